What follows belongs to an exercise in optimizing a design on an open flow for small area; a production flow would make more cautious choices. Where RTL was checked, it was by simulation tests only, not by an equivalence proof against the original. Runs are listed by start time; runs that overlapped did not see each other's results, and the first one shown may already differ from the original design. Not every run is shown, and edits may drop behaviour that the tests do not exercise. For runs 3, 5 and 6, only the layout was checked, not whether the RTL still works. The clock input has no modelled driver; a real chip could not lean on it and would need a root buffer or a full tree.

**run.sh**
```bash
#!/bin/bash
# synth_recipe.tcl (not shown) runs the flow's synth.tcl, then flattens the netlist and writes it again
# the make line also repeats each setting of config.mk as NAME=value (left out here)
make -C /OpenROAD-flow-scripts/flow DESIGN_CONFIG=/design/flow/config.mk WORK_HOME=/design/flow/orfs CLKGATE_MAP_FILE= SYNTH_SCRIPT=/design/flow/synth_recipe.tcl finish
```
**config.mk**
```make
export PLATFORM = sky130hd
export DESIGN_NAME = Top_UART
export DESIGN_NICKNAME = Top_UART
export VERILOG_FILES = /design/flow/design.v
export SDC_FILE = /design/flow/constraint.sdc
export NUM_CORES = 4
export LEC_CHECK = 0
export CAP_MARGIN = 20
export CORE_MARGIN = 2
export CORE_UTILIZATION = 40
export SLEW_MARGIN = 20
```
**constraint.sdc**
```tcl
create_clock -name core_clock -period 10.0 [get_ports {i_clk}]
set_input_delay 2.0000 -clock core_clock [delete_from_list [all_inputs] [get_ports {i_clk}]]
set_output_delay 2.0000 -clock core_clock [all_outputs]
set_load 0.01 [all_outputs]
```
**design.v**
```verilog
`timescale 1ns / 1ps
module BaudGenerator#(parameter BAUD_RATE = 19200,
                      parameter OVERSAMPLING_FACTOR = 16,
                      parameter CLOCK_FREQUENCY = 100000000)
(
        input i_clk,           
        input i_reset,
        output o_tickSignal    
);
   localparam counter_max_value = CLOCK_FREQUENCY / (BAUD_RATE * OVERSAMPLING_FACTOR);  
    reg[8:0] counter;  
    assign o_tickSignal = (counter == counter_max_value);     
    always @(posedge i_clk)
        begin
            if (i_reset)
                counter <= 0;
            else if (counter == counter_max_value) 
                counter <= 0;
			else
                counter <= counter + 1;
        end
endmodule
`timescale 1ns / 1ps
module Receiver#(parameter IO_SIZE = 8,  
                 parameter SB_TICK = 16  
                 )
(
    input wire i_clk,
    input wire i_reset,
    input wire i_rx,         
    input wire i_tick,       
    output reg o_rx_done,    
    output wire [IO_SIZE-1:0] o_data_out  
);
localparam IDLE  = 2'b00;
localparam START = 2'b01;
localparam DATA  = 2'b10;
localparam STOP  = 2'b11;
reg [1:0] state, next_state;                 
reg [3:0] ticks, next_ticks;                 
reg [2:0] bits_rx, bits_rx_next;             
reg [IO_SIZE-1:0] byte_rx, byte_rx_next;     
always @(posedge i_clk) begin
    if (i_reset) begin
        state <= IDLE;
        ticks <= 0;
        bits_rx <= 0;
        byte_rx <= 0;
    end
    else begin
        state <= next_state;
        ticks <= next_ticks;
        bits_rx <= bits_rx_next;
        byte_rx <= byte_rx_next;
    end
end
always @(*) begin
    next_state = state;
    next_ticks = ticks;
    bits_rx_next = bits_rx;
    byte_rx_next = byte_rx;
    o_rx_done = 1'b0;
    case (state)
        IDLE:
            if (~i_rx) begin  
               next_state = START;
               next_ticks = 0; 
               o_rx_done = 1'b0;
            end
        START:
            if (i_tick) begin
                if (ticks == 7) begin
                    next_state = DATA;
                    next_ticks = 0;
                    bits_rx_next = 0;
                end
                else begin
                    next_ticks = ticks + 1;
                end
            end
        DATA:
            if (i_tick) begin
                if (ticks == SB_TICK-1) begin
                    next_ticks = 0;
                    byte_rx_next = {i_rx, byte_rx[IO_SIZE-1:1]}; 
                    if (bits_rx == (IO_SIZE-1)) begin
                        next_state = STOP;
                    end
                    else begin
                        bits_rx_next = bits_rx + 1;
                    end
                end
                else begin 
                    next_ticks = ticks + 1;
                end
            end
        STOP:
            if (i_tick) begin
                if (ticks == (SB_TICK-1)) begin
                    next_state = IDLE;
                    if(i_rx) begin
                        o_rx_done = 1'b1;
                    end
                end 
                else begin
                    next_ticks = ticks + 1;
                end
            end
        default: 
            next_state = IDLE;   
    endcase
end
assign o_data_out = byte_rx;
endmodule
`timescale 1ns / 1ps
module Interface_Rx(
    input wire i_clk, i_reset,
    input wire [7:0] i_data,               
    input wire i_reception_done,           
    input wire i_alu_result_ready,         
    output wire [7:0] o_data_A,            
    output wire [7:0] o_data_B,            
    output wire [5:0] o_opcode,            
    output wire o_ready                    
);
    localparam STATE_A = 2'b00;        
    localparam STATE_B = 2'b01;        
    localparam STATE_OPCODE = 2'b10;   
    localparam STATE_READY = 2'b11;    
    reg [1:0] state, next_state;                  
    reg [7:0] buffer_A, buffer_B;                 
    reg [7:0] next_buffer_A, next_buffer_B;       
    reg [5:0] buffer_opcode, next_opcode;         
    reg ready_flag, next_ready_flag;              
    always @(posedge i_clk) begin
        if (i_reset) begin
            state      <= STATE_A;
            buffer_A   <= 8'b00000000;
            buffer_B   <= 8'b00000000;
            buffer_opcode <= 8'b00000000;
            ready_flag <= 1'b0;
        end
        else begin
            state <= next_state;
            buffer_A <= next_buffer_A;
            buffer_B <= next_buffer_B;
            buffer_opcode <= next_opcode;
            ready_flag <= next_ready_flag;
        end
    end
    always @(*) begin
        next_state = state;
        next_buffer_A = buffer_A;
        next_buffer_B = buffer_B;
        next_opcode = buffer_opcode;
        next_ready_flag = ready_flag;
        case (state)
            STATE_A: begin
                if (i_reception_done) begin
                    next_buffer_A = i_data;     
                    next_state = STATE_B;
                end
            end
            STATE_B: begin
                if (i_reception_done) begin
                    next_buffer_B = i_data;     
                    next_state = STATE_OPCODE;
                end
            end
            STATE_OPCODE: begin
                if (i_reception_done) begin
                    next_opcode = i_data[5:0];  
                    next_state = STATE_READY;
                    next_ready_flag = 1'b1;     
                end
            end
            STATE_READY: begin 
                if (i_alu_result_ready)  begin   
                    next_state = STATE_A;       
                    next_ready_flag = 1'b0;  
                 end           
            end
            default:
            next_state = STATE_A;
        endcase
    end
    assign o_data_A = buffer_A;
    assign o_data_B = buffer_B;
    assign o_opcode = buffer_opcode;
    assign o_ready = ready_flag;
endmodule
`timescale 1ns / 1ps
module ALU#(parameter DATA_SIZE = 8)(
    input [7:0] i_OperandoA,
    input [7:0] i_OperandoB,
    input  [5:0] i_opcode,
    input i_clk, i_reset,                            
    input i_start,                           
    output [DATA_SIZE - 1 : 0] o_output,     
    output o_alu_result_ready                      
);
    localparam SRL      =   6'b101000;    
    localparam SRA      =   6'b100111;    
    localparam ADD      =   6'b100000;
    localparam SUBU     =   6'b100010;    
    localparam AND      =   6'b100100; 
    localparam OR       =   6'b100101; 
    localparam XOR      =   6'b100110; 
    localparam NOR      =   6'b101001;
   reg[DATA_SIZE : 0] reg_resultado;  
   reg alu_result_ready;
    always @(*) begin     
     alu_result_ready = i_start;
	 case (i_opcode)
                SRL  : reg_resultado    = i_OperandoB  >>  i_OperandoA;
                SRA  : reg_resultado    = $signed(i_OperandoB) >>>  i_OperandoA;
                ADD  : reg_resultado    = $signed (i_OperandoA) + $signed (i_OperandoB);
                SUBU : reg_resultado    = $signed (i_OperandoA) - $signed (i_OperandoB);
                AND  : reg_resultado    =  i_OperandoA & i_OperandoB;
                OR   : reg_resultado    =  i_OperandoA | i_OperandoB;
                XOR  : reg_resultado    =  i_OperandoA ^ i_OperandoB;
                NOR  : reg_resultado    = ~(i_OperandoA | i_OperandoB);
                default: reg_resultado   = {DATA_SIZE{1'b1}};
	    endcase
    end
    assign o_alu_result_ready = alu_result_ready;
    assign o_output = reg_resultado;
endmodule
`timescale 1ns / 1ps
module Interface_Tx(
        input wire i_clk, i_reset,
        input wire [7:0] i_data,            
        input wire i_transmission_done,     
        input wire i_alu_result_ready,             
        output wire [7:0] o_data,           
        output wire o_interface_tx_full      
    );
    reg [7:0] buffer, buffer_next;
    reg tx_full_flag, tx_full_flag_next;
    always@(posedge i_clk) begin
        if(i_reset)begin
            buffer <= 0; 
            tx_full_flag <= 0;   
        end
        else begin
            buffer <= buffer_next;
            tx_full_flag <= tx_full_flag_next;
        end
    end
    always@(*) begin
        buffer_next = buffer;
        tx_full_flag_next = tx_full_flag;
        if(i_transmission_done) begin
            tx_full_flag_next = 1'b0;            
        end 
       if(i_alu_result_ready) begin    
           if(~tx_full_flag)begin
            buffer_next = i_data;                  
            tx_full_flag_next = 1'b1;           
           end
        end
     end
    assign o_data = buffer;                      
    assign o_interface_tx_full = tx_full_flag;    
endmodule
`timescale 1ns / 1ps
module Transmitter(
        input wire i_clk, i_reset,
        input wire i_tx_start, i_tickSignal,
        input wire [7:0] i_received_data_tx,     
        output wire o_transmission_done,
        output wire o_transmitted_data_tx
    );
    localparam idle = 2'b00;
    localparam start = 2'b01;
    localparam data = 2'b10;
    localparam stop = 2'b11;
    reg [1:0] state, next_state;                 
    reg [2:0] bit_counter, next_bit_counter;     
    reg [3:0] tick_counter, next_tick_counter;   
    reg [7:0] data_reg, next_data_reg;           
    reg tx_reg, tx_next;                         
    reg transmission_done, transmission_done_next;
    always@(posedge i_clk)
        begin
            if (i_reset) begin
                state <= 2'b0;
                bit_counter <= 3'b0;
                tick_counter <= 4'b0;
                data_reg <= 8'b0;
                tx_reg <= 1'b0;
                transmission_done <= 1'b0;
            end
            else begin
                state <= next_state;
                bit_counter <= next_bit_counter;
                tick_counter <= next_tick_counter;
                data_reg <= next_data_reg;
                tx_reg <= tx_next;
                transmission_done <= transmission_done_next;
            end
        end
        always@*
            begin
                next_state = state;
                next_data_reg = data_reg;
                next_bit_counter = bit_counter;
                next_tick_counter = tick_counter;
                transmission_done_next = 1'b0;
                case(state)
                    idle:
                        begin
                            tx_next = 1'b1;                          
                            if(i_tx_start && !transmission_done) begin    
                                next_state = start;
                                transmission_done_next = 1'b0;
                                next_tick_counter = 4'b0;         
                                next_data_reg = i_received_data_tx;  
                            end
                        end
                     start:
                        begin
                            tx_next = 1'b0;                          
                            if(i_tickSignal) begin
                                if(tick_counter == 15) begin
                                    next_state = data;
                                    next_tick_counter = 4'b0;
                                    next_bit_counter = 3'b0;
                                end
                                else begin
                                    next_tick_counter = tick_counter + 1;
                                end
                            end
                        end
                     data:
                        begin
                            tx_next = data_reg[0];                       
                            if(i_tickSignal) begin
                                if(tick_counter == 15) begin
                                    next_tick_counter = 4'b0;
                                    next_data_reg = data_reg >> 1;       
                                    if(bit_counter == 7) begin
                                        next_state = stop;
                                    end
                                    else begin
                                        next_bit_counter = bit_counter + 1;
                                    end 
                                end
                                else begin
                                    next_tick_counter = tick_counter + 1;
                                end
                            end                           
                        end
                    stop:
                        begin
                            tx_next = 1'b1;          
                            if(i_tickSignal) begin
                                if (tick_counter == 15) begin
                                    next_state = idle;
                                    next_tick_counter = 4'b0;
                                    transmission_done_next = 1'b1;
                                end   
                                else begin
                                    next_tick_counter = tick_counter + 1;
                                end                               
                            end 
                        end
                    default: 
                    next_state = idle; 
                endcase
            end  
    assign o_transmitted_data_tx = tx_reg;  
    assign o_transmission_done = transmission_done;
endmodule
`timescale 1ns / 1ps
module Top_UART(
    input wire i_clk,           
    input wire i_reset,         
    input wire i_rx,            
    output wire o_tx,
    output wire [7:0] operando_A, operando_B
);
    wire tx_done, rx_done;
    wire [7:0] alu_out;
    wire [7:0] byte_to_transmit;
    wire tx_interface_buffer_full;
    wire tickSignal;
    wire [7:0] byte_recived;
    wire [5:0] opcode;
    wire alu_start;
    wire alu_result_ready;
    BaudGenerator u_baud_generator (
        .i_clk(i_clk),
        .i_reset(i_reset),
        .o_tickSignal(tickSignal)      
    );
    Receiver u_rx (
        .i_clk(i_clk),
        .i_reset(i_reset),
        .i_rx(i_rx),            
        .i_tick(tickSignal),
        .o_rx_done(rx_done),
        .o_data_out(byte_recived)           
    );
    Interface_Rx u_interface_rx (
        .i_clk(i_clk),
        .i_reset(i_reset),
        .i_data(byte_recived),     
        .i_reception_done(rx_done),    
        .i_alu_result_ready(alu_result_ready),       
        .o_data_A(operando_A),         
        .o_data_B(operando_B),         
        .o_opcode(opcode),             
        .o_ready(alu_start)                
    );
    ALU u_alu (
        .i_OperandoA(operando_A),
        .i_OperandoB(operando_B),
        .i_opcode(opcode),
        .i_clk(i_clk),
        .i_reset(i_reset),
        .i_start(alu_start),               
        .o_output(alu_out),         
        .o_alu_result_ready(alu_result_ready)              
    );
    Interface_Tx u_interface_tx (
        .i_clk(i_clk),
        .i_reset(i_reset),
        .i_data(alu_out),           
        .i_alu_result_ready(alu_result_ready),       
        .i_transmission_done(tx_done),  
        .o_data(byte_to_transmit),              
        .o_interface_tx_full(tx_interface_buffer_full)   
    );
    Transmitter u_tx (
        .i_clk(i_clk),
        .i_reset(i_reset),
        .i_tx_start(tx_interface_buffer_full),         
        .i_tickSignal(tickSignal),     
        .i_received_data_tx(byte_to_transmit),  
        .o_transmission_done(tx_done), 
        .o_transmitted_data_tx(o_tx)   
    );
endmodule
```
==> results of run 1 <==
[per-layer routing]
layer	global-route usage	share of wire
met5	0	0
met4	0.0698	0.017
met3	0.0278	0.041
met2	0.314	0.47
met1	0.260	0.47
[stage by stage]
stage / cells / hold slack, ns / setup slack (ns)
after floorplan: 604 / 0.442 / 7.05
after global placement: 773 / 0.457 / 6.31
after detailed placement: 773 / 0.465 / 6.26
after CTS: 789 / 0.476 / 6.05
after global routing: 789 / 0.505 / 5.95
final: 789 / 0.475 / 6.05
[worst paths after layout]
path                                        start                       end  slack, ns  cells past startpoint
setup reg to reg  u_interface_rx.buffer_opcode[5]  u_interface_tx.buffer[7]       7.02                     11
hold / removal                   u_tx.data_reg[7]          u_tx.data_reg[7]       0.47                      2
hold reg to reg                  u_tx.data_reg[7]          u_tx.data_reg[7]       0.47                      2
setup / recovery       u_interface_rx.buffer_A[1]             operando_A[1]       6.05                      1
[cells by family (layout without fill, tap and decap cells)]
group / count (synthesis) / count (layout) / share of synthesized area
mux: 54 / 54 / 0.111
compound gates: 137 / 137 / 0.172
flops: 79 / 79 / 0.310
xor+xnor: 17 / 17 / 0.0291
simple gates: 214 / 214 / 0.207
fa+ha+maj: 49 / 49 / 0.121
buf+inv: 54 / 67 / 0.0500
[layout by cell type, fill, tap and decap left out, types with 6 or more instances in the layout]
| cell type | n |
|---|---|
| ha_1 | 48 |
| dfxtp_1 | 79 |
| a21oi_1 | 41 |
| nor2_1 | 72 |
| o21ai_0 | 29 |
| xnor2_1 | 8 |
| nor3_1 | 10 |
| o21a_1 | 6 |
| clkdlybuf4s50_1 | 18 |
| xor2_1 | 9 |
| a31oi_1 | 8 |
| o22ai_1 | 6 |
| nand2_1 | 56 |
| nand2b_1 | 13 |
| clkbuf_16 | 9 |
| mux2i_1 | 50 |
| a211oi_1 | 14 |
| a22oi_1 | 7 |
| nand3_1 | 17 |
| inv_1 | 30 |
[final cells by class]
type	count	area, um^2	area share
Clock buffer	12	236	0.0420
Multi-Input combinational cell	471	3270	0.580
Sequential cell	79	1580	0.281
Timing Repair Buffer	20	193	0.0342
Tap cell	172	215	0.0382
Inverter	31	116	0.0206
Clock inverter	4	22.5	0.00400
==> summary.md, run 1 <==
| Metric | Value |
|---|---|
| Status | `finished clean` |
| Fin crit share | `0.395` |
| Crit-path slowest cell | `dfxtp_1` |
| Die width | `117 um` |
| Yosys top cell area share | `0.310` |
| Area leader, netlist | `dfxtp_1` |
| Ys async rst share | `0` |
| Top FF cell, synth | `dfxtp_1` |
| Buffers inserted by post-CTS timing repair | `0` |
| Mapped Nets | `656` |
| Layout Utilization | `0.448` |
| Clock Sinks | `79` |
| Via Count | `4,344` |
| Syn Area/Cell | `8.46 um^2` |
| Max Cap Viol | `0` |
| WL/cell | `15.7 um` |
| CTS Buf Count | `9` |
| 1st-pass router iterations | `5` |
| Share of layout cells above drive strength 1 | `0.0502` |
| Max incr delay on CP | `0.92 ns` |
| Initial Util | `0.406` |
| Dpl hpwl | `9.13 mm` |
| Antenna-violating nets left | `0` |
| CTS tree | `yes` |
| Site Rows | `41` |
| Fmax | `0.253 GHz` |
| Min-Delay Path Class | `reg -> reg` |
| CP Data Arrival Time | `1.95 ns` |
| Synth unique cells | `64` |
| Tot GR Track Use | `0.192` |
| Sequential share of the synthesized area | `0.310` |
| RSZ-0062 raised after global routing | `false` |
| ANT cells | `0` |
| Drc violations | `0` |
| WS Path Type | `reg -> out` |
| WP data required | `8.00 ns` |
| Nets | `664` |
| Vias in the first global route | `4,158` |
| Clock latency on the worst-skew pair | `0.34 ns` |
| Max-slew violations | `0` |
| Worst-Margin Slew | `about 0.97 ns` |
| Port-buffer cells | `19` |
| Layout Area Growth over Synthesis | `10.3%` |
| Root buffer cell | `clkbuf_16` |
| Critical path cell sequence | `clkdlybuf4s50_1` |
| Top post-synthesis cells by area | `dfxtp_1 (31%), ha_1 (12%), mux2i_1 (9.8%), nor2_1 (5.3%), nand2_1 (4.1%)` |
| Family with the most delay on the worst path | `flip-flops` |
| Clock Skew | `0.00496 ns` |
| Max reg flops | `9` |
| Grt total ovfl | `0` |
| YS warnings | `6` |
| First-pass GRT wire length | `around 21 mm` |
| # fillers | `1,247` |
| Buf/Inv on CP | `1` |
| # IOs | `20` |
| Final Cell Area | `about 5600 um^2` |
| Startpoint types | `flop` |
| Post-synth top cells | `dfxtp_1 (79), nor2_1 (72), nand2_1 (56)` |
| Drt total wl | `between 10 and 15 mm` |
| Clk slew on worst S/H paths | `approximately 0.060 ns` |
| # hold bufs at CTS | `0` |
| Core box area | `about 13,000 um^2` |
| Post-route setup TNS | `0 ns` |
| Kind of end point of the critical path | `primary output` |
| Slew HR | `0.353` |
| CTS max path bufs | `2` |
| Top reg by flops | `u_baud_generator.counter` |
| Syn Std Cell Area | `5110 um^2` |
| Die area | `13,700 um^2` |
| Synth Instances | `about 600` |
| Final hold violations | `0` |
| Placer's final routability congestion estimate | `approximately 0.9` |
| Post-Place Cell Area | `approximately 5400 um^2` |
| Post-CTS Resized | `0` |
| Setup violators final | `0` |
| Largest net degree at the start of global routing | `63` |
| Chip height | `approximately 120 um` |
| #FFs+latches synth | `slightly below 80` |
| Max FO, Critical Path | `20` |
| H-tree levels | `3` |
| Initial drt markers | `263` |
| Most common cell in the netlist | `dfxtp_1` |
| Antenna violations before repair | `0` |
| Number of flops mapped to enable cells by yosys | `0` |
| Final Critical Period | `3.95 ns` |
| Via density per instance | `5.51` |
Power of run 1 is not shown: the default activity estimate is doubtful for this run.
==> run 2: changes to the inputs <==
==> design.v (replaced) <==
`timescale 1ns / 1ps
module Top_UART(
    input wire i_clk,
    input wire i_reset,
    input wire i_rx,
    output wire o_tx,
    output wire [7:0] operando_A, operando_B
);
    reg [8:0] bcnt;
    wire tick = (bcnt == 9'd325);
    always @(posedge i_clk)
        if (i_reset | tick) bcnt <= 9'd0;
        else                bcnt <= bcnt + 9'd1;
    reg        ridle;
    reg [3:0]  rt;
    reg [9:0]  rsr;
    wire rseg    = tick & (rt == 4'd15);
    wire rx_done = ~ridle & rseg & rsr[0] & i_rx;
    wire [7:0] rbyte = rsr[9:2];
    always @(posedge i_clk) begin
        if (i_reset)
            ridle <= 1'b1;
        else if (ridle) begin
            if (~i_rx) ridle <= 1'b0;
        end else if (rseg & rsr[0])
            ridle <= 1'b1;
    end
    always @(posedge i_clk) begin
        if (ridle) begin
            rt  <= 4'd8;
            rsr <= 10'b10_0000_0000;
        end else begin
            if (tick) rt <= rt + 4'd1;
            if (rseg) rsr <= {i_rx, rsr[9:1]};
        end
    end
    reg [1:0] ist;           
    reg [7:0] ra, rb;
    always @(posedge i_clk) begin
        if (i_reset) begin
            ist <= 2'd0;
            ra  <= 8'd0;
            rb  <= 8'd0;
        end else if (rx_done) begin
            ist <= {ist[0], ~(ist[1] | ist[0])};
            if (ist == 2'd0) ra <= rbyte;
            if (ist == 2'd1) rb <= rbyte;
        end
    end
    assign operando_A = ra;
    assign operando_B = rb;
    wire load = rx_done & ist[1];
    localparam C_ADD = 4'd0, C_SUB = 4'd1, C_AND = 4'd2, C_OR = 4'd3,
               C_XOR = 4'd4, C_NOR = 4'd5, C_SRA = 4'd6, C_SRL = 4'd7,
               C_FF = 4'd8;
    reg [3:0] opc;
    reg [3:0] cls;
    always @(*) begin
        case (rbyte[5:0])
            6'b100000: cls = C_ADD;
            6'b100010: cls = C_SUB;
            6'b100100: cls = C_AND;
            6'b100101: cls = C_OR;
            6'b100110: cls = C_XOR;
            6'b101001: cls = C_NOR;
            6'b100111: cls = C_SRA;
            6'b101000: cls = C_SRL;
            default:   cls = C_FF;
        endcase
    end
    always @(posedge i_clk)
        if (load) opc <= cls;
    reg [7:0] tc;
    wire [3:0] s = tc[7:4];
    wire pre = ~s[3] & s[2] & ~s[0];
    wire tadv = pre | (tick & (s[3] | s[2]));
    always @(posedge i_clk) begin
        if (i_reset)   tc <= 8'd0;
        else if (load) tc <= 8'h6E;
        else if (tadv) tc <= tc + 8'd1;
    end
    wire tseg = tick & (tc[3:0] == 4'd15);
    wire [2:0] bi = s[2:0];
    wire shift = (opc == C_SRA) | (opc == C_SRL);
    wire [3:0] bidx = {1'b0, bi} + (shift ? {1'b0, ra[2:0]} : 4'd0);
    wire ovf = bidx[3] | (|ra[7:3]);
    wire a = ra[bi];
    wire b = rb[bidx[2:0]];
    reg cy;
    wire sub = (opc == C_SUB);
    wire bx = b ^ sub;
    wire cout = (a & bx) | (a & cy) | (bx & cy);
    always @(posedge i_clk)
        if (~s[3])     cy <= sub;
        else if (tseg) cy <= cout;
    reg rbit;
    always @(*) begin
        case (opc)
            C_ADD, C_SUB: rbit = a ^ bx ^ cy;
            C_AND: rbit = a & b;
            C_OR:  rbit = a | b;
            C_XOR: rbit = a ^ b;
            C_NOR: rbit = ~(a | b);
            C_SRA: rbit = ovf ? rb[7] : b;
            C_SRL: rbit = ~ovf & b;
            default: rbit = 1'b1;
        endcase
    end
    reg txr;
    always @(posedge i_clk)
        if (i_reset) txr <= 1'b0;
        else         txr <= s[3] ? rbit : ~s[0];
    assign o_tx = txr;
endmodule
==> run 2 against run 1 <==
  * Largest cell class unchanged
  * Still clean
  * Flip-flop and latch count decreased by 23
  * First-iteration DRC count is 76% lower
  * Clock-buffer cell count down 7
  * Hold slack improved by 0.023 ns
  * Global-route usage decreased by 4.0 points
  * Setup slack improved by 0.38 ns
  * Via count shrank 56%
==> summary.md, run 2 <==
| Metric | Value |
|---|---|
| Status | `finished clean (unchanged)` |
| WS Path Type | `reg -> reg (was reg -> out)` |
| Drc violations | `0 (unchanged)` |
| Placer's final routability congestion estimate | `0.751 (was 0.904)` |
| 1st-pass router iterations | `16 (was 5)` |
| Initial Util | `0.418 (was 0.406)` |
| #FFs+latches synth | `56 (was 79)` |
| CTS max path bufs | `2 (unchanged)` |
| Kind of end point of the critical path | `flop (was primary output)` |
| Min-Delay Path Class | `reg -> reg (unchanged)` |
| Final Non-Filler Cells | `367 (was 789)` |
| Clock Skew | `0.00583 ns (was 0.00496 ns)` |
| # IOs | `20 (unchanged)` |
| Worst-Margin Slew | `0.947 ns (was 0.970 ns)` |
| Fmax | `0.280 GHz (was 0.253 GHz)` |
| Max incr delay on CP | `0.57 ns (was 0.92 ns)` |
| Fin crit share | `0.358 (was 0.395)` |
| Tot GR Track Use | `0.153 (was 0.192)` |
| Slew HR | `0.365 (was 0.353)` |
| Syn Area/Cell | `9.75 um^2 (was 8.46 um^2)` |
| Drt total wl | `5.24 mm (was 12.4 mm)` |
| Post-CTS Resized | `0 (unchanged)` |
| Post-synth top cells | `dfxtp_1 (51), nor2_1 (51), mux2i_1 (29) (was dfxtp_1 (79), nor2_1 (72), nand2_1 (56))` |
| Largest regs | `rsr (10), bcnt (9)` |
| Via density per instance | `5.16 (was 5.51)` |
| WL/cell | `14.3 um (was 15.7 um)` |
| Antenna violations before repair | `0 (unchanged)` |
| Buffers inserted by post-CTS timing repair | `0 (unchanged)` |
| H-tree levels | `2 (was 3)` |
| YS warnings | `1 (was 6)` |
| Area leader, netlist | `dfxtp_1 (unchanged)` |
| Max reg flops | `10 (was 9)` |
| Commonest non-fill, non-tap cells in the layout | `nor2_1 (51), dfxtp_1 (51), mux2i_1 (29), clkdlybuf4s50_1 (18), a21oi_1 (12) (was dfxtp_1 (79), nor2_1 (72), nand2_1 (56), mux2i_1 (50), ha_1 (48))` |
| Startpoint types | `flop (unchanged)` |
| Layout Area Growth over Synthesis | `12.3% (was 10.3%)` |
| Share of layout cells above drive strength 1 | `0.0724 (was 0.0502)` |
| Dpl hpwl | `3.82 mm (was 9.13 mm)` |
| # hold bufs at CTS | `0 (unchanged)` |
| ANT cells | `0 (unchanged)` |
| Via Count | `1,894 (was 4,344)` |
| CTS Buf Count | `5 (was 9)` |
| Root buffer cell | `clkbuf_8 (was clkbuf_16)` |
| Clock latency on the worst-skew pair | `0.31 ns (was 0.34 ns)` |
| Vias in the first global route | `1,847 (was 4,158)` |
| Core box area | `6420 um^2 (was 12,600 um^2)` |
| Final hold violations | `0 (unchanged)` |
| Antenna-violating nets left | `0 (unchanged)` |
| Post-route setup TNS | `0 ns (unchanged)` |
| Clock Sinks | `56 (was 79)` |
| Site Rows | `29 (was 41)` |
| # fillers | `596 (was 1,247)` |
| Die area | `7380 um^2 (was 13,700 um^2)` |
| Most Frequent Cell on Critical Path | `fa_1` |
| Syn Std Cell Area | `2680 um^2 (was 5110 um^2)` |
| Clk slew on worst S/H paths | `0.10 ns (was 0.06 ns)` |
| Top FF cell, synth | `dfxtp_1 (unchanged)` |
| Yosys top cell area share | `0.381 (was 0.310)` |
| Top reg by flops | `rsr (was u_baud_generator.counter)` |
| Die width | `85.9 um (was 117 um)` |
| CTS tree | `yes (unchanged)` |
| First-pass GRT wire length | `9.02 mm (was 20.6 mm)` |
| Ys async rst share | `0 (unchanged)` |
| Setup violators final | `0 (unchanged)` |
| Sequential share of the synthesized area | `0.437 (was 0.310)` |
| Max Cap Viol | `0 (unchanged)` |
| Grt total ovfl | `0 (unchanged)` |
| Chip height | `85.9 um (was 117 um)` |
| Initial drt markers | `62 (was 263)` |
| Critical path cell sequence | `and3b_1 -> and2_1 -> ha_1 -> fa_1 -> mux4_2 -> mux2i_1 -> xor2_1 -> fa_1 -> nor2_1 -> o21ai_0 -> a31oi_1 (was clkdlybuf4s50_1)` |
| CP Data Arrival Time | `3.82 ns (was 1.95 ns)` |
| WP data required | `10.24 ns (was 8.00 ns)` |
| Number of flops mapped to enable cells by yosys | `5 (was 0)` |
| RSZ-0062 raised after global routing | `false (unchanged)` |
| Setup WS pre-CTS | `6.14 ns (was 6.26 ns)` |
| Synth Instances | `275 (was 604)` |
| Final Critical Period | `3.58 ns (was 3.95 ns)` |
| Port-buffer cells | `19 (unchanged)` |
| Crit-path slowest cell | `fa_1 (was dfxtp_1)` |
| Mapped Nets | `287 (was 656)` |
| Max-slew violations | `0 (unchanged)` |
| WHS | `0.497 ns (was 0.475 ns)` |
| Largest net degree at the start of global routing | `30 (was 63)` |
| Top post-synthesis cells by area | `dfxtp_1 (38%), mux2i_1 (11%), nor2_1 (7.1%), edfxtp_1 (5.6%), mux4_2 (3.4%) (was dfxtp_1 (31%), ha_1 (12%), mux2i_1 (9.8%), nor2_1 (5.3%), nand2_1 (4.1%))` |
| Max FO, Critical Path | `7 (was 20)` |
| Placed Instances | `359 (was 773)` |
| Nets | `301 (was 664)` |
| Fin worst setup slack | `6.42 ns (was 6.05 ns)` |
| Synth unique cells | `46 (was 64)` |
## run 2: cell count changes after synthesis, moves of 7 or more
cell	previous run	this run
dfxtp_1	79	51
inv_1	30	7
nand2b_1	13	5
a31oi_1	8	1
ha_1	48	7
o21ai_0	29	3
mux2i_1	50	29
nand3_1	17	6
a21oi_1	41	12
a22oi_1	7	0
nor2_1	72	51
nand2_1	56	11
a211oi_1	14	1
## run 2: critical path, delay by kind of cell (launching register included)
family | cells | cell delay, ns
DFF | 1 | 0.49
xor gates and xnor gates | 1 | 0.24
AOI/OAI and AO/OA | 2 | 0.22
and+or+nand+nor | 3 | 0.52
muxes | 2 | 0.82
adders and majority gates | 3 | 1.22
## run 2: layer usage
layer	share of wire	vias up	wire, um	track usage
li1	-	985	-	-
met1	0.53	887	2760	0.220
met2	0.45	18	2340	0.237
met3	0.019	4	98	0.0269
met4	0.0088	0	46	0.0404
met5	0	-	0	0
## run 2: cells by family after synthesis
group                      count (synthesis)  share of synthesized area
and+or+nand+nor                          108                      0.210
AOI/OAI and AO/OA                         30                     0.0709
muxes                                     33                      0.142
xor gates and xnor gates                  19                     0.0620
adders and majority gates                  9                     0.0476
buffers and inverters                     20                     0.0312
DFF                                       56                      0.437
## run 2: final timing paths
check | startpoint | endpoint | slack, ns | depth (start not counted)
max | opc[1] | txr | 6.42 | 11
min | rsr[1] | rsr[0] | 0.50 | 2
max reg2reg | opc[1] | txr | 6.42 | 11
min reg2reg | rsr[1] | rsr[0] | 0.50 | 2
## run 2: layout make-up
type                    instances  area [um^2]  share of cell area
clock inverters                 3         28.8             0.00955
clock buffers                   5         68.8              0.0228
flip-flops and latches         56         1170               0.389
inverters                       8         30.0             0.00997
repair buffers                 19          185              0.0615
multi-input cells             199         1430               0.475
well taps                      77         96.3              0.0320
## run 2: stage by stage
step | cell area [um^2] | utilization
6_report | 3010 | 0.469
5_1_grt | 3010 | 0.469
4_1_cts | 3020 | 0.470
3_5_place_dp | 2920 | 0.455
3_3_place_gp | 2920 | 0.455
2_1_floorplan | 2680 | -
Power of run 2 is not shown: the default activity estimate is doubtful for this run.
==> run 3: changes to the inputs <==
--- a/design.v
+++ b/design.v
@@ -7,10 +7,10 @@
     output wire [7:0] operando_A, operando_B
 );
     reg [8:0] bcnt;
-    wire tick = (bcnt == 9'd325);
+    wire tick = ~bcnt[8] & ~bcnt[6] & bcnt[5] & ~bcnt[4] & bcnt[3] & bcnt[1];
     always @(posedge i_clk)
-        if (i_reset | tick) bcnt <= 9'd0;
-        else                bcnt <= bcnt + 9'd1;
+        if (i_reset | tick) bcnt <= 9'd48;
+        else                bcnt <= {bcnt[7:0], bcnt[8] ^ bcnt[3]};
     reg        ridle;
     reg [3:0]  rt;
     reg [9:0]  rsr;
@@ -50,26 +50,26 @@
     assign operando_A = ra;
     assign operando_B = rb;
     wire load = rx_done & ist[1];
-    localparam C_ADD = 4'd0, C_SUB = 4'd1, C_AND = 4'd2, C_OR = 4'd3,
-               C_XOR = 4'd4, C_NOR = 4'd5, C_SRA = 4'd6, C_SRL = 4'd7,
-               C_FF = 4'd8;
-    reg [3:0] opc;
-    reg [3:0] cls;
+    localparam K_ADD = 3'd0, K_SUB = 3'd1, K_XOR = 3'd2, K_MAJ = 3'd3,
+               K_NOR = 3'd4, K_SHF = 3'd5, K_FF = 3'd6;
+    reg [2:0] opc;
+    reg [2:0] kin;
+    reg       cin;
     always @(*) begin
         case (rbyte[5:0])
-            6'b100000: cls = C_ADD;
-            6'b100010: cls = C_SUB;
-            6'b100100: cls = C_AND;
-            6'b100101: cls = C_OR;
-            6'b100110: cls = C_XOR;
-            6'b101001: cls = C_NOR;
-            6'b100111: cls = C_SRA;
-            6'b101000: cls = C_SRL;
-            default:   cls = C_FF;
+            6'b100000: begin kin = K_ADD; cin = 1'b0; end
+            6'b100010: begin kin = K_SUB; cin = 1'b1; end
+            6'b100100: begin kin = K_MAJ; cin = 1'b0; end
+            6'b100101: begin kin = K_MAJ; cin = 1'b1; end
+            6'b100110: begin kin = K_XOR; cin = 1'b0; end
+            6'b101001: begin kin = K_NOR; cin = 1'b1; end
+            6'b100111: begin kin = K_SHF; cin = 1'b1; end
+            6'b101000: begin kin = K_SHF; cin = 1'b0; end
+            default:   begin kin = K_FF;  cin = 1'b0; end
         endcase
     end
     always @(posedge i_clk)
-        if (load) opc <= cls;
+        if (load) opc <= kin;
     reg [7:0] tc;
     wire [3:0] s = tc[7:4];
     wire pre = ~s[3] & s[2] & ~s[0];
@@ -81,28 +81,26 @@
     end
     wire tseg = tick & (tc[3:0] == 4'd15);
     wire [2:0] bi = s[2:0];
-    wire shift = (opc == C_SRA) | (opc == C_SRL);
+    wire shift = (opc == K_SHF);
     wire [3:0] bidx = {1'b0, bi} + (shift ? {1'b0, ra[2:0]} : 4'd0);
     wire ovf = bidx[3] | (|ra[7:3]);
     wire a = ra[bi];
     wire b = rb[bidx[2:0]];
     reg cy;
-    wire sub = (opc == C_SUB);
-    wire bx = b ^ sub;
-    wire cout = (a & bx) | (a & cy) | (bx & cy);
+    wire bx = b ^ (opc == K_SUB);
+    wire sum = a ^ bx ^ cy;
+    wire mj = (a & bx) | (a & cy) | (bx & cy);
+    wire upd = (opc == K_ADD) | (opc == K_SUB);
     always @(posedge i_clk)
-        if (~s[3])     cy <= sub;
-        else if (tseg) cy <= cout;
+        if (load)              cy <= cin;
+        else if (tseg & upd & s[3]) cy <= mj;
     reg rbit;
     always @(*) begin
         case (opc)
-            C_ADD, C_SUB: rbit = a ^ bx ^ cy;
-            C_AND: rbit = a & b;
-            C_OR:  rbit = a | b;
-            C_XOR: rbit = a ^ b;
-            C_NOR: rbit = ~(a | b);
-            C_SRA: rbit = ovf ? rb[7] : b;
-            C_SRL: rbit = ~ovf & b;
+            K_ADD, K_SUB, K_XOR: rbit = sum;
+            K_MAJ: rbit = mj;
+            K_NOR: rbit = ~mj;
+            K_SHF: rbit = ovf ? (cy & rb[7]) : b;
             default: rbit = 1'b1;
         endcase
     end
==> flow/run.sh (new file) <==
#!/bin/bash
bash standard.sh finish > flow_standard.log 2>&1
==> standard.sh (new file) <==
#!/bin/bash
# synth_recipe.tcl (not shown) runs the flow's synth.tcl, then flattens the netlist and writes it again
# the make line also repeats each setting of config.mk as NAME=value (left out here)
make -C /OpenROAD-flow-scripts/flow DESIGN_CONFIG=/design/flow/config.mk WORK_HOME=/design/flow/orfs CLKGATE_MAP_FILE= SYNTH_SCRIPT=/design/flow/synth_recipe.tcl "${@:-finish}"
removed: run.sh
==> run 3 against run 2 <==
  * Critical endpoint is now rb[2]
  * Cell count up 1.6%
  * Clock-buffer cell count up 1
  * Critical path type is now in -> reg
  * Utilization shrank 0.92 points
  * Synthesized area is 2.0% lower
  * Still clean
  * Largest cell class unchanged
  * Flip-flop and latch count is 1 lower
  * Via count up 10%
  * Wire length up 2.8%
  * Die area shrank 1.9%
==> summary.md, run 3 <==
| Metric | Value |
|---|---|
| Status | `finished clean (unchanged)` |
| CTS Buf Count | `5 (unchanged)` |
| Mapped Nets | `297 (was 287)` |
| Post-Place Cell Area | `2840 um^2 (was 2920 um^2)` |
| Antenna-violating nets left | `0 (unchanged)` |
| CTS max path bufs | `2 (unchanged)` |
| Yosys top cell area share | `0.388 (was 0.381)` |
| Core box area | `6350 um^2 (was 6420 um^2)` |
| CP Data Arrival Time | `3.87 ns (was 3.82 ns)` |
| Syn Area/Cell | `9.16 um^2 (was 9.75 um^2)` |
| WP data required | `10.18 ns (was 10.24 ns)` |
| Min-Delay Path Class | `reg -> reg (unchanged)` |
| Max-slew violations | `0 (unchanged)` |
| ANT cells | `0 (unchanged)` |
| Max Cap Viol | `0 (unchanged)` |
| Port-buffer cells | `19 (unchanged)` |
| Critical path cell sequence | `clkdlybuf4s50_1 -> nand3b_1 -> or4_1 -> o21ai_0 -> a21oi_1 (was and3b_1 -> and2_1 -> ha_1 -> fa_1 -> mux4_2 -> mux2i_1 -> xor2_1 -> fa_1 -> nor2_1 -> o21ai_0 -> a31oi_1)` |
| Max FO, Critical Path | `18 (was 7)` |
| Syn Std Cell Area | `2630 um^2 (was 2680 um^2)` |
| Buffers inserted by post-CTS timing repair | `0 (unchanged)` |
| RSZ-0062 raised after global routing | `false (unchanged)` |
| Via Count | `2,090 (was 1,894)` |
| Initial Util | `0.414 (was 0.418)` |
| 1st-pass router iterations | `4 (was 16)` |
| # IOs | `20 (unchanged)` |
| Grt total ovfl | `0 (unchanged)` |
| Post-synth top cells | `dfxtp_1 (51), a21oi_1 (30), nand3_1 (22) (was dfxtp_1 (51), nor2_1 (51), mux2i_1 (29))` |
| WS Path Type | `in -> reg (was reg -> reg)` |
| Clock Sinks | `55 (was 56)` |
| Top FF cell, synth | `dfxtp_1 (unchanged)` |
| Commonest non-fill, non-tap cells in the layout | `dfxtp_1 (51), a21oi_1 (30), nand3_1 (22), nor2_1 (20), clkdlybuf4s50_1 (19) (was nor2_1 (51), dfxtp_1 (51), mux2i_1 (29), clkdlybuf4s50_1 (18), a21oi_1 (12))` |
| Top post-synthesis cells by area | `dfxtp_1 (39%), a21oi_1 (5.7%), mux2i_1 (4.9%), edfxtp_1 (4.6%), nand3_1 (4.2%) (was dfxtp_1 (38%), mux2i_1 (11%), nor2_1 (7.1%), edfxtp_1 (5.6%), mux4_2 (3.4%))` |
| Clock latency on the worst-skew pair | `0.30 ns (was 0.31 ns)` |
| Antenna violations before repair | `0 (unchanged)` |
| Family with the most delay on the worst path | `simple AND/OR/NAND/NOR gates (was adder cells)` |
| Worst-Margin Slew | `0.845 ns (was 0.947 ns)` |
| Site Rows | `29 (unchanged)` |
| Crit-path slowest cell | `or4_1 (was fa_1)` |
| Placer's final routability congestion estimate | `0.772 (was 0.751)` |
| #FFs+latches synth | `55 (was 56)` |
| Dpl hpwl | `3.83 mm (was 3.82 mm)` |
| Vias in the first global route | `1,847 (unchanged)` |
| Fin crit share | `0.370 (was 0.358)` |
| Tot GR Track Use | `0.157 (was 0.153)` |
| Clk slew on worst S/H paths | `0.09 ns (was 0.10 ns)` |
| Synth Instances | `287 (was 275)` |
| Largest regs | `rsr (10), bcnt (9) (unchanged)` |
| Final Cell Area | `2920 um^2 (was 3010 um^2)` |
| Buf/Inv on CP | `1 (was 0)` |
| Commonest non-fill, non-tap cell in the layout | `dfxtp_1` |
| Area occupied by multi-input gates | `1380 um^2 (was 1430 um^2)` |
| Area leader, netlist | `dfxtp_1 (unchanged)` |
| Final Critical Period | `3.70 ns (was 3.58 ns)` |
| Nets | `305 (was 301)` |
| Sequential share of the synthesized area | `0.434 (was 0.437)` |
| Drt total wl | `5.38 mm (was 5.24 mm)` |
| YS warnings | `1 (unchanged)` |
| Register area | `1140 um^2 (was 1170 um^2)` |
| Layout Area Growth over Synthesis | `11.0% (was 12.3%)` |
| Share of layout cells above drive strength 1 | `0.0608 (was 0.0724)` |
| Most common cell in the netlist | `dfxtp_1` |
| First-pass GRT wire length | `9.18 mm (was 9.02 mm)` |
| Post-CTS Resized | `0 (unchanged)` |
| Max incr delay on CP | `0.80 ns (was 0.57 ns)` |
| Post-route setup TNS | `0 ns (unchanged)` |
| # hold bufs at CTS | `0 (unchanged)` |
| Drc violations | `0 (unchanged)` |
| Layout Utilization | `0.460 (was 0.469)` |
| Root buffer cell | `clkbuf_8 (unchanged)` |
| Top reg by flops | `rsr (unchanged)` |
| Fmax | `0.271 GHz (was 0.280 GHz)` |
| Via density per instance | `5.60 (was 5.16)` |
| Kind of end point of the critical path | `flop (unchanged)` |
| WL/cell | `14.4 um (was 14.3 um)` |
| Slew HR | `0.432 (was 0.365)` |
| Ys async rst share | `0 (unchanged)` |
| Die width | `85.1 um (was 85.9 um)` |
| Max reg flops | `10 (unchanged)` |
| Die area | `7240 um^2 (was 7380 um^2)` |
| Clock Skew | `0.0103 ns (was 0.00583 ns)` |
| Final hold violations | `0 (unchanged)` |
| Number of flops mapped to enable cells by yosys | `4 (was 5)` |
| # fillers | `619 (was 596)` |
| Setup violators final | `0 (unchanged)` |
| Synth unique cells | `48 (was 46)` |
| CTS tree | `yes (unchanged)` |
| H-tree levels | `2 (unchanged)` |
| Initial drt markers | `135 (was 62)` |
| Chip height | `85.1 um (was 85.9 um)` |
| Largest net degree at the start of global routing | `32 (was 30)` |
| Startpoint types | `input pin (was flop)` |
[run 3: cell type report]
cell class	instances	area share
flip-flops and latches	55	0.391
well taps	77	0.0330
multi-input cells	206	0.472
clock inverters	2	0.00257
clock buffers	6	0.0249
repair buffers	20	0.0677
inverters	7	0.00900
[run 3: path summary, 6_finish.rpt]
check,from,to,slack (ns),cells after the start
max,i_rx,rb[2],6.30,5
min,bcnt[2],bcnt[3],0.43,1
max reg2reg,opc[0],txr,6.42,13
min reg2reg,bcnt[2],bcnt[3],0.43,1
[run 3: kinds of logic after synthesis]
| kind of cell | synth area share |
|---|---|
| simple gates | 0.215 |
| compound gates | 0.156 |
| flops | 0.434 |
| buf+inv | 0.0419 |
| mux | 0.0880 |
| xor+xnor | 0.0266 |
| fa+ha+maj | 0.0390 |
[run 3: stage by stage]
| stage | worst slack (ns) | std cells | hold slack [ns] |
|---|---|---|---|
| final | 6.30 | 373 | 0.432 |
| after global routing | 6.25 | 373 | 0.477 |
| after CTS | 6.34 | 373 | 0.435 |
| after detailed placement | 6.02 | 365 | 0.413 |
| after global placement | 6.05 | 365 | 0.409 |
| after floorplan | 6.77 | 287 | 0.406 |
[run 3: per-layer routing]
layer | up-vias | share of wire | GRT usage
met5 | - | 0 | 0
met4 | 0 | 0.026 | 0.0606
met3 | 13 | 0.032 | 0.0302
met2 | 49 | 0.43 | 0.212
met1 | 974 | 0.51 | 0.245
li1 | 1054 | - | -
Power of run 3 is not shown: the default activity estimate is doubtful for this run.
==> run 4: changes to the inputs <==
--- a/design.v
+++ b/design.v
@@ -36,16 +36,13 @@
     end
     reg [1:0] ist;           
     reg [7:0] ra, rb;
+    always @(posedge i_clk)
+        if (i_reset)      ist <= 2'd0;
+        else if (rx_done) ist <= {ist[0], ~(ist[1] | ist[0])};
+    wire [7:0] rdat = rbyte & {8{~i_reset}};
     always @(posedge i_clk) begin
-        if (i_reset) begin
-            ist <= 2'd0;
-            ra  <= 8'd0;
-            rb  <= 8'd0;
-        end else if (rx_done) begin
-            ist <= {ist[0], ~(ist[1] | ist[0])};
-            if (ist == 2'd0) ra <= rbyte;
-            if (ist == 2'd1) rb <= rbyte;
-        end
+        if (i_reset | (rx_done & (ist == 2'd0))) ra <= rdat;
+        if (i_reset | (rx_done & (ist == 2'd1))) rb <= rdat;
     end
     assign operando_A = ra;
     assign operando_B = rb;
==> flow/run.sh (replaced) <==
#!/bin/bash
# The standard layout with three changes:
#  - the synthesis script is the standard flow's own, except that ABC maps the logic with
#    an area-oriented script (flow/area.abc); registers are mapped as before;
#  - port buffers are the smallest buffer (buf_1);
#  - clock tree buffers are small ones, without dummy loads.
set -euo pipefail
here=$(pwd)
export FLOW_ABC_SCRIPT=$here/flow/area.abc
{ head -n 1 synth_recipe.tcl; cat flow/abc_override.tcl; tail -n +2 synth_recipe.tcl; } > flow_synth.tcl
bash standard.sh \
  SYNTH_SCRIPT=$here/flow_synth.tcl \
  "BUFFER_PORTS_ARGS=-buffer_cell sky130_fd_sc_hd__buf_1" \
  "CTS_ARGS=-sink_clustering_enable -repair_clock_nets -dont_use_dummy_load -buf_list sky130_fd_sc_hd__clkbuf_8" \
  finish > flow_standard.log 2>&1
==> flow/abc_override.tcl (new file) <==
# ORFS maps the logic with one abc call; give it an area-oriented script.
proc abc {args} {
  set i [lsearch -exact $args -script]
  if {$i >= 0} { lset args [expr {$i + 1}] $::env(FLOW_ABC_SCRIPT) }
  yosys abc {*}$args
}
==> flow/area.abc (new file) <==
strash
dch -f
amap
topo
==> run 4 against run 3 <==
  * Sequential share of layout area is 12 points higher
  * Via count is 16% lower
  * Setup slack worse by 0.18 ns
  * Global-route usage is 0.52 points lower
  * Register-to-register slack better by 0.31 ns
  * Non-clock buffer count stayed put
  * Critical path depth is 2 lower
  * Wire length is 16% lower
  * Synthesized cell count is 18% lower
==> summary.md, run 4 <==
| Metric | Value |
|---|---|
| Fin crit share | `0.387 (was 0.370)` |
| Kind of end point of the critical path | `flop (unchanged)` |
| Via density per instance | `5.27 (was 5.60)` |
| Number of flops mapped to enable cells by yosys | `20 (was 4)` |
| Clk slew on worst S/H paths | `0.09 ns (about the same)` |
| Top post-synthesis cells by area | `dfxtp_1 (30%), edfxtp_1 (26%), nor2_1 (5.5%), clkinv_1 (5.0%), a21oi_1 (3.4%) (was dfxtp_1 (39%), a21oi_1 (5.7%), mux2i_1 (4.9%), edfxtp_1 (4.6%), nand3_1 (4.2%))` |
| # hold bufs at CTS | `0 (unchanged)` |
| XOR/XNOR Fraction of Synth Area | `0 (was 0.0266)` |
| Syn Area/Cell | `9.85 um^2 (was 9.16 um^2)` |
| Dpl hpwl | `3.48 mm (was 3.83 mm)` |
| Drt total wl | `4.54 mm (was 5.38 mm)` |
| Final Critical Period | `3.87 ns (was 3.70 ns)` |
| Max reg flops | `10 (unchanged)` |
| Family with the most delay on the worst path | `buffers and inverters (was simple AND/OR/NAND/NOR gates)` |
| Buf/Inv on CP | `2 (was 1)` |
| Syn Std Cell Area | `2320 um^2 (was 2630 um^2)` |
| Share of layout cells above drive strength 1 | `0.0268 (was 0.0608)` |
| #FFs+latches synth | `55 (unchanged)` |
| RSZ-0062 raised after global routing | `false (unchanged)` |
| Mapped Nets | `246 (was 297)` |
| CP Data Arrival Time | `3.78 ns (was 3.87 ns)` |
| Simple-Gate Fraction of Synth Area | `0.160 (was 0.215)` |
| Yosys top cell area share | `0.301 (was 0.388)` |
| Area leader, netlist | `dfxtp_1 (unchanged)` |
| Commonest non-fill, non-tap cells in the layout | `dfxtp_1 (35), nor2_1 (34), clkinv_1 (31), edfxtp_1 (20), buf_1 (19) (was dfxtp_1 (51), a21oi_1 (30), nand3_1 (22), nor2_1 (20), clkdlybuf4s50_1 (19))` |
| WP data required | `9.91 ns (was 10.18 ns)` |
| Min-Delay Path Class | `reg -> reg (unchanged)` |
| Commonest non-fill, non-tap cell in the layout | `dfxtp_1 (unchanged)` |
| Antenna-violating nets left | `0 (unchanged)` |
| Sequential share of the synthesized area | `0.560 (was 0.434)` |
| Clock latency on the worst-skew pair | `0.31 ns (was 0.30 ns)` |
| Crit-path slowest cell | `a21oi_1 (was or4_1)` |
| Final hold violations | `0 (unchanged)` |
| Multiplexer share of the synthesized area | `0 (was 0.0880)` |
| Die area | `6440 um^2 (was 7240 um^2)` |
| Largest regs | `rsr (10), bcnt (9) (unchanged)` |
| Core box area | `5570 um^2 (was 6350 um^2)` |
| Antenna violations before repair | `0 (unchanged)` |
| Grt total ovfl | `0 (unchanged)` |
| Worst-Margin Slew | `0.857 ns (was 0.845 ns)` |
| Largest family of logic cells by synthesized area | `compound AO/OA/AOI/OAI gates (was simple AND/OR/NAND/NOR gates)` |
| H-tree levels | `2 (unchanged)` |
| Site Rows | `27 (was 29)` |
| Max incr delay on CP | `0.71 ns (was 0.80 ns)` |
| Top FF cell, synth | `dfxtp_1 (unchanged)` |
| Hold path startpoint | `bcnt[5] (was bcnt[2])` |
| Max Cap Viol | `0 (unchanged)` |
| Post-CTS Resized | `0 (unchanged)` |
| Startpoint types | `input pin (unchanged)` |
| Root buffer cell | `clkbuf_8 (unchanged)` |
| WL/cell | `13.6 um (was 14.4 um)` |
| Layout Area Growth over Synthesis | `10.4% (was 11.0%)` |
| Top reg by flops | `rsr (unchanged)` |
| # fillers | `535 (was 619)` |
| CTS Buf Count | `5 (unchanged)` |
| Initial drt markers | `76 (was 135)` |
| Adder-cell area share of the yosys netlist | `0.0441 (was 0.0390)` |
| WS Path Type | `in -> reg (unchanged)` |
| Port-buffer cells | `19 (unchanged)` |
| Critical path cell sequence | `buf_1 -> clkinv_1 -> a21oi_1 (was clkdlybuf4s50_1 -> nand3b_1 -> or4_1 -> o21ai_0 -> a21oi_1)` |
| Nets | `273 (was 305)` |
| Status | `finished clean (unchanged)` |
| CTS tree | `yes (unchanged)` |
| Slew HR | `0.429 (was 0.432)` |
| Chip height | `80.2 um (was 85.1 um)` |
| Largest net degree at the start of global routing | `21 (was 32)` |
| Synth Area in Compound Gates | `0.186 (was 0.156)` |
| ANT cells | `0 (unchanged)` |
| YS warnings | `1 (unchanged)` |
| Ys async rst share | `0 (unchanged)` |
| First-pass GRT wire length | `7.45 mm (was 9.18 mm)` |
| Vias in the first global route | `1,569 (was 1,847)` |
| R2R Path Start | `opc[0] (unchanged)` |
| Placer's final routability congestion estimate | `0.773 (was 0.772)` |
| CP startpoint | `i_reset (was i_rx)` |
| Post-route setup TNS | `0 ns (unchanged)` |
| Drc violations | `0 (unchanged)` |
| Synth unique cells | `30 (was 48)` |
| Via Count | `1,755 (was 2,090)` |
| Most common cell in the netlist | `dfxtp_1 (unchanged)` |
| 1st-pass router iterations | `5 (was 4)` |
| Synth Instances | `236 (was 287)` |
| Clock Skew | `0.0343 ns (was 0.0103 ns)` |
| Max-slew violations | `0 (unchanged)` |
| CTS max path bufs | `2 (unchanged)` |
| Buffers inserted by post-CTS timing repair | `0 (unchanged)` |
| Post-synth top cells | `dfxtp_1 (35), nor2_1 (34), clkinv_1 (31) (was dfxtp_1 (51), a21oi_1 (30), nand3_1 (22))` |
| WHS | `0.434 ns (was 0.432 ns)` |
| Setup violators final | `0 (unchanged)` |
| Die width | `80.2 um (was 85.1 um)` |
| Max FO, Critical Path | `20 (was 18)` |
| Clock Sinks | `55 (unchanged)` |
| # IOs | `20 (unchanged)` |
| Fmax | `0.258 GHz (was 0.271 GHz)` |
| Tot GR Track Use | `0.152 (was 0.157)` |
| Initial Util | `0.417 (was 0.414)` |
[run 4: changes by cell type in the layout (fill, tap and decap cells not counted), moves of 8 or more]
| cell | delta |
|---|---|
| nand3_1 | -15 |
| edfxtp_1 | +16 |
| mux2i_1 | -13 |
| o21ai_1 | -8 |
| dfxtp_1 | -16 |
| buf_1 | +19 |
| clkdlybuf4s50_1 | -19 |
| clkinv_1 | +29 |
| nor2_1 | +14 |
| a21oi_1 | -14 |
| and2_1 | -9 |
[run 4: cell type report]
| type | count | area, um^2 | share of cell area |
|---|---|---|---|
| clock buffers | 5 | 68.8 | 0.0268 |
| repair buffers | 20 | 78.8 | 0.0307 |
| well taps | 72 | 90.1 | 0.0351 |
| flip-flops and latches | 55 | 1300 | 0.507 |
| multi-input cells | 150 | 912 | 0.355 |
| inverters | 31 | 116 | 0.0453 |
[run 4: cell families (layout without fill, tap and decap cells)]
group	count (synthesis)	count (layout)
simple gates	79	79
compound gates	64	64
flops	55	55
buf+inv	31	56
fa+ha+maj	7	7
[run 4: final timing paths]
check / to / slack (ns) / cells past startpoint
min: bcnt[6] / 0.43 / 2
min reg2reg: bcnt[6] / 0.43 / 2
max: ra[1] / 6.13 / 3
max reg2reg: txr / 6.73 / 18
[run 4: layer usage]
layer  up-vias  GRT usage  part of all wire
li1        920          -                 -
met1       803      0.218              0.52
met2        30      0.221              0.44
met3         2     0.0416             0.038
met4         0     0.0508            0.0075
met5         -          0                 0
[run 4: worst min-delay path, delay by kind of cell (launching register included)]
kind / cells / cell delay, ns
flops: 1 / 0.31
buf+inv: 1 / 0.05
simple gates: 1 / 0.04
[run 4: metrics by stage]
| step | util | setup WS (ns) | instance area (um^2) | std cells |
|---|---|---|---|---|
| CTS | 0.460 | 6.13 | 2560 | 333 |
| finish | 0.461 | 6.13 | 2570 | 333 |
| global placement | 0.447 | 5.87 | 2490 | 328 |
| global route | 0.461 | 5.86 | 2570 | 333 |
| floorplan | - | 6.42 | 2320 | 236 |
| detailed placement | 0.447 | 5.84 | 2490 | 328 |
Power of run 4 is not shown: the default activity estimate is doubtful for this run.
==> run 5: changes to the inputs <==
==> design.v (replaced) <==
`timescale 1ns / 1ps
module Top_UART(
    input wire i_clk,
    input wire i_reset,
    input wire i_rx,
    output wire o_tx,
    output wire [7:0] operando_A, operando_B
);
    reg [8:0] bcnt;
    wire tick = bcnt[0] & ~bcnt[2] & ~bcnt[5] & bcnt[6] & bcnt[7] & ~bcnt[8];
    always @(posedge i_clk)
        if (i_reset | tick) bcnt <= 9'd17;
        else                bcnt <= {~bcnt[7:0], bcnt[8] ^ bcnt[1]};
    reg        ridle;
    reg [3:0]  rt;
    reg [9:0]  rsr;
    wire rseg    = tick & (rt == 4'd15);
    wire rx_done = ~ridle & rseg & rsr[0] & i_rx;
    wire [7:0] rbyte = rsr[9:2];
    always @(posedge i_clk) begin
        if (i_reset)
            ridle <= 1'b1;
        else if (ridle) begin
            if (~i_rx) ridle <= 1'b0;
        end else if (rseg & rsr[0])
            ridle <= 1'b1;
    end
    always @(posedge i_clk) begin
        if (ridle) begin
            rt  <= 4'd8;
            rsr <= 10'b10_0000_0000;
        end else begin
            if (tick) rt <= rt + 4'd1;
            if (rseg) rsr <= {i_rx, rsr[9:1]};
        end
    end
    reg [1:0] ist;           
    reg [7:0] ra, rb;
    always @(posedge i_clk)
        if (i_reset)      ist <= 2'd0;
        else if (rx_done) ist <= {ist[0], ~(ist[1] | ist[0])};
    wire [7:0] rdat = rbyte & {8{~i_reset}};
    always @(posedge i_clk) begin
        if (i_reset | (rx_done & (ist == 2'd0))) ra <= rdat;
        if (i_reset | (rx_done & (ist == 2'd1))) rb <= rdat;
    end
    assign operando_A = ra;
    assign operando_B = rb;
    wire load = rx_done & ist[1];
    reg [7:0] tc;
    wire [3:0] s = tc[7:4];
    wire pre = ~s[3] & s[2] & ~s[0];
    wire tadv = pre | (tick & (s[3] | s[2]));
    wire tend = (tc[3:0] == 4'd15);
    always @(posedge i_clk) begin
        if (load)      tc[3:0] <= 4'hE;
        else if (tadv) tc[3:0] <= tc[3:0] + 4'd1;
        if (i_reset)   tc[7:4] <= 4'd0;
        else if (load) tc[7:4] <= 4'd6;
        else if (tadv & tend) tc[7:4] <= tc[7:4] + 4'd1;
    end
    wire tseg = tick & tend;
    wire [5:0] o = rbyte[5:0];
    wire valid = o[5] & ~o[4] & ~(o[3] & (o[2] | o[1])) & ~(~o[3] & ~o[2] & o[0]);
    reg [2:0] opc;
    reg cy;
    wire [2:0] bi = s[2:0];
    wire p2 = opc[2], p1 = opc[1], p0 = opc[0];
    wire shift = (~p2 & p1 & p0 & cy) | (p2 & ~p1 & ~cy);
    wire [3:0] bidx = {1'b0, bi} + (shift ? {1'b0, ra[2:0]} : 4'd0);
    wire ovf = bidx[3] | (|ra[7:3]);
    wire a = ra[bi];
    wire b = rb[bidx[2:0]];
    wire sub = ~p2 & ~p1 & p0;
    wire bx = b ^ sub;
    wire sum = a ^ bx ^ cy;
    wire mj = (a & bx) | (a & cy) | (bx & cy);
    wire upd = ~p2 & ~p1;
    always @(posedge i_clk) begin
        if (load) begin
            opc <= o[3:1] | {3{~valid}};
            cy  <= o[0] | (~o[2] & o[1]);
        end else if (tseg & upd & s[3])
            cy <= mj;
    end
    wire shb = ovf ? (cy & rb[7]) : b;
    wire rbit = p2 ? (p1 ? 1'b1 : (cy ? ~mj : shb)) : (p1 ? (p0 ? (cy ? shb : sum) : mj) : sum);
    reg txr;
    always @(posedge i_clk)
        if (i_reset) txr <= 1'b0;
        else         txr <= s[3] ? rbit : ~s[0];
    assign o_tx = txr;
endmodule
==> run 5 against run 4 <==
  * Still clean on timing, DRC and antenna
  * Register-to-register slack got worse by 0.63 ns
  * Synthesized cell count fell by 6.4%
  * Die area fell by 1.7%
  * Clock-buffer cell count did not move
  * Critical endpoint is now txr
  * Largest cell class unchanged
==> summary.md, run 5 <==
| Metric | Value |
|---|---|
| Setup violators final | `0 (unchanged)` |
| Worst-Margin Slew | `0.732 ns (was 0.857 ns)` |
| Antenna violations before repair | `0 (unchanged)` |
| #FFs+latches synth | `55 (unchanged)` |
| Status | `finished clean (unchanged)` |
| RSZ-0062 raised after global routing | `false (unchanged)` |
| Sequential share of the synthesized area | `0.570 (was 0.560)` |
| Grt total ovfl | `0 (unchanged)` |
| First-pass GRT wire length | `7.32 mm (was 7.45 mm)` |
| Synth unique cells | `34 (was 30)` |
| Register area | `1300 um^2 (unchanged)` |
| Largest net degree at the start of global routing | `17 (was 21)` |
| H-tree levels | `2 (unchanged)` |
| Final Non-Filler Cells | `317 (was 333)` |
| Dpl hpwl | `3.31 mm (was 3.48 mm)` |
| Drc violations | `0 (unchanged)` |
| FF-to-FF path depth | `18 (unchanged)` |
| Via Count | `1,671 (was 1,755)` |
| Site Rows | `27 (unchanged)` |
| WP data required | `10.15 ns (was 9.91 ns)` |
| CP Data Arrival Time | `4.05 ns (was 3.78 ns)` |
| Nets | `258 (was 273)` |
| Initial drt markers | `79 (was 76)` |
| Startpoint types | `flop (was input pin)` |
| YS warnings | `1 (unchanged)` |
| Max-slew violations | `0 (unchanged)` |
| Die width | `79.6 um (was 80.2 um)` |
| Port-buffer cells | `19 (unchanged)` |
| Antenna-violating nets left | `0 (unchanged)` |
| Core box area | `5510 um^2 (was 5570 um^2)` |
| Syn Area/Cell | `10.3 um^2 (was 9.85 um^2)` |
| Fmax | `0.257 GHz (was 0.258 GHz)` |
| Most common cell in the netlist | `dfxtp_1 (unchanged)` |
| WS Path Type | `reg -> reg (was in -> reg)` |
| Area leader, netlist | `dfxtp_1 (unchanged)` |
| Placer's final routability congestion estimate | `0.786 (was 0.773)` |
| Chip height | `79.6 um (was 80.2 um)` |
| CTS Buf Count | `5 (unchanged)` |
| 1st-pass router iterations | `4 (was 5)` |
| Commonest non-fill, non-tap cells in the layout | `dfxtp_1 (35), nor2_1 (32), clkinv_1 (25), edfxtp_1 (20), buf_1 (19) (was dfxtp_1 (35), nor2_1 (34), clkinv_1 (31), edfxtp_1 (20), buf_1 (19))` |
| Max FO, Critical Path | `6 (was 20)` |
| Min-Delay Path Class | `reg -> reg (unchanged)` |
| Buffers inserted by post-CTS timing repair | `0 (unchanged)` |
| Initial Util | `0.415 (was 0.417)` |
| ANT cells | `0 (unchanged)` |
| Placed Instances | `312 (was 328)` |
| Area occupied by multi-input gates | `893 um^2 (was 912 um^2)` |
| Share of layout cells above drive strength 1 | `0.0245 (was 0.0268)` |
| Commonest non-fill, non-tap cell in the layout | `dfxtp_1 (unchanged)` |
| Tot GR Track Use | `0.150 (was 0.152)` |
| # hold bufs at CTS | `0 (unchanged)` |
| Top reg by flops | `rsr (unchanged)` |
| CTS tree | `yes (unchanged)` |
| Number of flops mapped to enable cells by yosys | `20 (unchanged)` |
| Final hold violations | `0 (unchanged)` |
| CTS max path bufs | `2 (unchanged)` |
| Top FF cell, synth | `dfxtp_1 (unchanged)` |
| Mapped Nets | `232 (was 246)` |
| Post-synth top cells | `dfxtp_1 (35), nor2_1 (32), clkinv_1 (25) (was dfxtp_1 (35), nor2_1 (34), clkinv_1 (31))` |
| Slew HR | `0.509 (was 0.429)` |
| Via density per instance | `5.27 (about the same)` |
| # fillers | `528 (was 535)` |
| Largest regs | `rsr (10), bcnt (9) (unchanged)` |
| Clock Skew | `0.0147 ns (was 0.0343 ns)` |
| Root buffer cell | `clkbuf_8 (unchanged)` |
| Yosys top cell area share | `0.307 (was 0.301)` |
| Hold depth | `1 (was 2)` |
| Clock latency on the worst-skew pair | `0.30 ns (was 0.31 ns)` |
| Max reg flops | `10 (unchanged)` |
| WL/cell | `13.7 um (was 13.6 um)` |
| Synth Instances | `221 (was 236)` |
| Die area | `6330 um^2 (was 6440 um^2)` |
| # IOs | `20 (unchanged)` |
| Layout Area Growth over Synthesis | `10.3% (was 10.4%)` |
| Syn Std Cell Area | `2280 um^2 (was 2320 um^2)` |
| Clock Sinks | `55 (unchanged)` |
| Drt total wl | `4.36 mm (was 4.54 mm)` |
| Ys async rst share | `0 (unchanged)` |
| Top post-synthesis cells by area | `dfxtp_1 (31%), edfxtp_1 (26%), nor2_1 (5.3%), clkinv_1 (4.1%), ha_1 (3.3%) (was dfxtp_1 (30%), edfxtp_1 (26%), nor2_1 (5.5%), clkinv_1 (5.0%), a21oi_1 (3.4%))` |
| Vias in the first global route | `1,568 (was 1,569)` |
| Post-CTS Resized | `0 (unchanged)` |
| Post-route setup TNS | `0 ns (unchanged)` |
| Clk slew on worst S/H paths | `0.09 ns (about the same)` |
| Final Critical Period | `3.90 ns (was 3.87 ns)` |
| Max Cap Viol | `0 (unchanged)` |
| Kind of end point of the critical path | `flop (unchanged)` |
| Fin crit share | `0.390 (was 0.387)` |
## run 5: logic make-up after synthesis
kind of cell,synth area share
simple gates,0.140
compound gates,0.198
fa+ha+maj,0.0504
flops,0.570
buf+inv,0.0411
## run 5: worst paths after layout
kind | start | endpoint | slack (ns)
max | cy | txr | 6.10
max reg2reg | cy | txr | 6.10
min reg2reg | bcnt[4] | bcnt[5] | 0.39
min | bcnt[4] | bcnt[5] | 0.39
## run 5: per-stage QoR
step           worst slack (ns)   util  hold WS (ns)  cell area, um^2
6_report                   6.10  0.457         0.387             2520
5_1_grt                    5.59  0.457         0.431             2520
4_1_cts                    5.95  0.456         0.390             2510
3_5_place_dp               5.94  0.444         0.377             2440
3_3_place_gp               6.10  0.444         0.369             2440
2_1_floorplan              6.60      -         0.368             2280
## run 5: cell type report
type,instances,share of cell area
tap,72,0.0358
multi-input combinational,141,0.355
inverter,25,0.0373
timing repair buffer,19,0.0283
sequential,55,0.517
clock buffer,5,0.0273
## run 5: critical path, stage by stage (launching register included)
cell,delay (ns)
edfxtp_1,0.48
clkinv_1,0.14
o221ai_1,0.35
nor2b_1,0.09
ha_1,0.22
fa_1,0.54
clkinv_1,0.10
o22ai_1,0.14
nor2_1,0.05
a31oi_1,0.26
nor2_1,0.07
a21oi_1,0.15
fa_1,0.46
o21ai_0,0.15
a21oi_1,0.06
o22ai_1,0.16
o21ai_0,0.10
a21oi_1,0.17
nor2_1,0.05
## run 5: layer usage
metal / vias up / GRT usage / share of wire
met3: 7 / 0.0328 / 0.036
met2: 34 / 0.218 / 0.46
met4: 0 / 0.0707 / 0.014
met5: - / 0 / 0
li1: 871 / - / -
met1: 759 / 0.210 / 0.49
Power of run 5 is not shown: the default activity estimate is doubtful for this run.
==> run 6: changes to the inputs <==
==> flow/run.sh (replaced) <==
#!/bin/bash
# The standard layout with these changes:
#  - the synthesis script is the standard flow's own, except that ABC maps the logic with
#    an area-oriented script (flow/area.abc); registers are mapped as before;
#  - port buffers are the smallest buffer (buf_1);
#  - after CTS, its tree is replaced by two clkbuf_16 driven from the clock
#    port, each driving one half of the flip-flops (flow/clock_tree.tcl).
set -euo pipefail
here=$(pwd)
export FLOW_ABC_SCRIPT=$here/flow/area.abc
export FLOW_CLK_K=2
export FLOW_CLK_BUF=sky130_fd_sc_hd__clkbuf_16
{ head -n 1 synth_recipe.tcl; cat flow/abc_override.tcl; tail -n +2 synth_recipe.tcl; } > flow_synth.tcl
bash standard.sh \
  SYNTH_SCRIPT=$here/flow_synth.tcl \
  "BUFFER_PORTS_ARGS=-buffer_cell sky130_fd_sc_hd__buf_1" \
  "CTS_ARGS=-sink_clustering_enable -repair_clock_nets -dont_use_dummy_load -buf_list sky130_fd_sc_hd__clkbuf_8" \
  POST_CTS_TCL=$here/flow/clock_tree.tcl \
  finish > flow_standard.log 2>&1
==> flow/clock_tree.tcl (new file) <==
# Replace the clock tree built by CTS with FLOW_CLK_K buffers driven straight
# from the clock port, each driving one cluster of the clock sinks (k-means on
# the sink locations), placed at its cluster's centre.
set block [ord::get_db_block]
set clk_port_net [$block findNet i_clk]
set bufs {}
foreach inst [$block getInsts] {
  set m [[$inst getMaster] getName]
  if {[string match "sky130_fd_sc_hd__clkbuf_*" $m] && [string match "clkbuf_*" [$inst getName]]} {
    lappend bufs [$inst getName]
  }
}
puts "flow: removing clock tree buffers: $bufs"
if {[llength $bufs] > 0} { remove_buffers {*}$bufs }
set pts {}
foreach it [$clk_port_net getITerms] {
  set inst [$it getInst]
  set bb [$inst getBBox]
  set x [expr {([$bb xMin] + [$bb xMax]) / 2.0}]
  set y [expr {([$bb yMin] + [$bb yMax]) / 2.0}]
  lappend pts [list [$inst getName] [[$it getMTerm] getName] $x $y]
}
set k $::env(FLOW_CLK_K)
set n [llength $pts]
# initial centres: sinks spread by sorted x+y
set sorted [lsort -real -index 2 $pts]
set cs {}
for {set i 0} {$i < $k} {incr i} {
  set p [lindex $sorted [expr {int(($i + 0.5) * $n / $k)}]]
  lappend cs [list [lindex $p 2] [lindex $p 3]]
}
for {set iter 0} {$iter < 50} {incr iter} {
  set groups {}
  for {set i 0} {$i < $k} {incr i} { lappend groups {} }
  foreach p $pts {
    set best 0; set bd 1e30
    for {set i 0} {$i < $k} {incr i} {
      set c [lindex $cs $i]
      set d [expr {abs([lindex $p 2] - [lindex $c 0]) + abs([lindex $p 3] - [lindex $c 1])}]
      if {$d < $bd} { set bd $d; set best $i }
    }
    lset groups $best [concat [lindex $groups $best] [list $p]]
  }
  set cs {}
  foreach g $groups {
    set sx 0; set sy 0
    foreach p $g { set sx [expr {$sx + [lindex $p 2]}]; set sy [expr {$sy + [lindex $p 3]}] }
    set m [llength $g]
    if {$m == 0} { set m 1 }
    lappend cs [list [expr {$sx / $m}] [expr {$sy / $m}]]
  }
}
set dbu [$block getDbUnitsPerMicron]
for {set i 0} {$i < $k} {incr i} {
  set g [lindex $groups $i]
  if {[llength $g] == 0} continue
  set pins {}
  foreach p $g { lappend pins [get_pins "[lindex $p 0]/[lindex $p 1]"] }
  set c [lindex $cs $i]
  set cx [expr {[lindex $c 0] / $dbu}]; set cy [expr {[lindex $c 1] / $dbu}]
  set ib [insert_buffer -buffer_cell $::env(FLOW_CLK_BUF) -net i_clk -load_pins $pins -location [list $cx $cy] -buffer_name clkleaf_$i -net_name clkleaf_$i]
  set bi [$block findInst [get_full_name $ib]]
  puts "flow: buffer [$bi getName] [[$bi getMaster] getName] drives [llength $g] sinks at $cx $cy"
  foreach it [$bi getITerms] {
    if {[$it isOutputSignal]} { [$it getNet] setSigType CLOCK }
  }
}
$clk_port_net setSigType CLOCK
detailed_placement
check_placement -verbose
estimate_parasitics -placement
--- a/config.mk
+++ b/config.mk
@@ -7,5 +7,5 @@
 export LEC_CHECK = 0
 export CAP_MARGIN = 20
 export CORE_MARGIN = 2
-export CORE_UTILIZATION = 40
+export CORE_UTILIZATION = 70
 export SLEW_MARGIN = 20
==> run 6 against run 5 <==
  * Still clean
  * Critical path depth unchanged
  * Global-route usage grew 16 points
  * Sequential share of layout area grew 1.1 points
  * Clock skew grew 0.0024 ns
  * Cell count decreased by 9.8%
  * Flip-flop and latch count stayed put
  * Register-to-register slack lost 0.08 ns
  * Setup slack lost 0.082 ns
  * Synthesized area unchanged
  * Wire length increased by 11%
  * Final area is 2.1% lower
  * Die area fell by 41%
  * Critical path type unchanged
  * Critical endpoint unchanged
==> summary.md, run 6 <==
| Metric | Value |
|---|---|
| Syn Area/Cell | `10.3 um^2 (unchanged)` |
| Top FF cell, synth | `dfxtp_1 (unchanged)` |
| Reg2reg end | `txr (unchanged)` |
| Clock Sinks | `55 (unchanged)` |
| Max reg flops | `10 (unchanged)` |
| # fillers | `207 (was 528)` |
| Final hold violations | `0 (unchanged)` |
| Top reg by flops | `rsr (unchanged)` |
| WHS Endpoint | `bcnt[5] (unchanged)` |
| Port-buffer cells | `19 (unchanged)` |
| Fin crit share | `0.398 (was 0.390)` |
| Top post-synthesis cells by area | `dfxtp_1 (31%), edfxtp_1 (26%), nor2_1 (5.3%), clkinv_1 (4.1%), ha_1 (3.3%) (unchanged)` |
| Setup violators final | `0 (unchanged)` |
| WP data required | `10.02 ns (was 10.15 ns)` |
| Hold path startpoint | `bcnt[4] (unchanged)` |
| Nets | `255 (was 258)` |
| Slew HR | `0.512 (was 0.509)` |
| Post-route setup TNS | `0 ns (unchanged)` |
| # IOs | `20 (unchanged)` |
| WS Path Type | `reg -> reg (unchanged)` |
| Crit-path slowest cell | `fa_1 (unchanged)` |
| Synth Instances | `221 (unchanged)` |
| Fin worst setup slack | `6.02 ns (was 6.10 ns)` |
| Max Cap Viol | `0 (unchanged)` |
| Drt total wl | `4.85 mm (was 4.36 mm)` |
| Antenna violations before repair | `0 (unchanged)` |
| Startpoint types | `flop (unchanged)` |
| #FFs+latches synth | `55 (unchanged)` |
| RSZ-0062 raised after global routing | `false (unchanged)` |
| Tot GR Track Use | `0.313 (was 0.150)` |
| Die area | `3740 um^2 (was 6330 um^2)` |
| WL/cell | `17.0 um (was 13.7 um)` |
| Yosys top cell area share | `0.307 (unchanged)` |
| Area leader, netlist | `dfxtp_1 (unchanged)` |
| Mapped Nets | `232 (unchanged)` |
| Worst-Margin Slew | `0.727 ns (was 0.732 ns)` |
| Largest net degree at the start of global routing | `32 (was 17)` |
| Sequential share of the synthesized area | `0.570 (unchanged)` |
| Vias in the first global route | `1,647 (was 1,568)` |
| Synth unique cells | `34 (unchanged)` |
| Initial drt markers | `323 (was 79)` |
| Antenna-violating nets left | `0 (unchanged)` |
| Final Critical Period | `3.98 ns (was 3.90 ns)` |
| FF-to-FF path depth | `18 (unchanged)` |
| Initial Util | `0.742 (was 0.415)` |
| Placer's final routability congestion estimate | `0.858 (was 0.786)` |
| ANT cells | `0 (unchanged)` |
| Clock latency on the worst-skew pair | `0.17 ns (was 0.30 ns)` |
| Most common cell in the netlist | `dfxtp_1 (unchanged)` |
| Grt total ovfl | `0 (unchanged)` |
| YS warnings | `1 (unchanged)` |
| Status | `finished clean (unchanged)` |
| Register area | `1300 um^2 (unchanged)` |
| Site Rows | `20 (was 27)` |
| Drc violations | `0 (unchanged)` |
| Area occupied by multi-input gates | `893 um^2 (unchanged)` |
| Commonest non-fill, non-tap cell in the layout | `dfxtp_1 (unchanged)` |
| Max-slew violations | `0 (unchanged)` |
| CP Data Arrival Time | `4.00 ns (was 4.05 ns)` |
| Setup WS pre-CTS | `5.98 ns (was 5.94 ns)` |
| Post-synth top cells | `dfxtp_1 (35), nor2_1 (32), clkinv_1 (25) (unchanged)` |
| Routed wl met2 | `2.43 mm (was 2.00 mm)` |
| Kind of end point of the critical path | `flop (unchanged)` |
| Syn Std Cell Area | `2280 um^2 (unchanged)` |
| Min-Delay Path Class | `reg -> reg (unchanged)` |
| Hold depth | `1 (unchanged)` |
| 1st-pass router iterations | `7 (was 4)` |
| Number of flops mapped to enable cells by yosys | `20 (unchanged)` |
| First-pass GRT wire length | `7.63 mm (was 7.32 mm)` |
| Via Count | `1,862 (was 1,671)` |
| Max incr delay on CP | `0.54 ns (about the same)` |
| Ys async rst share | `0 (unchanged)` |
| Commonest non-fill, non-tap cells in the layout | `dfxtp_1 (35), nor2_1 (32), clkinv_1 (25), edfxtp_1 (20), buf_1 (19) (unchanged)` |
| Clk slew on worst S/H paths | `0.10 ns (was 0.09 ns)` |
| Top Metal Used | `met4 (unchanged)` |
| Max FO, Critical Path | `6 (unchanged)` |
| Largest regs | `rsr (10), bcnt (9) (unchanged)` |
| Dpl hpwl | `3.62 mm (was 3.31 mm)` |
| Routed wl met3 | `369 um (was 157 um)` |
| Clock Skew | `0.0171 ns (was 0.0147 ns)` |
| Share of layout cells above drive strength 1 | `0.0124 (was 0.0245)` |
| Layout Area Growth over Synthesis | `7.95% (was 10.3%)` |
| Core box area | `3080 um^2 (was 5510 um^2)` |
| Via density per instance | `6.51 (was 5.27)` |
| Wire length on met1 | `1.89 mm (was 2.14 mm)` |
| Chip height | `61.1 um (was 79.6 um)` |
| R2R Path Start | `cy (unchanged)` |
| Critical path cell sequence | `clkinv_1 -> o221ai_1 -> nor2b_1 -> ha_1 -> fa_1 -> clkinv_1 -> o22ai_1 -> nor2_1 -> a31oi_1 -> nor2_1 -> a21oi_1 -> fa_1 -> o21ai_0 -> a21oi_1 -> o22ai_1 -> o21ai_0 -> a21oi_1 -> nor2_1 (unchanged)` |
| Die width | `61.1 um (was 79.6 um)` |
| Reg-to-reg setup timing slack | `6.02 ns (was 6.10 ns)` |
| Fmax | `0.251 GHz (was 0.257 GHz)` |
## run 6: area by class of cell, clock buffers not listed
class | instances | area share
multi-input combinational | 141 | 0.362
tap | 44 | 0.0223
inverter | 25 | 0.0381
timing repair buffer | 19 | 0.0289
sequential | 55 | 0.528
## run 6: logic make-up after synthesis
kind of cell             count (synthesis)  share of synthesized area
adder cells (fa/ha/maj)                  8                     0.0504
buffers and inverters                   25                     0.0411
AO/OA/AOI/OAI                           64                      0.198
flip-flops                              55                      0.570
AND/OR/NAND/NOR                         69                      0.140
## run 6: metrics by stage
step | area (um^2) | cells | hold slack [ns] | util
floorplan | 2280 | 221 | 0.368 | -
global placement | 2410 | 284 | 0.381 | 0.783
detailed placement | 2410 | 284 | 0.376 | 0.783
global route | 2460 | 286 | 0.423 | 0.801
finish | 2460 | 286 | 0.402 | 0.801
## run 6: per-layer routing
metal,vias up,global-route usage
met5,-,0
met4,0,0.106
met3,22,0.0441
met2,119,0.547
li1,869,-
met1,852,0.401
## run 6: critical path: cells and delay by family, from the launching register on
kind                     cells  cell delay, ns
adder cells (fa/ha/maj)      3            1.22
buffers and inverters        2            0.26
AO/OA/AOI/OAI                9            1.58
AND/OR/NAND/NOR              4            0.27
flip-flops                   1            0.50
## run 6: worst max-delay path by stage
| stage | from | end | slack, ns | depth (start not counted) |
|---|---|---|---|---|
| final | cy | txr | 6.02 | 18 |
| after global routing | bcnt[8] | ra[4] | 5.73 | 9 |
| after floorplan | i_rx | ra[0] | 6.60 | 2 |
| after global placement | i_rx | ra[4] | 6.26 | 3 |
| after detailed placement | bcnt[8] | ra[6] | 5.98 | 9 |
Power of run 6 is not shown: the default activity estimate is doubtful for this run.
==> run 7: changes to the inputs <==
--- a/design.v
+++ b/design.v
@@ -13,25 +13,25 @@
         else                bcnt <= {~bcnt[7:0], bcnt[8] ^ bcnt[1]};
     reg        ridle;
     reg [3:0]  rt;
-    reg [9:0]  rsr;
+    reg [9:0]  rsn;
     wire rseg    = tick & (rt == 4'd15);
-    wire rx_done = ~ridle & rseg & rsr[0] & i_rx;
-    wire [7:0] rbyte = rsr[9:2];
+    wire rx_done = ~ridle & rseg & ~rsn[0] & i_rx;
+    wire [7:0] rbyte = ~rsn[9:2];
     always @(posedge i_clk) begin
         if (i_reset)
             ridle <= 1'b1;
         else if (ridle) begin
             if (~i_rx) ridle <= 1'b0;
-        end else if (rseg & rsr[0])
+        end else if (rseg & ~rsn[0])
             ridle <= 1'b1;
     end
     always @(posedge i_clk) begin
         if (ridle) begin
             rt  <= 4'd8;
-            rsr <= 10'b10_0000_0000;
+            rsn <= 10'b01_1111_1111;
         end else begin
             if (tick) rt <= rt + 4'd1;
-            if (rseg) rsr <= {i_rx, rsr[9:1]};
+            if (rseg) rsn <= {~i_rx, rsn[9:1]};
         end
     end
     reg [1:0] ist;           
@@ -39,7 +39,7 @@
     always @(posedge i_clk)
         if (i_reset)      ist <= 2'd0;
         else if (rx_done) ist <= {ist[0], ~(ist[1] | ist[0])};
-    wire [7:0] rdat = rbyte & {8{~i_reset}};
+    wire [7:0] rdat = ~(rsn[9:2] | {8{i_reset}});
     always @(posedge i_clk) begin
         if (i_reset | (rx_done & (ist == 2'd0))) ra <= rdat;
         if (i_reset | (rx_done & (ist == 2'd1))) rb <= rdat;
==> flow/run.sh (replaced) <==
#!/bin/bash
# The standard layout (standard.sh) with these changes:
#  - synthesis is the standard flow's own script, except that the one ABC call that maps
#    the logic is run with several area-oriented ABC scripts (flow/abc_*.abc)
#    and the smallest result is kept (flow/abc_override.tcl), and adders are
#    left to ABC instead of being mapped to full/half-adder cells first;
#    registers are mapped before ABC, as in the standard synthesis;
#  - port buffers are the smallest buffer (buf_1);
#  - clock tree: small buffers without dummy loads.
set -euo pipefail
here=$(pwd)
export FLOW_DIR=$here
export FLOW_ABC_SCRIPTS="$(ls $here/flow/abc_*.abc | tr '\n' ' ')"
{ head -n 1 synth_recipe.tcl; cat flow/abc_override.tcl; tail -n +2 synth_recipe.tcl; } > flow_synth.tcl
bash standard.sh \
  SYNTH_SCRIPT=$here/flow_synth.tcl \
  ADDER_MAP_FILE= \
  "BUFFER_PORTS_ARGS=-buffer_cell sky130_fd_sc_hd__buf_1" \
  "CTS_ARGS=-sink_clustering_enable -repair_clock_nets -dont_use_dummy_load -buf_list sky130_fd_sc_hd__clkbuf_8" \
  finish > flow_standard.log 2>&1
==> flow/abc_a2.abc (new file) <==
&get -n
&st
&dch -f
&nf -R 1000
&put
==> flow/abc_b5.abc (new file) <==
strash
dch -f
amap
topo
==> flow/abc_d1.abc (new file) <==
strash
dch
amap
==> flow/abc_d3.abc (new file) <==
strash
balance
dch -f
amap
==> flow/abc_d4.abc (new file) <==
&get -n
&st
&dch
&nf -R 1000
&put
==> flow/abc_d6.abc (new file) <==
&get -n
&st
&dc2
&dch -f
&nf -R 1000
&put
==> flow/abc_d7.abc (new file) <==
strash
dch -f
amap -m
==> flow/abc_override.tcl (replaced) <==
# ORFS maps the logic with one abc call. Run it once per script in
# FLOW_ABC_SCRIPTS (area-oriented ABC scripts) on the same design and keep the
# smallest result. Registers are mapped before this call and are not touched.
proc abc {args} {
  set si [expr {[lsearch -exact $args -script] + 1}]
  set statargs {}
  for {set j 0} {$j < [llength $args]} {incr j} {
    if {[lindex $args $j] eq "-liberty"} { lappend statargs -liberty [lindex $args [expr {$j + 1}]] }
  }
  yosys design -save flow_pre_abc
  set bestarea 1e18
  set best ""
  set k 0
  foreach sc $::env(FLOW_ABC_SCRIPTS) {
    yosys design -load flow_pre_abc
    if {$si > 0} { lset args $si $sc }
    yosys abc {*}$args
    set f $::env(FLOW_DIR)/abc_stat_$k.txt
    yosys tee -q -o $f stat {*}$statargs
    set fh [open $f]
    set txt [read $fh]
    close $fh
    set area 1e18
    foreach {m a} [regexp -all -inline {Chip area for module[^:]*:\s*([0-9.]+)} $txt] { set area $a }
    puts "flow: abc script [file tail $sc]: area $area"
    if {$area < $bestarea} {
      set bestarea $area
      set best $sc
      yosys design -save flow_best_abc
    }
    incr k
  }
  yosys design -load flow_best_abc
  puts "flow: kept abc script [file tail $best], area $bestarea"
}
--- a/config.mk
+++ b/config.mk
@@ -7,5 +7,5 @@
 export LEC_CHECK = 0
 export CAP_MARGIN = 20
 export CORE_MARGIN = 2
-export CORE_UTILIZATION = 70
+export CORE_UTILIZATION = 40
 export SLEW_MARGIN = 20
removed: flow/area.abc
==> run 7 against run 6 <==
  * Still clean
  * Setup slack better by 0.39 ns
  * Cell count increased by 7.7%
  * Hold slack got worse by 0.043 ns
  * Die area increased by 63%
  * First-iteration DRC count is 70% lower
  * Synthesized area decreased by 4.2%
  * Register-to-register slack better by 0.39 ns
  * Global-route usage shrank 16 points
  * Synthesized cell count down 3.6%
  * Via count decreased by 15%
  * Critical path depth is 3 lower
  * Critical endpoint unchanged
  * Largest cell class unchanged
==> summary.md, run 7 <==
| Metric | Value |
|---|---|
| Crit-path slowest cell | `mux4_2 (was fa_1)` |
| Ys async rst share | `0 (unchanged)` |
| Top reg by flops | `rsn (was rsr)` |
| Most common cell in the netlist | `dfxtp_1 (unchanged)` |
| Status | `finished clean (unchanged)` |
| #FFs+latches synth | `55 (unchanged)` |
| Site Rows | `26 (was 20)` |
| WS Path Type | `reg -> reg (unchanged)` |
| Clock Skew | `0.0187 ns (was 0.0171 ns)` |
| Commonest non-fill, non-tap cell in the layout | `dfxtp_1 (unchanged)` |
| Share of layout cells above drive strength 1 | `0.0420 (was 0.0124)` |
| Max FO, Critical Path | `9 (was 6)` |
| Number of flops mapped to enable cells by yosys | `20 (unchanged)` |
| WL/cell | `13.5 um (was 17.0 um)` |
| Root buffer cell | `clkbuf_8` |
| WHS Endpoint | `bcnt[5] (unchanged)` |
| CP startpoint | `cy (unchanged)` |
| Min-Delay Path Class | `reg -> reg (unchanged)` |
| Synth Instances | `213 (was 221)` |
| Buffers inserted by post-CTS timing repair | `0` |
| Worst-Margin Slew | `0.933 ns (was 0.727 ns)` |
| First-pass GRT wire length | `7.32 mm (was 7.63 mm)` |
| Layout Utilization | `0.465 (was 0.801)` |
| Max reg flops | `10 (unchanged)` |
| Fmax | `0.279 GHz (was 0.251 GHz)` |
| Startpoint types | `flop (unchanged)` |
| Reg2reg end | `txr (unchanged)` |
| Initial drt markers | `97 (was 323)` |
| Slew HR | `0.378 (was 0.512)` |
| Largest regs | `rsn (10), bcnt (9) (was rsr (10), bcnt (9))` |
| Register area | `1300 um^2 (unchanged)` |
| Drt total wl | `4.16 mm (was 4.85 mm)` |
| WP data required | `10.16 ns (was 10.02 ns)` |
| Most Frequent Cell on Critical Path | `a21oi_1` |
| Post-synth top cells | `dfxtp_1 (35), nand2_1 (31), nor2_1 (31) (was dfxtp_1 (35), nor2_1 (32), clkinv_1 (25))` |
| Placed Instances | `303 (was 284)` |
| H-tree levels | `2` |
| Top FF cell, synth | `dfxtp_1 (unchanged)` |
| Kind of end point of the critical path | `flop (unchanged)` |
| Top post-synthesis cells by area | `dfxtp_1 (32%), edfxtp_1 (27%), a21oi_1 (5.5%), nand2_1 (5.3%), nor2_1 (5.3%) (was dfxtp_1 (31%), edfxtp_1 (26%), nor2_1 (5.3%), clkinv_1 (4.1%), ha_1 (3.3%))` |
| 1st-pass router iterations | `4 (was 7)` |
| Via Count | `1,586 (was 1,862)` |
| # IOs | `20 (unchanged)` |
| Reg-to-reg setup timing slack | `6.41 ns (was 6.02 ns)` |
| Synth unique cells | `31 (was 34)` |
| Port-buffer cells | `19 (unchanged)` |
| Syn Area/Cell | `10.3 um^2 (about the same)` |
| Drc violations | `0 (unchanged)` |
| CTS tree | `yes` |
| # fillers | `514 (was 207)` |
| ANT cells | `0 (unchanged)` |
| Via density per instance | `5.15 (was 6.51)` |
| R2R Path Start | `cy (unchanged)` |
| Initial Util | `0.420 (was 0.742)` |
| # hold bufs at CTS | `0` |
| CP Data Arrival Time | `3.74 ns (was 4.00 ns)` |
| CTS Buf Count | `5` |
| Placer's final routability congestion estimate | `0.748 (was 0.858)` |
| Final Non-Filler Cells | `308 (was 286)` |
| Clock Sinks | `55 (unchanged)` |
| Mapped Nets | `216 (was 232)` |
| Hold path startpoint | `bcnt[4] (unchanged)` |
| Final Critical Period | `3.59 ns (was 3.98 ns)` |
| YS warnings | `1 (unchanged)` |
| Dpl hpwl | `3.09 mm (was 3.62 mm)` |
| Yosys top cell area share | `0.320 (was 0.307)` |
| Hold depth | `1 (unchanged)` |
| Nets | `243 (was 255)` |
| Max-slew violations | `0 (unchanged)` |
| Syn Std Cell Area | `2190 um^2 (was 2280 um^2)` |
| FF-to-FF path depth | `15 (was 18)` |
| Die area | `6080 um^2 (was 3740 um^2)` |
| Fin crit share | `0.359 (was 0.398)` |
| Setup violators final | `0 (unchanged)` |
| Vias in the first global route | `1,511 (was 1,647)` |
| Tot GR Track Use | `0.153 (was 0.313)` |
| Core box area | `5200 um^2 (was 3080 um^2)` |
| RSZ-0062 raised after global routing | `false (unchanged)` |
| Clk slew on worst S/H paths | `0.09 ns (was 0.10 ns)` |
| CTS max path bufs | `2` |
| Area leader, netlist | `dfxtp_1 (unchanged)` |
| Critical path cell sequence | `a21boi_0 -> a211oi_1 -> nand3_1 -> nand2_1 -> mux4_2 -> mux2i_1 -> xnor2_1 -> and2_0 -> clkinv_1 -> a21oi_1 -> o21ai_0 -> a21oi_1 -> o21ai_0 -> a21oi_1 -> nor2_1 (was clkinv_1 -> o221ai_1 -> nor2b_1 -> ha_1 -> fa_1 -> clkinv_1 -> o22ai_1 -> nor2_1 -> a31oi_1 -> nor2_1 -> a21oi_1 -> fa_1 -> o21ai_0 -> a21oi_1 -> o22ai_1 -> o21ai_0 -> a21oi_1 -> nor2_1)` |
| Clock latency on the worst-skew pair | `0.30 ns (was 0.17 ns)` |
| Antenna violations before repair | `0 (unchanged)` |
| Antenna-violating nets left | `0 (unchanged)` |
| Chip height | `77.9 um (was 61.1 um)` |
| Max Cap Viol | `0 (unchanged)` |
| Sequential share of the synthesized area | `0.595 (was 0.570)` |
| Max incr delay on CP | `0.50 ns (was 0.54 ns)` |
| Area occupied by multi-input gates | `875 um^2 (was 893 um^2)` |
| Post-route setup TNS | `0 ns (unchanged)` |
| Final hold violations | `0 (unchanged)` |
| Layout Area Growth over Synthesis | `10.8% (was 7.95%)` |
| Die width | `77.9 um (was 61.1 um)` |
| Grt total ovfl | `0 (unchanged)` |
| Post-CTS Resized | `0` |
| Commonest non-fill, non-tap cells in the layout | `dfxtp_1 (35), nand2_1 (31), nor2_1 (31), a21oi_1 (24), edfxtp_1 (20) (was dfxtp_1 (35), nor2_1 (32), clkinv_1 (25), edfxtp_1 (20), buf_1 (19))` |
| Largest net degree at the start of global routing | `24 (was 32)` |
==> run 7: cell types whose count changed after synthesis, sizes merged, moves of 4 or more <==
cell    delta
nor2b      -6
o221ai     -5
and2       +5
o22ai      -8
ha         -6
clkinv    -22
xnor2      +6
mux4       +4
nand2     +20
a22oi      -7
a221oi     -4
a21oi     +12
nor3       +5
==> run 7: worst max path at each step <==
| stage | end | slack (ns) | cells past startpoint |
|---|---|---|---|
| finish | txr | 6.41 | 15 |
| global placement | ra[0] | 6.43 | 2 |
| floorplan | txr | 6.89 | 15 |
| CTS | txr | 6.43 | 15 |
| detailed placement | ra[1] | 6.34 | 2 |
| global route | txr | 5.98 | 15 |
==> run 7: per-layer routing <==
metal	vias to the layer above	track usage	wire, um
li1	812	-	-
met1	735	0.211	2110
met2	32	0.230	1830
met3	7	0.0453	167
met4	0	0.0561	47
met5	-	0	0
==> run 7: logic make-up after synthesis <==
| group | synth area share |
|---|---|
| XOR/XNOR | 0.0320 |
| buffers and inverters | 0.00515 |
| adder cells (fa/ha/maj) | 0.00458 |
| multiplexers | 0.0503 |
| AO/OA/AOI/OAI | 0.116 |
| AND/OR/NAND/NOR | 0.197 |
| flip-flops | 0.595 |
==> run 7: cell type report <==
| class | count | area share |
|---|---|---|
| clock buffers | 5 | 0.0284 |
| inverters | 3 | 0.00465 |
| multi-input cells | 155 | 0.361 |
| flip-flops and latches | 55 | 0.537 |
| well taps | 70 | 0.0362 |
| repair buffers | 20 | 0.0325 |
==> run 7: stage by stage <==
step	hold WS (ns)	area (um^2)	setup WS, ns
2_1_floorplan	0.343	2190	6.89
3_3_place_gp	0.347	2350	6.43
3_5_place_dp	0.353	2350	6.34
4_1_cts	0.361	2420	6.43
5_1_grt	0.364	2420	5.98
6_report	0.358	2420	6.41
==> run 7: critical path, delay by kind of cell (launching register included) <==
kind | cells | cell delay [ns]
AO/OA/AOI/OAI | 7 | 1.24
buffers and inverters | 1 | 0.11
flip-flops | 1 | 0.48
XOR/XNOR | 1 | 0.18
AND/OR/NAND/NOR | 4 | 0.68
multiplexers | 2 | 0.75
Power of run 7 is not shown: the default activity estimate is doubtful for this run.
==> run 8: changes to the inputs <==
--- a/flow/run.sh
+++ b/flow/run.sh
@@ -6,10 +6,13 @@
 #    left to ABC instead of being mapped to full/half-adder cells first;
 #    registers are mapped before ABC, as in the standard synthesis;
 #  - port buffers are the smallest buffer (buf_1);
-#  - clock tree: small buffers without dummy loads.
+#  - after CTS, its tree is replaced by 4 clkbuf_8 driven straight from the
+#    clock port, each driving one cluster of flip-flops (flow/clock_tree.tcl).
 set -euo pipefail
 here=$(pwd)
 export FLOW_DIR=$here
+export FLOW_CLK_K=4
+export FLOW_CLK_BUF=sky130_fd_sc_hd__clkbuf_8
 export FLOW_ABC_SCRIPTS="$(ls $here/flow/abc_*.abc | tr '\n' ' ')"
 { head -n 1 synth_recipe.tcl; cat flow/abc_override.tcl; tail -n +2 synth_recipe.tcl; } > flow_synth.tcl
 bash standard.sh \
@@ -17,4 +20,5 @@
   ADDER_MAP_FILE= \
   "BUFFER_PORTS_ARGS=-buffer_cell sky130_fd_sc_hd__buf_1" \
   "CTS_ARGS=-sink_clustering_enable -repair_clock_nets -dont_use_dummy_load -buf_list sky130_fd_sc_hd__clkbuf_8" \
+  POST_CTS_TCL=$here/flow/clock_tree.tcl \
   finish > flow_standard.log 2>&1
==> run 8 against run 7 <==
  * Sequential share of layout area up 0.31 points
  * Synthesized area is the same
  * Critical path type unchanged
  * Register-to-register slack gained 0.03 ns
  * Final area fell by 0.57%
==> summary.md, run 8 <==
| Metric | Value |
|---|---|
| Status | `finished clean (unchanged)` |
| Clock Skew | `0.0389 ns (was 0.0187 ns)` |
| Startpoint types | `flop (unchanged)` |
| Via Count | `1,664 (was 1,586)` |
| Post-synth top cells | `dfxtp_1 (35), nand2_1 (31), nor2_1 (31) (unchanged)` |
| Grt total ovfl | `0 (unchanged)` |
| Clk slew on worst S/H paths | `0.11 ns (was 0.09 ns)` |
| Synth unique cells | `31 (unchanged)` |
| Chip height | `77.9 um (unchanged)` |
| Ys async rst share | `0 (unchanged)` |
| Final hold violations | `0 (unchanged)` |
| WL/cell | `13.8 um (was 13.5 um)` |
| Initial drt markers | `195 (was 97)` |
| Commonest non-fill, non-tap cells in the layout | `dfxtp_1 (35), nand2_1 (31), nor2_1 (31), a21oi_1 (24), edfxtp_1 (20) (unchanged)` |
| Placer's final routability congestion estimate | `0.748 (unchanged)` |
| Number of flops mapped to enable cells by yosys | `20 (unchanged)` |
| Initial Util | `0.420 (unchanged)` |
| Fin crit share | `0.356 (was 0.359)` |
| Via density per instance | `5.42 (was 5.15)` |
| 1st-pass router iterations | `6 (was 4)` |
| Top post-synthesis cells by area | `dfxtp_1 (32%), edfxtp_1 (27%), a21oi_1 (5.5%), nand2_1 (5.3%), nor2_1 (5.3%) (unchanged)` |
| WP data required | `10.02 ns (was 10.16 ns)` |
| WS Path Type | `reg -> reg (unchanged)` |
| First-pass GRT wire length | `7.23 mm (was 7.32 mm)` |
| Drt total wl | `4.24 mm (was 4.16 mm)` |
| Drc violations | `0 (unchanged)` |
| Critical path cell sequence | `a21boi_0 -> a211oi_1 -> nand3_1 -> nand2_1 -> mux4_2 -> mux2i_1 -> xnor2_1 -> and2_0 -> clkinv_1 -> a21oi_1 -> o21ai_0 -> a21oi_1 -> o21ai_0 -> a21oi_1 -> nor2_1 (unchanged)` |
| Site Rows | `26 (unchanged)` |
| Setup violators final | `0 (unchanged)` |
| Max FO, Critical Path | `9 (unchanged)` |
| RSZ-0062 raised after global routing | `false (unchanged)` |
| Min-Delay Path Class | `reg -> reg (unchanged)` |
| Most Frequent Cell on Critical Path | `a21oi_1 (unchanged)` |
| Die width | `77.9 um (unchanged)` |
| Largest regs | `rsn (10), bcnt (9) (unchanged)` |
| Max incr delay on CP | `0.50 ns (about the same)` |
| Yosys top cell area share | `0.320 (unchanged)` |
| Mapped Nets | `216 (unchanged)` |
| Port-buffer cells | `19 (unchanged)` |
| Syn Area/Cell | `10.3 um^2 (unchanged)` |
| M2 GR Usage | `0.260 (was 0.230)` |
| Worst-Margin Slew | `0.953 ns (was 0.933 ns)` |
| Kind of end point of the critical path | `flop (unchanged)` |
| Grt peak-use layer | `met2 (unchanged)` |
| # fillers | `518 (was 514)` |
| Area leader, netlist | `dfxtp_1 (unchanged)` |
| Core box area | `5200 um^2 (unchanged)` |
| Max-slew violations | `0 (unchanged)` |
| Sequential share of the synthesized area | `0.595 (unchanged)` |
| ANT cells | `0 (unchanged)` |
| Clock latency on the worst-skew pair | `0.16 ns (was 0.30 ns)` |
| Largest net degree at the start of global routing | `24 (unchanged)` |
| Synth Instances | `213 (unchanged)` |
| Commonest non-fill, non-tap cell in the layout | `dfxtp_1 (unchanged)` |
| Top FF cell, synth | `dfxtp_1 (unchanged)` |
| GR Util met1 | `0.253 (was 0.211)` |
| Syn Std Cell Area | `2190 um^2 (unchanged)` |
| Final Critical Period | `3.56 ns (was 3.59 ns)` |
| Tot GR Track Use | `0.175 (was 0.153)` |
| Crit-path slowest cell | `mux4_2 (unchanged)` |
| Most common cell in the netlist | `dfxtp_1 (unchanged)` |
| Nets | `242 (was 243)` |
| Slew HR | `0.365 (was 0.378)` |
| Clock Sinks | `55 (unchanged)` |
| Vias in the first global route | `1,491 (was 1,511)` |
| Antenna violations before repair | `0 (unchanged)` |
| Die area | `6080 um^2 (unchanged)` |
| #FFs+latches synth | `55 (unchanged)` |
| Routing usage on met3 | `0.0407 (was 0.0453)` |
| Layout Area Growth over Synthesis | `10.1% (was 10.8%)` |
| Max Cap Viol | `0 (unchanged)` |
| YS warnings | `1 (unchanged)` |
| Post-route setup TNS | `0 ns (unchanged)` |
| # IOs | `20 (unchanged)` |
| Dpl hpwl | `3.09 mm (unchanged)` |
| Top reg by flops | `rsn (unchanged)` |
| Max reg flops | `10 (unchanged)` |
| Antenna-violating nets left | `0 (unchanged)` |
| Fmax | `0.281 GHz (was 0.279 GHz)` |
| CP Data Arrival Time | `3.58 ns (was 3.74 ns)` |
| Share of layout cells above drive strength 1 | `0.0380 (was 0.0420)` |
## run 8: cell count changes in the layout (fill, tap and decap cells not counted), sizes merged
cell	previous run	this run
clkbuf	5	4
## run 8: cell families (layout without fill, tap and decap cells)
| group | Yosys count | in the layout | share of synthesized area |
|---|---|---|---|
| muxes | 6 | 6 | 0.0503 |
| buffers and inverters | 3 | 27 | 0.00515 |
| xor gates and xnor gates | 8 | 8 | 0.0320 |
| and+or+nand+nor | 95 | 95 | 0.197 |
| DFF | 55 | 55 | 0.595 |
| AOI/OAI and AO/OA | 45 | 45 | 0.116 |
| adders and majority gates | 1 | 1 | 0.00458 |
## run 8: metrics by stage
step	instance area [um^2]	setup slack (ns)	instances	hold slack, ns	util
finish	2410	6.44	307	0.375	0.463
floorplan	2190	6.89	213	0.343	-
global route	2410	5.98	307	0.393	0.463
detailed placement	2350	6.34	303	0.353	0.452
global placement	2350	6.43	303	0.347	0.452
## run 8: per-layer routing
layer | part of all wire | vias up
met5 | 0 | -
met4 | 0.017 | 0
met3 | 0.076 | 9
met2 | 0.46 | 59
met1 | 0.45 | 784
li1 | - | 812
## run 8: critical path: cells and delay by family, from the launching register on
family,cells,cell delay (ns)
buffers and inverters,1,0.11
AOI/OAI and AO/OA,7,1.22
and+or+nand+nor,4,0.67
xor gates and xnor gates,1,0.18
muxes,2,0.75
DFF,1,0.49
## run 8: final cells by class, clock buffers not listed
cell class	instances	area (um^2)	share of cell area
multi-input cells	155	875	0.363
well taps	70	87.6	0.0364
repair buffers	20	78.8	0.0327
inverters	3	11.3	0.00468
flip-flops and latches	55	1300	0.540
## run 8: final timing paths
path / from / end / slack (ns) / cells past startpoint
worst min-delay path: bcnt[3] / bcnt[4] / 0.37 / 1
worst max register to register: cy / txr / 6.44 / 15
worst min register to register: bcnt[3] / bcnt[4] / 0.37 / 1
worst max-delay path: cy / txr / 6.44 / 15
Power of run 8 is not shown: the default activity estimate is doubtful for this run.
==> run 9: changes to the inputs <==
--- a/flow/run.sh
+++ b/flow/run.sh
@@ -7,7 +7,7 @@
 #    registers are mapped before ABC, as in the standard synthesis;
 #  - port buffers are the smallest buffer (buf_1);
 #  - after CTS, its tree is replaced by 4 clkbuf_8 driven straight from the
-#    clock port, each driving one cluster of flip-flops (flow/clock_tree.tcl).
+#    clock port, each driving one balanced cluster of flip-flops (flow/clock_tree.tcl).
 set -euo pipefail
 here=$(pwd)
 export FLOW_DIR=$here
==> flow/abc_e4.abc (new file) <==
strash
ifraig
dch
amap
==> flow/abc_e7.abc (new file) <==
strash
refactor
rewrite
dch
amap
==> flow/abc_g4.abc (new file) <==
&get -n
&st
&syn2
&deepsyn -T 20 -S 3
&put
strash
dch
amap
==> flow/abc_h1.abc (new file) <==
&get -n
&st
&syn2
&deepsyn -T 20 -S 1
&put
strash
dch
amap
==> flow/abc_h2.abc (new file) <==
&get -n
&st
&syn2
&deepsyn -T 20 -S 2
&put
strash
dch
amap
==> flow/abc_h4.abc (new file) <==
&get -n
&st
&syn2
&deepsyn -T 20 -S 4
&put
strash
dch
amap
==> flow/abc_i2.abc (new file) <==
&get -n
&st
&syn2
&deepsyn -T 20 -S 2
&dch
&nf -R 1000
&put
==> flow/abc_i3.abc (new file) <==
&get -n
&st
&syn2
&deepsyn -T 20 -S 3
&dch
&nf -R 1000
&put
--- a/flow/clock_tree.tcl
+++ b/flow/clock_tree.tcl
@@ -1,6 +1,6 @@
 # Replace the clock tree built by CTS with FLOW_CLK_K buffers driven straight
 # from the clock port, each driving one cluster of the clock sinks (k-means on
-# the sink locations), placed at its cluster's centre.
+# the sink locations, balanced), placed at its cluster's centre.
 set block [ord::get_db_block]
 set clk_port_net [$block findNet i_clk]
 set bufs {}
@@ -29,17 +29,35 @@
   set p [lindex $sorted [expr {int(($i + 0.5) * $n / $k)}]]
   lappend cs [list [lindex $p 2] [lindex $p 3]]
 }
+# k-means with balanced clusters: each cluster takes at most ceil(n/k) sinks;
+# sinks are assigned in order of how much they prefer their nearest centre
+set cap [expr {($n + $k - 1) / $k}]
 for {set iter 0} {$iter < 50} {incr iter} {
-  set groups {}
-  for {set i 0} {$i < $k} {incr i} { lappend groups {} }
+  set order {}
   foreach p $pts {
-    set best 0; set bd 1e30
+    set ds {}
     for {set i 0} {$i < $k} {incr i} {
       set c [lindex $cs $i]
-      set d [expr {abs([lindex $p 2] - [lindex $c 0]) + abs([lindex $p 3] - [lindex $c 1])}]
-      if {$d < $bd} { set bd $d; set best $i }
+      lappend ds [list $i [expr {abs([lindex $p 2] - [lindex $c 0]) + abs([lindex $p 3] - [lindex $c 1])}]]
     }
-    lset groups $best [concat [lindex $groups $best] [list $p]]
+    set ds [lsort -real -index 1 $ds]
+    set regret [expr {[llength $ds] > 1 ? [lindex $ds 1 1] - [lindex $ds 0 1] : 0}]
+    lappend order [list $regret $p $ds]
+  }
+  set order [lsort -real -decreasing -index 0 $order]
+  set groups {}
+  set cnt {}
+  for {set i 0} {$i < $k} {incr i} { lappend groups {}; lappend cnt 0 }
+  foreach e $order {
+    set p [lindex $e 1]
+    foreach d [lindex $e 2] {
+      set i [lindex $d 0]
+      if {[lindex $cnt $i] < $cap} {
+        lset groups $i [concat [lindex $groups $i] [list $p]]
+        lset cnt $i [expr {[lindex $cnt $i] + 1}]
+        break
+      }
+    }
   }
   set cs {}
   foreach g $groups {
==> run 9 against run 8 <==
  * Synthesized cell count is 4.2% higher
  * Synthesized area down 1.1%
  * Setup slack better by 0.13 ns
  * Clock skew is 0.031 ns lower
  * First-iteration DRC count decreased by 23%
  * Final area is 0.73% lower
  * Flip-flop and latch count is the same
  * Register-to-register slack gained 0.13 ns
  * Die area fell by 1.1%
  * Global-route usage down 0.58 points
  * Sequential share of layout area up 0.40 points
==> summary.md, run 9 <==
| Metric | Value |
|---|---|
| Status | `finished clean (unchanged)` |
| Synth unique cells | `29 (was 31)` |
| Site Rows | `26 (unchanged)` |
| Max reg flops | `10 (unchanged)` |
| Top post-synthesis cells by area | `dfxtp_1 (32%), edfxtp_1 (28%), nor2_1 (8.2%), o22a_1 (4.1%), clkinv_1 (3.6%) (was dfxtp_1 (32%), edfxtp_1 (27%), a21oi_1 (5.5%), nand2_1 (5.3%), nor2_1 (5.3%))` |
| Chip height | `77.5 um (was 77.9 um)` |
| Antenna-violating nets left | `0 (unchanged)` |
| Largest regs | `rsn (10), bcnt (9) (unchanged)` |
| Mapped Nets | `225 (was 216)` |
| WS Path Type | `reg -> reg (unchanged)` |
| Final Critical Period | `3.43 ns (was 3.56 ns)` |
| Clock Sinks | `55 (unchanged)` |
| RSZ-0062 raised after global routing | `false (unchanged)` |
| Max-slew violations | `0 (unchanged)` |
| Initial drt markers | `151 (was 195)` |
| YS warnings | `1 (unchanged)` |
| Port-buffer cells | `19 (unchanged)` |
| WL/cell | `13.1 um (was 13.8 um)` |
| Sequential share of the synthesized area | `0.602 (was 0.595)` |
| First-pass GRT wire length | `7.00 mm (was 7.23 mm)` |
| Min-Delay Path Class | `reg -> reg (unchanged)` |
| Syn Area/Cell | `9.74 um^2 (was 10.3 um^2)` |
| Setup violators final | `0 (unchanged)` |
| Vias in the first global route | `1,490 (was 1,491)` |
| Dpl hpwl | `3.11 mm (was 3.09 mm)` |
| Initial Util | `0.418 (was 0.420)` |
| Max FO, Critical Path | `5 (was 9)` |
| Critical path cell sequence | `clkinv_1 -> nand2_1 -> o221ai_1 -> nor2b_1 -> nor2_1 -> a21oi_1 -> clkinv_1 -> o22ai_1 -> o22ai_1 -> o21ai_0 -> o21ai_0 -> nor2_1 -> o21ai_0 -> o22a_1 -> o2111a_1 -> nor2_1 -> nor2_1 (was a21boi_0 -> a211oi_1 -> nand3_1 -> nand2_1 -> mux4_2 -> mux2i_1 -> xnor2_1 -> and2_0 -> clkinv_1 -> a21oi_1 -> o21ai_0 -> a21oi_1 -> o21ai_0 -> a21oi_1 -> nor2_1)` |
| Share of layout cells above drive strength 1 | `0.0243 (was 0.0380)` |
| Buf/Inv on CP | `2 (was 1)` |
| Crit-path slowest cell | `edfxtp_1 (was mux4_2)` |
| Fin crit share | `0.343 (was 0.356)` |
| Die area | `6010 um^2 (was 6080 um^2)` |
| Drc violations | `0 (unchanged)` |
| FF-to-FF path depth | `17 (was 15)` |
| CP Data Arrival Time | `3.47 ns (was 3.58 ns)` |
| Clk slew on worst S/H paths | `0.08 ns (was 0.11 ns)` |
| Worst-Margin Slew | `0.666 ns (was 0.953 ns)` |
| Nets | `252 (was 242)` |
| Syn Std Cell Area | `2160 um^2 (was 2190 um^2)` |
| ANT cells | `0 (unchanged)` |
| Number of flops mapped to enable cells by yosys | `20 (unchanged)` |
| Worst path depth | `17 (was 15)` |
| Max incr delay on CP | `0.39 ns (was 0.50 ns)` |
| Most Frequent Cell on Critical Path | `nor2_1 (was a21oi_1)` |
| Largest net degree at the start of global routing | `19 (was 24)` |
| Post-synth top cells | `nor2_1 (47), dfxtp_1 (35), clkinv_1 (21) (was dfxtp_1 (35), nand2_1 (31), nor2_1 (31))` |
| Top reg by flops | `rsn (unchanged)` |
| Layout Area Growth over Synthesis | `10.6% (was 10.1%)` |
| Via density per instance | `5.16 (was 5.42)` |
| Hold depth | `1 (unchanged)` |
| Kind of end point of the critical path | `flop (unchanged)` |
| Synth Instances | `222 (was 213)` |
| Commonest non-fill, non-tap cell in the layout | `nor2_1 (was dfxtp_1)` |
| Grt total ovfl | `0 (unchanged)` |
| Ys async rst share | `0 (unchanged)` |
| Max Cap Viol | `0 (unchanged)` |
| Antenna violations before repair | `0 (unchanged)` |
| # IOs | `20 (unchanged)` |
| Via Count | `1,635 (was 1,664)` |
| #FFs+latches synth | `55 (unchanged)` |
| Slew HR | `0.553 (was 0.365)` |
| Die width | `77.5 um (was 77.9 um)` |
| Commonest non-fill, non-tap cells in the layout | `nor2_1 (47), dfxtp_1 (35), clkinv_1 (21), edfxtp_1 (20), buf_1 (19) (was dfxtp_1 (35), nand2_1 (31), nor2_1 (31), a21oi_1 (24), edfxtp_1 (20))` |
| Core box area | `5170 um^2 (was 5200 um^2)` |
| Top FF cell, synth | `dfxtp_1 (unchanged)` |
| Final hold violations | `0 (unchanged)` |
| Tot GR Track Use | `0.169 (was 0.175)` |
| Placer's final routability congestion estimate | `0.805 (was 0.748)` |
| Area leader, netlist | `dfxtp_1 (unchanged)` |
| WP data required | `10.04 ns (was 10.02 ns)` |
| Yosys top cell area share | `0.324 (was 0.320)` |
| Most common cell in the netlist | `nor2_1 (was dfxtp_1)` |
| Startpoint types | `flop (unchanged)` |
| Drt total wl | `4.16 mm (was 4.24 mm)` |
| Family with the most delay on the worst path | `compound AO/OA/AOI/OAI gates (unchanged)` |
| Fmax | `0.291 GHz (was 0.281 GHz)` |
| Post-route setup TNS | `0 ns (unchanged)` |
| Clock Skew | `0.00760 ns (was 0.0389 ns)` |
| Clock latency on the worst-skew pair | `0.15 ns (was 0.16 ns)` |
| 1st-pass router iterations | `4 (was 6)` |
run 9: changes by cell type in the layout (fill, tap and decap cells not counted), moves of 4 or more:
| cell | change |
|---|---|
| xnor2_1 | -6 |
| a21oi_1 | -18 |
| o22a_1 | +9 |
| nor2_1 | +16 |
| o22ai_1 | +9 |
| mux4_2 | -4 |
| nand2_1 | -14 |
| clkinv_1 | +18 |
run 9: cells by family (layout without fill, tap and decap cells):
logic type / after synthesis / count (layout) / share of synthesized area
buffers and inverters: 21 / 46 / 0.0365
AND/OR/NAND/NOR: 88 / 88 / 0.175
flip-flops: 55 / 55 / 0.602
AO/OA/AOI/OAI: 58 / 58 / 0.186
run 9: metrics by stage:
step / setup slack [ns] / cells / hold slack [ns] / utilization / instance area, um^2
2_1_floorplan: 6.89 / 222 / 0.343 / - / 2160
3_3_place_gp: 6.44 / 313 / 0.352 / 0.452 / 2340
3_5_place_dp: 6.48 / 313 / 0.353 / 0.452 / 2340
5_1_grt: 6.05 / 317 / 0.400 / 0.462 / 2390
6_report: 6.57 / 317 / 0.370 / 0.462 / 2390
run 9: final cells by class, clock buffers not listed:
class,instances,area [um^2]
tap,70,87.6
inverter,21,78.8
timing repair buffer,21,86.3
fill,521,2780
sequential,55,1300
multi-input combinational,146,782
run 9: path summary, 6_finish.rpt:
path / start / to / slack [ns]
max reg2reg: opc[2] / txr / 6.57
min reg2reg: bcnt[3] / bcnt[4] / 0.37
max: opc[2] / txr / 6.57
min: bcnt[3] / bcnt[4] / 0.37
run 9: metal layers:
metal	global-route usage	part of all wire	up-vias
met4	0.0321	0.0082	0
met5	0	0	-
met2	0.270	0.46	41
met1	0.236	0.48	731
li1	-	-	859
met3	0.0407	0.054	4
Power of run 9 is not shown: the default activity estimate is doubtful for this run.
==> run 10: changes to the inputs <==
--- a/config.mk
+++ b/config.mk
@@ -8,4 +8,5 @@
 export CAP_MARGIN = 20
 export CORE_MARGIN = 2
 export CORE_UTILIZATION = 40
+export GPL_TIMING_DRIVEN = 0
 export SLEW_MARGIN = 20
==> run 10 against run 9 <==
  * Via count rose by 1.5%
  * Sequential share of layout area rose by 0.34 points
  * Maximum frequency fell by 4.1%
  * Hold slack got worse by 0.0037 ns
  * Flip-flop and latch count did not move
  * Still clean
  * Largest cell class unchanged
  * Cell count fell by 0.63%
  * Register-to-register slack got worse by 0.15 ns
==> summary.md, run 10 <==
| Metric | Value |
|---|---|
| Via Count | `1,660 (was 1,635)` |
| Site Rows | `26 (unchanged)` |
| Max-slew violations | `0 (unchanged)` |
| Fin crit share | `0.358 (was 0.343)` |
| Initial Util | `0.418 (unchanged)` |
| YS warnings | `1 (unchanged)` |
| Drt total wl | `4.16 mm (unchanged)` |
| Post-synth top cells | `nor2_1 (47), dfxtp_1 (35), clkinv_1 (21) (unchanged)` |
| Synth Instances | `222 (unchanged)` |
| Nets | `250 (was 252)` |
| Grt total ovfl | `0 (unchanged)` |
| Syn Area/Cell | `9.74 um^2 (unchanged)` |
| # fillers | `498 (was 521)` |
| Sequential share of the synthesized area | `0.602 (unchanged)` |
| RSZ-0062 raised after global routing | `false (unchanged)` |
| Port-buffer cells | `19 (unchanged)` |
| Area leader, netlist | `dfxtp_1 (unchanged)` |
| Final Critical Period | `3.58 ns (was 3.43 ns)` |
| Most common cell in the netlist | `nor2_1 (unchanged)` |
| Startpoint types | `flop (unchanged)` |
| Tot GR Track Use | `0.168 (was 0.169)` |
| Layout Utilization | `0.459 (was 0.462)` |
| Initial drt markers | `143 (was 151)` |
| Setup violators final | `0 (unchanged)` |
| Syn Std Cell Area | `2160 um^2 (unchanged)` |
| Yosys top cell area share | `0.324 (unchanged)` |
| Drc violations | `0 (unchanged)` |
| WS Path Type | `reg -> reg (unchanged)` |
| Max reg flops | `10 (unchanged)` |
| #FFs+latches synth | `55 (unchanged)` |
| Clock Skew | `0.00894 ns (was 0.00760 ns)` |
| Commonest non-fill, non-tap cells in the layout | `nor2_1 (47), dfxtp_1 (35), clkinv_1 (21), edfxtp_1 (20), buf_1 (19) (unchanged)` |
| Antenna-violating nets left | `0 (unchanged)` |
| Antenna violations before repair | `0 (unchanged)` |
| Clock Sinks | `55 (unchanged)` |
| Post-route setup TNS | `0 ns (unchanged)` |
| Placed Instances | `311 (was 313)` |
| Clk slew on worst S/H paths | `0.09 ns (was 0.08 ns)` |
| Final Cell Area | `2380 um^2 (was 2390 um^2)` |
| Final hold violations | `0 (unchanged)` |
| Vias in the first global route | `1,391 (was 1,490)` |
| Share of layout cells above drive strength 1 | `0.0163 (was 0.0243)` |
| Top reg by flops | `rsn (unchanged)` |
| Largest net degree at the start of global routing | `19 (unchanged)` |
| Final Non-Filler Cells | `315 (was 317)` |
| Post-Place Cell Area | `2320 um^2 (was 2340 um^2)` |
| # IOs | `20 (unchanged)` |
| ANT cells | `0 (unchanged)` |
| Placer's final routability congestion estimate | `0.872 (was 0.805)` |
| Max FO, Critical Path | `5 (unchanged)` |
| 1st-pass router iterations | `7 (was 4)` |
| CP Data Arrival Time | `3.59 ns (was 3.47 ns)` |
| Area occupied by multi-input gates | `782 um^2 (unchanged)` |
| Layout Area Growth over Synthesis | `9.90% (was 10.6%)` |
| Ys async rst share | `0 (unchanged)` |
| Dpl hpwl | `3.12 mm (was 3.11 mm)` |
| Chip height | `77.5 um (unchanged)` |
| Via density per instance | `5.27 (was 5.16)` |
| Status | `finished clean (unchanged)` |
| Register area | `1300 um^2 (unchanged)` |
| Fmax | `0.279 GHz (was 0.291 GHz)` |
| Die width | `77.5 um (unchanged)` |
| Worst-Margin Slew | `0.841 ns (was 0.666 ns)` |
| Min-Delay Path Class | `reg -> reg (unchanged)` |
| Commonest non-fill, non-tap cell in the layout | `nor2_1 (unchanged)` |
| Top FF cell, synth | `dfxtp_1 (unchanged)` |
| Number of flops mapped to enable cells by yosys | `20 (unchanged)` |
| Mapped Nets | `225 (unchanged)` |
| Core box area | `5170 um^2 (unchanged)` |
| Top post-synthesis cells by area | `dfxtp_1 (32%), edfxtp_1 (28%), nor2_1 (8.2%), o22a_1 (4.1%), clkinv_1 (3.6%) (unchanged)` |
| Max Cap Viol | `0 (unchanged)` |
| Die area | `6010 um^2 (unchanged)` |
| Slew HR | `0.440 (was 0.553)` |
| Kind of end point of the critical path | `flop (unchanged)` |
| Largest regs | `rsn (10), bcnt (9) (unchanged)` |
| WP data required | `10.01 ns (was 10.04 ns)` |
| First-pass GRT wire length | `6.68 mm (was 7.00 mm)` |
| WL/cell | `13.2 um (was 13.1 um)` |
| Synth unique cells | `29 (unchanged)` |
| Clock latency on the worst-skew pair | `0.15 ns (about the same)` |
-- run 10: cell count changes in the layout (fill, tap and decap cells not counted) --
| cell | delta |
|---|---|
| buf_4 | -2 |
-- run 10: path summary, 6_finish.rpt --
kind	startpoint	end	slack (ns)	cells past startpoint
setup / recovery	opc[2]	txr	6.42	17
hold / removal	bcnt[3]	bcnt[4]	0.37	1
setup reg to reg	opc[2]	txr	6.42	17
hold reg to reg	bcnt[3]	bcnt[4]	0.37	1
-- run 10: metal layers --
metal / share of wire / up-vias / global-route usage
met4: 0.0091 / 0 / 0.0429
met1: 0.49 / 766 / 0.259
met5: 0 / - / 0
li1: - / 852 / -
met2: 0.46 / 38 / 0.239
met3: 0.041 / 4 / 0.0360
-- run 10: through the flow --
stage | worst slack [ns] | hold slack (ns)
floorplan | 6.89 | 0.343
global placement | 6.16 | 0.348
detailed placement | 6.18 | 0.351
global route | 5.99 | 0.386
finish | 6.42 | 0.366
-- run 10: critical path: stages, from the launching register on --
cell and delay (ns):
edfxtp_1 0.41, clkinv_1 0.13, nand2_1 0.12, o221ai_1 0.22, nor2b_1 0.20, nor2_1 0.05
a21oi_1 0.34, clkinv_1 0.23, o22ai_1 0.21, o22ai_1 0.10, o21ai_0 0.34, o21ai_0 0.20
nor2_1 0.18, o21ai_0 0.15, o22a_1 0.20, o2111a_1 0.23, nor2_1 0.08, nor2_1 0.04
-- run 10: final cells by class, clock buffers not listed --
class,instances,share of cell area
Sequential cell,55,0.548
Inverter,21,0.0332
Multi-Input combinational cell,146,0.329
Timing Repair Buffer,19,0.0300
Tap cell,70,0.0369
-- run 10: cell families after synthesis --
logic type / count (synthesis) / synth area share
AO/OA/AOI/OAI: 58 / 0.186
buffers and inverters: 21 / 0.0365
flip-flops: 55 / 0.602
AND/OR/NAND/NOR: 88 / 0.175
Power of run 10 is not shown: the default activity estimate is doubtful for this run.
==> run 11: changes to the inputs <==
--- a/design.v
+++ b/design.v
@@ -34,32 +34,30 @@
             if (rseg) rsn <= {~i_rx, rsn[9:1]};
         end
     end
-    reg [1:0] ist;           
+    reg [3:0] ts, tt;
+    wire [3:0] s = ts;
+    wire loada = rx_done & ~ts[2] & ~ts[1];
+    wire loadb = rx_done & ts[1];
+    wire load  = rx_done & ts[2];
+    wire pre   = ~ts[3] & ts[2] & ts[1] & ~ts[0];
+    wire tadv  = pre | (tick & (ts[3] | (ts[2] & ts[1])));
+    wire tend  = (tt == 4'd15);
+    always @(posedge i_clk) begin
+        if (load)      tt <= 4'hE;
+        else if (tadv) tt <= tt + 4'd1;
+        if (i_reset)   ts <= 4'd0;
+        else if (rx_done)     ts <= ts + 4'd2;
+        else if (tadv & tend) ts <= ts + 4'd1;
+    end
+    wire tseg = tick & tend;
     reg [7:0] ra, rb;
-    always @(posedge i_clk)
-        if (i_reset)      ist <= 2'd0;
-        else if (rx_done) ist <= {ist[0], ~(ist[1] | ist[0])};
     wire [7:0] rdat = ~(rsn[9:2] | {8{i_reset}});
     always @(posedge i_clk) begin
-        if (i_reset | (rx_done & (ist == 2'd0))) ra <= rdat;
-        if (i_reset | (rx_done & (ist == 2'd1))) rb <= rdat;
+        if (i_reset | loada) ra <= rdat;
+        if (i_reset | loadb) rb <= rdat;
     end
     assign operando_A = ra;
     assign operando_B = rb;
-    wire load = rx_done & ist[1];
-    reg [7:0] tc;
-    wire [3:0] s = tc[7:4];
-    wire pre = ~s[3] & s[2] & ~s[0];
-    wire tadv = pre | (tick & (s[3] | s[2]));
-    wire tend = (tc[3:0] == 4'd15);
-    always @(posedge i_clk) begin
-        if (load)      tc[3:0] <= 4'hE;
-        else if (tadv) tc[3:0] <= tc[3:0] + 4'd1;
-        if (i_reset)   tc[7:4] <= 4'd0;
-        else if (load) tc[7:4] <= 4'd6;
-        else if (tadv & tend) tc[7:4] <= tc[7:4] + 4'd1;
-    end
-    wire tseg = tick & tend;
     wire [5:0] o = rbyte[5:0];
     wire valid = o[5] & ~o[4] & ~(o[3] & (o[2] | o[1])) & ~(~o[3] & ~o[2] & o[0]);
     reg [2:0] opc;
==> run 11 against run 10 <==
  * Register-to-register slack better by 0.02 ns
  * Setup slack got worse by 0.16 ns
  * Via count fell by 0.60%
  * Global-route usage up 1.6 points
  * Utilization shrank 0.39 points
  * Hold slack gained 0.016 ns
  * First-iteration DRC count is 4.9% lower
  * Clock skew about the same
  * Wire length is 5.7% higher
  * Critical path depth shrank 14
  * Critical path type is now in -> reg
  * Highest routed layer unchanged
==> summary.md, run 11 <==
| Metric | Value |
|---|---|
| Grt peak-use layer | `met2 (was met1)` |
| Commonest non-fill, non-tap cell in the layout | `nor2_1 (unchanged)` |
| WL/cell | `14.2 um (was 13.2 um)` |
| Final Critical Period | `3.74 ns (was 3.58 ns)` |
| Routing usage on met3 | `0.0353 (was 0.0360)` |
| Final Non-Filler Cells | `309 (was 315)` |
| Sequential share of the synthesized area | `0.597 (was 0.602)` |
| Die width | `76.7 um (was 77.5 um)` |
| #FFs+latches synth | `53 (was 55)` |
| Tot GR Track Use | `0.184 (was 0.168)` |
| Via Count | `1,650 (was 1,660)` |
| Largest regs | `rsn (10), bcnt (9) (unchanged)` |
| Layout Utilization | `0.455 (was 0.459)` |
| Area leader, netlist | `dfxtp_1 (unchanged)` |
| Initial drt markers | `136 (was 143)` |
| Max-slew violations | `0 (unchanged)` |
| Synth Instances | `216 (was 222)` |
| Fmax | `0.268 GHz (was 0.279 GHz)` |
| Drt total wl | `4.40 mm (was 4.16 mm)` |
| Hold depth | `1 (unchanged)` |
| Placer's final routability congestion estimate | `0.764 (was 0.872)` |
| Family with the most delay on the worst path | `buffers and inverters (was compound AO/OA/AOI/OAI gates)` |
| Die area | `5880 um^2 (was 6010 um^2)` |
| Min-Delay Path Class | `reg -> reg (unchanged)` |
| # fillers | `516 (was 498)` |
| Syn Area/Cell | `9.78 um^2 (was 9.74 um^2)` |
| Clock latency on the worst-skew pair | `0.14 ns (was 0.15 ns)` |
| WS Path Type | `in -> reg (was reg -> reg)` |
| Largest net degree at the start of global routing | `19 (unchanged)` |
| Dpl hpwl | `3.22 mm (was 3.12 mm)` |
| Reg-to-reg setup timing slack | `6.44 ns (was 6.42 ns)` |
| Final Cell Area | `2330 um^2 (was 2380 um^2)` |
| Kind of end point of the critical path | `flop (unchanged)` |
| Fin crit share | `0.374 (was 0.358)` |
| Yosys top cell area share | `0.313 (was 0.324)` |
| Synth unique cells | `30 (was 29)` |
| ANT cells | `0 (unchanged)` |
| Grt total ovfl | `0 (unchanged)` |
| FF-to-FF path depth | `16 (was 17)` |
| Placed Instances | `305 (was 311)` |
| Startpoint types | `input pin (was flop)` |
| Setup violators final | `0 (unchanged)` |
| Drc violations | `0 (unchanged)` |
| Number of flops mapped to enable cells by yosys | `20 (unchanged)` |
| 1st-pass router iterations | `5 (was 7)` |
| Status | `finished clean (unchanged)` |
| Max Cap Viol | `0 (unchanged)` |
| Vias in the first global route | `1,492 (was 1,391)` |
| Site Rows | `26 (unchanged)` |
| RSZ-0062 raised after global routing | `false (unchanged)` |
| Top reg by flops | `rsn (unchanged)` |
| Worst path depth | `3 (was 17)` |
| Syn Std Cell Area | `2110 um^2 (was 2160 um^2)` |
| Antenna violations before repair | `0 (unchanged)` |
| Clock Sinks | `53 (was 55)` |
| Top FF cell, synth | `dfxtp_1 (unchanged)` |
| Most common cell in the netlist | `nor2_1 (unchanged)` |
| Max FO, Critical Path | `18 (was 5)` |
| Post-route setup TNS | `0 ns (unchanged)` |
| Max incr delay on CP | `0.65 ns (was 0.41 ns)` |
| Antenna-violating nets left | `0 (unchanged)` |
| Clock Skew | `0.00893 ns (was 0.00894 ns)` |
| CP Data Arrival Time | `3.51 ns (was 3.59 ns)` |
| Commonest non-fill, non-tap cells in the layout | `nor2_1 (45), dfxtp_1 (33), clkinv_1 (22), edfxtp_1 (20), buf_1 (19) (was nor2_1 (47), dfxtp_1 (35), clkinv_1 (21), edfxtp_1 (20), buf_1 (19))` |
| Post-synth top cells | `nor2_1 (45), dfxtp_1 (33), clkinv_1 (22) (was nor2_1 (47), dfxtp_1 (35), clkinv_1 (21))` |
| YS warnings | `1 (unchanged)` |
| # IOs | `20 (unchanged)` |
| Crit-path slowest cell | `buf_1 (was edfxtp_1)` |
| Share of layout cells above drive strength 1 | `0.0167 (was 0.0163)` |
| CP startpoint | `i_reset (was opc[2])` |
| WP data required | `9.77 ns (was 10.01 ns)` |
| Layout Area Growth over Synthesis | `10.1% (was 9.90%)` |
| GR Util met1 | `0.261 (was 0.259)` |
| Via density per instance | `5.34 (was 5.27)` |
| Reg2reg end | `cy (was txr)` |
| Final hold violations | `0 (unchanged)` |
| Max reg flops | `10 (unchanged)` |
| Clk slew on worst S/H paths | `0.08 ns (was 0.09 ns)` |
| Core box area | `5110 um^2 (was 5170 um^2)` |
| R2R Path Start | `ts[0] (was opc[2])` |
| Chip height | `76.7 um (was 77.5 um)` |
| Slew HR | `0.403 (was 0.440)` |
| Top post-synthesis cells by area | `dfxtp_1 (31%), edfxtp_1 (28%), nor2_1 (8.0%), o22a_1 (4.1%), clkinv_1 (3.9%) (was dfxtp_1 (32%), edfxtp_1 (28%), nor2_1 (8.2%), o22a_1 (4.1%), clkinv_1 (3.6%))` |
| Ys async rst share | `0 (unchanged)` |
| Worst-Margin Slew | `0.896 ns (was 0.841 ns)` |
| CP endpoint | `rb[7] (was txr)` |
| First-pass GRT wire length | `7.39 mm (was 6.68 mm)` |
| M2 GR Usage | `0.288 (was 0.239)` |
| Nets | `244 (was 250)` |
| Critical path cell sequence | `buf_1 -> clkinv_1 -> o21ai_1 (was clkinv_1 -> nand2_1 -> o221ai_1 -> nor2b_1 -> nor2_1 -> a21oi_1 -> clkinv_1 -> o22ai_1 -> o22ai_1 -> o21ai_0 -> o21ai_0 -> nor2_1 -> o21ai_0 -> o22a_1 -> o2111a_1 -> nor2_1 -> nor2_1)` |
| Mapped Nets | `219 (was 225)` |
| Port-buffer cells | `19 (unchanged)` |
| Initial Util | `0.414 (was 0.418)` |
| Post-Place Cell Area | `2270 um^2 (was 2320 um^2)` |
| Buf/Inv on CP | `2 (unchanged)` |
-- run 11: cell types whose count changed in the layout (fill, tap and decap cells not counted), moves of 2 or more --
cell / previous run / this run
o32ai_1: 2 / 0
o21ai_0: 11 / 3
nor2_1: 47 / 45
a221o_1: 0 / 2
o22ai_1: 9 / 6
nand3_1: 2 / 5
and3_1: 3 / 6
o2111ai_1: 1 / 3
dfxtp_1: 35 / 33
-- run 11: metal layers --
metal  up-vias  wire length, um  share of wire
met2        45             2070           0.47
met5         -                0              0
met3         3              256          0.058
li1        833                -              -
met1       769             2010           0.46
met4         0               57          0.013
-- run 11: how the worst min path moves through the flow --
stage          startpoint      end
5_1_grt           bcnt[3]  bcnt[4]
6_report          bcnt[3]  bcnt[4]
3_5_place_dp      bcnt[3]  bcnt[4]
2_1_floorplan     bcnt[3]  bcnt[4]
3_3_place_gp      bcnt[3]  bcnt[4]
-- run 11: cell type report, clock buffers not listed --
cell class	count	area, um^2	area share
inverter	22	82.6	0.0355
multi-input combinational	141	768	0.330
sequential	53	1260	0.542
tap	70	87.6	0.0377
timing repair buffer	19	71.3	0.0307
-- run 11: logic make-up after synthesis --
group | synth area share
buf+inv | 0.0391
flops | 0.597
compound gates | 0.183
simple gates | 0.181
-- run 11: metrics by stage --
step | setup slack (ns) | hold slack (ns)
global placement | 6.07 | 0.345
finish | 6.26 | 0.382
detailed placement | 6.11 | 0.366
floorplan | 6.84 | 0.343
global route | 5.98 | 0.399
Power of run 11 is not shown: the default activity estimate is doubtful for this run.
==> run 12: changes to the inputs <==
--- a/flow/run.sh
+++ b/flow/run.sh
@@ -6,12 +6,12 @@
 #    left to ABC instead of being mapped to full/half-adder cells first;
 #    registers are mapped before ABC, as in the standard synthesis;
 #  - port buffers are the smallest buffer (buf_1);
-#  - after CTS, its tree is replaced by 4 clkbuf_8 driven straight from the
+#  - after CTS, its tree is replaced by 3 clkbuf_8 driven straight from the
 #    clock port, each driving one balanced cluster of flip-flops (flow/clock_tree.tcl).
 set -euo pipefail
 here=$(pwd)
 export FLOW_DIR=$here
-export FLOW_CLK_K=4
+export FLOW_CLK_K=3
 export FLOW_CLK_BUF=sky130_fd_sc_hd__clkbuf_8
 export FLOW_ABC_SCRIPTS="$(ls $here/flow/abc_*.abc | tr '\n' ' ')"
 { head -n 1 synth_recipe.tcl; cat flow/abc_override.tcl; tail -n +2 synth_recipe.tcl; } > flow_synth.tcl
==> flow/abc_h5.abc (new file) <==
&get -n
&st
&syn2
&deepsyn -T 20 -S 5
&put
strash
dch
amap
==> flow/abc_h6.abc (new file) <==
&get -n
&st
&syn2
&deepsyn -T 20 -S 6
&put
strash
dch
amap
==> flow/abc_h7.abc (new file) <==
&get -n
&st
&syn2
&deepsyn -T 20 -S 7
&put
strash
dch
amap
==> flow/abc_j3.abc (new file) <==
&get -n
&st
&syn2
&deepsyn -T 60 -S 3
&put
strash
dch
amap
==> flow/abc_k10.abc (new file) <==
&get -n
&st
&syn2
&deepsyn -T 20 -S 10
&put
strash
dch
amap
==> flow/abc_k11.abc (new file) <==
&get -n
&st
&syn2
&deepsyn -T 20 -S 11
&put
strash
dch
amap
==> flow/abc_k8.abc (new file) <==
&get -n
&st
&syn2
&deepsyn -T 20 -S 8
&put
strash
dch
amap
==> flow/abc_k9.abc (new file) <==
&get -n
&st
&syn2
&deepsyn -T 20 -S 9
&put
strash
dch
amap
==> run 12 against run 11 <==
  * Hold slack lost 0.0073 ns
  * Synthesized cell count grew 1.9%
  * First-iteration DRC count grew 21%
  * Die area shrank 0.29%
  * Flip-flop and latch count is the same
  * Critical path type is now reg -> reg
  * Utilization shrank 0.39 points
==> summary.md, run 12 <==
| Metric | Value |
|---|---|
| Clk slew on worst S/H paths | `0.11 ns (was 0.08 ns)` |
| Largest net degree at the start of global routing | `19 (unchanged)` |
| WS Path Type | `reg -> reg (was in -> reg)` |
| Share of layout cells above drive strength 1 | `0.0124 (was 0.0167)` |
| Fin crit share | `0.350 (was 0.374)` |
| WL/cell | `13.3 um (was 14.2 um)` |
| Ys async rst share | `0 (unchanged)` |
| Chip height | `76.6 um (was 76.7 um)` |
| Commonest non-fill, non-tap cell in the layout | `nor2_1 (unchanged)` |
| Drc violations | `0 (unchanged)` |
| Via Count | `1,675 (was 1,650)` |
| Max Cap Viol | `0 (unchanged)` |
| # IOs | `20 (unchanged)` |
| Final Critical Period | `3.50 ns (was 3.74 ns)` |
| #FFs+latches synth | `53 (unchanged)` |
| Via density per instance | `5.37 (was 5.34)` |
| Syn Std Cell Area | `2110 um^2 (about the same)` |
| Max incr delay on CP | `0.44 ns (was 0.65 ns)` |
| Startpoint types | `flop (was input pin)` |
| Largest regs | `rsn (10), bcnt (9) (unchanged)` |
| Status | `finished clean (unchanged)` |
| Clock Skew | `0.00584 ns (was 0.00893 ns)` |
| Crit-path slowest cell | `o32ai_1 (was buf_1)` |
| Clock latency on the worst-skew pair | `0.16 ns (was 0.14 ns)` |
| Die width | `76.6 um (was 76.7 um)` |
| Dpl hpwl | `3.10 mm (was 3.22 mm)` |
| Fmax | `0.285 GHz (was 0.268 GHz)` |
| Max-slew violations | `0 (unchanged)` |
| Antenna-violating nets left | `0 (unchanged)` |
| Commonest non-fill, non-tap cells in the layout | `nor2_1 (52), dfxtp_1 (33), edfxtp_1 (20), clkinv_1 (19), buf_1 (19) (was nor2_1 (45), dfxtp_1 (33), clkinv_1 (22), edfxtp_1 (20), buf_1 (19))` |
| Initial drt markers | `164 (was 136)` |
| Max FO, Critical Path | `5 (was 18)` |
| Top post-synthesis cells by area | `dfxtp_1 (31%), edfxtp_1 (29%), nor2_1 (9.3%), o22a_1 (4.2%), clkinv_1 (3.4%) (was dfxtp_1 (31%), edfxtp_1 (28%), nor2_1 (8.0%), o22a_1 (4.1%), clkinv_1 (3.9%))` |
| Nets | `247 (was 244)` |
| Area leader, netlist | `dfxtp_1 (unchanged)` |
| WP data required | `10.03 ns (was 9.77 ns)` |
| Sequential share of the synthesized area | `0.599 (was 0.597)` |
| Synth Instances | `220 (was 216)` |
| Top reg by flops | `rsn (unchanged)` |
| Kind of end point of the critical path | `flop (unchanged)` |
| Synth unique cells | `28 (was 30)` |
| RSZ-0062 raised after global routing | `false (unchanged)` |
| Vias in the first global route | `1,440 (was 1,492)` |
| Die area | `5860 um^2 (was 5880 um^2)` |
| Clock Sinks | `53 (unchanged)` |
| Site Rows | `26 (unchanged)` |
| Family with the most delay on the worst path | `compound AO/OA/AOI/OAI gates (was buffers and inverters)` |
| YS warnings | `1 (unchanged)` |
| Min-Delay Path Class | `reg -> reg (unchanged)` |
| Core box area | `5110 um^2 (unchanged)` |
| Syn Area/Cell | `9.57 um^2 (was 9.78 um^2)` |
| Max reg flops | `10 (unchanged)` |
| Most common cell in the netlist | `nor2_1 (unchanged)` |
| WHS | `0.375 ns (was 0.382 ns)` |
| Antenna violations before repair | `0 (unchanged)` |
| Port-buffer cells | `19 (unchanged)` |
| Drt total wl | `4.15 mm (was 4.40 mm)` |
| Post-route setup TNS | `0 ns (unchanged)` |
| Yosys top cell area share | `0.314 (was 0.313)` |
| Initial Util | `0.412 (was 0.414)` |
| Number of flops mapped to enable cells by yosys | `20 (unchanged)` |
| CP Data Arrival Time | `3.54 ns (was 3.51 ns)` |
| Tot GR Track Use | `0.175 (was 0.184)` |
| Placer's final routability congestion estimate | `0.801 (was 0.764)` |
| Worst-Margin Slew | `0.763 ns (was 0.896 ns)` |
| Grt total ovfl | `0 (unchanged)` |
| Layout Area Growth over Synthesis | `9.51% (was 10.1%)` |
| Critical path cell sequence | `clkinv_1 -> nand2_1 -> o221ai_1 -> nor2_1 -> nor2_1 -> a21oi_1 -> clkinv_1 -> o22ai_1 -> nor2_1 -> o32ai_1 -> o21ai_0 -> nor2_1 -> o21ai_0 -> o311ai_0 -> a21oi_1 -> nor2_1 -> nor2_1 (was buf_1 -> clkinv_1 -> o21ai_1)` |
| 1st-pass router iterations | `7 (was 5)` |
| Setup violators final | `0 (unchanged)` |
| Mapped Nets | `223 (was 219)` |
| Buf/Inv on CP | `2 (unchanged)` |
| ANT cells | `0 (unchanged)` |
| Post-synth top cells | `nor2_1 (52), dfxtp_1 (33), edfxtp_1 (20) (was nor2_1 (45), dfxtp_1 (33), clkinv_1 (22))` |
| # fillers | `521 (was 516)` |
| Most Frequent Cell on Critical Path | `nor2_1` |
| Top FF cell, synth | `dfxtp_1 (unchanged)` |
| First-pass GRT wire length | `6.91 mm (was 7.39 mm)` |
| Final hold violations | `0 (unchanged)` |
| Slew HR | `0.488 (was 0.403)` |
[run 12: path summary, 6_finish.rpt]
| kind | from | end | slack [ns] | cells after the start |
|---|---|---|---|---|
| hold reg to reg | bcnt[3] | bcnt[4] | 0.37 | 1 |
| setup / recovery | opc[1] | txr | 6.50 | 17 |
| hold / removal | bcnt[3] | bcnt[4] | 0.37 | 1 |
| setup reg to reg | opc[1] | txr | 6.50 | 17 |
[run 12: layer usage]
metal | track usage | wire length (um)
met4 | 0.0600 | 90
met2 | 0.273 | 1870
met1 | 0.248 | 1940
met3 | 0.0273 | 247
met5 | 0 | 0
[run 12: stage by stage]
step / area, um^2 / std cells / utilization / worst slack (ns)
2_1_floorplan: 2110 / 220 / - / 6.84
3_3_place_gp: 2260 / 309 / 0.443 / 6.17
3_5_place_dp: 2260 / 309 / 0.443 / 6.33
5_1_grt: 2310 / 312 / 0.451 / 5.97
6_report: 2310 / 312 / 0.451 / 6.50
[run 12: cell families after synthesis]
kind of cell	Yosys count	share of synthesized area
buffers and inverters	19	0.0339
AO/OA/AOI/OAI	54	0.176
AND/OR/NAND/NOR	94	0.191
flip-flops	53	0.599
[run 12: area by class of cell, clock buffers not listed]
type,count,area [um^2],share of cell area
flip-flops and latches,53,1260,0.547
multi-input cells,148,773,0.335
well taps,70,87.6,0.0380
inverters,19,71.3,0.0309
repair buffers,19,71.3,0.0309
[run 12: worst register-to-register path, delay by kind of cell, from the launching register on]
kind	cells	cell delay, ns
AO/OA/AOI/OAI	8	1.90
AND/OR/NAND/NOR	7	0.76
flip-flops	1	0.37
buffers and inverters	2	0.32
Power of run 12 is not shown: the default activity estimate is doubtful for this run.
==> run 13: changes to the inputs <==
--- a/flow/run.sh
+++ b/flow/run.sh
@@ -6,12 +6,12 @@
 #    left to ABC instead of being mapped to full/half-adder cells first;
 #    registers are mapped before ABC, as in the standard synthesis;
 #  - port buffers are the smallest buffer (buf_1);
-#  - after CTS, its tree is replaced by 3 clkbuf_8 driven straight from the
+#  - after CTS, its tree is replaced by 4 clkbuf_8 driven straight from the
 #    clock port, each driving one balanced cluster of flip-flops (flow/clock_tree.tcl).
 set -euo pipefail
 here=$(pwd)
 export FLOW_DIR=$here
-export FLOW_CLK_K=3
+export FLOW_CLK_K=4
 export FLOW_CLK_BUF=sky130_fd_sc_hd__clkbuf_8
 export FLOW_ABC_SCRIPTS="$(ls $here/flow/abc_*.abc | tr '\n' ' ')"
 { head -n 1 synth_recipe.tcl; cat flow/abc_override.tcl; tail -n +2 synth_recipe.tcl; } > flow_synth.tcl
==> run 13 against run 12 <==
  * Maximum frequency down 0.68%
  * First-iteration DRC count is 15% lower
  * Largest cell class unchanged
  * Critical path type unchanged
  * Critical path depth stayed put
  * Still clean on timing, DRC and antenna
  * Hold slack worse by 0.0028 ns
  * Cell count up 0.32%
  * Clock skew rose by 0.0021 ns
  * Register-to-register slack got worse by 0.02 ns
  * Highest routed layer unchanged
  * Utilization is 0.27 points higher
==> summary.md, run 13 <==
| Metric | Value |
|---|---|
| Drc violations | `0 (unchanged)` |
| Syn Area/Cell | `9.57 um^2 (unchanged)` |
| Tot GR Track Use | `0.183 (was 0.175)` |
| Layout Area Growth over Synthesis | `10.2% (was 9.51%)` |
| Commonest non-fill, non-tap cells in the layout | `nor2_1 (52), dfxtp_1 (33), edfxtp_1 (20), clkinv_1 (19), buf_1 (19) (unchanged)` |
| First-pass GRT wire length | `7.05 mm (was 6.91 mm)` |
| Core box area | `5110 um^2 (unchanged)` |
| # fillers | `514 (was 521)` |
| Via Count | `1,658 (was 1,675)` |
| Syn Std Cell Area | `2110 um^2 (unchanged)` |
| Antenna violations before repair | `0 (unchanged)` |
| Hold depth | `1 (unchanged)` |
| Worst-Margin Slew | `0.769 ns (was 0.763 ns)` |
| WP data required | `10.01 ns (was 10.03 ns)` |
| Kind of end point of the critical path | `flop (unchanged)` |
| Commonest non-fill, non-tap cell in the layout | `nor2_1 (unchanged)` |
| #FFs+latches synth | `53 (unchanged)` |
| Initial Util | `0.412 (unchanged)` |
| Fmax | `0.283 GHz (was 0.285 GHz)` |
| Antenna-violating nets left | `0 (unchanged)` |
| Setup violators final | `0 (unchanged)` |
| Site Rows | `26 (unchanged)` |
| 1st-pass router iterations | `5 (was 7)` |
| Fin crit share | `0.353 (was 0.350)` |
| Drt total wl | `4.21 mm (was 4.15 mm)` |
| Top post-synthesis cells by area | `dfxtp_1 (31%), edfxtp_1 (29%), nor2_1 (9.3%), o22a_1 (4.2%), clkinv_1 (3.4%) (unchanged)` |
| Largest net degree at the start of global routing | `17 (was 19)` |
| Max-slew violations | `0 (unchanged)` |
| Min-Delay Path Class | `reg -> reg (unchanged)` |
| Startpoint types | `flop (unchanged)` |
| Top reg by flops | `rsn (unchanged)` |
| Grt total ovfl | `0 (unchanged)` |
| RSZ-0062 raised after global routing | `false (unchanged)` |
| # IOs | `20 (unchanged)` |
| Port-buffer cells | `19 (unchanged)` |
| Mapped Nets | `223 (unchanged)` |
| Post-synth top cells | `nor2_1 (52), dfxtp_1 (33), edfxtp_1 (20) (unchanged)` |
| YS warnings | `1 (unchanged)` |
| WL/cell | `13.5 um (was 13.3 um)` |
| Synth unique cells | `28 (unchanged)` |
| Placer's final routability congestion estimate | `0.801 (unchanged)` |
| Nets | `248 (was 247)` |
| Most common cell in the netlist | `nor2_1 (unchanged)` |
| Final hold violations | `0 (unchanged)` |
| Largest regs | `rsn (10), bcnt (9) (unchanged)` |
| FF-to-FF path depth | `17 (unchanged)` |
| Via density per instance | `5.30 (was 5.37)` |
| Chip height | `76.6 um (unchanged)` |
| Max Cap Viol | `0 (unchanged)` |
| Clock Skew | `0.00798 ns (was 0.00584 ns)` |
| Status | `finished clean (unchanged)` |
| Ys async rst share | `0 (unchanged)` |
| Die area | `5860 um^2 (unchanged)` |
| Synth Instances | `220 (unchanged)` |
| Top FF cell, synth | `dfxtp_1 (unchanged)` |
| Sequential share of the synthesized area | `0.599 (unchanged)` |
| Number of flops mapped to enable cells by yosys | `20 (unchanged)` |
| Max FO, Critical Path | `5 (unchanged)` |
| WS Path Type | `reg -> reg (unchanged)` |
| Dpl hpwl | `3.10 mm (unchanged)` |
| Clock Sinks | `53 (unchanged)` |
| Die width | `76.6 um (unchanged)` |
| Clk slew on worst S/H paths | `0.09 ns (was 0.11 ns)` |
| Vias in the first global route | `1,487 (was 1,440)` |
| Initial drt markers | `139 (was 164)` |
| Share of layout cells above drive strength 1 | `0.0165 (was 0.0124)` |
| Max reg flops | `10 (unchanged)` |
| ANT cells | `0 (unchanged)` |
| Area leader, netlist | `dfxtp_1 (unchanged)` |
| Final Critical Period | `3.53 ns (was 3.50 ns)` |
| Yosys top cell area share | `0.314 (unchanged)` |
| CP Data Arrival Time | `3.53 ns (was 3.54 ns)` |
| Clock latency on the worst-skew pair | `0.15 ns (was 0.16 ns)` |
| Slew HR | `0.484 (was 0.488)` |
| Post-route setup TNS | `0 ns (unchanged)` |
[run 13: cell counts after synthesis]
Identical to the previous run, type by type.
[run 13: final timing paths]
| path | startpoint | slack [ns] | to |
|---|---|---|---|
| max reg2reg | opc[1] | 6.47 | txr |
| max | opc[1] | 6.47 | txr |
| min | bcnt[3] | 0.37 | bcnt[4] |
| min reg2reg | bcnt[3] | 0.37 | bcnt[4] |
[run 13: logic make-up (layout without fill, tap and decap cells)]
| logic type | count (synthesis) | count (layout) | share of synthesized area |
|---|---|---|---|
| compound gates | 54 | 54 | 0.176 |
| buf+inv | 19 | 42 | 0.0339 |
| flops | 53 | 53 | 0.599 |
| simple gates | 94 | 94 | 0.191 |
[run 13: critical path, stage by stage, from the launching register on]
cell,delay (ns)
edfxtp_1,0.37
clkinv_1,0.13
nand2_1,0.15
o221ai_1,0.21
nor2_1,0.17
nor2_1,0.05
a21oi_1,0.32
clkinv_1,0.21
o22ai_1,0.20
nor2_1,0.06
o32ai_1,0.45
o21ai_0,0.18
nor2_1,0.20
o21ai_0,0.15
o311ai_0,0.30
a21oi_1,0.12
nor2_1,0.09
nor2_1,0.04
[run 13: through the flow]
stage / area [um^2] / cells / setup slack [ns] / hold WS [ns] / util
after floorplan: 2110 / 220 / 6.84 / 0.343 / -
after global placement: 2260 / 309 / 6.17 / 0.347 / 0.443
after detailed placement: 2260 / 309 / 6.33 / 0.353 / 0.443
after global routing: 2320 / 313 / 5.97 / 0.403 / 0.454
final: 2320 / 313 / 6.47 / 0.372 / 0.454
[run 13: layer usage]
layer | track usage | share of wire | vias up | wire length [um]
li1 | - | - | 840 | -
met1 | 0.245 | 0.47 | 765 | 1990
met2 | 0.294 | 0.46 | 45 | 1940
met3 | 0.0355 | 0.049 | 8 | 208
met4 | 0.0709 | 0.018 | 0 | 75
met5 | 0 | 0 | - | 0
[run 13: area by class of cell, clock buffers not listed]
cell class,count,area (um^2),area share
inverter,19,71.3,0.0307
multi-input combinational,148,773,0.333
sequential,53,1260,0.544
tap,70,87.6,0.0378
timing repair buffer,19,71.3,0.0307
Power of run 13 is not shown: the default activity estimate is doubtful for this run.
==> run 14: changes to the inputs <==
==> flow/run.sh (replaced) <==
#!/bin/bash
# The standard layout (standard.sh) with these changes:
#  - synthesis is the standard flow's own script, except that the one ABC call that maps
#    the logic is run with several area-oriented ABC scripts (flow/abc_*.abc,
#    and deepsyn scripts with several seeds written by this script)
#    and the smallest result is kept (flow/abc_override.tcl), and adders are
#    left to ABC instead of being mapped to full/half-adder cells first;
#    registers are mapped before ABC, as in the standard synthesis;
#  - port buffers are the smallest buffer (buf_1);
#  - after CTS, its tree is replaced by 3 clkbuf_8 driven straight from the
#    clock port, each driving one balanced cluster of flip-flops (flow/clock_tree.tcl).
set -euo pipefail
here=$(pwd)
export FLOW_DIR=$here
export FLOW_CLK_K=3
export FLOW_CLK_BUF=sky130_fd_sc_hd__clkbuf_8
# deepsyn scripts, one per seed, written here
mkdir -p $here/abc_gen
for sd in $(seq 1 28); do
  printf '&get -n\n&st\n&syn2\n&deepsyn -T 20 -S %d\n&put\nstrash\ndch\namap\n' $sd > $here/abc_gen/abc_ds$sd.abc
done
for sd in 1 2 3; do
  printf '&get -n\n&st\n&syn2\n&deepsyn -T 20 -S %d\n&dch\n&nf -R 1000\n&put\n' $sd > $here/abc_gen/abc_dn$sd.abc
done
export FLOW_ABC_SCRIPTS="$(ls $here/flow/abc_*.abc $here/abc_gen/abc_*.abc | tr '\n' ' ')"
{ head -n 1 synth_recipe.tcl; cat flow/abc_override.tcl; tail -n +2 synth_recipe.tcl; } > flow_synth.tcl
bash standard.sh \
  SYNTH_SCRIPT=$here/flow_synth.tcl \
  ADDER_MAP_FILE= \
  "BUFFER_PORTS_ARGS=-buffer_cell sky130_fd_sc_hd__buf_1" \
  "CTS_ARGS=-sink_clustering_enable -repair_clock_nets -dont_use_dummy_load -buf_list sky130_fd_sc_hd__clkbuf_8" \
  POST_CTS_TCL=$here/flow/clock_tree.tcl \
  finish > flow_standard.log 2>&1
removed: flow/abc_g4.abc
removed: flow/abc_h1.abc
removed: flow/abc_h2.abc
removed: flow/abc_h4.abc
removed: flow/abc_h5.abc
removed: flow/abc_h6.abc
removed: flow/abc_h7.abc
removed: flow/abc_i2.abc
removed: flow/abc_i3.abc
removed: flow/abc_j3.abc
removed: flow/abc_k10.abc
removed: flow/abc_k11.abc
removed: flow/abc_k8.abc
removed: flow/abc_k9.abc
==> run 14 against run 13 <==
  * Synthesized area shrank 0.24%
  * Final area down 0.59%
  * Critical path depth rose by 2
  * Cell count decreased by 2.6%
  * Wire length is 2.7% lower
  * Global-route usage fell by 1.3 points
  * Register-to-register slack got worse by 0.55 ns
  * Via count shrank 1.3%
  * Flip-flop and latch count unchanged
  * Synthesized cell count is 3.2% lower
  * Die area decreased by 0.22%
  * Clock skew grew 0.0094 ns
  * Critical path type unchanged
==> summary.md, run 14 <==
| Metric | Value |
|---|---|
| Chip height | `76.5 um (was 76.6 um)` |
| Synth unique cells | `32 (was 28)` |
| Largest family of logic cells by synthesized area | `compound AO/OA/AOI/OAI gates (was simple AND/OR/NAND/NOR gates)` |
| WS Path Type | `reg -> reg (unchanged)` |
| Top post-synthesis cells by area | `dfxtp_1 (31%), edfxtp_1 (29%), nor2_1 (9.1%), o22a_1 (3.8%), clkinv_1 (3.2%) (was dfxtp_1 (31%), edfxtp_1 (29%), nor2_1 (9.3%), o22a_1 (4.2%), clkinv_1 (3.4%))` |
| Final hold violations | `0 (unchanged)` |
| Register area | `1260 um^2 (unchanged)` |
| Clock Sinks | `53 (unchanged)` |
| 1st-pass router iterations | `5 (unchanged)` |
| # fillers | `497 (was 514)` |
| Largest regs | `rsn (10), bcnt (9) (unchanged)` |
| Reg2reg end | `txr (unchanged)` |
| Most Frequent Cell on Critical Path | `nor2_1 (unchanged)` |
| Ys async rst share | `0 (unchanged)` |
| Status | `finished clean (unchanged)` |
| Fin crit share | `0.407 (was 0.353)` |
| Drc violations | `0 (unchanged)` |
| Critical path cell sequence | `clkinv_1 -> o21ai_0 -> nor2_1 -> a211oi_1 -> nor2_1 -> a21oi_1 -> clkinv_1 -> a221o_1 -> a31oi_1 -> a21oi_1 -> a31oi_1 -> nand2_1 -> nand2_1 -> o21ai_0 -> o21ai_0 -> nor2_1 -> nor3_1 -> nor2_1 -> o31ai_1 (was clkinv_1 -> nand2_1 -> o221ai_1 -> nor2_1 -> nor2_1 -> a21oi_1 -> clkinv_1 -> o22ai_1 -> nor2_1 -> o32ai_1 -> o21ai_0 -> nor2_1 -> o21ai_0 -> o311ai_0 -> a21oi_1 -> nor2_1 -> nor2_1)` |
| Hold depth | `1 (unchanged)` |
| WHS Endpoint | `bcnt[4] (unchanged)` |
| Site Rows | `26 (unchanged)` |
| Kind of end point of the critical path | `flop (unchanged)` |
| R2R Path Start | `ts[1] (was opc[1])` |
| RSZ-0062 raised after global routing | `false (unchanged)` |
| Sequential share of the synthesized area | `0.600 (was 0.599)` |
| Max reg flops | `10 (unchanged)` |
| Port-buffer cells | `19 (unchanged)` |
| Crit-path slowest cell | `dfxtp_1 (was o32ai_1)` |
| Family with the most delay on the worst path | `compound AO/OA/AOI/OAI gates (unchanged)` |
| Post-route setup TNS | `0 ns (unchanged)` |
| Hold path startpoint | `bcnt[3] (unchanged)` |
| Dpl hpwl | `2.96 mm (was 3.10 mm)` |
| Drt total wl | `4.10 mm (was 4.21 mm)` |
| Final Critical Period | `4.07 ns (was 3.53 ns)` |
| Max incr delay on CP | `0.51 ns (was 0.45 ns)` |
| Synth Instances | `213 (was 220)` |
| Via Count | `1,636 (was 1,658)` |
| Grt total ovfl | `0 (unchanged)` |
| Min-Delay Path Class | `reg -> reg (unchanged)` |
| Placer's final routability congestion estimate | `0.899 (was 0.801)` |
| Area leader, netlist | `dfxtp_1 (unchanged)` |
| WL/cell | `13.4 um (was 13.5 um)` |
| Adder-cell area share of the yosys netlist | `0 (unchanged)` |
| Share of layout cells above drive strength 1 | `0.0170 (was 0.0165)` |
| FF-to-FF path depth | `19 (was 17)` |
| Setup violators final | `0 (unchanged)` |
| Clk slew on worst S/H paths | `0.12 ns (was 0.09 ns)` |
| Max-slew violations | `0 (unchanged)` |
| Via density per instance | `5.36 (was 5.30)` |
| ANT cells | `0 (unchanged)` |
| Reg-to-reg setup timing slack | `5.93 ns (was 6.47 ns)` |
| Core box area | `5070 um^2 (was 5110 um^2)` |
| WP data required | `10.08 ns (was 10.01 ns)` |
| Nets | `240 (was 248)` |
| Post-synth top cells | `nor2_1 (51), dfxtp_1 (33), edfxtp_1 (20) (was nor2_1 (52), dfxtp_1 (33), edfxtp_1 (20))` |
| Startpoint types | `flop (unchanged)` |
| Max Cap Viol | `0 (unchanged)` |
| Top reg by flops | `rsn (unchanged)` |
| YS warnings | `1 (unchanged)` |
| Die area | `5850 um^2 (was 5860 um^2)` |
| Slew HR | `0.451 (was 0.484)` |
| Clock Skew | `0.0174 ns (was 0.00798 ns)` |
| Antenna violations before repair | `0 (unchanged)` |
| Area occupied by multi-input gates | `777 um^2 (was 773 um^2)` |
| #FFs+latches synth | `53 (unchanged)` |
| Initial Util | `0.414 (was 0.412)` |
| # IOs | `20 (unchanged)` |
| Initial drt markers | `189 (was 139)` |
| Clock latency on the worst-skew pair | `0.17 ns (was 0.15 ns)` |
| XOR/XNOR Fraction of Synth Area | `0 (unchanged)` |
| Commonest non-fill, non-tap cell in the layout | `nor2_1 (unchanged)` |
| Largest net degree at the start of global routing | `19 (was 17)` |
| Max FO, Critical Path | `10 (was 5)` |
| Synth Area in Compound Gates | `0.193 (was 0.176)` |
| CP Data Arrival Time | `4.15 ns (was 3.53 ns)` |
| Commonest non-fill, non-tap cells in the layout | `nor2_1 (51), dfxtp_1 (33), edfxtp_1 (20), buf_1 (19), clkinv_1 (18) (was nor2_1 (52), dfxtp_1 (33), edfxtp_1 (20), clkinv_1 (19), buf_1 (19))` |
| Most common cell in the netlist | `nor2_1 (unchanged)` |
| Number of flops mapped to enable cells by yosys | `20 (unchanged)` |
| Top FF cell, synth | `dfxtp_1 (unchanged)` |
| Antenna-violating nets left | `0 (unchanged)` |
| Buf/Inv on CP | `2 (unchanged)` |
| Syn Std Cell Area | `2100 um^2 (was 2110 um^2)` |
| First-pass GRT wire length | `6.60 mm (was 7.05 mm)` |
| Yosys top cell area share | `0.314 (about the same)` |
| Syn Area/Cell | `9.86 um^2 (was 9.57 um^2)` |
| Vias in the first global route | `1,388 (was 1,487)` |
| Tot GR Track Use | `0.170 (was 0.183)` |
| Worst-Margin Slew | `0.818 ns (was 0.769 ns)` |
| Mapped Nets | `216 (was 223)` |
| Layout Area Growth over Synthesis | `9.77% (was 10.2%)` |
| Multiplexer share of the synthesized area | `0 (unchanged)` |
| Die width | `76.5 um (was 76.6 um)` |
| Fmax | `0.246 GHz (was 0.283 GHz)` |
| Simple-Gate Fraction of Synth Area | `0.175 (was 0.191)` |
-- run 14: changes by cell type after synthesis, moves of 2 or more --
cell / previous run / this run
and2_0: 3 / 1
o31ai_1: 0 / 2
and3_1: 5 / 2
o21ai_0: 9 / 5
o22ai_1: 9 / 7
o221ai_1: 2 / 0
a21oi_1: 9 / 7
o221a_1: 0 / 2
a211oi_1: 2 / 5
-- run 14: worst max-delay path by stage --
| stage | startpoint | slack (ns) | cells past startpoint | to |
|---|---|---|---|---|
| global route | ts[1] | 5.49 | 19 | txr |
| finish | ts[1] | 5.93 | 19 | txr |
| detailed placement | ts[1] | 6.08 | 19 | txr |
| floorplan | ts[0] | 6.75 | 21 | txr |
| global placement | i_rx | 6.05 | 3 | ra[5] |
-- run 14: cell families (layout without fill, tap and decap cells) --
family	Yosys count	in the layout
buffers and inverters	18	40
AOI/OAI and AO/OA	55	55
and+or+nand+nor	87	87
DFF	53	53
-- run 14: final cells by class, clock buffers not listed --
| cell class | count | area share |
|---|---|---|
| repair buffers | 19 | 0.0309 |
| multi-input cells | 142 | 0.337 |
| well taps | 70 | 0.0380 |
| flip-flops and latches | 53 | 0.547 |
| inverters | 18 | 0.0293 |
-- run 14: layer usage --
layer | global-route usage | vias up | wire length, um
li1 | - | 826 | -
met1 | 0.269 | 739 | 1940
met2 | 0.236 | 62 | 1740
met3 | 0.0308 | 9 | 332
met4 | 0.0473 | 0 | 86
met5 | 0 | - | 0
-- run 14: worst reg2reg max path, delay by kind of cell (launching register included) --
| kind | cells | cell delay, ns |
|---|---|---|
| and+or+nand+nor | 7 | 0.73 |
| buffers and inverters | 2 | 0.47 |
| AOI/OAI and AO/OA | 10 | 2.28 |
| DFF | 1 | 0.51 |
-- run 14: per-stage QoR --
| stage | utilization | instances | setup WS [ns] | hold WS [ns] | area, um^2 |
|---|---|---|---|---|---|
| 2_1_floorplan | - | 213 | 6.75 | 0.343 | 2100 |
| 3_3_place_gp | 0.445 | 302 | 6.05 | 0.348 | 2260 |
| 3_5_place_dp | 0.446 | 302 | 6.08 | 0.351 | 2260 |
| 5_1_grt | 0.454 | 305 | 5.49 | 0.388 | 2310 |
| 6_report | 0.454 | 305 | 5.93 | 0.373 | 2310 |
Power of run 14 is not shown: the default activity estimate is doubtful for this run.

## port drivers added, routing unchanged
No port has a modelled driver above. Below, the same layouts with a new extraction and two added sets of constraints. Step 1 assumes that a clkbuf_16 drives the clock port and a buf_2 every other input. Step 2 moves the port delays by t, midway between the first and last clock arrival at a register: inputs arrive t later, outputs are due t later. That takes back most of the time a late clock gives input paths. a / b / c = no drivers / after step 1 / after step 2; a / b = the first two.
run	shift t [ns]	setup WS [ns]	worst setup path after step 2	clock arrival spread, ns
run 1	0.376	6.045 / 6.005 / 6.253	input to register	0.005 / 0.005
run 2	0.333	6.425 / 6.425 / 6.278	input to register	0.006 / 0.006
run 3	0.324	6.305 / 6.310 / 5.986	input to register	0.010 / 0.010
run 4	0.322	6.129 / 6.130 / 5.808	input to register	0.035 / 0.034
run 5	0.320	6.104 / 6.104 / 6.104	register to register	0.014 / 0.015
run 6	0.201	6.022 / 6.022 / 6.022	register to register	0.017 / 0.017
run 7	0.315	6.413 / 6.413 / 6.389	input to register	0.018 / 0.019
run 8	0.199	6.439 / 6.439 / 6.373	input to register	0.039 / 0.039
run 9	0.194	6.568 / 6.568 / 6.568	register to register	0.008 / 0.008
run 10	0.195	6.420 / 6.420 / 6.257	input to register	0.009 / 0.008
run 11	0.194	6.265 / 6.289 / 6.095	input to register	0.009 / 0.009
run 12	0.206	6.496 / 6.496 / 6.368	input to register	0.006 / 0.006
run 13	0.193	6.472 / 6.472 / 6.365	input to register	0.008 / 0.008
run 14	0.209	5.927 / 5.927 / 5.927	register to register	0.018 / 0.018
After both steps every run listed still meets setup and hold. For run 4, which loses most, drivers alone change the setup slack by +0.001 ns; drivers and shift together by -0.321 ns.
